What follows belongs to an exercise in optimizing a design on an open flow for a short achievable clock period and few clock cycles; a production flow would make more cautious choices. In this exercise RTL edits were held to simulation tests only and were not proved equivalent to the original. The runs stand in the order in which they began. Some may have run side by side, so a run need not build on the results above it, and the first need not be the original design. Some runs may be left out. An edit can pass the tests and still lose a function that they never use. Power and IR drop assume default switching activity.

**flow/design.v**
```verilog
module Mux2_1 (
    sel,
    in1,
    in2,
    out
);
    parameter N=1;
    output [N-1:0] out;
    input [N-1:0] in1, in2;
    input sel;
    assign out = (sel)?in2:in1;
endmodule
module Mux4_1 (
    sel,
    in1,
    in2,
    in3,
    in4,
    out
);
    parameter N=1;
    input [1:0] sel;
    input [N-1:0] in1, in2, in3, in4;
    output reg [N-1:0] out;
    always @(*) begin
        case(sel)
            2'b00: out = in1;
            2'b01: out = in2;
            2'b10: out = in3;
            2'b11: out = in4;
				default: out =in1;
        endcase
    end
endmodule
module FlipFlop(
    input clk, 
    input rst, 
    input d, 
    output reg q
);
    always @(posedge clk or posedge rst) begin
	if(rst == 1)
      q<=0; 
	 else 
begin
		  q<=d;
    end
end
endmodule
module RegWLoad(
    clk,
    rst,
    load,
    data_in, 
    data_out 
);
    parameter SIZE=32;
    input clk, rst, load;
    input [SIZE-1:0] data_in; 
    output [SIZE-1:0] data_out;
    wire [SIZE-1:0] ds;
    genvar i;
    generate
    for(i=0;i<SIZE;i=i+1) begin : GENERATE_HEADER
        Mux2_1 m (load,data_out[i],data_in[i],ds[i]);
        FlipFlop f(clk,rst,ds[i],data_out[i]);
    end
    endgenerate
endmodule
module rca32(
input [31:0] a,
input [31:0] b,
input cin,
output wire [31:0] sum,
output wire [31:0] cout
);
integer i;
reg [31:0] sumtemp;
reg [31:0] couttemp;
always @(*)
begin	
   sumtemp[0] = a[0] ^ b[0] ^ cin;
   couttemp[0] = a[0]&b[0] | b[0]&cin | a[0]&cin;
for(i=1;i<32;i=i+1)
    begin
		sumtemp[i] = a[i] ^ b[i] ^ couttemp[i-1];
		  couttemp[i] = a[i]&b[i] | b[i]&couttemp[i-1] | a[i]&couttemp[i-1];
	end
end
assign cout=couttemp;
assign sum = sumtemp;
endmodule
module AdderSub (
    input sub,
    input [31:0] input1,
    input [31:0] input2,
    output [31:0] adderout
);
    wire co;
    wire ci;
    wire [31:0] b2;
    assign ci=sub?1:0;
    assign b2=sub?~input2:input2;
    rca32 r(input1,b2,ci,adderout,co);
endmodule
module Shifter(
input [31:0] tobeshifted,
input [4:0] amount,
input [1:0] left,
output [31:0] aftershifting
);
reg signed [31:0] shifting;
always @(*) begin
    shifting=tobeshifted;
    if(left[0]==1 && left[1]==0)begin
        if(amount[0]==1) begin 
				shifting = shifting <<1; 
        end
        if(amount[1]==1) begin 
				shifting = shifting <<2;
        end
        if(amount[2]==1) begin
				shifting = shifting <<4;
        end
        if(amount[3]==1) begin
				shifting = shifting <<8;
        end
        if(amount[4]==1) begin
				shifting = shifting <<16;
        end
    end
    else if(left[1]==0 && left[0]==0)begin
        if(amount[0]==1) begin 
				shifting = shifting>>1; 
        end
        if(amount[1]==1)begin 
				shifting = shifting>>2;
        end
        if(amount[2]==1)begin
				shifting = shifting >>4;
        end
        if(amount[3]==1)begin
				shifting = shifting >>8;
        end
        if(amount[4]==1) begin
				shifting = shifting >>16;
        end
    end
    else begin
        if(amount[0]==1) begin 
				shifting = $signed(shifting)>>>1; 
        end
        if(amount[1]==1)begin 
				shifting = $signed(shifting)>>>2;
        end
        if(amount[2]==1)begin
				shifting = $signed(shifting)>>>4;
        end
        if(amount[3]==1)begin
				shifting = $signed(shifting)>>>8;
        end
        if(amount[4]==1) begin
				shifting = $signed(shifting)>>>16;
        end
    end
end
assign aftershifting=shifting;
endmodule
module ALU(
    input [3:0] sel,
    input [2:0] func3,
    input [31:0] input1,
    input [31:0] input2,
	 input CompFlag,
    output reg [31:0] alu_out,
    output reg flag
);
    wire [31:0] sum_diff;
    wire sub;
    wire [31:0] shifted;
    assign sub = (sel==1)?1:0;
    AdderSub a1(sub,input1,input2,sum_diff);
    Shifter s1(input1,{input2[4],input2[3],input2[2],input2[1],input2[0]},{sel[1],sel[0]}, shifted);
    always @(*) begin
        case(sel)
            4'b00_00: alu_out=sum_diff;
            4'b00_01: alu_out=sum_diff;
            4'b01_01: alu_out=input1&input2;
            4'b01_00: alu_out=input1|input2;
            4'b01_11: alu_out=input1^input2;
            4'b10_01: alu_out=shifted;
            4'b10_00: alu_out=shifted;
            4'b10_10: alu_out=shifted;
            4'b11_11: alu_out= (input1<input2)?1'b1:1'b0;
            4'b11_01: alu_out= ($signed(input1)<$signed(input2))?1'b1:1'b0;
				4'b00_11: alu_out= input2;
				4'b00_10: alu_out= (CompFlag == 1'b1)?(input2 + 32'd2):(input2 + 32'd4);
				4'b11_00: alu_out=input1;
				4'b11_10: alu_out=(~input1)&input2;
            default: alu_out=0;
        endcase
        case(func3)
            3'b000: flag=(input1==input2)?1:0;
            3'b001 : flag=(input1!=input2)?1:0;
            3'b100 : flag=($signed(input1)<$signed(input2))?1:0;
            3'b101 : flag=($signed(input1)>=$signed(input2))?1:0;
            3'b110 :flag=(input1<input2)?1:0;
            3'b111 :flag=(input1>=input2)?1:0;
            default: flag=0;
        endcase
    end
endmodule
module ALUControl(
    input [1:0] ALUOp,
    input [2:0] func3,
    input func7,
	 input [4:0] opcode,
    output reg [3:0] sel
);
    always @(*) begin
        case(ALUOp) 
            0:	if (opcode==5'b11100 && (func3==3'b001 || func3==3'b101))
							sel = 4'b11_00;
						else if (opcode==5'b11100 && (func3==3'b010 || func3==3'b110))
							sel = 4'b01_00;
						else if (opcode==5'b11100 && (func3==3'b010 || func3==3'b110))
							sel = 4'b01_00;
						else if (opcode==5'b11100 && (func3==3'b011 || func3==3'b111))
							sel = 4'b11_10;
					else 
						sel = 4'b00_00;    
            1:	if((opcode==5'b11_011)||(opcode==5'b11_001))
						sel= 4'b00_10; 
					else 
						sel = 4'b00_00;    
            2: if(opcode==5'b01_101)
						sel = 4'b00_11;
					else if((func3==3'b000)&&!func7) 
                    sel = 4'b00_00;
                else if (func3==3'b000)
                    sel = 4'b00_01;
                else if(func3==3'b001)
                    sel = 4'b10_01;
                else if(func3==3'b010)
                    sel = 4'b11_01;
                else if(func3==3'b011)
                    sel = 4'b11_11;
                else if(func3==3'b101 && func7 ==1'b0) 
                    sel = 4'b10_00;
					 else if(func3==3'b101 && func7 == 1'b1) 
                    sel = 4'b10_10;
                else if(func3==3'b100)
                    sel = 4'b01_11;
                 else if(func3==3'b110)
                    sel = 4'b01_00;
                else if(func3==3'b111)
                    sel = 4'b01_01;
                else
                    sel = 4'b0000;
            3:	 if(func3==3'b000) 
                    sel = 4'b00_00;
                else if(func3==3'b001) 
                    sel = 4'b10_01;
                else if(func3==3'b010) 
                    sel = 4'b11_01;
                else if(func3==3'b011) 
                    sel = 4'b11_11;
                else if(func3==3'b101 && func7 ==1'b0) 
                    sel = 4'b10_00;
					 else if(func3==3'b101 && func7 == 1'b1) 
                    sel = 4'b10_10;
                else if(func3==3'b100) 
                    sel = 4'b01_11;
                 else if(func3==3'b110) 
                    sel = 4'b01_00;
                else if(func3==3'b111) 
                    sel = 4'b01_01;
                else
                    sel = 4'b0000;
            default: sel = 4'b00_11;        
        endcase
    end
endmodule
module ControlUnit (
    input [4:0] opcode,
	 input [2:0] func,
	 input [11:0]func12,
    output Branch,
    output MemRead,
    output MemToReg,
    output [1:0] ALUOp,
    output MemWrite,
    output ALUSrc,
    output RegWrite,
    output jump,
    output auipc,
	 output csr,
	 output csr_imm,
	 output MRET,
	 output US
);
    assign Branch = (opcode==5'b11_000)?1:0;
    assign MemRead = (opcode[4:2]==0)?1:0; 
    assign MemToReg = (opcode[4:2]==0)?1:0;
    assign ALUOp[1] = ((opcode[4:2]==3)||(opcode[4:2]==1))?1:0;
    assign ALUOp[0] = ((opcode[4:2]==6)||(opcode[4:2]==1))?1:0;
    assign MemWrite = (opcode[4:2]==2)?1:0;
    assign ALUSrc = ((opcode[4:2]==0)||(opcode[4:2]==2)||(opcode[4:2]==1)||(opcode==5'b01_101))?1:0;
    assign RegWrite = ((opcode[4:2]==0)||(opcode[4:2]==1)||(opcode[4:2]==3)||(opcode==5'b11_001)||(opcode==5'b11_011)||(opcode==5'b11100))?1:0;
    assign auipc = (opcode== (5'b00_101));
    assign jump = (opcode==(5'b11_001))||(opcode==(5'b11_011));
	 assign csr = (opcode== (5'b11100));
	 assign csr_imm = (func[2]==1&&opcode== (5'b11100));
	 assign MRET =((opcode== (5'b11100))&&(func12==32'h302))?1'b1:1'b0;
	 assign US = func[2]; 
endmodule
module rv32_ImmGen (
    input  wire [31:0]  IR,
    output reg  [31:0]  Imm
);
always @(*) begin
	case (IR[6:2])
		5'b00_100   : 	Imm = { {21{IR[31]}}, IR[30:25], IR[24:21], IR[20] };
		5'b01_000     :     Imm = { {21{IR[31]}}, IR[30:25], IR[11:8], IR[7] };
		5'b01_101       :     Imm = { IR[31], IR[30:20], IR[19:12], 12'b0 };
		5'b00_101     :     Imm = { IR[31], IR[30:20], IR[19:12], 12'b0 };
		5'b11_011       : 	Imm = { {12{IR[31]}}, IR[19:12], IR[20], IR[30:25], IR[24:21], 1'b0 };
		5'b11_001      : 	Imm = { {21{IR[31]}}, IR[30:25], IR[24:21], IR[20] };
		5'b11_000    : 	Imm = { {20{IR[31]}}, IR[7], IR[30:25], IR[11:8], 1'b0};
		5'b11100	: Imm = { 27'b0, IR[19:15] };
		default           : 	Imm = { {21{IR[31]}}, IR[30:25], IR[24:21], IR[20] };  
	endcase 
end
endmodule
module Decompressor(
input [15:0] IW_Comp,
output reg [31:0] IW_Decomp
    );
	 wire [1:0] opcode = IW_Comp[1:0];
	 wire [4:0] rd_rs1 = IW_Comp[11:7];
	 wire [4:0] rs2 = IW_Comp[6:2];
	 wire [2:0] funct3 = IW_Comp[15:13];
	 always @ (*)
	 begin
		IW_Decomp = 32'b11111111111111111111111111111111;
		if(IW_Comp == 16'b1001000000000010)
			begin
				IW_Decomp = 32'b00000000000100000000000001110011;
			end
		else if (opcode == 2'b00)
			begin
				case(funct3)
					0:  
					begin
						IW_Decomp = {{2'b0,IW_Comp[10:7],IW_Comp[12:11],IW_Comp[5],IW_Comp[6],2'b0}, 5'd2, 3'b0, {2'b1,IW_Comp[4:2]}, 7'b0010011};
					end
					2:  
					begin
						IW_Decomp = {{5'b0, IW_Comp[5], IW_Comp[12:10], IW_Comp[6], 2'b0}, {2'b1,IW_Comp[9:7]}, 3'b010, {2'b1,IW_Comp[4:2]}, 7'b0000011};
					end
					6:  
					begin
						IW_Decomp = {{5'b0, IW_Comp[5], IW_Comp[12]}, {2'b1,IW_Comp[4:2]}, {2'b1,IW_Comp[9:7]}, 3'b010, {IW_Comp[11:10], IW_Comp[6], 2'b0}, 7'b0100011};
					end
				endcase
			end
		else if (opcode == 2'b01)
			begin
				case(funct3)
					0:  
						begin
						IW_Decomp = {{(IW_Comp[12])?7'b1111111:7'b0, IW_Comp[6:2]}, IW_Comp[11:7], 3'b000, IW_Comp[11:7], 7'b0010011};
						end
					1:  
						begin
							IW_Decomp = {{IW_Comp[12],{IW_Comp[8], IW_Comp[10:9], IW_Comp[6], IW_Comp[7], IW_Comp[2], IW_Comp[11], IW_Comp[5:3]} , (IW_Comp[12])?9'b111111111:9'b0}, 5'b00001, 7'b1101111};
						end
					2:  
						begin
						IW_Decomp = {{(IW_Comp[12])?7'b1111111:7'b0, IW_Comp[6:2]}, 8'b0, rd_rs1, 7'b0010011};
						end
					3: 
						begin
						if (IW_Comp[11:7] == 5'b00010)  
							begin
							IW_Decomp = {{(IW_Comp[12])?2'b11:2'b0, IW_Comp[12], IW_Comp[4:3], IW_Comp[5], IW_Comp[2], IW_Comp[6], 4'b0}, IW_Comp[11:7], 3'b000, IW_Comp[11:7], 7'b0010011};
							end
						else  
							begin
							IW_Decomp = {{(IW_Comp[12])?14'b11111111111111:14'b0, IW_Comp[12], IW_Comp[6:2]}, rd_rs1, 7'b0110111};
							end
						end
					4:
						begin
						if ((IW_Comp[15:10] == 6'b100011) && (IW_Comp[6:5] == 2'b10))   
							begin
							IW_Decomp = {7'b0, {2'b01, IW_Comp[4:2]}, {2'b01, IW_Comp[9:7]}, 3'b110, {2'b01, IW_Comp[9:7]}, 7'b0110011};
							end
						else if ((IW_Comp[15:10] == 6'b100011) && (IW_Comp[6:5] == 2'b01))	 
							begin
							IW_Decomp = {7'b0, {2'b01, IW_Comp[4:2]}, {2'b01, IW_Comp[9:7]}, 3'b100, {2'b01, IW_Comp[9:7]}, 7'b0110011};
							end
						else if ((IW_Comp[15:10] == 6'b100011) && (IW_Comp[6:5] == 2'b00))	 
							begin
							IW_Decomp = {7'b0100000, {2'b01, IW_Comp[4:2]}, {2'b01, IW_Comp[9:7]}, 3'b000, {2'b01, IW_Comp[9:7]}, 7'b0110011};
							end
						else if (IW_Comp[11:10] == 2'b11)   
						begin
							IW_Decomp = {7'b0, {2'b01, IW_Comp[4:2]}, {2'b01, IW_Comp[9:7]}, 3'b111, {2'b01, IW_Comp[9:7]}, 7'b0110011};
						end
						else if (IW_Comp[11:10] == 2'b10)   
							begin
							IW_Decomp = {{(IW_Comp[12])?6'b111111:6'b0, IW_Comp[12], IW_Comp[6:2]}, {2'b01, IW_Comp[9:7]}, 3'b111, {2'b01, IW_Comp[9:7]}, 7'b0010011};
							end
						else if (IW_Comp[11:10] == 2'b01)   
							begin
							IW_Decomp = {6'b010000, IW_Comp[12], IW_Comp[6:2], {2'b01, IW_Comp[9:7]}, 3'b101, {2'b01, IW_Comp[9:7]}, 7'b0010011};
							end
						else if (IW_Comp[11:10] == 2'b00)   
							begin
							IW_Decomp = {6'b0, IW_Comp[12], IW_Comp[6:2], {2'b01, IW_Comp[9:7]}, 3'b101, {2'b01, IW_Comp[9:7]}, 7'b0010011};
							end
						end
					5:  
						begin
						IW_Decomp = {{IW_Comp[12],{IW_Comp[8], IW_Comp[10:9], IW_Comp[6], IW_Comp[7], IW_Comp[2], IW_Comp[11], IW_Comp[5:3]} , (IW_Comp[12])?9'b111111111:9'b0}, 5'b0, 7'b1101111};
						end
					6:  
						begin
							IW_Decomp = {{IW_Comp[12], IW_Comp[12], IW_Comp[12], IW_Comp[12], IW_Comp[6:5], IW_Comp[2]}, 5'b0, {2'b01, IW_Comp[9:7]}, 3'b000, {IW_Comp[11:10], IW_Comp[4:3], IW_Comp[12]}, 7'b1100011};
						end
					7:  
						begin
							IW_Decomp = {{IW_Comp[12], IW_Comp[12], IW_Comp[12], IW_Comp[12], IW_Comp[6:5], IW_Comp[2]}, 5'b0, {2'b01, IW_Comp[9:7]}, 3'b001, {IW_Comp[11:10], IW_Comp[4:3], IW_Comp[12]}, 7'b1100011};
						end
				endcase
			end
		else if (opcode == 2'b10)
		begin
			case(funct3)
				0:  
					begin
					IW_Decomp = {6'b0, IW_Comp[12], IW_Comp[6:2], rd_rs1, 3'b001, rd_rs1, 7'b0010011};
					end
				2:  
					begin
					IW_Decomp = {{4'b0, IW_Comp[3:2], IW_Comp[12], IW_Comp[6:4], 2'b0}, 5'b00010, 3'b010, rd_rs1, 7'b0000011};
					end
				4:
					begin
					if (IW_Comp[6:2] != 0)
						begin
							if (IW_Comp[12] == 1)  
								IW_Decomp = {7'b0, rs2, rd_rs1, 3'b0, rd_rs1, 7'b0110011};
							else  
								IW_Decomp = {7'b0, rs2, 5'b0, 3'b0, rd_rs1, 7'b0110011};
						end
					else if (IW_Comp[12] == 1)   
						IW_Decomp = {12'b0, rd_rs1, 3'b0, 5'b00001, 7'b1100111};
					else  
						IW_Decomp = {12'b0, rd_rs1, 3'b0, 5'b0, 7'b1100111};
					end
				6:  
					begin
					IW_Decomp = {{4'b0, IW_Comp[8:7], IW_Comp[12]}, rs2, 5'b00010, 3'b010, {IW_Comp[11:9], 2'b0}, 7'b0100011};
					end
				endcase
			end
		end
endmodule
module ForwardingUnit(
input MEMWB_RegWrite_out,
input IDEX_MemWrite_out,
input [4:0] IR_out_rs1,
input [4:0] IDEX_IW_out_rd,
input [4:0] IDEX_IW_out_rs1,
input [4:0] IDEX_IW_out_rs2,
input [4:0] IR_out_rs2,
input MEMWB_MemToReg_out,
input [4:0] MEMWB_RD,
output reg [1:0] forwardA,
output reg [1:0] forwardB
    );
always @(*)
begin
if(MEMWB_RegWrite_out && (MEMWB_RD!=0) && (MEMWB_RD == IDEX_IW_out_rs1))
    forwardA = 2'b10;
    else 
      forwardA = 2'b00;
if(MEMWB_RegWrite_out && (MEMWB_RD!=0) && (MEMWB_RD == IDEX_IW_out_rs2))
    forwardB = 2'b10;
     else 
       forwardB = 2'b00;
 if((MEMWB_MemToReg_out||(MEMWB_MemToReg_out&&IDEX_MemWrite_out)) && (MEMWB_RD != 0) && (MEMWB_RD==IDEX_IW_out_rs1) ) 
    forwardA = 2'b01;
if((MEMWB_MemToReg_out||(MEMWB_MemToReg_out&&IDEX_MemWrite_out)) && (MEMWB_RD != 0) && (MEMWB_RD==IDEX_IW_out_rs2) ) 
    forwardB = 2'b01;
end
endmodule
module RegFile(
	input  clk,
	input rst,
	input  rf_write_register,
	input  [4:0] rf_rd,
	input  [31:0] rf_write_data,
	input  [4:0] rs1,
	input  [4:0] rs2,
	output  [31:0] read_data1,
	output  [31:0] read_data2
	);
	assign read_data1 = (rs1==0) ? 32'b0: rf[rs1];
	assign read_data2 = (rs2==0) ? 32'b0: rf[rs2];
    reg[31:0] rf[31:0];
	  integer i;
    always @ (posedge clk or posedge rst)
	 begin
			 if(rst)begin
					 for (i=0; i<32; i=i+1) rf[i] <= 32'b0;
			 end
			 else begin
				  if(rf_write_register==1)
						rf[rf_rd] <= rf_write_data;
			 end
	end
endmodule
module DataPath(
   input clk,
   input rst,
	input [31:0] DataMem_out,
	output memory_write,
   output [31:0] RS2ALU_Mux_Out,
	output [1:0] MemSize,
	output [31:0] Mem_Addr,
	output memory_unsigned
);
    wire [31:0] PC_4;
    wire [31:0] PC_New;
    wire [31:0] IDEX_PC;
    wire jump;
    wire auipc;
    wire [31:0] PC;
    wire Branch_Sel;
    wire [31:0] IR_out;
    wire [31:0] Imm_in;
    wire Branch_in;
    wire MemRead_in;
    wire MemToReg_in;
    wire [1:0] ALUOp_in;
    wire MemWrite_in;
    wire ALUSrc_in;
    wire RegWrite_in;
    wire IDEX_Branch_out;
    wire IDEX_MemRead_out;
    wire IDEX_MemToReg_out;
    wire [1:0] IDEX_ALUOp_out;
    wire IDEX_MemWrite_out;
    wire IDEX_ALUSrc_out;
    wire IDEX_RegWrite_out;
    wire [31:0] IDEX_IW_out;
    wire MEMWB_MemToReg_out;
    wire Stall;
    wire [3:0] ALU_Sel;
    wire [31:0] ALU_out;
    wire ALUFlag;
    wire [31:0] RFIn_2;
    wire [31:0] RS1_in;
    wire [31:0] RS2_in;
    wire [31:0] IDEX_RS1_out;
    wire [31:0] IDEX_RS2_out;
    wire [31:0] WB_out;
    wire [31:0] JA_out;
    wire [31:0] ALUIn1;
    wire [31:0] ALUIn2;
    wire [31:0] MEMWB_ALUOut;
    wire [31:0] AUIPC_out;
    wire [31:0] MEMWB_DataMemOut;
    wire [1:0] forwardA;
    wire [1:0] forwardB;
    wire MEMWB_RegWrite_out;
    wire [4:0] MEMWB_RD;
    wire [31:0] IDEX_Imm_out;
	 wire [31:0] MEMWB_AUIPCadderout;
	 wire [31:0] jaltemp;
	 wire [31:0] DataIR_in;
	 wire [31:0] Inst_Decomp;
	 wire CompFlag_in;
	 wire IDEX_CompFlag;
	 wire MEMWB_jump_out;
	 wire MEMWB_auipc_out;
	 wire IDEX_jump_out;
	 wire IDEX_auipc_out;
    wire [31:0] Branching_out;
	 wire [31:0] IRMem_out;
	 wire UnsiSignal;
	 wire csr, csr_imm_control, MRET;
	 wire [31:0] JAL_R_out;
	 wire IDEX_JALR;
    reg counter;
    always @(posedge clk or posedge rst) begin
        if (rst) counter <= 1'b1;
        else     counter <= ~counter;
    end
    wire ld_long = ~counter;
    wire ld_ir   = counter;
    Mux4_1 #(32) PC_Mux(.sel({IDEX_jump_out,Branch_Sel}), .in1(PC_4), .in2(Branching_out),.in3(JAL_R_out), .in4(JAL_R_out), .out(PC_New));
    RegWLoad #(32) PC_reg(.clk(clk), .rst(rst), .load(ld_long & ~Stall), .data_in(PC_New), .data_out(PC));
	 assign PC_4 = (IRMem_out[1:0] == 2'b11)?(PC + 32'd4):(PC + 32'd2);
    Mux2_1 #(32) Addr_Mux(.sel(counter), .in2(PC), .in1(ALU_out), .out(Mem_Addr));
    Mux2_1 #(1) MemWrite_Mux(.sel(counter), .in1(IDEX_MemWrite_out), .in2(1'b0), .out(memory_write));
    Mux2_1 #(2) MemSize_Mux(.sel(counter), .in1(IDEX_IW_out[13:12]), .in2(2'b10), .out(MemSize));
    Decompressor Decomp(.IW_Comp(DataMem_out[15:0]), .IW_Decomp(Inst_Decomp));
	 assign DataIR_in = (DataMem_out[1:0] == 2'b11)?DataMem_out:Inst_Decomp;
	 assign CompFlag_in = (IRMem_out[1:0] == 2'b11)?1'b0:1'b1;
	 RegWLoad #(32) IR(.clk(clk), .rst(rst), .load(ld_ir), .data_in(DataIR_in), .data_out(IR_out));
	 RegWLoad #(32) IRDecomp(.clk(clk), .rst(rst), .load(ld_ir), .data_in(DataMem_out), .data_out(IRMem_out));
	 wire oring;
	 assign oring = MEMWB_jump_out | MEMWB_auipc_out;
    rv32_ImmGen ImmGen(.IR(IR_out), .Imm(Imm_in));
    ControlUnit ControlUnit(.opcode(IR_out[6:2]),.MRET(MRET),.func12(IR_out[31:20]), .Branch(Branch_in), .MemRead(MemRead_in), .MemToReg(MemToReg_in), .ALUOp(ALUOp_in), .MemWrite(MemWrite_in), .ALUSrc(ALUSrc_in), .RegWrite(RegWrite_in) ,.jump(jump),.auipc(auipc), .csr(csr), .csr_imm(csr_imm_control),.func(IR_out[14:12]), .US(UnsiSignal));
    Mux2_1 #(32) JAL_AUIPC_Mux(.sel(MEMWB_jump_out), .in1(MEMWB_AUIPCadderout), .in2(IDEX_PC), .out(JA_out));
    Mux2_1 #(32) RS2Data_Mux(.sel(oring), .in1(WB_out), .in2(JA_out), .out(RFIn_2));
    RegFile RF(.clk(clk), .rst(rst), .rf_write_register(counter & MEMWB_RegWrite_out), .rf_rd(MEMWB_RD), .rf_write_data(RFIn_2),
               .rs1(IR_out[19:15]), .rs2(IR_out[24:20]), .read_data1(RS1_in), .read_data2(RS2_in));
    assign Stall = 1'b0;
    wire kill = Stall||IDEX_jump_out||Branch_Sel;
    RegWLoad #(32) IDEX_IW_Reg(.clk(clk), .rst(rst), .load(ld_long), .data_in(IR_out), .data_out(IDEX_IW_out));
    RegWLoad #(32) IDEX_ImmGen_Reg(.clk(clk), .rst(rst), .load(ld_long), .data_in(Imm_in), .data_out(IDEX_Imm_out));
    RegWLoad #(1)  IDEX_Branch_Reg(.clk(clk), .rst(rst), .load(ld_long), .data_in(kill?1'b0:Branch_in), .data_out(IDEX_Branch_out));
    RegWLoad #(1)  IDEX_MemRead_Reg(.clk(clk), .rst(rst), .load(ld_long), .data_in(kill?1'b0:MemRead_in), .data_out(IDEX_MemRead_out));
    RegWLoad #(1)  IDEX_MemToReg_Reg(.clk(clk), .rst(rst), .load(ld_long), .data_in(kill?1'b0:MemToReg_in), .data_out(IDEX_MemToReg_out));
    RegWLoad #(2)  IDEX_ALUOp_Reg(.clk(clk), .rst(rst), .load(ld_long), .data_in(kill?2'b0:ALUOp_in), .data_out(IDEX_ALUOp_out));
    RegWLoad #(1)  IDEX_MemWrite_Reg(.clk(clk), .rst(rst), .load(ld_long), .data_in(kill?1'b0:MemWrite_in), .data_out(IDEX_MemWrite_out));
    RegWLoad #(1)  IDEX_UnsiSignal_Reg(.clk(clk), .rst(rst), .load(ld_long), .data_in(kill?1'b0:UnsiSignal), .data_out(memory_unsigned));
	 RegWLoad #(1)  IDEX_ALUSrc_Reg(.clk(clk), .rst(rst), .load(ld_long), .data_in(kill?1'b0:ALUSrc_in), .data_out(IDEX_ALUSrc_out));
    RegWLoad #(1)  IDEX_RegWrite_Reg(.clk(clk), .rst(rst), .load(ld_long), .data_in(kill?1'b0:RegWrite_in), .data_out(IDEX_RegWrite_out));
    RegWLoad #(32) IDEX_RS1_Reg(.clk(clk), .rst(rst), .load(ld_long), .data_in(RS1_in), .data_out(IDEX_RS1_out));
    RegWLoad #(32) IDEX_RS2_Reg(.clk(clk), .rst(rst), .load(ld_long), .data_in(RS2_in), .data_out(IDEX_RS2_out));
    RegWLoad #(32) IDEX_PC_Reg(.clk(clk),.rst(rst), .load(ld_long), .data_in(PC), .data_out(IDEX_PC));
	 RegWLoad #(1)  IDEX_jump_Reg(.clk(clk), .rst(rst), .load(ld_long), .data_in(kill?1'b0:jump), .data_out(IDEX_jump_out));
	 RegWLoad #(1)  IDEX_auipc_Reg(.clk(clk), .rst(rst), .load(ld_long), .data_in(kill?1'b0:auipc), .data_out(IDEX_auipc_out));
	 RegWLoad #(1)  IDEX_CompFlag_Reg(.clk(clk), .rst(rst), .load(ld_long), .data_in(kill?1'b0:CompFlag_in), .data_out(IDEX_CompFlag));
    ALUControl ALUControl(.opcode(IDEX_IW_out[6:2]),.ALUOp(IDEX_ALUOp_out), .func3(IDEX_IW_out[14:12]), .func7(IDEX_IW_out[30]), .sel(ALU_Sel));
    Mux4_1 #(32) ALUIn1_Mux(.sel(forwardA), .in1(IDEX_RS1_out), .in2(WB_out), .in3(MEMWB_ALUOut), .in4(32'b0), .out(ALUIn1));
    Mux4_1 #(32) RS2ALU_Mux(.sel(forwardB), .in1(IDEX_RS2_out), .in2(WB_out), .in3(MEMWB_ALUOut), .in4(32'b0), .out(RS2ALU_Mux_Out));
    Mux4_1 #(32) ALUIn2_Mux(.sel({IDEX_jump_out,IDEX_ALUSrc_out}), .in1(RS2ALU_Mux_Out), .in2(IDEX_Imm_out),.in3(IDEX_PC),.in4(IDEX_PC), .out(ALUIn2));
    ALU ALU(.sel(ALU_Sel), .func3(IDEX_IW_out[14:12]), .input1(ALUIn1), .input2(ALUIn2), .CompFlag(IDEX_CompFlag), .alu_out(ALU_out), .flag(ALUFlag));
	 assign IDEX_JALR = (IDEX_IW_out[6:2] == 5'b11_001);
	 Mux2_1 #(32) RggD_Mux(.sel(IDEX_JALR), .in1(IDEX_PC), .in2(ALUIn1), .out(jaltemp));
  	 AdderSub AUIPC_Addr(.sub(IDEX_Imm_out[31]), .input1(jaltemp), .input2(((IDEX_Imm_out[31]==1'b0)?IDEX_Imm_out:(~IDEX_Imm_out+32'b1))), .adderout(AUIPC_out));
	 assign JAL_R_out = (IDEX_JALR)?{AUIPC_out[31:1], 1'b0}:AUIPC_out;
  	 AdderSub branch_Addr(.sub(IDEX_Imm_out[31]), .input1(IDEX_PC), .input2(((IDEX_Imm_out[31]==1'b0)?IDEX_Imm_out:((~IDEX_Imm_out+32'b1)))), .adderout(Branching_out));
    ForwardingUnit fwd(.IDEX_MemWrite_out(IDEX_MemWrite_out),.MEMWB_RegWrite_out(MEMWB_RegWrite_out),.IR_out_rs1(IR_out[19:15]),.IDEX_IW_out_rd(IDEX_IW_out[11:7]),.IDEX_IW_out_rs1(IDEX_IW_out[19:15]),.IDEX_IW_out_rs2(IDEX_IW_out[24:20]),.IR_out_rs2(IR_out[24:20]),.MEMWB_MemToReg_out(MEMWB_MemToReg_out),.MEMWB_RD(MEMWB_RD),.forwardA(forwardA),.forwardB(forwardB));
	 Mux2_1 #(32) WB_Mux(.sel(MEMWB_MemToReg_out), .in1(MEMWB_ALUOut), .in2(MEMWB_DataMemOut), .out(WB_out));
    assign Branch_Sel = ALUFlag & IDEX_Branch_out;
    RegWLoad #(1)  MEMWB_MemToReg_Reg(.clk(clk), .rst(rst), .load(ld_long), .data_in(IDEX_MemToReg_out), .data_out(MEMWB_MemToReg_out));
    RegWLoad #(32) MEMWB_ALUOut_Reg(.clk(clk), .rst(rst), .load(ld_long), .data_in(IDEX_auipc_out ? AUIPC_out : ALU_out), .data_out(MEMWB_ALUOut));
    RegWLoad #(32) MEMWB_DataMemOut_Reg(.clk(clk), .rst(rst), .load(ld_long), .data_in(DataMem_out), .data_out(MEMWB_DataMemOut));
    RegWLoad #(1)  MEMWB_RegWrite_Reg(.clk(clk), .rst(rst), .load(ld_long), .data_in(IDEX_RegWrite_out), .data_out(MEMWB_RegWrite_out));
    RegWLoad #(5)  MEMWB_RD_Reg(.clk(clk), .rst(rst), .load(ld_long), .data_in(IDEX_IW_out[11:7]), .data_out(MEMWB_RD));
 	 RegWLoad #(1)  MEMWB_jump_Reg(.clk(clk), .rst(rst), .load(ld_long), .data_in(IDEX_jump_out), .data_out(MEMWB_jump_out));
	 RegWLoad #(1)  MEMWB_auipc_Reg(.clk(clk), .rst(rst), .load(ld_long), .data_in(IDEX_auipc_out), .data_out(MEMWB_auipc_out));
	 RegWLoad #(32) MEMWB_AUIPCout_reg(.clk(clk), .rst(rst), .load(ld_long), .data_in(AUIPC_out), .data_out(MEMWB_AUIPCadderout));
endmodule
```
**flow/run.sh**
```bash
#!/bin/bash
# synth_recipe.tcl (not shown) runs the flow's synth.tcl, then flattens the netlist and writes it again
# the make line also repeats each setting of config.mk as NAME=value (left out here)
make -C /OpenROAD-flow-scripts/flow DESIGN_CONFIG=/design/flow/config.mk WORK_HOME=/design/flow/orfs CLKGATE_MAP_FILE= SYNTH_SCRIPT=/design/flow/synth_recipe.tcl finish
```
**flow/config.mk**
```make
export PLATFORM = sky130hd
export DESIGN_NAME = DataPath
export DESIGN_NICKNAME = DataPath
export VERILOG_FILES = /design/flow/design.v
export SDC_FILE = /design/flow/constraint.sdc
export NUM_CORES = 4
export LEC_CHECK = 0
export CAP_MARGIN = 20
export CORE_MARGIN = 2
export CORE_UTILIZATION = 22
export PLACE_DENSITY = 0.4
export SLEW_MARGIN = 20
```
**flow/constraint.sdc**
```tcl
create_clock -name core_clock -period 20.0 [get_ports {clk}]
set_input_delay 4.0000 -clock core_clock [delete_from_list [all_inputs] [get_ports {clk}]]
set_output_delay 4.0000 -clock core_clock [all_outputs]
set_load 0.01 [all_outputs]
```
==> impl_metrics.tcl, run 1 <==
set metrics [dict create \
    status "no timing/DRC/antenna violations" \
    finalSetupTns_ps 0 \
    synth_commonest_cells "1324 x dfrtp_1, 1260 x nor2_1, 1180 x a21oi_1" \
    max_freq_mhz 50.4 \
    drt-initial-drc-count 12078 \
    port_buffers 101 \
    max_stage_delay_ps 420 \
    place_congestion 0.991 \
    vias_per_cell 5.94 \
    netlist_top_cells_area "dfrtp_1 43%, a21oi_1 7.7%, nor2_1 6.2%" \
    die_h_microns 594 \
    critPathLaunchType "flop" \
    post-place-ws_ps -1970 \
    finalWirelength_mm 493 \
    cp_max_fo 3 \
    num_io_pins 102 \
    antenna_found_initial 46 \
    gr-total-overflow 0 \
    rows 216 \
    insertion_delay_ps 880 \
    yosys_register_bits 1325 \
    ys_seq_area_share_pct 43.3 \
    largest_register "RF.rf" \
    drt.antenna.violating_nets 0 \
    syn_to_final_growth_pct 18.4 \
    worst_slew_pin_slew_ps 1320 \
    syn_area_sq_um 76500 \
    grt_pass1_vias 75055 \
    cts_buffers 169 \
    die_area_sq_um 353000 \
    worstPathArrival_ps 15830 \
    clkSinkCount 1325 \
    synth_edf_count 0 \
    end_kind "primary output" \
    slew_violations 0 \
    period_share_pct 99.2 \
    wl_per_cell_microns 36.6 \
    drv_cap 0 \
    period_minus_slack_ps 19830 \
    dr_total_vias 80028 \
    synth_top_area_share_pct 43.3 \
    cts_buffer_depth 4 \
    crit_slowest_cell "fa_2" \
    p_leak_nw 36.4 \
    p_per_area_nw_per_um2 155 \
    synth_nets 8998 \
    ir_worst_vdd_v 0.0000710 \
    hpwl_mm 322 \
    cp_data_required_time_ps 16000 \
    grt_usage_pct 26.9 \
    critPathKind "flop to primary output" \
    synth_area_leader_cell "dfrtp_1" \
    yosysMostFrequentCell "dfrtp_1" \
    h-tree-depth 4 \
    finalHoldViolCount 0 \
    drt_pre_antenna_iters 10 \
    cts_tree "built" \
    cts_hold_buf 0 \
    synth.distinct_cells 109 \
    fin_skew_ps 99.1 \
    rsz0062_at_grt "true" \
    hold_class "flop to flop" \
    die_w_microns 594 \
    syn_area_per_cell_sq_um 8.69 \
    synthArstFlopShare_pct 100 \
    cts-root-buf "clkbuf_16" \
    grt_first_pass_wirelength_mm 666 \
    drive_gt1_share_pct 12.8 \
    final.setup.worst_slack_ps 170 \
    largest_reg_flops 992 \
    yosysWarningCount 13 \
    core_sq_um 346000 \
    setup_viol 0 \
    start_util_pct 22.1 \
    nNetsFinal 8948 \
    synth_flop_cell "dfrtp_1" \
    clkTransAtPathRegs_ps 60 \
    slew_headroom_pct 11.5 \
    cpMostUsedCell "fa_2" \
    grt_max_degree 137 \
    drc 0 \
    synthCells 8803 \
]
per-layer routing:
layer | part of all wire (%) | track usage, %
met1 | 41 | 35.9
met5 | 0.041 | 0.0676
met2 | 42 | 39.4
met3 | 11 | 7.49
met4 | 6.0 | 13.6
critical path, delay by kind of cell, from the launching register on:
family / cells / cell delay, ps
simple gates: 2 / 430
compound gates: 9 / 1460
fa+ha+maj: 30 / 11750
xor+xnor: 2 / 320
buf+inv: 5 / 650
flops: 1 / 390
repair_timing:
action / CTS / global route
endpoints found under the setup margin: 8 / 3
buffers inserted: 4 / 1
pin swaps: 23 / 4
gates resized for setup: 37 / 10
final cells by class:
class / count / area, sq um
Fill cell: 37199 / 256000
Multi-Input combinational cell: 6496 / 40600
Sequential cell: 1325 / 33200
Tap cell: 4578 / 5730
Clock buffer: 250 / 5010
Timing Repair Buffer: 595 / 4770
Inverter: 166 / 632
Clock inverter: 49 / 606
Antenna cell: 19 / 47.5
final timing paths:
kind,startpoint,end,slack (ps),cells after the start
worst max register to register,MEMWB_RD_Reg.GENERATE_HEADER[1].f.q$_DFFE_PP0N_,PC_reg.GENERATE_HEADER[31].f.q$_DFFE_PP0N_,3480,49
worst min register to register,RF.rf[1][16]$_DFFE_PP0P_,RF.rf[1][16]$_DFFE_PP0P_,490,2
worst min-delay path,RF.rf[1][16]$_DFFE_PP0P_,RF.rf[1][16]$_DFFE_PP0P_,490,2
worst max-delay path,MEMWB_RD_Reg.GENERATE_HEADER[2].f.q$_DFFE_PP0N_,Mem_Addr[31],170,48
min in group asynchronous,rst,RF.rf[4][29]$_DFFE_PP0P_,3690,2
max in group asynchronous,rst,RF.rf[12][2]$_DFFE_PP0P_,12470,6
cell usage in the layout (no fill, tap or decap), types with 174 or more instances in the layout:
master and count:
a21oi_1 1149, buf_4 490, a22oi_1 359, dfrtp_1 1319, nand2_1 696, a22o_1 266
nor2_1 1169, a221oi_1 272, o21ai_0 577, clkbuf_16 174
logic make-up (layout without fill, tap and decap cells):
group,Yosys count,count (layout),synth area share [%]
xor+xnor,103,103,1.19
flops,1325,1325,43.3
buf+inv,982,1060,5.02
compound gates,3324,3324,28.4
fa+ha+maj,161,161,3.52
simple gates,2656,2656,15.0
mux,252,252,3.46
other cells,0,19,0
report_power, final:
group | switching, mW | leakage, nW | internal [mW]
logic | 4.26 | 16.7 | 1.97
registers | 1.01 | 16.9 | 3.57
clock network | 1.31 | 2.76 | 1.89
total | 6.58 | 36.4 | 7.43
stage by stage:
| stage | total power, mW | instances | hold slack, ps | utilization (%) | area [sq um] |
|---|---|---|---|---|---|
| 2_1_floorplan | 7.47 | 8803 | 439 | - | 76500 |
| 5_1_grt | 14.5 | 13460 | 526 | 26.2 | 90600 |
| 4_1_cts | 13.8 | 13456 | 495 | 26.1 | 90400 |
| 3_5_place_dp | 10.5 | 13153 | 482 | 24.5 | 84700 |
| 3_3_place_gp | 10.5 | 13153 | 478 | 24.5 | 84700 |
| 6_report | 14.0 | 13478 | 493 | 26.2 | 90600 |
Testbench counts, summed over its fixed seeds: cycles 30,954.
==> run 2: changes to the inputs <==
==> flow/design.v (replaced) <==
module DataPath(
   input clk,
   input rst,
   input [31:0] DataMem_out,
   output memory_write,
   output [31:0] RS2ALU_Mux_Out,
   output [1:0] MemSize,
   output [31:0] Mem_Addr,
   output memory_unsigned
);
    function [31:0] expand;
        input [15:0] c;
        reg [4:0] rdp, rs2p, rd, rs2;
        begin
            rdp  = {2'b01, c[4:2]};
            rs2p = {2'b01, c[4:2]};
            rd   = c[11:7];
            rs2  = c[6:2];
            expand = 32'h00000013;  
            case ({c[15:13], c[1:0]})
                5'b000_00:  
                    expand = {2'b0, c[10:7], c[12:11], c[5], c[6], 2'b00, 5'd2, 3'b000, rdp, 7'b0010011};
                5'b010_00:  
                    expand = {5'b0, c[5], c[12:10], c[6], 2'b00, 2'b01, c[9:7], 3'b010, rdp, 7'b0000011};
                5'b110_00:  
                    expand = {5'b0, c[5], c[12], rs2p, 2'b01, c[9:7], 3'b010, c[11:10], c[6], 2'b00, 7'b0100011};
                5'b000_01:  
                    expand = {{7{c[12]}}, c[6:2], rd, 3'b000, rd, 7'b0010011};
                5'b001_01:  
                    expand = {c[12], c[8], c[10:9], c[6], c[7], c[2], c[11], c[5:3], c[12], {8{c[12]}}, 5'd1, 7'b1101111};
                5'b010_01:  
                    expand = {{7{c[12]}}, c[6:2], 5'd0, 3'b000, rd, 7'b0010011};
                5'b011_01:
                    if (rd == 5'd2)  
                        expand = {{3{c[12]}}, c[4:3], c[5], c[2], c[6], 4'b0000, 5'd2, 3'b000, 5'd2, 7'b0010011};
                    else  
                        expand = {{15{c[12]}}, c[6:2], rd, 7'b0110111};
                5'b100_01:
                    case (c[11:10])
                        2'b00: expand = {7'b0000000, c[6:2], 2'b01, c[9:7], 3'b101, 2'b01, c[9:7], 7'b0010011};  
                        2'b01: expand = {7'b0100000, c[6:2], 2'b01, c[9:7], 3'b101, 2'b01, c[9:7], 7'b0010011};  
                        2'b10: expand = {{7{c[12]}}, c[6:2], 2'b01, c[9:7], 3'b111, 2'b01, c[9:7], 7'b0010011};  
                        default:
                            case (c[6:5])
                                2'b00: expand = {7'b0100000, rs2p, 2'b01, c[9:7], 3'b000, 2'b01, c[9:7], 7'b0110011};  
                                2'b01: expand = {7'b0000000, rs2p, 2'b01, c[9:7], 3'b100, 2'b01, c[9:7], 7'b0110011};  
                                2'b10: expand = {7'b0000000, rs2p, 2'b01, c[9:7], 3'b110, 2'b01, c[9:7], 7'b0110011};  
                                default: expand = {7'b0000000, rs2p, 2'b01, c[9:7], 3'b111, 2'b01, c[9:7], 7'b0110011};  
                            endcase
                    endcase
                5'b101_01:  
                    expand = {c[12], c[8], c[10:9], c[6], c[7], c[2], c[11], c[5:3], c[12], {8{c[12]}}, 5'd0, 7'b1101111};
                5'b110_01:  
                    expand = {{4{c[12]}}, c[6:5], c[2], 5'd0, 2'b01, c[9:7], 3'b000, c[11:10], c[4:3], c[12], 7'b1100011};
                5'b111_01:  
                    expand = {{4{c[12]}}, c[6:5], c[2], 5'd0, 2'b01, c[9:7], 3'b001, c[11:10], c[4:3], c[12], 7'b1100011};
                5'b000_10:  
                    expand = {7'b0000000, c[6:2], rd, 3'b001, rd, 7'b0010011};
                5'b010_10:  
                    expand = {4'b0, c[3:2], c[12], c[6:4], 2'b00, 5'd2, 3'b010, rd, 7'b0000011};
                5'b100_10:
                    if (c[12] == 1'b0) begin
                        if (rs2 == 5'd0) expand = {12'd0, rd, 3'b000, 5'd0, 7'b1100111};           
                        else             expand = {7'b0, rs2, 5'd0, 3'b000, rd, 7'b0110011};       
                    end else begin
                        if (rs2 == 5'd0) expand = {12'd0, rd, 3'b000, 5'd1, 7'b1100111};           
                        else             expand = {7'b0, rs2, rd, 3'b000, rd, 7'b0110011};         
                    end
                5'b110_10:  
                    expand = {4'b0, c[8:7], c[12], rs2, 5'd2, 3'b010, c[11:9], 2'b00, 7'b0100011};
                default: expand = 32'h00000013;
            endcase
        end
    endfunction
    reg [31:0] ba_r;       
    reg [1:0]  bsz_r;
    reg        bwr_r;
    reg        buns_r;
    reg [31:0] bwd_r;
    reg        bfetch_r;   
    reg        bload_r;    
    reg [31:0] lf_r;       
    assign Mem_Addr        = ba_r;
    assign MemSize         = bsz_r;
    assign memory_write    = bwr_r;
    assign memory_unsigned = buns_r;
    assign RS2ALU_Mux_Out  = bwd_r;
    reg [15:0] q0, q1, q2, q3, q4, q5, q6, q7;
    reg [3:0]  occ;
    reg [2:0]  rp;
    reg [1:0]  wp;         
    reg [31:0] d_pc;
    reg [15:0] h0, h1;
    always @(*) begin
        case (rp)
            3'd0: begin h0 = q0; h1 = q1; end
            3'd1: begin h0 = q1; h1 = q2; end
            3'd2: begin h0 = q2; h1 = q3; end
            3'd3: begin h0 = q3; h1 = q4; end
            3'd4: begin h0 = q4; h1 = q5; end
            3'd5: begin h0 = q5; h1 = q6; end
            3'd6: begin h0 = q6; h1 = q7; end
            default: begin h0 = q7; h1 = q0; end
        endcase
    end
    wire        h32     = (h0[1:0] == 2'b11);
    wire        d_avail = (occ != 4'd0) && (!h32 || occ >= 4'd2);
    wire [31:0] di      = h32 ? {h1, h0} : expand(h0);
    wire [6:0] opc = di[6:0];
    wire [4:0] d_rd  = di[11:7];
    wire [2:0] d_f3  = di[14:12];
    wire [4:0] d_rs1 = di[19:15];
    wire [4:0] d_rs2 = di[24:20];
    wire d_lui    = (opc == 7'b0110111);
    wire d_auipc  = (opc == 7'b0010111);
    wire d_jal    = (opc == 7'b1101111);
    wire d_jalr   = (opc == 7'b1100111);
    wire d_branch = (opc == 7'b1100011);
    wire d_load   = (opc == 7'b0000011);
    wire d_store  = (opc == 7'b0100011);
    wire d_opimm  = (opc == 7'b0010011);
    wire d_op     = (opc == 7'b0110011);
    wire [31:0] immI = {{20{di[31]}}, di[31:20]};
    wire [31:0] immS = {{20{di[31]}}, di[31:25], di[11:7]};
    wire [31:0] immB = {{20{di[31]}}, di[7], di[30:25], di[11:8], 1'b0};
    wire [31:0] immU = {di[31:12], 12'b0};
    wire [31:0] immJ = {{12{di[31]}}, di[19:12], di[20], di[30:21], 1'b0};
    reg [31:0] d_imm;
    always @(*) begin
        if (d_store)                d_imm = immS;
        else if (d_lui | d_auipc)   d_imm = immU;
        else                        d_imm = immI;
    end
    wire [31:0] d_boff = d_jal ? immJ : immB;      
    wire [31:0] d_pcimm = d_pc + (d_auipc ? immU : d_boff);
    wire [31:0] d_pcnext = d_pc + (h32 ? 32'd4 : 32'd2);
    wire d_use1 = ~(d_lui | d_auipc | d_jal);
    wire d_use2 = d_op | d_store | d_branch;
    wire d_we   = (d_lui | d_auipc | d_jal | d_jalr | d_load | d_opimm | d_op) && (d_rd != 5'd0);
    wire [4:0] d_rs1x = d_lui ? 5'd0 : d_rs1;      
    wire d_sub = d_op & di[30] & (d_f3 == 3'b000);
    wire d_sra = di[30];
    wire [2:0] d_fn = (d_lui) ? 3'b000 : d_f3;
    wire d_op2imm = ~d_op;
    reg [31:0] rf [1:31];
    reg        w_we;
    reg [4:0]  w_rd;
    reg [31:0] w_data;
    always @(posedge clk) begin
        if (w_we) rf[w_rd] <= w_data;
    end
    wire [31:0] rf1 = (d_rs1x == 5'd0) ? 32'd0 : rf[d_rs1x];
    wire [31:0] rf2 = (d_rs2  == 5'd0) ? 32'd0 : rf[d_rs2];
    wire [31:0] d_r1 = (w_we && w_rd == d_rs1x) ? w_data : rf1;
    wire [31:0] d_r2 = (w_we && w_rd == d_rs2)  ? w_data : rf2;
    reg        e_valid;
    reg [31:0] e_r1, e_r2, e_imm, e_pre, e_tgt;
    reg [4:0]  e_rd;
    reg        e_we, e_load, e_store, e_branch, e_jal, e_jalr;
    reg [2:0]  e_f3, e_fn;
    reg        e_sub, e_sra, e_op2imm, e_usepre;
    reg        e_faM, e_faW, e_fbM, e_fbW;
    reg        m_we, m_load;
    reg [4:0]  m_rd;
    reg [31:0] m_res;
    wire [31:0] a  = e_faM ? m_res : (e_faW ? w_data : e_r1);
    wire [31:0] br = e_fbM ? m_res : (e_fbW ? w_data : e_r2);
    wire [31:0] b  = e_op2imm ? e_imm : br;
    wire [31:0] addr_sum = a + e_imm;
    wire [31:0] add_res  = a + b;
    wire [31:0] sub_res  = a - b;
    wire        lt_s     = $signed(a) < $signed(b);
    wire        lt_u     = a < b;
    wire [31:0] sra_res = $signed(a) >>> b[4:0];
    wire [31:0] srl_res = a >> b[4:0];
    reg [31:0] alu;
    always @(*) begin
        case (e_fn)
            3'b000: alu = e_sub ? sub_res : add_res;
            3'b001: alu = a << b[4:0];
            3'b010: alu = {31'd0, lt_s};
            3'b011: alu = {31'd0, lt_u};
            3'b100: alu = a ^ b;
            3'b101: alu = e_sra ? sra_res : srl_res;
            3'b110: alu = a | b;
            default: alu = a & b;
        endcase
    end
    wire [31:0] e_res = e_usepre ? e_pre : alu;
    wire b_eq  = (a == br);
    wire b_lt  = $signed(a) < $signed(br);
    wire b_ltu = a < br;
    reg cond;
    always @(*) begin
        case (e_f3)
            3'b000: cond = b_eq;
            3'b001: cond = ~b_eq;
            3'b100: cond = b_lt;
            3'b101: cond = ~b_lt;
            3'b110: cond = b_ltu;
            3'b111: cond = ~b_ltu;
            default: cond = 1'b0;
        endcase
    end
    wire redirect = e_valid & (e_jal | e_jalr | (e_branch & cond));
    wire [31:0] target = e_jalr ? {addr_sum[31:1], 1'b0} : e_tgt;
    wire mem_next = e_valid & (e_load | e_store);
    wire ld_hazard = e_valid & e_load & e_we &
                     ((d_use1 && d_rs1x == e_rd) || (d_use2 && d_rs2 == e_rd));
    wire d_fire = d_avail & ~ld_hazard & ~redirect;
    wire [3:0] d_len = h32 ? 4'd2 : 4'd1;
    wire [3:0] occ_in = occ + (bfetch_r ? 4'd2 : 4'd0);
    wire       space  = (occ_in <= 4'd6);
    always @(posedge clk or posedge rst) begin
        if (rst) begin
            ba_r <= 32'd0; bsz_r <= 2'b10; bwr_r <= 1'b0; buns_r <= 1'b0;
            bfetch_r <= 1'b1; bload_r <= 1'b0; lf_r <= 32'd0;
            occ <= 4'd0; rp <= 3'd0; wp <= 2'd0; d_pc <= 32'd0;
            e_valid <= 1'b0; m_we <= 1'b0; m_load <= 1'b0; w_we <= 1'b0;
        end else begin
            if (mem_next) begin
                ba_r <= addr_sum; bwr_r <= e_store; bsz_r <= e_f3[1:0]; buns_r <= e_f3[2];
                bfetch_r <= 1'b0; bload_r <= e_load;
            end else if (redirect) begin
                ba_r <= target; lf_r <= target; bwr_r <= 1'b0; bsz_r <= 2'b10;
                bfetch_r <= 1'b1; bload_r <= 1'b0;
            end else if (space) begin
                ba_r <= lf_r + 32'd4; lf_r <= lf_r + 32'd4; bwr_r <= 1'b0; bsz_r <= 2'b10;
                bfetch_r <= 1'b1; bload_r <= 1'b0;
            end else begin
                bwr_r <= 1'b0; bfetch_r <= 1'b0; bload_r <= 1'b0;
            end
            if (redirect) begin
                occ <= 4'd0; rp <= 3'd0; wp <= 2'd0; d_pc <= target;
            end else begin
                if (bfetch_r) wp <= wp + 2'd1;
                occ <= occ_in - (d_fire ? d_len : 4'd0);
                if (d_fire) begin
                    rp <= rp + d_len[2:0];
                    d_pc <= d_pcnext;
                end
            end
            e_valid <= d_fire;
            m_we    <= e_valid & e_we;
            m_load  <= e_valid & e_load;
            w_we    <= m_we;
        end
    end
    always @(posedge clk) begin
        if (bfetch_r && !redirect) begin
            case (wp)
                2'd0: begin q0 <= DataMem_out[15:0]; q1 <= DataMem_out[31:16]; end
                2'd1: begin q2 <= DataMem_out[15:0]; q3 <= DataMem_out[31:16]; end
                2'd2: begin q4 <= DataMem_out[15:0]; q5 <= DataMem_out[31:16]; end
                default: begin q6 <= DataMem_out[15:0]; q7 <= DataMem_out[31:16]; end
            endcase
        end
        if (mem_next) bwd_r <= br;
    end
    always @(posedge clk) begin
        e_r1 <= d_r1; e_r2 <= d_r2; e_imm <= d_imm;
        e_pre <= d_auipc ? d_pcimm : d_pcnext;
        e_tgt <= d_pcimm;
        e_rd <= d_rd; e_we <= d_we; e_load <= d_load; e_store <= d_store;
        e_branch <= d_branch; e_jal <= d_jal; e_jalr <= d_jalr;
        e_f3 <= d_f3; e_fn <= d_fn; e_sub <= d_sub; e_sra <= d_sra;
        e_op2imm <= d_op2imm; e_usepre <= d_auipc | d_jal | d_jalr;
        e_faM <= e_valid & e_we & (e_rd == d_rs1x);
        e_faW <= m_we & (m_rd == d_rs1x);
        e_fbM <= e_valid & e_we & (e_rd == d_rs2);
        e_fbW <= m_we & (m_rd == d_rs2);
        m_rd <= e_rd; m_res <= e_res;
        w_rd <= m_rd;
        w_data <= m_load ? DataMem_out : m_res;
    end
endmodule
==> impl_metrics.tcl, run 2 <==
set metrics [dict create \
    fill_cells 40459 \
    synth_compound_area_share_pct 17.1 \
    dr_total_vias 74956 \
    grt_usage_pct 20.0 \
    cts_tree "built" \
    finalSetupTns_ps 0 \
    die_area_sq_um 388000 \
    status "no timing/DRC/antenna violations" \
    max_stage_delay_ps 710 \
    synth_top_family_by_area "simple AND/OR/NAND/NOR gates" \
    syn_to_final_growth_pct 15.6 \
    synth_nets 9396 \
    start_util_pct 22.1 \
    antenna_found_initial 19 \
    drt.antenna.violating_nets 0 \
    slew_violations 0 \
    die_h_microns 623 \
    critPathKind "flop to flop" \
    largest_reg_flops 992 \
    drt-initial-drc-count 9179 \
    cts-root-buf "clkbuf_16" \
    max_freq_mhz 115 \
    synth_edf_count 1152 \
    period_minus_slack_ps 8710 \
    synth-simple-area-share_pct 19.9 \
    largest_register "rf" \
    drv_cap 0 \
    synth_commonest_cells "2225 x nand2_1, 1152 x edfxtp_1, 785 x nand3_1" \
    clkTransAtPathRegs_ps 60 \
    die_w_microns 623 \
    period_share_pct 43.5 \
    cp_max_fo 81 \
    nNetsFinal 9228 \
    drc 0 \
    rsz0062_at_grt "false" \
    yosysWarningCount 1 \
    place_congestion 0.937 \
    synth_mux_area_share_pct 3.26 \
    post_cts_resized 0 \
    cp_data_required_time_ps 20760 \
    yosys_register_bits 1524 \
    hpwl_mm 258 \
    synth_area_leader_cell "edfxtp_1" \
    worst_slew_pin_slew_ps 1230 \
    cts_buffer_depth 4 \
    post_cts_buffers 0 \
    end_kind "flop" \
    layout_common_cells "2221 x nand2_1, 1152 x edfxtp_1, 782 x nand3_1" \
    hold_class "flop to flop" \
    gr-total-overflow 0 \
    synth.distinct_cells 118 \
    slew_headroom_pct 17.7 \
    syn_area_sq_um 84400 \
    crit_slowest_cell "o22ai_2" \
    num_io_pins 102 \
    layout_commonest_cell "nand2_1" \
    drive_gt1_share_pct 8.45 \
    synthAdderAreaFrac_pct 3.16 \
    insertion_delay_ps 930 \
    h-tree-depth 4 \
    yosysMostFrequentCell "nand2_1" \
    grt_first_pass_wirelength_mm 566 \
    finalNonFillerCells 14194 \
    grt_pass1_vias 71701 \
    setup_viol 0 \
    cts_hold_buf 0 \
    wl_per_cell_microns 28.6 \
    synth_top_area_share_pct 41.0 \
    holdWs_ps 380 \
    synth_flop_cell "edfxtp_1" \
    drt_pre_antenna_iters 6 \
    finalWirelength_mm 406 \
    synthArstFlopShare_pct 7.48 \
    dp_cells 13832 \
    cts_buffers 189 \
    fin_skew_ps 108 \
    core_sq_um 382000 \
    grt_max_degree 172 \
    vias_per_cell 5.28 \
    clkSinkCount 1524 \
    rows 227 \
    synth_xor_area_share_pct 1.73 \
    critPathLaunchType "flop" \
    finalHoldViolCount 0 \
    netlist_top_cells_area "edfxtp_1 41%, nand2_1 9.9%, dfxtp_1 6.1%" \
    ys_seq_area_share_pct 50.5 \
    worstPathArrival_ps 9470 \
    port_buffers 101 \
    syn_area_per_cell_sq_um 9.22 \
    synthCells 9153 \
]
-- run 2: changes by cell type in the layout (fill, tap and decap cells not counted), sizes merged, moves of 116 or more --
cell    before   now
a221oi     274   117
buf        498   240
o21ai      588   368
a21oi     1180   733
nor2      1262   445
nand3      159   786
dfrtp     1324   112
dfxtp        0   258
a32oi       15   131
ha          71   202
edfxtp       0  1152
nand2      703  2226
a22oi      359    24
a22o       266     3
-- run 2: metal layers --
layer	global-route usage (%)	part of all wire (%)	vias to the layer above
li1	-	-	33022
met1	26.7	42	37504
met2	32.0	45	3682
met3	3.08	7.6	746
met4	8.93	5.1	2
met5	0	0.0022	-
-- run 2: per-stage QoR --
step	area, sq um	util, %	setup slack (ps)
global placement	91200	23.9	11250
floorplan	84400	-	12990
finish	97500	25.5	11290
CTS	97500	25.5	11340
global route	97500	25.5	10700
detailed placement	91300	23.9	11350
-- run 2: cell type report --
type,instances,area [sq um],area share (%)
Sequential cell,1524,42600,43.7
Multi-Input combinational cell,6743,38700,39.6
Tap cell,5038,6300,6.46
Clock inverter,95,903,0.926
Antenna cell,9,22.5,0.0231
Inverter,186,704,0.722
Timing Repair Buffer,341,2990,3.06
Clock buffer,258,5320,5.46
-- run 2: worst max-delay path: cells and delay by family, from the launching register on --
family                     cells  cell delay [ps]
xor gates and xnor gates       2              350
AOI/OAI and AO/OA             11             3370
DFF                            1              590
adders and majority gates      2              470
and+or+nand+nor                7             2300
muxes                          1              130
buffers and inverters          3             1360
-- run 2: cells by family (layout without fill, tap and decap cells) --
logic type / Yosys count / count (layout)
xor+xnor: 166 / 166
other cells: 0 / 9
buf+inv: 886 / 880
compound gates: 2208 / 2208
flops: 1524 / 1524
simple gates: 3905 / 3905
fa+ha+maj: 209 / 209
mux: 255 / 255
-- run 2: worst paths after layout --
kind / startpoint / endpoint / slack (ps) / cells past startpoint
worst max-delay path: rp[1]$_DFFE_PP0P_ / e_pre[31]$_DFF_P_ / 11290 / 26
worst min-delay path: d_pc[0]$_DFFE_PP0P_ / e_tgt[0]$_DFF_P_ / 380 / 0
worst max register to register: rp[1]$_DFFE_PP0P_ / e_pre[31]$_DFF_P_ / 11290 / 26
worst min register to register: d_pc[0]$_DFFE_PP0P_ / e_tgt[0]$_DFF_P_ / 380 / 0
max in group asynchronous: rst / d_pc[30]$_DFFE_PP0P_ / 14960 / 3
min in group asynchronous: rst / bwr_r$_DFF_PP0_ / 3600 / 2
Testbench counts for the RTL of run 2, summed over its fixed seeds: cycles 19,297.
Power of run 2 is left out: the tool's default activity adds up to more than one toggle a clock period on the data nets, which glitch-free logic cannot reach.
==> run 3: changes to the inputs <==
--- a/flow/design.v
+++ b/flow/design.v
@@ -72,40 +72,71 @@
             endcase
         end
     endfunction
+    localparam NB = 8;     
+    localparam NQ = 8;     
     reg [31:0] ba_r;       
     reg [1:0]  bsz_r;
     reg        bwr_r;
     reg        buns_r;
     reg [31:0] bwd_r;
     reg        bfetch_r;   
-    reg        bload_r;    
-    reg [31:0] lf_r;       
+    reg [31:0] nf_r;       
     assign Mem_Addr        = ba_r;
     assign MemSize         = bsz_r;
     assign memory_write    = bwr_r;
     assign memory_unsigned = buns_r;
     assign RS2ALU_Mux_Out  = bwd_r;
-    reg [15:0] q0, q1, q2, q3, q4, q5, q6, q7;
-    reg [3:0]  occ;
-    reg [2:0]  rp;
-    reg [1:0]  wp;         
-    reg [31:0] d_pc;
-    reg [15:0] h0, h1;
+    reg          bt_v   [0:NB-1];
+    reg [31:1]   bt_tag [0:NB-1];
+    reg [31:1]   bt_tgt [0:NB-1];
+    reg          bt_l2  [0:NB-1];
+    reg [2:0]    bt_rr;
+    reg          bp_v, bp_inv, bp_l2;
+    reg [2:0]    bp_idx;
+    reg [31:1]   bp_tag, bp_tgt;
+    reg          ahit, al2;
+    reg [31:1]   atgt;
+    reg [2:0]    aidx;
+    integer k;
     always @(*) begin
-        case (rp)
-            3'd0: begin h0 = q0; h1 = q1; end
-            3'd1: begin h0 = q1; h1 = q2; end
-            3'd2: begin h0 = q2; h1 = q3; end
-            3'd3: begin h0 = q3; h1 = q4; end
-            3'd4: begin h0 = q4; h1 = q5; end
-            3'd5: begin h0 = q5; h1 = q6; end
-            3'd6: begin h0 = q6; h1 = q7; end
-            default: begin h0 = q7; h1 = q0; end
-        endcase
+        ahit = 1'b0; al2 = 1'b0; atgt = 31'd0; aidx = 3'd0;
+        for (k = 0; k < NB; k = k + 1) begin
+            if (bt_v[k] && bt_tag[k] == ba_r[31:1]) begin
+                ahit = 1'b1;
+                al2  = al2 | bt_l2[k];
+                atgt = atgt | bt_tgt[k];
+                aidx = aidx | k[2:0];
+            end
+        end
     end
+    wire         phit = bp_v && bp_tag == ba_r[31:1];
+    wire         hit  = phit ? ~bp_inv : ahit;
+    wire         hl2  = phit ? bp_l2 : al2;
+    wire [31:1]  htgt = phit ? bp_tgt : atgt;
+    wire [2:0]   hidx = phit ? bp_idx : aidx;
+    wire pt_lo = hit & ~hl2;           
+    wire pt_hi = hit & hl2;
+    reg [15:0] q     [0:NQ-1];
+    reg        s_pt  [0:NQ-1];    
+    reg [31:1] s_tgt [0:NQ-1];    
+    reg        s_hi  [0:NQ-1];    
+    reg        s_hit [0:NQ-1];    
+    reg [2:0]  s_hix [0:NQ-1];    
+    reg [3:0]  occ;
+    reg [31:0] d_pc;
+    wire [31:0] d_pc2 = d_pc + 32'd2;
+    wire [31:0] d_pc4 = d_pc + 32'd4;
+    wire [15:0] h0 = q[0];
+    wire [15:0] h1 = q[1];
     wire        h32     = (h0[1:0] == 2'b11);
     wire        d_avail = (occ != 4'd0) && (!h32 || occ >= 4'd2);
     wire [31:0] di      = h32 ? {h1, h0} : expand(h0);
+    wire        d_pt    = h32 ? s_pt[1] : s_pt[0];
+    wire [31:0] d_ptgt  = {(h32 ? s_tgt[1] : s_tgt[0]), 1'b0};
+    wire        d_hi    = h32 ? s_hi[1] : s_hi[0];
+    wire        d_hit   = h32 ? s_hit[1] : s_hit[0];
+    wire [2:0]  d_hix   = h32 ? s_hix[1] : s_hix[0];
+    wire        d_bad   = h32 & s_pt[0];     
     wire [6:0] opc = di[6:0];
     wire [4:0] d_rd  = di[11:7];
     wire [2:0] d_f3  = di[14:12];
@@ -113,11 +144,11 @@
     wire [4:0] d_rs2 = di[24:20];
     wire d_lui    = (opc == 7'b0110111);
     wire d_auipc  = (opc == 7'b0010111);
-    wire d_jal    = (opc == 7'b1101111);
-    wire d_jalr   = (opc == 7'b1100111);
-    wire d_branch = (opc == 7'b1100011);
-    wire d_load   = (opc == 7'b0000011);
-    wire d_store  = (opc == 7'b0100011);
+    wire d_jal    = (opc == 7'b1101111) & ~d_bad;
+    wire d_jalr   = (opc == 7'b1100111) & ~d_bad;
+    wire d_branch = (opc == 7'b1100011) & ~d_bad;
+    wire d_load   = (opc == 7'b0000011) & ~d_bad;
+    wire d_store  = (opc == 7'b0100011) & ~d_bad;
     wire d_opimm  = (opc == 7'b0010011);
     wire d_op     = (opc == 7'b0110011);
     wire [31:0] immI = {{20{di[31]}}, di[31:20]};
@@ -131,13 +162,14 @@
         else if (d_lui | d_auipc)   d_imm = immU;
         else                        d_imm = immI;
     end
-    wire [31:0] d_boff = d_jal ? immJ : immB;      
-    wire [31:0] d_pcimm = d_pc + (d_auipc ? immU : d_boff);
-    wire [31:0] d_pcnext = d_pc + (h32 ? 32'd4 : 32'd2);
+    wire [31:0] d_boff   = d_auipc ? immU : (d_jal ? immJ : immB);    
+    wire [31:0] d_pcnext = h32 ? d_pc4 : d_pc2;
+    wire [31:0] d_pnext  = d_pt ? d_ptgt : d_pcnext;
+    wire [31:0] d_jx     = d_ptgt - immI;
     wire d_use1 = ~(d_lui | d_auipc | d_jal);
     wire d_use2 = d_op | d_store | d_branch;
-    wire d_we   = (d_lui | d_auipc | d_jal | d_jalr | d_load | d_opimm | d_op) && (d_rd != 5'd0);
-    wire [4:0] d_rs1x = d_lui ? 5'd0 : d_rs1;      
+    wire d_we   = (d_lui | d_auipc | d_jal | d_jalr | d_load | d_opimm | d_op) && (d_rd != 5'd0) && !d_bad;
+    wire [4:0] d_rs1x = d_lui ? 5'd0 : d_rs1;
     wire d_sub = d_op & di[30] & (d_f3 == 3'b000);
     wire d_sra = di[30];
     wire [2:0] d_fn = (d_lui) ? 3'b000 : d_f3;
@@ -154,25 +186,34 @@
     wire [31:0] d_r1 = (w_we && w_rd == d_rs1x) ? w_data : rf1;
     wire [31:0] d_r2 = (w_we && w_rd == d_rs2)  ? w_data : rf2;
     reg        e_valid;
-    reg [31:0] e_r1, e_r2, e_imm, e_pre, e_tgt;
+    reg [31:0] e_r1, e_r2, e_imm, e_boff, e_link, e_pc, e_pnext, e_jx;
     reg [4:0]  e_rd;
-    reg        e_we, e_load, e_store, e_branch, e_jal, e_jalr;
+    reg        e_we, e_load, e_store, e_branch, e_jal, e_jalr, e_auipc;
     reg [2:0]  e_f3, e_fn;
     reg        e_sub, e_sra, e_op2imm, e_usepre;
     reg        e_faM, e_faW, e_fbM, e_fbW;
+    reg        e_pt, e_bad, e_h32, e_hi, e_hit;
+    reg [2:0]  e_hix;
     reg        m_we, m_load;
     reg [4:0]  m_rd;
     reg [31:0] m_res;
+    reg        m_tchk;             
+    reg [31:0] m_ttgt, m_tpn;
+    wire late   = m_tchk & (m_ttgt != m_tpn);
+    wire e_stall = e_valid & m_load & (e_faM | e_fbM);
+    wire e_live = e_valid & ~late;
+    wire e_go   = e_live & ~e_stall;
     wire [31:0] a  = e_faM ? m_res : (e_faW ? w_data : e_r1);
     wire [31:0] br = e_fbM ? m_res : (e_fbW ? w_data : e_r2);
     wire [31:0] b  = e_op2imm ? e_imm : br;
     wire [31:0] addr_sum = a + e_imm;
+    wire [31:0] pc_rel   = e_pc + e_boff;
     wire [31:0] add_res  = a + b;
     wire [31:0] sub_res  = a - b;
     wire        lt_s     = $signed(a) < $signed(b);
     wire        lt_u     = a < b;
-    wire [31:0] sra_res = $signed(a) >>> b[4:0];
-    wire [31:0] srl_res = a >> b[4:0];
+    wire [31:0] sra_res  = $signed(a) >>> b[4:0];
+    wire [31:0] srl_res  = a >> b[4:0];
     reg [31:0] alu;
     always @(*) begin
         case (e_fn)
@@ -186,7 +227,7 @@
             default: alu = a & b;
         endcase
     end
-    wire [31:0] e_res = e_usepre ? e_pre : alu;
+    wire [31:0] e_res = e_usepre ? (e_auipc ? pc_rel : e_link) : alu;
     wire b_eq  = (a == br);
     wire b_lt  = $signed(a) < $signed(br);
     wire b_ltu = a < br;
@@ -202,74 +243,130 @@
             default: cond = 1'b0;
         endcase
     end
-    wire redirect = e_valid & (e_jal | e_jalr | (e_branch & cond));
-    wire [31:0] target = e_jalr ? {addr_sum[31:1], 1'b0} : e_tgt;
-    wire mem_next = e_valid & (e_load | e_store);
-    wire ld_hazard = e_valid & e_load & e_we &
-                     ((d_use1 && d_rs1x == e_rd) || (d_use2 && d_rs2 == e_rd));
-    wire d_fire = d_avail & ~ld_hazard & ~redirect;
+    wire taken   = e_jal | e_jalr | (e_branch & cond);
+    wire [31:0] e_jx1 = e_jx + 32'd1;
+    wire jalr_ok = (a == e_jx) | (a == e_jx1);
+    wire mis     = e_bad | (e_pt ? (~taken | (e_jalr & ~jalr_ok)) : taken);
+    wire e_redir = e_go & mis;
+    wire redirect = late | e_redir;
+    wire [31:0] jtarget = {addr_sum[31:1], 1'b0};
+    wire [31:0] act_tgt = e_jalr ? jtarget : pc_rel;
+    wire [31:0] target  = late ? m_ttgt : (e_bad ? e_pc : (taken ? act_tgt : e_link));
+    wire mem_next = e_go & (e_load | e_store);
+    wire bt_wr  = e_redir & ~e_bad & taken;
+    wire bt_inv = e_redir & ~e_bad & ~taken & e_pt;
+    wire [31:0] e_lsa = e_h32 ? e_pc + 32'd2 : e_pc;        
+    wire [31:0] e_fa  = e_hi ? e_lsa - 32'd2 : e_lsa;       
+    wire bt_same = bp_v && bp_tag == e_fa[31:1];
+    wire [2:0] bt_wi = e_hit ? e_hix : (bt_same ? bp_idx : bt_rr);
+    wire d_fire = d_avail & ~e_stall;
     wire [3:0] d_len = h32 ? 4'd2 : 4'd1;
-    wire [3:0] occ_in = occ + (bfetch_r ? 4'd2 : 4'd0);
-    wire       space  = (occ_in <= 4'd6);
+    wire        f_in   = bfetch_r;
+    wire [3:0]  base   = occ - (d_fire ? d_len : 4'd0);
+    wire [3:0]  f_inc  = f_in ? (pt_lo ? 4'd1 : 4'd2) : 4'd0;
+    wire        space  = (occ + (bfetch_r ? 4'd2 : 4'd0)) <= (NQ - 2);
+    wire [31:0] f_seq  = hit ? {htgt, 1'b0} : (ba_r + 32'd4);
+    wire [31:0] nf_cur = bfetch_r ? f_seq : nf_r;
     always @(posedge clk or posedge rst) begin
         if (rst) begin
             ba_r <= 32'd0; bsz_r <= 2'b10; bwr_r <= 1'b0; buns_r <= 1'b0;
-            bfetch_r <= 1'b1; bload_r <= 1'b0; lf_r <= 32'd0;
-            occ <= 4'd0; rp <= 3'd0; wp <= 2'd0; d_pc <= 32'd0;
-            e_valid <= 1'b0; m_we <= 1'b0; m_load <= 1'b0; w_we <= 1'b0;
+            bfetch_r <= 1'b1; nf_r <= 32'd0;
+            occ <= 4'd0; d_pc <= 32'd0;
+            e_valid <= 1'b0; m_we <= 1'b0; m_load <= 1'b0; w_we <= 1'b0; m_tchk <= 1'b0;
+            bt_rr <= 3'd0; bp_v <= 1'b0;
+            for (k = 0; k < NB; k = k + 1) bt_v[k] <= 1'b0;
         end else begin
             if (mem_next) begin
                 ba_r <= addr_sum; bwr_r <= e_store; bsz_r <= e_f3[1:0]; buns_r <= e_f3[2];
-                bfetch_r <= 1'b0; bload_r <= e_load;
+                bfetch_r <= 1'b0; nf_r <= nf_cur;
             end else if (redirect) begin
-                ba_r <= target; lf_r <= target; bwr_r <= 1'b0; bsz_r <= 2'b10;
-                bfetch_r <= 1'b1; bload_r <= 1'b0;
+                ba_r <= target; bwr_r <= 1'b0; bsz_r <= 2'b10;
+                bfetch_r <= 1'b1;
             end else if (space) begin
-                ba_r <= lf_r + 32'd4; lf_r <= lf_r + 32'd4; bwr_r <= 1'b0; bsz_r <= 2'b10;
-                bfetch_r <= 1'b1; bload_r <= 1'b0;
+                ba_r <= nf_cur; bwr_r <= 1'b0; bsz_r <= 2'b10;
+                bfetch_r <= 1'b1;
             end else begin
-                bwr_r <= 1'b0; bfetch_r <= 1'b0; bload_r <= 1'b0;
+                bwr_r <= 1'b0; bfetch_r <= 1'b0; nf_r <= nf_cur;
             end
             if (redirect) begin
-                occ <= 4'd0; rp <= 3'd0; wp <= 2'd0; d_pc <= target;
+                occ <= 4'd0;
+                d_pc <= target;
             end else begin
-                if (bfetch_r) wp <= wp + 2'd1;
-                occ <= occ_in - (d_fire ? d_len : 4'd0);
+                occ <= base + f_inc;
                 if (d_fire) begin
-                    rp <= rp + d_len[2:0];
-                    d_pc <= d_pcnext;
+                    d_pc <= d_pnext;
                 end
             end
-            e_valid <= d_fire;
-            m_we    <= e_valid & e_we;
-            m_load  <= e_valid & e_load;
+            if (late || (e_go & e_bad)) begin
+                for (k = 0; k < NB; k = k + 1) bt_v[k] <= 1'b0;
+                bp_v <= 1'b0;
+            end else begin
+                if (bp_v) bt_v[bp_idx] <= ~bp_inv;
+                bp_v <= bt_wr | bt_inv;
+                if (bt_wr && !e_hit && !bt_same) bt_rr <= bt_rr + 3'd1;
+            end
+            if (!(e_stall & ~late)) e_valid <= d_fire & ~redirect;
+            m_we    <= e_go & e_we;
+            m_load  <= e_go & e_load;
+            m_tchk  <= e_go & ~mis & e_pt & (e_branch | e_jal);
             w_we    <= m_we;
         end
     end
+    integer i;
     always @(posedge clk) begin
-        if (bfetch_r && !redirect) begin
-            case (wp)
-                2'd0: begin q0 <= DataMem_out[15:0]; q1 <= DataMem_out[31:16]; end
-                2'd1: begin q2 <= DataMem_out[15:0]; q3 <= DataMem_out[31:16]; end
-                2'd2: begin q4 <= DataMem_out[15:0]; q5 <= DataMem_out[31:16]; end
-                default: begin q6 <= DataMem_out[15:0]; q7 <= DataMem_out[31:16]; end
-            endcase
+        bp_inv <= ~bt_wr;
+        bp_idx <= bt_wr ? bt_wi : e_hix;
+        bp_tag <= e_fa[31:1];
+        bp_tgt <= act_tgt[31:1];
+        bp_l2  <= e_hi;
+        if (bp_v && !bp_inv) begin
+            bt_tag[bp_idx] <= bp_tag;
+            bt_tgt[bp_idx] <= bp_tgt;
+            bt_l2[bp_idx]  <= bp_l2;
+        end
+        for (i = 0; i < NQ; i = i + 1) begin
+            if (i < base) begin
+                if (d_fire && h32) begin
+                    if (i + 2 < NQ) begin
+                        q[i] <= q[i+2]; s_pt[i] <= s_pt[i+2]; s_tgt[i] <= s_tgt[i+2];
+                        s_hi[i] <= s_hi[i+2]; s_hit[i] <= s_hit[i+2]; s_hix[i] <= s_hix[i+2];
+                    end
+                end else if (d_fire) begin
+                    if (i + 1 < NQ) begin
+                        q[i] <= q[i+1]; s_pt[i] <= s_pt[i+1]; s_tgt[i] <= s_tgt[i+1];
+                        s_hi[i] <= s_hi[i+1]; s_hit[i] <= s_hit[i+1]; s_hix[i] <= s_hix[i+1];
+                    end
+                end
+            end else if (i == base) begin
+                q[i] <= DataMem_out[15:0]; s_pt[i] <= pt_lo; s_tgt[i] <= htgt;
+                s_hi[i] <= 1'b0; s_hit[i] <= hit; s_hix[i] <= hidx;
+            end else if (i == base + 1) begin
+                q[i] <= DataMem_out[31:16]; s_pt[i] <= pt_hi; s_tgt[i] <= htgt;
+                s_hi[i] <= 1'b1; s_hit[i] <= hit; s_hix[i] <= hidx;
+            end
         end
         if (mem_next) bwd_r <= br;
     end
     always @(posedge clk) begin
-        e_r1 <= d_r1; e_r2 <= d_r2; e_imm <= d_imm;
-        e_pre <= d_auipc ? d_pcimm : d_pcnext;
-        e_tgt <= d_pcimm;
+        if (e_stall) begin
+            e_r1 <= a; e_r2 <= br;
+            e_faM <= 1'b0; e_faW <= e_faM; e_fbM <= 1'b0; e_fbW <= e_fbM;
+        end else begin
+        e_r1 <= d_r1; e_r2 <= d_r2; e_imm <= d_imm; e_boff <= d_boff;
+        e_link <= d_pcnext; e_pc <= d_pc; e_pnext <= d_pnext; e_jx <= d_jx;
+        e_pt <= d_pt; e_bad <= d_bad; e_h32 <= h32; e_hi <= d_hi;
+        e_hit <= d_hit; e_hix <= d_hix;
         e_rd <= d_rd; e_we <= d_we; e_load <= d_load; e_store <= d_store;
-        e_branch <= d_branch; e_jal <= d_jal; e_jalr <= d_jalr;
+        e_branch <= d_branch; e_jal <= d_jal; e_jalr <= d_jalr; e_auipc <= d_auipc;
         e_f3 <= d_f3; e_fn <= d_fn; e_sub <= d_sub; e_sra <= d_sra;
         e_op2imm <= d_op2imm; e_usepre <= d_auipc | d_jal | d_jalr;
-        e_faM <= e_valid & e_we & (e_rd == d_rs1x);
-        e_faW <= m_we & (m_rd == d_rs1x);
-        e_fbM <= e_valid & e_we & (e_rd == d_rs2);
-        e_fbW <= m_we & (m_rd == d_rs2);
+        e_faM <= e_valid & e_we & d_use1 & (e_rd == d_rs1x);
+        e_faW <= m_we & d_use1 & (m_rd == d_rs1x);
+        e_fbM <= e_valid & e_we & d_use2 & (e_rd == d_rs2);
+        e_fbW <= m_we & d_use2 & (m_rd == d_rs2);
+        end
         m_rd <= e_rd; m_res <= e_res;
+        m_ttgt <= pc_rel; m_tpn <= e_pnext;
         w_rd <= m_rd;
         w_data <= m_load ? DataMem_out : m_res;
     end
==> flow/flow/run.sh (new file) <==
#!/bin/bash
# The standard layout (standard.sh), with one change: repair_timing in the
# floorplan, CTS and global-route steps aims for SETUP_SLACK_MARGIN ns of setup
# slack instead of 0, so the resizer also works on paths that meet the 20 ns
# clock, which set the achieved period. The SDC, the clock and the steps are
# the standard ones.
set -euo pipefail
export SETUP_SLACK_MARGIN=14
bash standard.sh finish > flow_standard.log 2>&1
==> flow/standard.sh (new file) <==
#!/bin/bash
# synth_recipe.tcl (not shown) runs the flow's synth.tcl, then flattens the netlist and writes it again
# the make line also repeats each setting of config.mk as NAME=value (left out here)
make -C /OpenROAD-flow-scripts/flow DESIGN_CONFIG=/design/flow/config.mk WORK_HOME=/design/flow/orfs CLKGATE_MAP_FILE= SYNTH_SCRIPT=/design/flow/synth_recipe.tcl "${@:-finish}"
removed: flow/run.sh
==> impl_metrics.tcl, run 3 <==
set metrics [dict create \
    drt-initial-drc-count 13093 \
    period_minus_slack_ps 5940 \
    layout_common_cells "2648 x nand2_1, 2174 x edfxtp_1, 732 x nand3_1" \
    cts_buffer_depth 4 \
    status "no timing/DRC/antenna violations" \
    synth_top_family_by_area "simple AND/OR/NAND/NOR gates" \
    grt_first_pass_wirelength_mm 883 \
    gr-total-overflow 0 \
    fill_cells 64822 \
    grt_pass1_vias 105258 \
    antenna_found_initial 95 \
    drv_cap 0 \
    synth_flop_cell "edfxtp_1" \
    clkTransAtPathRegs_ps 60 \
    yosysMostFrequentCell "nand2_1" \
    slew_headroom_pct 15.2 \
    cts_hold_buf 0 \
    synthArstFlopShare_pct 4.75 \
    worst_slew_pin_slew_ps 1270 \
    grt_max_degree 144 \
    finalSetupTns_ps 0 \
    layout_commonest_cell "nand2_1" \
    vias_per_cell 5.14 \
    die_h_microns 790 \
    synth_edf_count 2174 \
    critPathKind "flop to flop" \
    ys_seq_area_share_pct 54.3 \
    synth_top_area_share_pct 48.1 \
    synth_compound_area_share_pct 14.9 \
    insertion_delay_ps 1000 \
    drt.antenna.violating_nets 0 \
    finalHoldViolCount 0 \
    core_sq_um 615000 \
    drc 0 \
    cp_max_fo 83 \
    finalWirelength_mm 649 \
    cts_buffers 319 \
    nNetsFinal 13547 \
    grt_usage_pct 19.8 \
    critPathLaunchType "flop" \
    synth_nets 13636 \
    yosysWarningCount 8 \
    cp_data_required_time_ps 20900 \
    post-place-ws_ps 11210 \
    start_util_pct 22.1 \
    synth.distinct_cells 120 \
    synthAdderAreaFrac_pct 2.25 \
    num_io_pins 102 \
    synth_area_leader_cell "edfxtp_1" \
    syn_to_final_growth_pct 17.2 \
    die_w_microns 790 \
    rows 288 \
    max_freq_mhz 168 \
    synth_xor_area_share_pct 4.23 \
    yosys_register_bits 2566 \
    wl_per_cell_microns 29.9 \
    synth-simple-area-share_pct 16.5 \
    clkSinkCount 2566 \
    period_share_pct 29.7 \
    rsz0062_at_grt "true" \
    setup_viol 0 \
    largest_register "rf" \
    netlist_top_cells_area "edfxtp_1 48%, nand2_1 7.3%, dfxtp_1 4.0%" \
    port_buffers 101 \
    synthCells 13362 \
    hpwl_mm 412 \
    dr_total_vias 111408 \
    cts-root-buf "clkbuf_16" \
    cts_tree "built" \
    syn_area_sq_um 136000 \
    h-tree-depth 5 \
    synth_mux_area_share_pct 4.08 \
    synth_commonest_cells "2658 x nand2_1, 2174 x edfxtp_1, 769 x clkbuf_1" \
    place_congestion 0.926 \
    hold_class "flop to flop" \
    worstPathArrival_ps 6840 \
    drive_gt1_share_pct 10.5 \
    slew_violations 0 \
    largest_reg_flops 992 \
    syn_area_per_cell_sq_um 10.2 \
    end_kind "flop" \
    die_area_sq_um 624000 \
    drt_pre_antenna_iters 6 \
    fin_skew_ps 78.5 \
    final.setup.worst_slack_ps 14060 \
]
## run 3: cell count changes in the layout (fill, tap and decap cells not counted), moves of 121 or more
cell,previous run,this run
nor2_1,401,665
and3_1,63,247
xor2_1,36,314
xnor2_1,129,303
clkbuf_16,192,332
edfxtp_1,1152,2174
nand2_1,2221,2648
buf_4,228,406
a31oi_1,148,377
mux2i_1,178,363
a32oi_1,131,10
## run 3: critical path, cell delays in order, from the launching register on
cell and delay [ps]:
edfxtp_1 620, nor3_1 520, a211oi_1 200, o32a_1 390, o311ai_2 690, buf_12 420, buf_4 570, buf_6 440
and3_1 220, a211oi_1 40, a31oi_1 210, o22ai_1 140, a21oi_2 540, a21oi_1 240, a22oi_1 210
## run 3: kinds of logic after synthesis
group	Yosys count
adder cells (fa/ha/maj)	240
flip-flops	2566
multiplexers	526
AND/OR/NAND/NOR	5045
AO/OA/AOI/OAI	3033
buffers and inverters	1318
XOR/XNOR	634
## run 3: metal layers
layer | vias up | routed length [microns] | GRT usage, %
met4 | 32 | 30300 | 7.99
li1 | 49084 | - | -
met5 | - | 414 | 0
met2 | 4694 | 295000 | 31.6
met1 | 56610 | 276000 | 26.6
met3 | 988 | 47400 | 3.29
## run 3: final cells by class
type | instances | area (sq um) | share of cell area [%]
sequential | 2566 | 73800 | 46.3
timing repair buffer | 595 | 5550 | 3.48
clock inverter | 137 | 1220 | 0.769
antenna | 27 | 67.6 | 0.0424
inverter | 304 | 1290 | 0.813
timing repair inverter | 2 | 10.0 | 0.00629
clock buffer | 448 | 8890 | 5.58
tap | 8120 | 10200 | 6.38
multi-input combinational | 9485 | 58300 | 36.6
## run 3: worst paths after layout
path | start | to | slack [ps] | cells past startpoint
max in group asynchronous | rst | ba_r[21]$_DFFE_PP0P_ | 14430 | 4
min in group asynchronous | rst | d_pc[27]$_DFFE_PP0P_ | 3380 | 2
worst min register to register | e_pnext[19]$_DFFE_PN_ | m_tpn[19]$_DFF_P_ | 340 | 0
worst max register to register | q[0][3]$_DFFE_PP_ | e_r1[24]$_DFF_P_ | 14060 | 14
worst min-delay path | e_pnext[19]$_DFFE_PN_ | m_tpn[19]$_DFF_P_ | 340 | 0
worst max-delay path | q[0][3]$_DFFE_PP_ | e_r1[24]$_DFF_P_ | 14060 | 14
## run 3: through the flow
stage               util, %  cell area [sq um]  hold slack [ps]  instances
floorplan                 -             136000              323      13362
global placement       24.0             147000              324      20999
detailed placement     24.0             147000              327      21002
CTS                    25.8             159000              337      21638
global route           25.9             159000              344      21665
finish                 25.9             159000              336      21684
## run 3: repair_timing
action,CTS,global route
gates resized for setup,246,60
pin swaps,9,2
cloned,7,4
endpoints found under the setup margin,1067,279
setup buffers,44,14
Testbench counts for the RTL of run 3, summed over its fixed seeds: cycles 16,228.
Power of run 3 is left out for the same reason.
==> run 4: changes to the inputs <==
--- a/flow/design.v
+++ b/flow/design.v
@@ -74,13 +74,14 @@
     endfunction
     localparam NB = 8;     
     localparam NQ = 8;     
+    localparam NC = 16;    
     reg [31:0] ba_r;       
     reg [1:0]  bsz_r;
     reg        bwr_r;
     reg        buns_r;
     reg [31:0] bwd_r;
     reg        bfetch_r;   
-    reg [31:0] nf_r;       
+    reg [31:0] fa_r;       
     assign Mem_Addr        = ba_r;
     assign MemSize         = bsz_r;
     assign memory_write    = bwr_r;
@@ -101,7 +102,7 @@
     always @(*) begin
         ahit = 1'b0; al2 = 1'b0; atgt = 31'd0; aidx = 3'd0;
         for (k = 0; k < NB; k = k + 1) begin
-            if (bt_v[k] && bt_tag[k] == ba_r[31:1]) begin
+            if (bt_v[k] && bt_tag[k] == fa_r[31:1]) begin
                 ahit = 1'b1;
                 al2  = al2 | bt_l2[k];
                 atgt = atgt | bt_tgt[k];
@@ -109,13 +110,29 @@
             end
         end
     end
-    wire         phit = bp_v && bp_tag == ba_r[31:1];
+    wire         phit = bp_v && bp_tag == fa_r[31:1];
     wire         hit  = phit ? ~bp_inv : ahit;
     wire         hl2  = phit ? bp_l2 : al2;
     wire [31:1]  htgt = phit ? bp_tgt : atgt;
     wire [2:0]   hidx = phit ? bp_idx : aidx;
     wire pt_lo = hit & ~hl2;           
     wire pt_hi = hit & hl2;
+    reg          ic_v   [0:NC-1];
+    reg [31:1]   ic_tag [0:NC-1];
+    reg [31:0]   ic_d   [0:NC-1];
+    reg [3:0]    ic_rr;
+    reg          chit;
+    reg [31:0]   cdata;
+    always @(*) begin
+        chit = 1'b0; cdata = 32'd0;
+        for (k = 0; k < NC; k = k + 1) begin
+            if (ic_v[k] && ic_tag[k] == fa_r[31:1]) begin
+                chit  = 1'b1;
+                cdata = cdata | ic_d[k];
+            end
+        end
+    end
+    wire [31:0] fword = chit ? cdata : DataMem_out;
     reg [15:0] q     [0:NQ-1];
     reg        s_pt  [0:NQ-1];    
     reg [31:1] s_tgt [0:NQ-1];    
@@ -164,8 +181,18 @@
     end
     wire [31:0] d_boff   = d_auipc ? immU : (d_jal ? immJ : immB);    
     wire [31:0] d_pcnext = h32 ? d_pc4 : d_pc2;
-    wire [31:0] d_pnext  = d_pt ? d_ptgt : d_pcnext;
-    wire [31:0] d_jx     = d_ptgt - immI;
+    wire [4:0]  c_op   = {h0[15:13], h0[1:0]};
+    wire        r_jal  = h32 & (h0[6:0] == 7'b1101111);
+    wire        r_br   = h32 & (h0[6:0] == 7'b1100011);
+    wire        r_cj   = ~h32 & (c_op == 5'b001_01 || c_op == 5'b101_01);
+    wire        r_cb   = ~h32 & (c_op == 5'b110_01 || c_op == 5'b111_01);
+    wire [31:0] t_j32  = d_pc + {{12{h1[15]}}, h0[15:12], h1[3:0], h1[4], h1[14:5], 1'b0};
+    wire [31:0] t_b32  = d_pc + {{20{h1[15]}}, h0[7], h1[14:9], h0[11:8], 1'b0};
+    wire [31:0] t_cj   = d_pc + {{20{h0[12]}}, h0[12], h0[8], h0[10:9], h0[6], h0[7], h0[2], h0[11], h0[5:3], 1'b0};
+    wire [31:0] t_cb   = d_pc + {{23{h0[12]}}, h0[12], h0[6:5], h0[2], h0[11:10], h0[4:3], 1'b0};
+    wire        d_early  = d_fire & ~d_pt & ~d_bad & (r_jal | r_cj | (r_br & h1[15]) | (r_cb & h0[12]));
+    wire [31:0] d_etgt   = r_jal ? t_j32 : (r_br ? t_b32 : (r_cj ? t_cj : t_cb));
+    wire [31:0] d_pnext  = d_early ? d_etgt : (d_pt ? d_ptgt : d_pcnext);
     wire d_use1 = ~(d_lui | d_auipc | d_jal);
     wire d_use2 = d_op | d_store | d_branch;
     wire d_we   = (d_lui | d_auipc | d_jal | d_jalr | d_load | d_opimm | d_op) && (d_rd != 5'd0) && !d_bad;
@@ -186,13 +213,13 @@
     wire [31:0] d_r1 = (w_we && w_rd == d_rs1x) ? w_data : rf1;
     wire [31:0] d_r2 = (w_we && w_rd == d_rs2)  ? w_data : rf2;
     reg        e_valid;
-    reg [31:0] e_r1, e_r2, e_imm, e_boff, e_link, e_pc, e_pnext, e_jx;
+    reg [31:0] e_r1, e_r2, e_imm, e_boff, e_link, e_pc, e_pnext;
     reg [4:0]  e_rd;
     reg        e_we, e_load, e_store, e_branch, e_jal, e_jalr, e_auipc;
     reg [2:0]  e_f3, e_fn;
     reg        e_sub, e_sra, e_op2imm, e_usepre;
     reg        e_faM, e_faW, e_fbM, e_fbW;
-    reg        e_pt, e_bad, e_h32, e_hi, e_hit;
+    reg        e_pt, e_bad, e_h32, e_hi, e_hit, e_dpred;
     reg [2:0]  e_hix;
     reg        m_we, m_load;
     reg [4:0]  m_rd;
@@ -244,55 +271,46 @@
         endcase
     end
     wire taken   = e_jal | e_jalr | (e_branch & cond);
-    wire [31:0] e_jx1 = e_jx + 32'd1;
-    wire jalr_ok = (a == e_jx) | (a == e_jx1);
-    wire mis     = e_bad | (e_pt ? (~taken | (e_jalr & ~jalr_ok)) : taken);
+    wire mis     = e_bad | (e_pt ? ~taken : taken);
     wire e_redir = e_go & mis;
     wire redirect = late | e_redir;
     wire [31:0] jtarget = {addr_sum[31:1], 1'b0};
     wire [31:0] act_tgt = e_jalr ? jtarget : pc_rel;
     wire [31:0] target  = late ? m_ttgt : (e_bad ? e_pc : (taken ? act_tgt : e_link));
     wire mem_next = e_go & (e_load | e_store);
-    wire bt_wr  = e_redir & ~e_bad & taken;
-    wire bt_inv = e_redir & ~e_bad & ~taken & e_pt;
+    wire bt_wr  = (e_redir | (e_go & e_dpred)) & ~e_bad & taken;
+    wire bt_inv = e_redir & ~e_bad & ~taken & e_pt & ~e_dpred;
     wire [31:0] e_lsa = e_h32 ? e_pc + 32'd2 : e_pc;        
     wire [31:0] e_fa  = e_hi ? e_lsa - 32'd2 : e_lsa;       
     wire bt_same = bp_v && bp_tag == e_fa[31:1];
     wire [2:0] bt_wi = e_hit ? e_hix : (bt_same ? bp_idx : bt_rr);
     wire d_fire = d_avail & ~e_stall;
     wire [3:0] d_len = h32 ? 4'd2 : 4'd1;
-    wire        f_in   = bfetch_r;
     wire [3:0]  base   = occ - (d_fire ? d_len : 4'd0);
-    wire [3:0]  f_inc  = f_in ? (pt_lo ? 4'd1 : 4'd2) : 4'd0;
-    wire        space  = (occ + (bfetch_r ? 4'd2 : 4'd0)) <= (NQ - 2);
-    wire [31:0] f_seq  = hit ? {htgt, 1'b0} : (ba_r + 32'd4);
-    wire [31:0] nf_cur = bfetch_r ? f_seq : nf_r;
+    wire        enq    = (chit | bfetch_r) & (base <= NQ - 2);
+    wire [3:0]  f_inc  = enq ? (pt_lo ? 4'd1 : 4'd2) : 4'd0;
+    wire [31:0] fa_nx  = hit ? {htgt, 1'b0} : (fa_r + 32'd4);
+    wire [31:0] fa_cur = enq ? fa_nx : fa_r;
+    wire        fill   = enq & ~chit & ~redirect;
     always @(posedge clk or posedge rst) begin
         if (rst) begin
-            ba_r <= 32'd0; bsz_r <= 2'b10; bwr_r <= 1'b0; buns_r <= 1'b0;
-            bfetch_r <= 1'b1; nf_r <= 32'd0;
+            fa_r <= 32'd0; ic_rr <= 4'd0;
+            for (k = 0; k < NC; k = k + 1) ic_v[k] <= 1'b0;
             occ <= 4'd0; d_pc <= 32'd0;
             e_valid <= 1'b0; m_we <= 1'b0; m_load <= 1'b0; w_we <= 1'b0; m_tchk <= 1'b0;
             bt_rr <= 3'd0; bp_v <= 1'b0;
             for (k = 0; k < NB; k = k + 1) bt_v[k] <= 1'b0;
         end else begin
-            if (mem_next) begin
-                ba_r <= addr_sum; bwr_r <= e_store; bsz_r <= e_f3[1:0]; buns_r <= e_f3[2];
-                bfetch_r <= 1'b0; nf_r <= nf_cur;
-            end else if (redirect) begin
-                ba_r <= target; bwr_r <= 1'b0; bsz_r <= 2'b10;
-                bfetch_r <= 1'b1;
-            end else if (space) begin
-                ba_r <= nf_cur; bwr_r <= 1'b0; bsz_r <= 2'b10;
-                bfetch_r <= 1'b1;
-            end else begin
-                bwr_r <= 1'b0; bfetch_r <= 1'b0; nf_r <= nf_cur;
+            fa_r <= redirect ? target : (d_early ? d_etgt : fa_cur);
+            if (fill) begin
+                ic_v[ic_rr] <= 1'b1;
+                ic_rr <= ic_rr + 4'd1;
             end
             if (redirect) begin
                 occ <= 4'd0;
                 d_pc <= target;
             end else begin
-                occ <= base + f_inc;
+                occ <= d_early ? 4'd0 : base + f_inc;
                 if (d_fire) begin
                     d_pc <= d_pnext;
                 end
@@ -308,10 +326,28 @@
             if (!(e_stall & ~late)) e_valid <= d_fire & ~redirect;
             m_we    <= e_go & e_we;
             m_load  <= e_go & e_load;
-            m_tchk  <= e_go & ~mis & e_pt & (e_branch | e_jal);
+            m_tchk  <= e_go & ~mis & e_pt;
             w_we    <= m_we;
         end
     end
+    always @(posedge clk) begin
+        if (rst) begin
+            ba_r <= 32'd0; bsz_r <= 2'b10; bwr_r <= 1'b0; buns_r <= 1'b0;
+            bfetch_r <= 1'b1;
+        end else if (mem_next) begin
+            ba_r <= addr_sum; bwr_r <= e_store; bsz_r <= e_f3[1:0]; buns_r <= e_f3[2];
+            bfetch_r <= 1'b0;
+        end else if (redirect) begin
+            ba_r <= target; bwr_r <= 1'b0; bsz_r <= 2'b10;
+            bfetch_r <= 1'b1;
+        end else if (d_early) begin
+            ba_r <= d_etgt; bwr_r <= 1'b0; bsz_r <= 2'b10;
+            bfetch_r <= 1'b1;
+        end else begin
+            ba_r <= fa_cur; bwr_r <= 1'b0; bsz_r <= 2'b10;
+            bfetch_r <= 1'b1;
+        end
+    end
     integer i;
     always @(posedge clk) begin
         bp_inv <= ~bt_wr;
@@ -338,14 +374,18 @@
                     end
                 end
             end else if (i == base) begin
-                q[i] <= DataMem_out[15:0]; s_pt[i] <= pt_lo; s_tgt[i] <= htgt;
+                q[i] <= fword[15:0]; s_pt[i] <= pt_lo; s_tgt[i] <= htgt;
                 s_hi[i] <= 1'b0; s_hit[i] <= hit; s_hix[i] <= hidx;
             end else if (i == base + 1) begin
-                q[i] <= DataMem_out[31:16]; s_pt[i] <= pt_hi; s_tgt[i] <= htgt;
+                q[i] <= fword[31:16]; s_pt[i] <= pt_hi; s_tgt[i] <= htgt;
                 s_hi[i] <= 1'b1; s_hit[i] <= hit; s_hix[i] <= hidx;
             end
         end
-        if (mem_next) bwd_r <= br;
+        bwd_r <= br;     
+        if (fill) begin
+            ic_tag[ic_rr] <= fa_r[31:1];
+            ic_d[ic_rr]   <= DataMem_out;
+        end
     end
     always @(posedge clk) begin
         if (e_stall) begin
@@ -353,8 +393,8 @@
             e_faM <= 1'b0; e_faW <= e_faM; e_fbM <= 1'b0; e_fbW <= e_fbM;
         end else begin
         e_r1 <= d_r1; e_r2 <= d_r2; e_imm <= d_imm; e_boff <= d_boff;
-        e_link <= d_pcnext; e_pc <= d_pc; e_pnext <= d_pnext; e_jx <= d_jx;
-        e_pt <= d_pt; e_bad <= d_bad; e_h32 <= h32; e_hi <= d_hi;
+        e_link <= d_pcnext; e_pc <= d_pc; e_pnext <= d_pnext;
+        e_pt <= d_pt | d_early; e_dpred <= d_early; e_bad <= d_bad; e_h32 <= h32; e_hi <= d_hi;
         e_hit <= d_hit; e_hix <= d_hix;
         e_rd <= d_rd; e_we <= d_we; e_load <= d_load; e_store <= d_store;
         e_branch <= d_branch; e_jal <= d_jal; e_jalr <= d_jalr; e_auipc <= d_auipc;
@@ -366,7 +406,7 @@
         e_fbW <= m_we & d_use2 & (m_rd == d_rs2);
         end
         m_rd <= e_rd; m_res <= e_res;
-        m_ttgt <= pc_rel; m_tpn <= e_pnext;
+        m_ttgt <= act_tgt; m_tpn <= e_pnext;
         w_rd <= m_rd;
         w_data <= m_load ? DataMem_out : m_res;
     end
--- a/flow/flow/run.sh
+++ b/flow/flow/run.sh
@@ -5,5 +5,5 @@
 # clock, which set the achieved period. The SDC, the clock and the steps are
 # the standard ones.
 set -euo pipefail
-export SETUP_SLACK_MARGIN=14
+export SETUP_SLACK_MARGIN=15
 bash standard.sh finish > flow_standard.log 2>&1
--- a/flow/config.mk
+++ b/flow/config.mk
@@ -7,6 +7,6 @@
 export LEC_CHECK = 0
 export CAP_MARGIN = 20
 export CORE_MARGIN = 2
-export CORE_UTILIZATION = 22
-export PLACE_DENSITY = 0.4
+export CORE_UTILIZATION = 35
+export PLACE_DENSITY = 0.55
 export SLEW_MARGIN = 20
==> impl_metrics.tcl, run 4 <==
set metrics [dict create \
    status "no timing/DRC/antenna violations" \
    yosysMostFrequentCell "edfxtp_1" \
    cts-root-buf "clkbuf_16" \
    crit_slowest_cell "dfxtp_4" \
    synthCells 15707 \
    finalWirelength_mm 726 \
    hold_class "flop to flop" \
    clkSinkCount 3532 \
    num_io_pins 102 \
    finalHoldViolCount 0 \
    fin_skew_ps 115 \
    drc 0 \
    synth_top_family_by_area "simple AND/OR/NAND/NOR gates" \
    slew_headroom_pct 18.1 \
    synth_nets 15982 \
    slew_violations 0 \
    synth_area_leader_cell "edfxtp_1" \
    synthAdderAreaFrac_pct 1.77 \
    max_stage_delay_ps 450 \
    clkTransAtPathRegs_ps 60 \
    synth_commonest_cells "3119 x edfxtp_1, 2793 x nand2_1, 939 x nand3_1" \
    largest_registers "rf x992, ic_d x512, ic_tag x496" \
    cp_data_required_time_ps 20730 \
    vias_per_cell 6.07 \
    syn_area_per_cell_sq_um 11.0 \
    setup_viol 0 \
    synth_xor_area_share_pct 5.49 \
    grt_max_degree 135 \
    grt_usage_pct 27.6 \
    finalSetupTns_ps 0 \
    largest_register "rf" \
    hp-start "e_pnext[30]$_DFFE_PN_" \
    antenna_found_initial 39 \
    rsz0062_at_grt "true" \
    synth_top_area_share_pct 54.0 \
    dr_total_vias 139223 \
    syn_to_final_growth_pct 19.1 \
    layout_commonest_cell "edfxtp_1" \
    start_util_pct 35.1 \
    drt_pre_antenna_iters 6 \
    cts_buffer_depth 4 \
    grt_first_pass_wirelength_mm 1000 \
    gr-total-overflow 0 \
    worst_slew_pin_slew_ps 1220 \
    h-tree-depth 5 \
    yosys_register_bits 3532 \
    die_h_microns 708 \
    largest_reg_flops 992 \
    critPathLaunchType "flop" \
    max_freq_mhz 176 \
    critPathKind "flop to flop" \
    rows 258 \
    netlist_top_cells_area "edfxtp_1 54%, nand2_1 6.0%, xnor2_1 3.6%" \
    drv_cap 0 \
    yosysWarningCount 9 \
    cp_max_fo 8 \
    startpoint "e_faW$_DFF_P_" \
    synth_flop_cell "edfxtp_1" \
    worstPathArrival_ps 6420 \
    layout_common_cells "3119 x edfxtp_1, 2769 x nand2_1, 933 x nand3_1" \
    cts_hold_buf 0 \
    cts_tree "built" \
    nNetsFinal 16333 \
    synth_mux_area_share_pct 2.42 \
    cts_buffers 392 \
    end_kind "flop" \
    hpwl_mm 427 \
    synthArstFlopShare_pct 2.97 \
    place_congestion 1.06 \
    wl_per_cell_microns 31.7 \
    synth_edf_count 3119 \
    insertion_delay_ps 1080 \
    die_area_sq_um 501000 \
    die_w_microns 708 \
    grt_pass1_vias 128938 \
    period_minus_slack_ps 5690 \
    synth.distinct_cells 111 \
    drt-initial-drc-count 19928 \
    period_share_pct 28.5 \
    synth-simple-area-share_pct 14.9 \
    synth_compound_area_share_pct 13.2 \
    drive_gt1_share_pct 14.6 \
    core_sq_um 494000 \
    ys_seq_area_share_pct 59.1 \
    port_buffers 101 \
    drt.antenna.violating_nets 0 \
    syn_area_sq_um 173000 \
    reg2reg_from "e_faW$_DFF_P_" \
]
run 4: changes by cell type after synthesis, moves of 136 or more:
| cell | change |
|---|---|
| edfxtp_1 | +945 |
| xnor2_1 | +417 |
| nand4_1 | +241 |
| nand3_1 | +203 |
| a22o_1 | +139 |
| nor2_1 | +136 |
run 4: repair_timing:
item                       in CTS  in global routing
buffers inserted              243                154
gates cloned                  120                 27
pin swaps                      69                105
resized for setup            1038                352
hold endpoints to repair        0                  0
setup endpoints to repair    2140               1602
run 4: through the flow:
step	hold WS (ps)	instances	area, sq um	util, %	setup slack (ps)
finish	340	22921	207000	41.8	14310
global route	346	22895	206000	41.8	14330
global placement	324	21619	183000	37.0	11660
floorplan	323	15707	174000	-	13640
CTS	340	22710	203000	41.2	14320
detailed placement	327	21620	183000	37.0	11680
run 4: cell families (layout without fill, tap and decap cells):
| logic type | after synthesis | count (layout) |
|---|---|---|
| fa+ha+maj | 241 | 241 |
| other cells | 0 | 30 |
| simple gates | 5755 | 5801 |
| buf+inv | 1378 | 2009 |
| mux | 405 | 405 |
| xor+xnor | 1076 | 1076 |
| compound gates | 3320 | 3327 |
| flops | 3532 | 3532 |
run 4: final timing paths:
check | to | slack, ps | cells past startpoint
hold reg to reg | m_tpn[30]$_DFF_P_ | 340 | 0
hold / removal | m_tpn[30]$_DFF_P_ | 340 | 0
setup / recovery | ic_tag[0][10]$_DFFE_PP_ | 14310 | 29
min in group asynchronous | fa_r[16]$_DFF_PP0_ | 3530 | 3
setup reg to reg | ic_tag[0][10]$_DFFE_PP_ | 14310 | 29
max in group asynchronous | ic_rr[2]$_DFFE_PP0P_ | 15900 | 3
run 4: final cells by class:
type	instances	area (sq um)
diodes	30	75.1
clock buffers	538	10700
flip-flops and latches	3532	103000
inverters	257	1030
repair inverters	1	5.00
fillers	45820	287000
multi-input cells	10850	69300
well taps	6500	8130
clock inverters	189	1900
repair buffers	1024	12600
run 4: worst max-delay path: cells and delay by family, from the launching register on:
kind / cells / cell delay [ps]
buffers and inverters: 14 / 2070
and+or+nand+nor: 7 / 1170
AOI/OAI and AO/OA: 5 / 1000
DFF: 1 / 450
muxes: 2 / 390
adders and majority gates: 1 / 280
run 4: per-layer routing:
metal,track usage [%],routed length [microns]
met5,0.0769,288
met4,15.1,47300
met3,5.72,76200
met2,42.2,317000
met1,36.7,285000
Testbench counts for the RTL of run 4, summed over its fixed seeds: cycles 15,090.
Power of run 4 is not shown: the default activity estimate is doubtful for this run.
==> run 5: changes to the inputs <==
--- a/flow/design.v
+++ b/flow/design.v
@@ -291,7 +291,7 @@
     wire [3:0]  f_inc  = enq ? (pt_lo ? 4'd1 : 4'd2) : 4'd0;
     wire [31:0] fa_nx  = hit ? {htgt, 1'b0} : (fa_r + 32'd4);
     wire [31:0] fa_cur = enq ? fa_nx : fa_r;
-    wire        fill   = enq & ~chit & ~redirect;
+    wire        fill   = enq & ~chit;     
     always @(posedge clk or posedge rst) begin
         if (rst) begin
             fa_r <= 32'd0; ic_rr <= 4'd0;
==> impl_metrics.tcl, run 5 <==
set metrics [dict create \
    status "no timing/DRC/antenna violations" \
    clkSinkCount 3532 \
    grt_util_met2_pct 41.7 \
    whs_path_depth 0 \
    nNetsFinal 15810 \
    yosysWarningCount 9 \
    end_kind "primary output" \
    synth_nets 15635 \
    slew_violations 0 \
    cp_max_fo 1 \
    synthArstFlopShare_pct 2.97 \
    finalHoldViolCount 0 \
    period_minus_slack_ps 5580 \
    drc 0 \
    num_io_pins 102 \
    hold_class "flop to flop" \
    crit_slowest_cell "dfxtp_4" \
    dr_total_vias 135924 \
    die_w_microns 704 \
    clkTransAtPathRegs_ps 60 \
    antenna_found_initial 38 \
    yosys_register_bits 3532 \
    place_congestion 1.02 \
    worst_slew_pin_slew_ps 1160 \
    drt_pre_antenna_iters 8 \
    start_util_pct 35.1 \
    drt.antenna.violating_nets 0 \
    max_stage_delay_ps 440 \
    worstPathArrival_ps 1580 \
    slew_headroom_pct 21.4 \
    synth_commonest_cells "3119 x edfxtp_1, 2994 x nand2_1, 845 x nand3_1" \
    h-tree-depth 5 \
    reg2reg_from "e_faW$_DFF_P_" \
    cts_buffer_depth 4 \
    drive_gt1_share_pct 13.5 \
    worstHoldEndpoint "m_tpn[17]$_DFF_P_" \
    syn_area_sq_um 172000 \
    largest_register "rf" \
    wl_per_cell_microns 31.9 \
    gr-total-overflow 0 \
    cts_buffers 388 \
    cp_data_required_time_ps 16000 \
    synth_flop_cell "edfxtp_1" \
    grt_first_pass_wirelength_mm 980 \
    rrSetupSlack_ps 14920 \
    ys_seq_area_share_pct 59.7 \
    hpwl_mm 422 \
    finalWirelength_mm 713 \
    crit_family "flip-flops" \
    port_buffers 101 \
    rsz0062_at_grt "true" \
    cts_tree "built" \
    synth.distinct_cells 117 \
    layout_common_cells "3119 x edfxtp_1, 2977 x nand2_1, 840 x nand3_1" \
    layout_commonest_cell "edfxtp_1" \
    largest_registers "rf x992, ic_d x512, ic_tag x496" \
    cts-root-buf "clkbuf_16" \
    grt_max_degree 105 \
    largest_reg_flops 992 \
    grt_usage_pct 27.3 \
    rr_endpoint "ba_r[13]$_SDFF_PP0_" \
    die_h_microns 704 \
    finalSetupTns_ps 0 \
    cp_cell_sequence "buf_6" \
    critPathKind "flop to primary output" \
    hp-start "e_pnext[17]$_DFFE_PN_" \
    period_share_pct 27.9 \
    use_met1_pct 36.5 \
    drv_cap 0 \
    netlist_top_cells_area "edfxtp_1 55%, nand2_1 6.5%, dfxtp_1 3.6%" \
    syn_area_per_cell_sq_um 11.2 \
    use_met3_pct 6.07 \
    critPathBufInv 1 \
    synthCells 15360 \
    vias_per_cell 6.08 \
    startpoint "ba_r[6]$_SDFF_PP0_" \
    rows 257 \
    max_freq_mhz 179 \
    yosysMostFrequentCell "edfxtp_1" \
    fin_skew_ps 150 \
    grt_pass1_vias 126095 \
    insertion_delay_ps 1070 \
    synth_edf_count 3119 \
    syn_to_final_growth_pct 17.1 \
    synth_area_leader_cell "edfxtp_1" \
    fill_cells 46107 \
    rr_worst_depth 18 \
    die_area_sq_um 496000 \
    synth_top_area_share_pct 54.6 \
    critPathLaunchType "flop" \
    top_usage_layer "met2" \
    drt-initial-drc-count 20757 \
    core_sq_um 489000 \
    cts_hold_buf 0 \
    setup_viol 0 \
]
[run 5: cell count changes after synthesis, sizes merged, moves of 160 or more]
cell,before,now
a211oi,243,83
nand2,2794,2996
nand4,343,183
nor2,852,598
o21ai,482,690
xnor2,722,545
xor2,348,516
[run 5: how the worst max path moves through the flow]
stage,to,slack (ps),cells after the start
detailed placement,q[2][12]$_DFFE_PP_,12850,15
finish,Mem_Addr[6],14420,1
global placement,q[2][8]$_DFFE_PP_,12820,15
global route,Mem_Addr[2],14390,1
CTS,Mem_Addr[4],14380,1
floorplan,ba_r[24]$_SDFF_PP0_,13700,4
[run 5: cell families (layout without fill, tap and decap cells)]
logic type                 after synthesis  after routing  synth area share [%]
AOI/OAI and AO/OA                     3389           3395                  13.5
xor gates and xnor gates              1073           1073                  5.58
adders and majority gates              242            242                  1.79
buffers and inverters                 1362           1817                  3.16
DFF                                   3532           3532                  59.7
muxes                                  410            410                  2.47
other                                    0             10                     0
and+or+nand+nor                       5352           5390                  13.8
[run 5: area by class of cell]
type	instances	area, sq um	share of cell area, %
flip-flops and latches	3532	103000	51.1
multi-input cells	10510	67300	33.5
clock buffers	529	10700	5.34
repair buffers	833	9160	4.56
well taps	6475	8100	4.03
clock inverters	185	1760	0.875
inverters	269	1160	0.578
diodes	10	25.0	0.0125
repair inverters	1	8.76	0.00436
[run 5: stage by stage]
stage | worst slack, ps | hold slack [ps] | instance area (sq um) | instances | utilization, %
CTS | 14380 | 285 | 198000 | 22191 | 40.5
finish | 14420 | 293 | 201000 | 22344 | 41.1
global route | 14390 | 290 | 201000 | 22335 | 41.1
global placement | 12820 | 325 | 181000 | 21261 | 36.9
floorplan | 13700 | 323 | 172000 | 15360 | -
detailed placement | 12850 | 327 | 181000 | 21263 | 36.9
[run 5: repair_timing]
| action | CTS | global route |
|---|---|---|
| resized for setup | 1011 | 322 |
| gates cloned | 65 | 17 |
| pin swaps | 53 | 64 |
| setup buffers | 149 | 126 |
| setup endpoints to repair | 2155 | 1589 |
[run 5: metal layers]
metal / vias up / share of wire, %
met1: 68064 / 39
li1: 57478 / -
met5: - / 0.012
met4: 14 / 5.9
met3: 1769 / 11
met2: 8599 / 44
Testbench counts for the RTL of run 5, summed over its fixed seeds: cycles 15,093.
Power of run 5 is not shown: the default activity estimate is doubtful for this run.
==> run 6: changes to the inputs <==
--- a/flow/design.v
+++ b/flow/design.v
@@ -154,6 +154,21 @@
     wire        d_hit   = h32 ? s_hit[1] : s_hit[0];
     wire [2:0]  d_hix   = h32 ? s_hix[1] : s_hix[0];
     wire        d_bad   = h32 & s_pt[0];     
+    reg        e_valid;
+    reg [31:0] e_r1, e_r2, e_imm, e_boff, e_link, e_pc, e_pnext;
+    reg [4:0]  e_rd;
+    reg        e_we, e_load, e_store, e_branch, e_jal, e_jalr, e_auipc;
+    reg [2:0]  e_f3, e_fn;
+    reg        e_sub, e_sra, e_op2imm, e_usepre;
+    reg        e_faM, e_faW, e_fbM, e_fbW;
+    reg        e_pt, e_bad, e_h32, e_hi, e_hit, e_dpred, e_addi;
+    reg [31:0] e_auv;
+    reg [2:0]  e_hix;
+    reg        m_we, m_load;
+    reg [4:0]  m_rd;
+    reg [31:0] m_res;
+    reg        m_tchk;             
+    reg [31:0] m_ttgt, m_tpn;
     wire [6:0] opc = di[6:0];
     wire [4:0] d_rd  = di[11:7];
     wire [2:0] d_f3  = di[14:12];
@@ -190,8 +205,18 @@
     wire [31:0] t_b32  = d_pc + {{20{h1[15]}}, h0[7], h1[14:9], h0[11:8], 1'b0};
     wire [31:0] t_cj   = d_pc + {{20{h0[12]}}, h0[12], h0[8], h0[10:9], h0[6], h0[7], h0[2], h0[11], h0[5:3], 1'b0};
     wire [31:0] t_cb   = d_pc + {{23{h0[12]}}, h0[12], h0[6:5], h0[2], h0[11:10], h0[4:3], 1'b0};
-    wire        d_early  = d_fire & ~d_pt & ~d_bad & (r_jal | r_cj | (r_br & h1[15]) | (r_cb & h0[12]));
-    wire [31:0] d_etgt   = r_jal ? t_j32 : (r_br ? t_b32 : (r_cj ? t_cj : t_cb));
+    wire        r_jr32 = h32 & (h0[6:0] == 7'b1100111);
+    wire        r_jr16 = ~h32 & (h0[15:13] == 3'b100) & (h0[6:0] == 7'b0000010) & (h0[11:7] != 5'd0);
+    wire [4:0]  jr_rs1 = h32 ? {h1[3:0], h0[15]} : h0[11:7];
+    wire        jr_e   = e_valid & e_we & (e_rd == jr_rs1);
+    wire        r_jra  = (r_jr32 | r_jr16) & jr_e & e_auipc;
+    wire        r_jrb  = r_jr16 & jr_e & e_addi & e_faM;
+    wire [31:0] t_jra  = e_auv + (h32 ? {{20{h1[15]}}, h1[15:4]} : 32'd0);
+    wire [31:0] t_jrb  = m_res + e_imm;
+    wire        d_early  = d_fire & ~d_pt & ~d_bad & (r_jal | r_cj | (r_br & h1[15]) | (r_cb & h0[12]) | r_jra | r_jrb);
+    wire [31:0] d_etgt   = r_jal ? t_j32 : (r_br ? t_b32 : (r_cj ? t_cj : (r_cb ? t_cb :
+                           {(r_jra ? t_jra[31:1] : t_jrb[31:1]), 1'b0})));
+    wire [31:0] d_auv    = d_pc + {h1, h0[15:12], 12'b0};
     wire [31:0] d_pnext  = d_early ? d_etgt : (d_pt ? d_ptgt : d_pcnext);
     wire d_use1 = ~(d_lui | d_auipc | d_jal);
     wire d_use2 = d_op | d_store | d_branch;
@@ -212,20 +237,6 @@
     wire [31:0] rf2 = (d_rs2  == 5'd0) ? 32'd0 : rf[d_rs2];
     wire [31:0] d_r1 = (w_we && w_rd == d_rs1x) ? w_data : rf1;
     wire [31:0] d_r2 = (w_we && w_rd == d_rs2)  ? w_data : rf2;
-    reg        e_valid;
-    reg [31:0] e_r1, e_r2, e_imm, e_boff, e_link, e_pc, e_pnext;
-    reg [4:0]  e_rd;
-    reg        e_we, e_load, e_store, e_branch, e_jal, e_jalr, e_auipc;
-    reg [2:0]  e_f3, e_fn;
-    reg        e_sub, e_sra, e_op2imm, e_usepre;
-    reg        e_faM, e_faW, e_fbM, e_fbW;
-    reg        e_pt, e_bad, e_h32, e_hi, e_hit, e_dpred;
-    reg [2:0]  e_hix;
-    reg        m_we, m_load;
-    reg [4:0]  m_rd;
-    reg [31:0] m_res;
-    reg        m_tchk;             
-    reg [31:0] m_ttgt, m_tpn;
     wire late   = m_tchk & (m_ttgt != m_tpn);
     wire e_stall = e_valid & m_load & (e_faM | e_fbM);
     wire e_live = e_valid & ~late;
@@ -398,6 +409,7 @@
         e_hit <= d_hit; e_hix <= d_hix;
         e_rd <= d_rd; e_we <= d_we; e_load <= d_load; e_store <= d_store;
         e_branch <= d_branch; e_jal <= d_jal; e_jalr <= d_jalr; e_auipc <= d_auipc;
+        e_addi <= d_opimm & (d_f3 == 3'b000); e_auv <= d_auv;
         e_f3 <= d_f3; e_fn <= d_fn; e_sub <= d_sub; e_sra <= d_sra;
         e_op2imm <= d_op2imm; e_usepre <= d_auipc | d_jal | d_jalr;
         e_faM <= e_valid & e_we & d_use1 & (e_rd == d_rs1x);
==> impl_metrics.tcl, run 6 <==
set metrics [dict create \
    dr_total_vias 151283 \
    synth_edf_count 3140 \
    critPathBufInv 1 \
    post-place-ws_ps 12360 \
    crit_family "flip-flops" \
    max_stage_delay_ps 400 \
    drive_gt1_share_pct 13.6 \
    cp_max_fo 1 \
    cts-root-buf "clkbuf_16" \
    cp_cell_sequence "buf_6" \
    end_kind "primary output" \
    ys_seq_area_share_pct 56.5 \
    final.setup.worst_slack_ps 14430 \
    wl_per_cell_microns 33.7 \
    hp-start "e_pnext[5]$_DFFE_PN_" \
    grt_util_met2_pct 45.7 \
    gr-total-overflow 0 \
    slew_headroom_pct 12.6 \
    use_met3_pct 6.71 \
    whs_path_depth 0 \
    top_usage_layer "met2" \
    clkTransAtPathRegs_ps 60 \
    yosys_register_bits 3553 \
    die_area_sq_um 527000 \
    hold_class "flop to flop" \
    reg2reg_from "q[0][0]$_DFFE_PP_" \
    use_met1_pct 38.3 \
    drv_cap 0 \
    grt_first_pass_wirelength_mm 1130 \
    start_util_pct 35.1 \
    port_buffers 101 \
    h-tree-depth 5 \
    cts_tree "built" \
    syn_area_per_cell_sq_um 10.6 \
    synthCells 17126 \
    nNetsFinal 17710 \
    grt_max_degree 202 \
    synthArstFlopShare_pct 2.96 \
    rows 265 \
    cp_data_required_time_ps 16000 \
    drt.antenna.violating_nets 0 \
    drt_pre_antenna_iters 8 \
    die_w_microns 726 \
    critPathKind "flop to primary output" \
    crit_slowest_cell "dfxtp_4" \
    cts_buffers 396 \
    vias_per_cell 6.15 \
    rr_worst_depth 19 \
    netlist_top_cells_area "edfxtp_1 52%, nand2_1 6.7%, dfxtp_1 3.4%" \
    hpwl_mm 513 \
    period_minus_slack_ps 5570 \
    clkSinkCount 3553 \
    largest_register "rf" \
    startpoint "ba_r[12]$_SDFF_PP0_" \
    worstHoldEndpoint "m_tpn[5]$_DFF_P_" \
    num_io_pins 102 \
    fill_cells 49592 \
    grt_pass1_vias 140018 \
    core_sq_um 520000 \
    layout_commonest_cell "nand2_1" \
    critPathLaunchType "flop" \
    worstPathArrival_ps 1570 \
    synth_top_area_share_pct 51.7 \
    largest_registers "rf x992, ic_d x512, ic_tag x496" \
    finalWirelength_mm 829 \
    synth_commonest_cells "3259 x nand2_1, 3140 x edfxtp_1, 935 x clkbuf_1" \
    yosysWarningCount 9 \
    cts_buffer_depth 4 \
    insertion_delay_ps 1060 \
    syn_area_sq_um 182000 \
    place_congestion 1.02 \
    fin_skew_ps 109 \
    largest_reg_flops 992 \
    drt-initial-drc-count 21669 \
    rrSetupSlack_ps 14910 \
    worst_slew_pin_slew_ps 1310 \
    status "no timing/DRC/antenna violations" \
    grt_usage_pct 29.8 \
    syn_to_final_growth_pct 17.4 \
    synth.distinct_cells 110 \
    finalHoldViolCount 0 \
    slew_violations 0 \
    synth_area_leader_cell "edfxtp_1" \
    cts_hold_buf 0 \
    rsz0062_at_grt "true" \
    period_share_pct 27.8 \
    antenna_found_initial 56 \
    setup_viol 0 \
    max_freq_mhz 180 \
    synth_flop_cell "edfxtp_1" \
    drc 0 \
    layout_common_cells "3236 x nand2_1, 3140 x edfxtp_1, 816 x a21oi_1" \
    finalSetupTns_ps 0 \
    rr_endpoint "ba_r[23]$_SDFF_PP0_" \
    synth_nets 17529 \
    yosysMostFrequentCell "nand2_1" \
    die_h_microns 726 \
]
==> run 6: cell count changes after synthesis, moves of 103 or more <==
cell	before	now
nand2_1	2994	3259
nor2_1	594	844
clkbuf_1	768	935
a21oi_1	728	891
and3_1	141	280
ha_1	234	357
a221oi_1	275	162
a31oi_1	187	293
inv_1	254	357
==> run 6: worst max path at each step <==
| stage | depth (start not counted) | end | slack, ps |
|---|---|---|---|
| after CTS | 1 | Mem_Addr[12] | 14390 |
| final | 1 | Mem_Addr[12] | 14430 |
| after floorplan | 5 | ba_r[11]$_SDFF_PP0_ | 13290 |
| after global placement | 16 | ic_d[15][14]$_DFFE_PP_ | 12460 |
| after global routing | 1 | Mem_Addr[26] | 14410 |
| after detailed placement | 16 | ic_d[15][14]$_DFFE_PP_ | 12360 |
==> run 6: kinds of logic (layout without fill, tap and decap cells) <==
logic type      Yosys count  in the layout  synth area share (%)
compound gates         3953           3955                  14.7
fa+ha+maj               369            369                  2.58
mux                     387            387                  2.21
buf+inv                1564           2070                  3.34
xor+xnor               1149           1149                  5.62
flops                  3553           3553                  56.5
other cells               0             23                     0
simple gates           6151           6167                  15.0
==> run 6: what timing repair did <==
| item | 4_1_cts | 5_1_grt |
|---|---|---|
| endpoints found under the hold margin | 0 | 0 |
| pin swaps | 72 | 63 |
| gates resized for setup | 1042 | 313 |
| gates cloned | 40 | 23 |
| endpoints found under the setup margin | 2216 | 780 |
| setup buffers | 121 | 153 |
==> run 6: cell type report <==
class / count / area (sq um) / share of cell area, %
Timing Repair inverter: 5 / 36.3 / 0.0169
Sequential cell: 3553 / 103000 / 48.3
Clock inverter: 251 / 2690 / 1.26
Antenna cell: 23 / 57.6 / 0.0269
Multi-Input combinational cell: 12027 / 76900 / 35.9
Timing Repair Buffer: 958 / 10200 / 4.76
Tap cell: 6942 / 8690 / 4.06
Inverter: 366 / 1490 / 0.694
Clock buffer: 490 / 10700 / 5.00
==> run 6: layer usage <==
layer,up-vias,wire [microns]
li1,64098,-
met3,2181,88100
met4,34,63700
met5,-,209
met1,75413,314000
met2,9557,363000
==> run 6: through the flow <==
| stage | std cells | hold WS [ps] | utilization [%] | area, sq um |
|---|---|---|---|---|
| finish | 24615 | 315 | 41.2 | 214000 |
| global placement | 23512 | 324 | 37.1 | 193000 |
| floorplan | 17126 | 323 | - | 183000 |
| detailed placement | 23512 | 327 | 37.1 | 193000 |
| global route | 24599 | 310 | 41.2 | 214000 |
| CTS | 24414 | 295 | 40.6 | 211000 |
Testbench counts for the RTL of run 6, summed over its fixed seeds: cycles 14,952.
Power of run 6 is not shown: the default activity estimate is doubtful for this run.
==> run 7: changes to the inputs <==
--- a/flow/design.v
+++ b/flow/design.v
@@ -139,6 +139,7 @@
     reg        s_hi  [0:NQ-1];    
     reg        s_hit [0:NQ-1];    
     reg [2:0]  s_hix [0:NQ-1];    
+    reg        s_pd  [0:NQ-1];    
     reg [3:0]  occ;
     reg [31:0] d_pc;
     wire [31:0] d_pc2 = d_pc + 32'd2;
@@ -216,6 +217,27 @@
     wire        d_early  = d_fire & ~d_pt & ~d_bad & (r_jal | r_cj | (r_br & h1[15]) | (r_cb & h0[12]) | r_jra | r_jrb);
     wire [31:0] d_etgt   = r_jal ? t_j32 : (r_br ? t_b32 : (r_cj ? t_cj : (r_cb ? t_cb :
                            {(r_jra ? t_jra[31:1] : t_jrb[31:1]), 1'b0})));
+    wire [15:0] n0     = h32 ? q[2] : q[1];
+    wire [15:0] n1     = h32 ? q[3] : q[2];
+    wire        n32    = (n0[1:0] == 2'b11);
+    wire [3:0]  nlen   = n32 ? 4'd2 : 4'd1;
+    wire        n_in   = occ >= (h32 ? 4'd2 : 4'd1) + nlen;
+    wire        n_pt1  = h32 ? s_pt[2] : s_pt[1];
+    wire        n_pt2  = h32 ? s_pt[3] : s_pt[2];
+    wire [4:0]  nc_op  = {n0[15:13], n0[1:0]};
+    wire        n_jal  = n32 & (n0[6:0] == 7'b1101111);
+    wire        n_br   = n32 & (n0[6:0] == 7'b1100011) & n1[15];
+    wire        n_cj   = ~n32 & (nc_op == 5'b001_01 || nc_op == 5'b101_01);
+    wire        n_cb   = ~n32 & (nc_op == 5'b110_01 || nc_op == 5'b111_01) & n0[12];
+    wire [31:0] n_pc   = h32 ? d_pc4 : d_pc2;
+    wire [31:0] tn_j32 = n_pc + {{12{n1[15]}}, n0[15:12], n1[3:0], n1[4], n1[14:5], 1'b0};
+    wire [31:0] tn_b32 = n_pc + {{20{n1[15]}}, n0[7], n1[14:9], n0[11:8], 1'b0};
+    wire [31:0] tn_cj  = n_pc + {{20{n0[12]}}, n0[12], n0[8], n0[10:9], n0[6], n0[7], n0[2], n0[11], n0[5:3], 1'b0};
+    wire [31:0] tn_cb  = n_pc + {{23{n0[12]}}, n0[12], n0[6:5], n0[2], n0[11:10], n0[4:3], 1'b0};
+    wire        n_early = d_fire & ~d_pt & ~d_bad & ~d_early & n_in & ~n_pt1 & ~(n32 & n_pt2) &
+                          (n_jal | n_br | n_cj | n_cb);
+    wire [31:0] n_etgt = n_jal ? tn_j32 : (n_br ? tn_b32 : (n_cj ? tn_cj : tn_cb));
+    wire        d_pd   = h32 ? s_pd[1] : s_pd[0];
     wire [31:0] d_auv    = d_pc + {h1, h0[15:12], 12'b0};
     wire [31:0] d_pnext  = d_early ? d_etgt : (d_pt ? d_ptgt : d_pcnext);
     wire d_use1 = ~(d_lui | d_auipc | d_jal);
@@ -312,7 +334,7 @@
             bt_rr <= 3'd0; bp_v <= 1'b0;
             for (k = 0; k < NB; k = k + 1) bt_v[k] <= 1'b0;
         end else begin
-            fa_r <= redirect ? target : (d_early ? d_etgt : fa_cur);
+            fa_r <= redirect ? target : (d_early ? d_etgt : (n_early ? n_etgt : fa_cur));
             if (fill) begin
                 ic_v[ic_rr] <= 1'b1;
                 ic_rr <= ic_rr + 4'd1;
@@ -321,7 +343,7 @@
                 occ <= 4'd0;
                 d_pc <= target;
             end else begin
-                occ <= d_early ? 4'd0 : base + f_inc;
+                occ <= d_early ? 4'd0 : (n_early ? nlen : base + f_inc);
                 if (d_fire) begin
                     d_pc <= d_pnext;
                 end
@@ -354,6 +376,9 @@
         end else if (d_early) begin
             ba_r <= d_etgt; bwr_r <= 1'b0; bsz_r <= 2'b10;
             bfetch_r <= 1'b1;
+        end else if (n_early) begin
+            ba_r <= n_etgt; bwr_r <= 1'b0; bsz_r <= 2'b10;
+            bfetch_r <= 1'b1;
         end else begin
             ba_r <= fa_cur; bwr_r <= 1'b0; bsz_r <= 2'b10;
             bfetch_r <= 1'b1;
@@ -377,18 +402,23 @@
                     if (i + 2 < NQ) begin
                         q[i] <= q[i+2]; s_pt[i] <= s_pt[i+2]; s_tgt[i] <= s_tgt[i+2];
                         s_hi[i] <= s_hi[i+2]; s_hit[i] <= s_hit[i+2]; s_hix[i] <= s_hix[i+2];
+                        s_pd[i] <= s_pd[i+2];
                     end
                 end else if (d_fire) begin
                     if (i + 1 < NQ) begin
                         q[i] <= q[i+1]; s_pt[i] <= s_pt[i+1]; s_tgt[i] <= s_tgt[i+1];
                         s_hi[i] <= s_hi[i+1]; s_hit[i] <= s_hit[i+1]; s_hix[i] <= s_hix[i+1];
+                        s_pd[i] <= s_pd[i+1];
                     end
                 end
+                if (n_early && i == nlen - 1) begin
+                    s_pt[i] <= 1'b1; s_tgt[i] <= n_etgt[31:1]; s_pd[i] <= 1'b1;
+                end
             end else if (i == base) begin
-                q[i] <= fword[15:0]; s_pt[i] <= pt_lo; s_tgt[i] <= htgt;
+                q[i] <= fword[15:0]; s_pt[i] <= pt_lo; s_tgt[i] <= htgt; s_pd[i] <= 1'b0;
                 s_hi[i] <= 1'b0; s_hit[i] <= hit; s_hix[i] <= hidx;
             end else if (i == base + 1) begin
-                q[i] <= fword[31:16]; s_pt[i] <= pt_hi; s_tgt[i] <= htgt;
+                q[i] <= fword[31:16]; s_pt[i] <= pt_hi; s_tgt[i] <= htgt; s_pd[i] <= 1'b0;
                 s_hi[i] <= 1'b1; s_hit[i] <= hit; s_hix[i] <= hidx;
             end
         end
@@ -405,7 +435,7 @@
         end else begin
         e_r1 <= d_r1; e_r2 <= d_r2; e_imm <= d_imm; e_boff <= d_boff;
         e_link <= d_pcnext; e_pc <= d_pc; e_pnext <= d_pnext;
-        e_pt <= d_pt | d_early; e_dpred <= d_early; e_bad <= d_bad; e_h32 <= h32; e_hi <= d_hi;
+        e_pt <= d_pt | d_early; e_dpred <= d_early | (d_pt & d_pd); e_bad <= d_bad; e_h32 <= h32; e_hi <= d_hi;
         e_hit <= d_hit; e_hix <= d_hix;
         e_rd <= d_rd; e_we <= d_we; e_load <= d_load; e_store <= d_store;
         e_branch <= d_branch; e_jal <= d_jal; e_jalr <= d_jalr; e_auipc <= d_auipc;
==> impl_metrics.tcl, run 7 <==
set metrics [dict create \
    wl_per_cell_microns 33.4 \
    synth_area_leader_cell "edfxtp_1" \
    largest_registers "rf x992, ic_d x512, ic_tag x496" \
    cts-root-buf "clkbuf_16" \
    synth_commonest_cells "3148 x edfxtp_1, 2794 x nand2_1, 1005 x a21oi_1" \
    ys_seq_area_share_pct 56.1 \
    insertion_delay_ps 1070 \
    yosysMostFrequentCell "edfxtp_1" \
    cp_cell_sequence "buf_6" \
    worstHoldEndpoint "m_tpn[0]$_DFF_P_" \
    gr-total-overflow 0 \
    finalWirelength_mm 823 \
    die_area_sq_um 532000 \
    antenna_found_initial 71 \
    max_freq_mhz 174 \
    core_sq_um 525000 \
    rr_endpoint "ba_r[20]$_SDFF_PP0_" \
    finalSetupTns_ps 0 \
    synth_flop_cell "edfxtp_1" \
    dr_total_vias 152254 \
    syn_area_per_cell_sq_um 10.8 \
    setup_viol 0 \
    cp_data_required_time_ps 16000 \
    drt.antenna.violating_nets 0 \
    critPathLaunchType "flop" \
    crit_family "flip-flops" \
    period_minus_slack_ps 5740 \
    synthArstFlopShare_pct 2.95 \
    hold_class "flop to flop" \
    cts_buffer_depth 4 \
    worst_slew_pin_slew_ps 1320 \
    synth_edf_count 3148 \
    grt_max_degree 164 \
    critPathBufInv 1 \
    synth_xor_area_share_pct 5.88 \
    synthCells 17041 \
    synthAdderAreaFrac_pct 2.80 \
    netlist_top_cells_area "edfxtp_1 51%, nand2_1 5.7%, dfxtp_1 3.3%" \
    rows 266 \
    cp_max_fo 2 \
    die_w_microns 730 \
    reg2reg_from "e_faW$_DFF_P_" \
    cts_hold_buf 0 \
    fill_cells 49728 \
    largest_register "rf" \
    cts_tree "built" \
    finalHoldViolCount 0 \
    drt_pre_antenna_iters 9 \
    slew_headroom_pct 10.8 \
    cts_buffers 395 \
    start_util_pct 35.1 \
    largest_reg_flops 992 \
    startpoint "bwr_r$_SDFF_PP0_" \
    rsz0062_at_grt "true" \
    synth_top_family_by_area "compound AO/OA/AOI/OAI gates" \
    layout_common_cells "3148 x edfxtp_1, 2762 x nand2_1, 915 x a21oi_1" \
    yosysWarningCount 10 \
    slew_violations 0 \
    synth_nets 17480 \
    nNetsFinal 17742 \
    end_kind "primary output" \
    num_io_pins 102 \
    place_congestion 1.02 \
    vias_per_cell 6.18 \
    synth_compound_area_share_pct 15.5 \
    h-tree-depth 5 \
    rrSetupSlack_ps 14740 \
    yosys_register_bits 3561 \
    critPathKind "flop to primary output" \
    drc 0 \
    synth_top_area_share_pct 51.3 \
    max_stage_delay_ps 510 \
    layout_commonest_cell "edfxtp_1" \
    hp-start "e_pnext[0]$_DFFE_PN_" \
    crit_slowest_cell "dfxtp_4" \
    period_share_pct 28.7 \
    port_buffers 101 \
    drv_cap 0 \
    clkTransAtPathRegs_ps 70 \
    whs_path_depth 0 \
    rr_worst_depth 24 \
    grt_first_pass_wirelength_mm 1120 \
    drive_gt1_share_pct 14.8 \
    syn_to_final_growth_pct 18.1 \
    clkSinkCount 3561 \
    grt_pass1_vias 138882 \
    fin_skew_ps 153 \
    worstPathArrival_ps 1740 \
    hpwl_mm 510 \
    syn_area_sq_um 184000 \
    synth-simple-area-share_pct 13.8 \
    grt_usage_pct 29.5 \
    status "no timing/DRC/antenna violations" \
    drt-initial-drc-count 21803 \
    die_h_microns 730 \
    synth.distinct_cells 112 \
    synth_mux_area_share_pct 2.73 \
]
run 7: cell count changes after synthesis, sizes merged, moves of 65 or more:
cell / previous run / this run
mux2i: 300 / 396
a222oi: 106 / 0
nand3: 806 / 690
a211oi: 137 / 202
nand2: 3260 / 2794
a21oi: 892 / 1006
and3: 280 / 373
o21ai: 718 / 810
xnor2: 570 / 681
inv: 361 / 263
a221oi: 162 / 256
run 7: metrics by stage:
step / cell area [sq um] / instances / hold WS (ps) / util, % / setup slack [ps]
global route: 218000 / 24623 / 340 / 41.5 / 14280
floorplan: 184000 / 17041 / 323 / - / 13810
detailed placement: 194000 / 23394 / 327 / 37.0 / 12560
CTS: 213000 / 24400 / 322 / 40.7 / 14250
finish: 218000 / 24653 / 340 / 41.5 / 14260
global placement: 194000 / 23394 / 324 / 37.0 / 12610
run 7: metal layers:
metal  global-route usage (%)  share of wire [%]  up-vias
li1                         -                  -    64447
met1                     38.3                 38    75869
met4                     18.9                7.9       40
met2                     44.6                 43     9629
met5                        0              0.031        -
met3                     6.27                 11     2269
run 7: cell families after synthesis:
logic type               count (synthesis)
XOR/XNOR                              1212
adder cells (fa/ha/maj)                405
AO/OA/AOI/OAI                         4275
AND/OR/NAND/NOR                       5642
flip-flops                            3561
buffers and inverters                 1463
multiplexers                           483
run 7: how the worst max path moves through the flow:
stage	cells past startpoint	endpoint
after global routing	1	memory_write
after detailed placement	19	ic_tag[5][21]$_DFFE_PP_
after CTS	1	memory_write
final	1	memory_write
after floorplan	3	ba_r[30]$_SDFF_PP0_
after global placement	23	ba_r[30]$_SDFF_PP0_
run 7: layout make-up:
type	instances	area [sq um]	area share [%]
timing repair buffer	1018	11000	5.06
timing repair inverter	7	50.0	0.0230
clock buffer	487	10400	4.78
sequential	3561	104000	47.6
multi-input combinational	12052	79900	36.7
antenna	39	97.6	0.0448
tap	6968	8720	4.01
inverter	268	1180	0.544
clock inverter	253	2630	1.21
run 7: repair_timing:
item                       in CTS  in global routing
resized for setup            1118                519
setup buffers                 198                199
pin swaps                      78                139
gates cloned                   68                 13
setup endpoints to repair    2270               1674
Testbench counts for the RTL of run 7, summed over its fixed seeds: cycles 14,842.
Power of run 7 is not shown: the default activity estimate is doubtful for this run.
==> run 8: changes to the inputs <==
--- a/flow/design.v
+++ b/flow/design.v
@@ -88,13 +88,14 @@
     assign memory_unsigned = buns_r;
     assign RS2ALU_Mux_Out  = bwd_r;
     reg          bt_v   [0:NB-1];
-    reg [31:1]   bt_tag [0:NB-1];
+    reg [15:1]   bt_tag [0:NB-1];    
     reg [31:1]   bt_tgt [0:NB-1];
     reg          bt_l2  [0:NB-1];
     reg [2:0]    bt_rr;
     reg          bp_v, bp_inv, bp_l2;
     reg [2:0]    bp_idx;
-    reg [31:1]   bp_tag, bp_tgt;
+    reg [15:1]   bp_tag;
+    reg [31:1]   bp_tgt;
     reg          ahit, al2;
     reg [31:1]   atgt;
     reg [2:0]    aidx;
@@ -102,7 +103,7 @@
     always @(*) begin
         ahit = 1'b0; al2 = 1'b0; atgt = 31'd0; aidx = 3'd0;
         for (k = 0; k < NB; k = k + 1) begin
-            if (bt_v[k] && bt_tag[k] == fa_r[31:1]) begin
+            if (bt_v[k] && bt_tag[k] == fa_r[15:1]) begin
                 ahit = 1'b1;
                 al2  = al2 | bt_l2[k];
                 atgt = atgt | bt_tgt[k];
@@ -110,7 +111,7 @@
             end
         end
     end
-    wire         phit = bp_v && bp_tag == fa_r[31:1];
+    wire         phit = bp_v && bp_tag == fa_r[15:1];
     wire         hit  = phit ? ~bp_inv : ahit;
     wire         hl2  = phit ? bp_l2 : al2;
     wire [31:1]  htgt = phit ? bp_tgt : atgt;
@@ -118,7 +119,7 @@
     wire pt_lo = hit & ~hl2;           
     wire pt_hi = hit & hl2;
     reg          ic_v   [0:NC-1];
-    reg [31:1]   ic_tag [0:NC-1];
+    reg [15:1]   ic_tag [0:NC-1];    
     reg [31:0]   ic_d   [0:NC-1];
     reg [3:0]    ic_rr;
     reg          chit;
@@ -126,7 +127,7 @@
     always @(*) begin
         chit = 1'b0; cdata = 32'd0;
         for (k = 0; k < NC; k = k + 1) begin
-            if (ic_v[k] && ic_tag[k] == fa_r[31:1]) begin
+            if (ic_v[k] && ic_tag[k] == fa_r[15:1]) begin
                 chit  = 1'b1;
                 cdata = cdata | ic_d[k];
             end
@@ -139,7 +140,6 @@
     reg        s_hi  [0:NQ-1];    
     reg        s_hit [0:NQ-1];    
     reg [2:0]  s_hix [0:NQ-1];    
-    reg        s_pd  [0:NQ-1];    
     reg [3:0]  occ;
     reg [31:0] d_pc;
     wire [31:0] d_pc2 = d_pc + 32'd2;
@@ -217,27 +217,6 @@
     wire        d_early  = d_fire & ~d_pt & ~d_bad & (r_jal | r_cj | (r_br & h1[15]) | (r_cb & h0[12]) | r_jra | r_jrb);
     wire [31:0] d_etgt   = r_jal ? t_j32 : (r_br ? t_b32 : (r_cj ? t_cj : (r_cb ? t_cb :
                            {(r_jra ? t_jra[31:1] : t_jrb[31:1]), 1'b0})));
-    wire [15:0] n0     = h32 ? q[2] : q[1];
-    wire [15:0] n1     = h32 ? q[3] : q[2];
-    wire        n32    = (n0[1:0] == 2'b11);
-    wire [3:0]  nlen   = n32 ? 4'd2 : 4'd1;
-    wire        n_in   = occ >= (h32 ? 4'd2 : 4'd1) + nlen;
-    wire        n_pt1  = h32 ? s_pt[2] : s_pt[1];
-    wire        n_pt2  = h32 ? s_pt[3] : s_pt[2];
-    wire [4:0]  nc_op  = {n0[15:13], n0[1:0]};
-    wire        n_jal  = n32 & (n0[6:0] == 7'b1101111);
-    wire        n_br   = n32 & (n0[6:0] == 7'b1100011) & n1[15];
-    wire        n_cj   = ~n32 & (nc_op == 5'b001_01 || nc_op == 5'b101_01);
-    wire        n_cb   = ~n32 & (nc_op == 5'b110_01 || nc_op == 5'b111_01) & n0[12];
-    wire [31:0] n_pc   = h32 ? d_pc4 : d_pc2;
-    wire [31:0] tn_j32 = n_pc + {{12{n1[15]}}, n0[15:12], n1[3:0], n1[4], n1[14:5], 1'b0};
-    wire [31:0] tn_b32 = n_pc + {{20{n1[15]}}, n0[7], n1[14:9], n0[11:8], 1'b0};
-    wire [31:0] tn_cj  = n_pc + {{20{n0[12]}}, n0[12], n0[8], n0[10:9], n0[6], n0[7], n0[2], n0[11], n0[5:3], 1'b0};
-    wire [31:0] tn_cb  = n_pc + {{23{n0[12]}}, n0[12], n0[6:5], n0[2], n0[11:10], n0[4:3], 1'b0};
-    wire        n_early = d_fire & ~d_pt & ~d_bad & ~d_early & n_in & ~n_pt1 & ~(n32 & n_pt2) &
-                          (n_jal | n_br | n_cj | n_cb);
-    wire [31:0] n_etgt = n_jal ? tn_j32 : (n_br ? tn_b32 : (n_cj ? tn_cj : tn_cb));
-    wire        d_pd   = h32 ? s_pd[1] : s_pd[0];
     wire [31:0] d_auv    = d_pc + {h1, h0[15:12], 12'b0};
     wire [31:0] d_pnext  = d_early ? d_etgt : (d_pt ? d_ptgt : d_pcnext);
     wire d_use1 = ~(d_lui | d_auipc | d_jal);
@@ -315,7 +294,7 @@
     wire bt_inv = e_redir & ~e_bad & ~taken & e_pt & ~e_dpred;
     wire [31:0] e_lsa = e_h32 ? e_pc + 32'd2 : e_pc;        
     wire [31:0] e_fa  = e_hi ? e_lsa - 32'd2 : e_lsa;       
-    wire bt_same = bp_v && bp_tag == e_fa[31:1];
+    wire bt_same = bp_v && bp_tag == e_fa[15:1];
     wire [2:0] bt_wi = e_hit ? e_hix : (bt_same ? bp_idx : bt_rr);
     wire d_fire = d_avail & ~e_stall;
     wire [3:0] d_len = h32 ? 4'd2 : 4'd1;
@@ -334,7 +313,7 @@
             bt_rr <= 3'd0; bp_v <= 1'b0;
             for (k = 0; k < NB; k = k + 1) bt_v[k] <= 1'b0;
         end else begin
-            fa_r <= redirect ? target : (d_early ? d_etgt : (n_early ? n_etgt : fa_cur));
+            fa_r <= redirect ? target : (d_early ? d_etgt : fa_cur);
             if (fill) begin
                 ic_v[ic_rr] <= 1'b1;
                 ic_rr <= ic_rr + 4'd1;
@@ -343,7 +322,7 @@
                 occ <= 4'd0;
                 d_pc <= target;
             end else begin
-                occ <= d_early ? 4'd0 : (n_early ? nlen : base + f_inc);
+                occ <= d_early ? 4'd0 : base + f_inc;
                 if (d_fire) begin
                     d_pc <= d_pnext;
                 end
@@ -376,9 +355,6 @@
         end else if (d_early) begin
             ba_r <= d_etgt; bwr_r <= 1'b0; bsz_r <= 2'b10;
             bfetch_r <= 1'b1;
-        end else if (n_early) begin
-            ba_r <= n_etgt; bwr_r <= 1'b0; bsz_r <= 2'b10;
-            bfetch_r <= 1'b1;
         end else begin
             ba_r <= fa_cur; bwr_r <= 1'b0; bsz_r <= 2'b10;
             bfetch_r <= 1'b1;
@@ -388,7 +364,7 @@
     always @(posedge clk) begin
         bp_inv <= ~bt_wr;
         bp_idx <= bt_wr ? bt_wi : e_hix;
-        bp_tag <= e_fa[31:1];
+        bp_tag <= e_fa[15:1];
         bp_tgt <= act_tgt[31:1];
         bp_l2  <= e_hi;
         if (bp_v && !bp_inv) begin
@@ -402,29 +378,24 @@
                     if (i + 2 < NQ) begin
                         q[i] <= q[i+2]; s_pt[i] <= s_pt[i+2]; s_tgt[i] <= s_tgt[i+2];
                         s_hi[i] <= s_hi[i+2]; s_hit[i] <= s_hit[i+2]; s_hix[i] <= s_hix[i+2];
-                        s_pd[i] <= s_pd[i+2];
                     end
                 end else if (d_fire) begin
                     if (i + 1 < NQ) begin
                         q[i] <= q[i+1]; s_pt[i] <= s_pt[i+1]; s_tgt[i] <= s_tgt[i+1];
                         s_hi[i] <= s_hi[i+1]; s_hit[i] <= s_hit[i+1]; s_hix[i] <= s_hix[i+1];
-                        s_pd[i] <= s_pd[i+1];
                     end
                 end
-                if (n_early && i == nlen - 1) begin
-                    s_pt[i] <= 1'b1; s_tgt[i] <= n_etgt[31:1]; s_pd[i] <= 1'b1;
-                end
             end else if (i == base) begin
-                q[i] <= fword[15:0]; s_pt[i] <= pt_lo; s_tgt[i] <= htgt; s_pd[i] <= 1'b0;
+                q[i] <= fword[15:0]; s_pt[i] <= pt_lo; s_tgt[i] <= htgt;
                 s_hi[i] <= 1'b0; s_hit[i] <= hit; s_hix[i] <= hidx;
             end else if (i == base + 1) begin
-                q[i] <= fword[31:16]; s_pt[i] <= pt_hi; s_tgt[i] <= htgt; s_pd[i] <= 1'b0;
+                q[i] <= fword[31:16]; s_pt[i] <= pt_hi; s_tgt[i] <= htgt;
                 s_hi[i] <= 1'b1; s_hit[i] <= hit; s_hix[i] <= hidx;
             end
         end
         bwd_r <= br;     
         if (fill) begin
-            ic_tag[ic_rr] <= fa_r[31:1];
+            ic_tag[ic_rr] <= fa_r[15:1];
             ic_d[ic_rr]   <= DataMem_out;
         end
     end
@@ -435,7 +406,7 @@
         end else begin
         e_r1 <= d_r1; e_r2 <= d_r2; e_imm <= d_imm; e_boff <= d_boff;
         e_link <= d_pcnext; e_pc <= d_pc; e_pnext <= d_pnext;
-        e_pt <= d_pt | d_early; e_dpred <= d_early | (d_pt & d_pd); e_bad <= d_bad; e_h32 <= h32; e_hi <= d_hi;
+        e_pt <= d_pt | d_early; e_dpred <= d_early; e_bad <= d_bad; e_h32 <= h32; e_hi <= d_hi;
         e_hit <= d_hit; e_hix <= d_hix;
         e_rd <= d_rd; e_we <= d_we; e_load <= d_load; e_store <= d_store;
         e_branch <= d_branch; e_jal <= d_jal; e_jalr <= d_jalr; e_auipc <= d_auipc;
==> impl_metrics.tcl, run 8 <==
set metrics [dict create \
    status "no timing/DRC/antenna violations" \
    finalWirelength_mm 710 \
    drt-initial-drc-count 19360 \
    synth_nets 15780 \
    ff_latch_area_sq_um 91400 \
    netlist_top_cells_area "edfxtp_1 51%, nand2_1 5.8%, dfxtp_1 3.6%" \
    syn_area_per_cell_sq_um 10.6 \
    synth_top_family_by_area "compound AO/OA/AOI/OAI gates" \
    drt.antenna.violating_nets 0 \
    synthAdderAreaFrac_pct 2.89 \
    worstSetupEndpoint "Mem_Addr[0]" \
    rr_worst_depth 24 \
    cts_hold_buf 0 \
    port_buffers 101 \
    cp_cell_sequence "buf_6" \
    synth_commonest_cells "2756 x edfxtp_1, 2514 x nand2_1, 1086 x a21oi_1" \
    cp_data_required_time_ps 16000 \
    cp_max_fo 1 \
    synthCells 15377 \
    core_sq_um 464000 \
    fin_skew_ps 110 \
    setup_viol 0 \
    worst_slew_pin_slew_ps 1250 \
    rr_endpoint "ba_r[7]$_SDFF_PP0_" \
    grt_usage_pct 28.4 \
    synth_area_leader_cell "edfxtp_1" \
    drv_cap 0 \
    ys_seq_area_share_pct 55.9 \
    synth_xor_area_share_pct 3.82 \
    drive_gt1_share_pct 13.3 \
    end_kind "primary output" \
    holdWs_ps 341 \
    vias_per_cell 6.21 \
    insertion_delay_ps 1030 \
    period_minus_slack_ps 5520 \
    synthArstFlopShare_pct 3.33 \
    hpwl_mm 436 \
    die_h_microns 687 \
    worstPathArrival_ps 1520 \
    synth_mux_area_share_pct 3.19 \
    nNetsFinal 15840 \
    die_w_microns 687 \
    synth_flop_cell "edfxtp_1" \
    syn_area_sq_um 163000 \
    post-place-ws_ps 12390 \
    synth_top_area_share_pct 50.7 \
    dr_total_vias 136293 \
    grt_first_pass_wirelength_mm 967 \
    synth_edf_count 2756 \
    hold_class "flop to flop" \
    critPathLaunchType "flop" \
    place_congestion 1.01 \
    cts_tree "built" \
    max_stage_delay_ps 420 \
    max_freq_mhz 181 \
    slew_headroom_pct 15.6 \
    drc 0 \
    final.setup.worst_slack_ps 14480 \
    yosysMostFrequentCell "edfxtp_1" \
    cts-root-buf "clkbuf_16" \
    period_share_pct 27.6 \
    yosysWarningCount 9 \
    clkTransAtPathRegs_ps 60 \
    synth.distinct_cells 103 \
    whs_path_depth 0 \
    finalSetupTns_ps 0 \
    cp.depth 1 \
    gr-total-overflow 0 \
    fill_cells 44203 \
    start_util_pct 35.2 \
    multi_input_area_sq_um 70400 \
    h-tree-depth 5 \
    layout_common_cells "2756 x edfxtp_1, 2486 x nand2_1, 1009 x a21oi_1" \
    synth-simple-area-share_pct 14.2 \
    clkSinkCount 3153 \
    rsz0062_at_grt "true" \
    largest_reg_flops 992 \
    slew_violations 0 \
    synth_compound_area_share_pct 16.6 \
    largest_register "rf" \
    drt_pre_antenna_iters 7 \
    critPathBufInv 1 \
    cts_buffer_depth 4 \
    rrSetupSlack_ps 14750 \
    num_io_pins 102 \
    yosys_register_bits 3153 \
    reg2reg_from "e_faW$_DFF_P_" \
    cts_buffers 356 \
    syn_to_final_growth_pct 16.7 \
    largest_registers "rf x992, ic_d x512" \
    finalHoldViolCount 0 \
    startpoint "ba_r[0]$_SDFF_PP0_" \
    critPathKind "flop to primary output" \
    crit_slowest_cell "dfxtp_4" \
    grt_pass1_vias 124649 \
    antenna_found_initial 43 \
    wl_per_cell_microns 32.3 \
    die_area_sq_um 472000 \
    crit_family "flip-flops" \
    rows 250 \
    grt_max_degree 129 \
    layout_commonest_cell "edfxtp_1" \
]
-- run 8: worst min-delay path by stage --
| stage | from | to | slack [ps] |
|---|---|---|---|
| after floorplan | e_pnext[0]$_DFFE_PN_ | m_tpn[0]$_DFF_P_ | 320 |
| after global placement | e_pnext[20]$_DFFE_PN_ | m_tpn[20]$_DFF_P_ | 320 |
| final | e_pnext[20]$_DFFE_PN_ | m_tpn[20]$_DFF_P_ | 340 |
| after global routing | e_pnext[1]$_DFFE_PN_ | m_tpn[1]$_DFF_P_ | 340 |
| after CTS | e_pnext[1]$_DFFE_PN_ | m_tpn[1]$_DFF_P_ | 340 |
| after detailed placement | e_pnext[23]$_DFFE_PN_ | m_tpn[23]$_DFF_P_ | 330 |
-- run 8: cell type report --
type	instances	share of cell area, %
diodes	31	0.0407
multi-input cells	10850	37.0
repair buffers	774	4.24
clock buffers	495	5.18
well taps	6174	4.06
flip-flops and latches	3153	48.0
repair inverters	5	0.0204
clock inverters	157	0.814
inverters	297	0.657
-- run 8: metrics by stage --
stage	util [%]	cell area, sq um	std cells
after floorplan	-	164000	15377
after global placement	37.1	172000	20991
after detailed placement	37.1	172000	20991
after CTS	40.3	187000	21787
after global routing	41.0	190000	21909
final	41.0	190000	21936
-- run 8: logic make-up (layout without fill, tap and decap cells) --
kind of cell,count (synthesis),count (layout)
xor+xnor,711,711
compound gates,4037,4042
simple gates,5219,5231
fa+ha+maj,369,369
other cells,0,31
mux,497,497
flops,3153,3153
buf+inv,1391,1728
-- run 8: routing by layer --
layer	wire, microns	vias to the layer above	global-route usage [%]
li1	-	57940	-
met1	275000	67679	37.6
met2	308000	8761	43.4
met3	77400	1891	6.01
met4	48300	22	16.1
met5	141	-	0
-- run 8: what timing repair did --
action,CTS,global route
gates cloned,28,22
endpoints found under the setup margin,1938,1165
hold endpoints to repair,0,0
buffers inserted,116,95
gates resized for setup,843,505
pin swaps,54,139
Testbench counts for the RTL of run 8, summed over its fixed seeds: cycles 14,952.
Power of run 8 is not shown: the default activity estimate is doubtful for this run.

-- what the ideal ports hide --
How much do the figures lean on ideal ports? The routed layouts below were timed once more, with nothing changed but the port constraints.
Step 1 (the two cells are an assumption about what drives the block):
set clk [get_ports {clk}]
set_driving_cell -lib_cell sky130_fd_sc_hd__clkbuf_16 $clk
set_driving_cell -lib_cell sky130_fd_sc_hd__buf_2 [delete_from_list [all_inputs] $clk]
Step 2 times the ports against the registers' clock, not the clock port: input delays grow and output delays shrink by t, the midpoint of the rising clock arrivals with the driver on.
a / b / c = no drivers / after step 1 / after step 2; a / b = the first two.
| run | t, ns | setup slack, ns | clock arrival spread, ns | worst register clock-pin slew, ns | pins driven straight from the clock port |
|---|---|---|---|---|---|
| run 1 | 0.928 | 0.170 / 0.074 / 1.002 | 0.104 / 0.104 | 0.07 / 0.07 | 1 |
| run 2 | 0.986 | 11.293 / 11.293 / 11.293 | 0.109 / 0.109 | 0.07 / 0.07 | 1 |
| run 3 | 1.091 | 14.063 / 13.955 / 13.439 | 0.079 / 0.079 | 0.07 / 0.07 | 1 |
| run 4 | 1.141 | 14.310 / 14.244 / 13.966 | 0.117 / 0.117 | 0.07 / 0.07 | 1 |
| run 5 | 1.099 | 14.418 / 14.310 / 13.992 | 0.151 / 0.152 | 0.07 / 0.07 | 1 |
| run 6 | 1.121 | 14.435 / 14.314 / 14.001 | 0.121 / 0.121 | 0.08 / 0.08 | 1 |
| run 7 | 1.138 | 14.259 / 14.121 / 13.852 | 0.171 / 0.171 | 0.08 / 0.08 | 1 |
| run 8 | 1.080 | 14.481 / 14.372 / 13.904 | 0.127 / 0.127 | 0.07 / 0.07 | 1 |
After both steps every run listed still meets setup and hold. For run 3, which loses most, drivers alone change the setup slack by -0.108 ns; drivers and shift together by -0.624 ns. Setup slack includes reset recovery checks.
